Source: an optimization exercise on an open RTL-to-GDS flow (aim: small area and a short achievable clock period). Production flows keep margins and buffers that such runs may drop. Where RTL was checked, it was by simulation tests only, not by an equivalence proof against the original. The runs stand in the order in which they began. Some may have run side by side, so a run need not build on the results above it, and the first need not be the original design. Not every run is shown, and edits may drop behaviour that the tests do not exercise. No functional check of the RTL was part of runs 2 to 9 and 11 to 15. Power figures rest on the tool's default switching activity, not on a simulated workload.

==> flow/design.v <==
module ALU(clk,operand_a,operand_b,result,opcode,zero_flag);
    parameter OPERAND_SIZE=32;
    parameter OPCODE_SIZE=8;
    input clk;
    input[OPERAND_SIZE-1:0] operand_a;
    input[OPERAND_SIZE-1:0] operand_b;
    input[OPCODE_SIZE-1:0] opcode;
    output reg[OPERAND_SIZE-1:0] result;
    output reg zero_flag;
    always@(posedge clk)
    begin
        casex(opcode)
        { {(OPCODE_SIZE-3){1'b0}},1'b0,1'b0 }:begin  
            result<=operand_a+operand_b;
        end
        { {(OPCODE_SIZE-3){1'b0}},1'b0,1'b1 }:begin  
            result<=operand_a+(~operand_b+32'b1);
        end
        { {(OPCODE_SIZE-3){1'b0}},1'b1,1'b0}:begin  
            result<=operand_a & operand_b;
        end
        { {(OPCODE_SIZE-3){1'b0}},1'b1,1'b1 }:begin  
            result<=operand_a | operand_b; 
        end
        { {(OPCODE_SIZE-4){1'b0}},1'b1,1'b0,1'b0 }:begin 
            result<=~(operand_a | operand_b);
        end
        { {(OPCODE_SIZE-4){1'b0}},1'b1,1'b0,1'b1 }:begin  
            result<=operand_a ^ operand_b;
        end
        { {(OPCODE_SIZE-4){1'b0}},1'b1,1'b1,1'b0 }:begin  
            result<=( operand_a < operand_b ? {OPERAND_SIZE-1{1'b1}}:{OPERAND_SIZE-1{1'b0}} );
        end
        default: begin  
            result<={OPERAND_SIZE{1'b0}};
        end
        endcase
        if(result==0)
                zero_flag<=1'b1;
        else
            zero_flag<=1'b0;
    end
endmodule
==> flow/run.sh <==
#!/bin/bash
# synth_recipe.tcl (not shown) runs the flow's synth.tcl, then flattens the netlist and writes it again
# the make line also repeats each setting of config.mk as NAME=value (left out here)
make -C /OpenROAD-flow-scripts/flow DESIGN_CONFIG=/design/flow/config.mk WORK_HOME=/design/flow/orfs CLKGATE_MAP_FILE= SYNTH_SCRIPT=/design/flow/synth_recipe.tcl finish
==> flow/config.mk <==
export PLATFORM = sky130hd
export DESIGN_NAME = ALU
export DESIGN_NICKNAME = ALU
export VERILOG_FILES = /design/flow/design.v
export SDC_FILE = /design/flow/constraint.sdc
export NUM_CORES = 4
export LEC_CHECK = 0
export CAP_MARGIN = 20
export CORE_MARGIN = 2
export CORE_UTILIZATION = 40
export SLEW_MARGIN = 20
==> flow/constraint.sdc <==
create_clock -name core_clock -period 5.0 [get_ports {clk}]
set_input_delay 1.0000 -clock core_clock [delete_from_list [all_inputs] [get_ports {clk}]]
set_output_delay 1.0000 -clock core_clock [all_outputs]
set_load 0.01 [all_outputs]
==> summary.md, run 1 <==
| Metric | Value |
|---|---|
| Synthesized area | `0.00613 sq mm` |
| Final core occ | `50.2%` |
| Synth warn | `1` |
| Initial DRT Pass Iterations | `7` |
| Tmin final | `4.39 ns` |
| Area post-placement | `0.00740 sq mm` |
| CTS buffer count | `5` |
| PwrDens | `174 mW/mm^2` |
| Multi-input logic area | `0.00492 sq mm` |
| Fillers | `1538` |
| Endpoints failing hold | `0` |
| Maximum buffer depth of the clock tree | `2` |
| Die H | `128 um` |
| Syn_nets | `1063` |
| Largest stage delay, worst path | `0.55 ns` |
| Antenna cell count | `0` |
| Vias | `7010` |
| First-pass GRT wire length | `34.4 mm` |
| Hold buffers post-CTS | `0` |
| Htree depth | `2` |
| Post-route ant nets | `0` |
| HPWL Detailed | `16.6 mm` |
| Clock tree root driver cell | `clkbuf_16` |
| Crit path max fanout | `12` |
| CP Data Arrival Time | `4.56 ns` |
| Syn avg cell area | `6.94 sq um` |
| Initial Util | `40.6%` |
| Rel. slew slack | `31.1%` |
| Initial antenna violation count | `0` |
| Status | `no timing/DRC/antenna violations` |
| Worst EP required | `5.17 ns` |
| Placer Congestion | `0.939` |
| Setup TNS | `0 ns` |
| RSZ-0062 raised after global routing | `no` |
| Final setup margin | `0.610 ns` |
| Worst-path clk slew | `0.06 ns` |
| Sequential Area | `661 sq um` |
| Via-per-instance ratio | `6.07` |
| Lkg Pwr | `3.37 nW` |
| Setup Fix Bufs, Post-CTS | `0` |
| Final Routed Wirelength | `21.6 mm` |
| P&R area growth vs syn | `23.6%` |
| Cells resized by post-CTS repair | `0` |
| Least-Margin Pin Slew | `1.03 ns` |
| Max cap viols | `0` |
| Die area | `0.0163 sq mm` |
| Final max-slew violation count | `0` |
| Gate count of the mapped netlist | `883` |
| Fin crit share | `87.8%` |
| Asr flop ratio synth | `0%` |
| CTS tree | `done` |
| Chip width | `128 um` |
| Fmax | `228 MHz` |
| Num rows | `45` |
| CP max-delay cell | `or4b_4` |
| Vias in the first global route | `6358` |
| Synth Flop Type | `dfxtp_1` |
| Post-synthesis register bit count | `33` |
| Most frequent cells in the layout | `ha_1 (105), clkdlybuf4s50_1 (105), inv_1 (93)` |
| Startpoint Class | `input port` |
| CP Class | `input port to flop` |
| Final setup violation count | `0` |
| Pin count of the biggest net entering global routing | `33` |
| Register area share after synthesis | `10.8%` |
| Final Skew | `0.00546 ns` |
| # IOs | `106` |
| Crit. End Element | `flop` |
| DR WL/cell | `18.7 um` |
| Clock Latency Late Sink | `0.28 ns` |
| Design area | `0.00757 sq mm` |
| Grt ovf | `0` |
| Drt initial violations | `705` |
| Layout cells sized above 1 | `5.38%` |
| # DRC | `0` |
| Nets | `1145` |
| Core Area | `0.0151 sq mm` |
| Clk sinks | `33` |
| Crit-path cells | `clkdlybuf4s50_1, inv_1, ha_1, nand4_1, o21bai_1, a21oi_2, or4b_4, a211oi_4, o21ai_2, a2111o_1, a21o_1, a311o_1` |
| Post-synth EDFFs | `0` |
| IO buf count | `105` |
| Number of library cell types mapped by synthesis | `65` |
| Worst vdd ir | `0.120 mV` |
| HP Class | `flop to flop` |
| Worst slack, placed | `0.388 ns` |
| Total GRT Usage | `26.0%` |
-- worst paths after layout --
kind,slack [ns],startpoint,endpoint,cells after the start
setup / recovery,0.61,operand_a[9],result[30]$_DFF_P_,12
hold / removal,0.55,result[27]$_DFF_P_,zero_flag$_DFF_P_,3
setup reg to reg,3.70,result[17]$_DFF_P_,zero_flag$_DFF_P_,3
hold reg to reg,0.55,result[27]$_DFF_P_,zero_flag$_DFF_P_,3
-- worst max-delay path: cells and delay by family --
kind	cells	cell delay (ns)
AO/OA/AOI/OAI	7	1.78
adder cells (fa/ha/maj)	1	0.45
buffers and inverters	2	0.58
AND/OR/NAND/NOR	2	0.75
-- state kept, by name (all words and copies together), names as in the netlist --
register / cells
zero_flag: 1
result: 32
-- synth_stat cells (8+ instances only) --
library cell	number	area [sq um]
a211oi_1	10	75.1
a21o_1	10	75.1
a21oi_1	76	380
a221oi_1	30	263
a22oi_1	12	90.1
clkbuf_1	45	169
dfxtp_1	33	661
ha_1	105	1310
inv_1	93	349
nand2_1	63	236
nand3_1	34	170
nand4_1	13	81.3
nor2_1	85	319
nor3_1	20	100
nor4_1	16	100
o2111ai_1	13	114
o211ai_1	10	75.1
o21a_1	8	60.1
o21ai_0	53	265
o21bai_1	13	97.6
o22ai_1	10	62.6
o31ai_1	14	105
-- kinds of logic after synthesis --
family          synth area share [%]
xor+xnor                        1.00
flops                           10.8
buf+inv                         9.10
fa+ha+maj                       22.1
mux                            0.163
compound gates                  35.6
simple gates                    21.2
-- stage by stage --
stage / total power, W / std cells / hold WS, ns
after detailed placement: 0.000926 / 1146 / 0.539
after global routing: 0.00139 / 1154 / 0.596
final: 0.00132 / 1154 / 0.550
after global placement: 0.000927 / 1146 / 0.539
after floorplan: 0.000687 / 883 / 0.549
after CTS: 0.00131 / 1154 / 0.549
-- area by class of cell --
type | count | area share, %
clock buffer | 6 | 1.83
clock inverter | 2 | 0.496
inverter | 93 | 4.61
multi-input combinational | 704 | 64.9
sequential | 33 | 8.72
tap | 188 | 3.11
timing repair buffer | 128 | 16.3
-- layer usage --
metal / vias up / global-route usage (%) / part of all wire [%]
met3: 26 / 3.01 / 6.7
met4: 0 / 5.04 / 1.5
met5: - / 0 / 0
li1: 3400 / - / -
met2: 292 / 42.2 / 45
met1: 3292 / 37.5 / 47
-- where the power goes --
group / switching (W) / leakage (nW) / total (W) / internal, W
Clock: 0.000133 / 0.0831 / 0.000382 / 0.000249
Combinational: 0.000367 / 3.02 / 0.000636 / 0.000269
Sequential: 0.0000166 / 0.272 / 0.000300 / 0.000283
==> inputs of run 2 (changes only) <==
==> flow/design.v (replaced) <==
module ALU(clk,operand_a,operand_b,result,opcode,zero_flag);
    input clk;
    input [31:0] operand_a;
    input [31:0] operand_b;
    input [7:0] opcode;
    output reg [31:0] result;
    output reg zero_flag;
    wire valid = ~|opcode[7:3];
    wire [2:0] op = opcode[2:0];
    wire sub = (op == 3'd1) | (op == 3'd6);
    wire [31:0] bx = operand_b ^ {32{sub}};
    wire [31:0] p = operand_a ^ bx;
    wire [31:0] g = operand_a & bx;
    wire g0c = g[0] | (p[0] & sub);
    wire G0_1 = g[1] | (p[1] & g0c);
    wire P0_1 = p[1] & p[0];
    wire G0_3 = g[3] | (p[3] & g[2]);
    wire P0_3 = p[3] & p[2];
    wire G0_5 = g[5] | (p[5] & g[4]);
    wire P0_5 = p[5] & p[4];
    wire G0_7 = g[7] | (p[7] & g[6]);
    wire P0_7 = p[7] & p[6];
    wire G0_9 = g[9] | (p[9] & g[8]);
    wire P0_9 = p[9] & p[8];
    wire G0_11 = g[11] | (p[11] & g[10]);
    wire P0_11 = p[11] & p[10];
    wire G0_13 = g[13] | (p[13] & g[12]);
    wire P0_13 = p[13] & p[12];
    wire G0_15 = g[15] | (p[15] & g[14]);
    wire P0_15 = p[15] & p[14];
    wire G0_17 = g[17] | (p[17] & g[16]);
    wire P0_17 = p[17] & p[16];
    wire G0_19 = g[19] | (p[19] & g[18]);
    wire P0_19 = p[19] & p[18];
    wire G0_21 = g[21] | (p[21] & g[20]);
    wire P0_21 = p[21] & p[20];
    wire G0_23 = g[23] | (p[23] & g[22]);
    wire P0_23 = p[23] & p[22];
    wire G0_25 = g[25] | (p[25] & g[24]);
    wire P0_25 = p[25] & p[24];
    wire G0_27 = g[27] | (p[27] & g[26]);
    wire P0_27 = p[27] & p[26];
    wire G0_29 = g[29] | (p[29] & g[28]);
    wire P0_29 = p[29] & p[28];
    wire G0_31 = g[31] | (p[31] & g[30]);
    wire P0_31 = p[31] & p[30];
    wire G1_3 = G0_3 | (P0_3 & G0_1);
    wire P1_3 = P0_3 & P0_1;
    wire G1_5 = G0_5 | (P0_5 & G1_3);
    wire P1_5 = P0_5 & P1_3;
    wire G1_7 = G0_7 | (P0_7 & G1_5);
    wire P1_7 = P0_7 & P1_5;
    wire G1_9 = G0_9 | (P0_9 & G1_7);
    wire P1_9 = P0_9 & P1_7;
    wire G1_11 = G0_11 | (P0_11 & G1_9);
    wire P1_11 = P0_11 & P1_9;
    wire G1_13 = G0_13 | (P0_13 & G1_11);
    wire P1_13 = P0_13 & P1_11;
    wire G1_15 = G0_15 | (P0_15 & G1_13);
    wire P1_15 = P0_15 & P1_13;
    wire G1_17 = G0_17 | (P0_17 & G1_15);
    wire P1_17 = P0_17 & P1_15;
    wire G1_19 = G0_19 | (P0_19 & G1_17);
    wire P1_19 = P0_19 & P1_17;
    wire G1_21 = G0_21 | (P0_21 & G1_19);
    wire P1_21 = P0_21 & P1_19;
    wire G1_23 = G0_23 | (P0_23 & G1_21);
    wire P1_23 = P0_23 & P1_21;
    wire G1_25 = G0_25 | (P0_25 & G1_23);
    wire P1_25 = P0_25 & P1_23;
    wire G1_27 = G0_27 | (P0_27 & G1_25);
    wire P1_27 = P0_27 & P1_25;
    wire G1_29 = G0_29 | (P0_29 & G1_27);
    wire P1_29 = P0_29 & P1_27;
    wire G1_31 = G0_31 | (P0_31 & G1_29);
    wire P1_31 = P0_31 & P1_29;
    wire G2_5 = G1_5 | (P1_5 & G0_1);
    wire P2_5 = P1_5 & P0_1;
    wire G2_7 = G1_7 | (P1_7 & G1_3);
    wire P2_7 = P1_7 & P1_3;
    wire G2_9 = G1_9 | (P1_9 & G2_5);
    wire P2_9 = P1_9 & P2_5;
    wire G2_11 = G1_11 | (P1_11 & G2_7);
    wire P2_11 = P1_11 & P2_7;
    wire G2_13 = G1_13 | (P1_13 & G2_9);
    wire P2_13 = P1_13 & P2_9;
    wire G2_15 = G1_15 | (P1_15 & G2_11);
    wire P2_15 = P1_15 & P2_11;
    wire G2_17 = G1_17 | (P1_17 & G2_13);
    wire P2_17 = P1_17 & P2_13;
    wire G2_19 = G1_19 | (P1_19 & G2_15);
    wire P2_19 = P1_19 & P2_15;
    wire G2_21 = G1_21 | (P1_21 & G2_17);
    wire P2_21 = P1_21 & P2_17;
    wire G2_23 = G1_23 | (P1_23 & G2_19);
    wire P2_23 = P1_23 & P2_19;
    wire G2_25 = G1_25 | (P1_25 & G2_21);
    wire P2_25 = P1_25 & P2_21;
    wire G2_27 = G1_27 | (P1_27 & G2_23);
    wire P2_27 = P1_27 & P2_23;
    wire G2_29 = G1_29 | (P1_29 & G2_25);
    wire P2_29 = P1_29 & P2_25;
    wire G2_31 = G1_31 | (P1_31 & G2_27);
    wire P2_31 = P1_31 & P2_27;
    wire G3_9 = G2_9 | (P2_9 & G0_1);
    wire P3_9 = P2_9 & P0_1;
    wire G3_11 = G2_11 | (P2_11 & G1_3);
    wire P3_11 = P2_11 & P1_3;
    wire G3_13 = G2_13 | (P2_13 & G2_5);
    wire P3_13 = P2_13 & P2_5;
    wire G3_15 = G2_15 | (P2_15 & G2_7);
    wire P3_15 = P2_15 & P2_7;
    wire G3_17 = G2_17 | (P2_17 & G3_9);
    wire P3_17 = P2_17 & P3_9;
    wire G3_19 = G2_19 | (P2_19 & G3_11);
    wire P3_19 = P2_19 & P3_11;
    wire G3_21 = G2_21 | (P2_21 & G3_13);
    wire P3_21 = P2_21 & P3_13;
    wire G3_23 = G2_23 | (P2_23 & G3_15);
    wire P3_23 = P2_23 & P3_15;
    wire G3_25 = G2_25 | (P2_25 & G3_17);
    wire P3_25 = P2_25 & P3_17;
    wire G3_27 = G2_27 | (P2_27 & G3_19);
    wire P3_27 = P2_27 & P3_19;
    wire G3_29 = G2_29 | (P2_29 & G3_21);
    wire P3_29 = P2_29 & P3_21;
    wire G3_31 = G2_31 | (P2_31 & G3_23);
    wire P3_31 = P2_31 & P3_23;
    wire G4_17 = G3_17 | (P3_17 & G0_1);
    wire P4_17 = P3_17 & P0_1;
    wire G4_19 = G3_19 | (P3_19 & G1_3);
    wire P4_19 = P3_19 & P1_3;
    wire G4_21 = G3_21 | (P3_21 & G2_5);
    wire P4_21 = P3_21 & P2_5;
    wire G4_23 = G3_23 | (P3_23 & G2_7);
    wire P4_23 = P3_23 & P2_7;
    wire G4_25 = G3_25 | (P3_25 & G3_9);
    wire P4_25 = P3_25 & P3_9;
    wire G4_27 = G3_27 | (P3_27 & G3_11);
    wire P4_27 = P3_27 & P3_11;
    wire G4_29 = G3_29 | (P3_29 & G3_13);
    wire P4_29 = P3_29 & P3_13;
    wire G4_31 = G3_31 | (P3_31 & G3_15);
    wire P4_31 = P3_31 & P3_15;
    wire G5_2 = g[2] | (p[2] & G0_1);
    wire P5_2 = p[2] & P0_1;
    wire G5_4 = g[4] | (p[4] & G1_3);
    wire P5_4 = p[4] & P1_3;
    wire G5_6 = g[6] | (p[6] & G2_5);
    wire P5_6 = p[6] & P2_5;
    wire G5_8 = g[8] | (p[8] & G2_7);
    wire P5_8 = p[8] & P2_7;
    wire G5_10 = g[10] | (p[10] & G3_9);
    wire P5_10 = p[10] & P3_9;
    wire G5_12 = g[12] | (p[12] & G3_11);
    wire P5_12 = p[12] & P3_11;
    wire G5_14 = g[14] | (p[14] & G3_13);
    wire P5_14 = p[14] & P3_13;
    wire G5_16 = g[16] | (p[16] & G3_15);
    wire P5_16 = p[16] & P3_15;
    wire G5_18 = g[18] | (p[18] & G4_17);
    wire P5_18 = p[18] & P4_17;
    wire G5_20 = g[20] | (p[20] & G4_19);
    wire P5_20 = p[20] & P4_19;
    wire G5_22 = g[22] | (p[22] & G4_21);
    wire P5_22 = p[22] & P4_21;
    wire G5_24 = g[24] | (p[24] & G4_23);
    wire P5_24 = p[24] & P4_23;
    wire G5_26 = g[26] | (p[26] & G4_25);
    wire P5_26 = p[26] & P4_25;
    wire G5_28 = g[28] | (p[28] & G4_27);
    wire P5_28 = p[28] & P4_27;
    wire G5_30 = g[30] | (p[30] & G4_29);
    wire P5_30 = p[30] & P4_29;
    wire [32:0] c;
    assign c[0] = sub;
    assign c[1] = g0c;
    assign c[2] = G0_1;
    assign c[3] = G5_2;
    assign c[4] = G1_3;
    assign c[5] = G5_4;
    assign c[6] = G2_5;
    assign c[7] = G5_6;
    assign c[8] = G2_7;
    assign c[9] = G5_8;
    assign c[10] = G3_9;
    assign c[11] = G5_10;
    assign c[12] = G3_11;
    assign c[13] = G5_12;
    assign c[14] = G3_13;
    assign c[15] = G5_14;
    assign c[16] = G3_15;
    assign c[17] = G5_16;
    assign c[18] = G4_17;
    assign c[19] = G5_18;
    assign c[20] = G4_19;
    assign c[21] = G5_20;
    assign c[22] = G4_21;
    assign c[23] = G5_22;
    assign c[24] = G4_23;
    assign c[25] = G5_24;
    assign c[26] = G4_25;
    assign c[27] = G5_26;
    assign c[28] = G4_27;
    assign c[29] = G5_28;
    assign c[30] = G4_29;
    assign c[31] = G5_30;
    assign c[32] = G4_31;
    wire [31:0] sum = p ^ c[31:0];
    wire lt = ~c[32];
    reg [31:0] r;
    always @* begin
        case (op)
            3'd0, 3'd1: r = sum;
            3'd2: r = g;
            3'd3: r = g | p;
            3'd4: r = ~(g | p);
            3'd5: r = p;
            3'd6: r = {1'b0, {31{lt}}};
            default: r = 32'b0;
        endcase
    end
    always @(posedge clk) begin
        result <= valid ? r : 32'b0;
        zero_flag <= ~|result;
    end
endmodule
==> flow/flow/run.sh (new file) <==
#!/bin/bash
# Standard ORFS layout, with two changes: Yosys's full/half-adder extraction is
# off (ADDER_MAP_FILE empty) so ABC maps the whole datapath, and the I/O port
# buffers use buf_1 instead of the cell buffer_ports picks by default.
set -euo pipefail
bash standard.sh ADDER_MAP_FILE= "BUFFER_PORTS_ARGS=-buffer_cell sky130_fd_sc_hd__buf_1" finish > standard_flow.log 2>&1
==> flow/standard.sh (new file) <==
#!/bin/bash
# synth_recipe.tcl (not shown) runs the flow's synth.tcl, then flattens the netlist and writes it again
# the make line also repeats each setting of config.mk as NAME=value (left out here)
make -C /OpenROAD-flow-scripts/flow DESIGN_CONFIG=/design/flow/config.mk WORK_HOME=/design/flow/orfs CLKGATE_MAP_FILE= SYNTH_SCRIPT=/design/flow/synth_recipe.tcl "${@:-finish}"
--- a/flow/config.mk
+++ b/flow/config.mk
@@ -7,2 +7,3 @@
 export LEC_CHECK = 0
+export ABC_AREA = 1
 export CAP_MARGIN = 20
removed: flow/run.sh
==> run 2 against run 1 <==
Against the previous run:
- worst setup slack worse by 0.13 ns
- clock skew up 0.0013 ns
- first-iteration DRC count down 67%
- sequential power down 9.7%
- die area down 40%
- critical path depth up 28
- clock power down 48%
- largest cell class unchanged
- highest routed layer unchanged
==> summary.md, run 2 <==
| Metric | Value |
|---|---|
| Crit path max fanout | `24 (+12)` |
| Rel. slew slack | `53.5% (+22 points)` |
| Int Pwr | `0.000504 W (-37%)` |
| Biggest register | `result` |
| Tmin final | `4.52 ns (+0.134 ns)` |
| Worst vdd ir | `0.0857 mV (-29%)` |
| Startpoint Class | `input port` |
| Syn avg cell area | `5.91 sq um (-15%)` |
| CP max-delay cell | `nand2_4` |
| Die H | `99.1 um (-22%)` |
| Register area share after synthesis | `18.3% (+7.5 points)` |
| Crit-path leading delay family | `simple AND/OR/NAND/NOR gates` |
| Logic pwr share | `46.1% (-2.1 points)` |
| R2R setup slack | `3.84 ns (+0.14 ns)` |
| Asr flop ratio synth | `0% (unchanged)` |
| Initial DRT Pass Iterations | `5 (-2)` |
| Lkg Pwr | `2.01 nW (-40%)` |
| Largest register FFs | `32 (unchanged)` |
| Pin count of the biggest net entering global routing | `33 (unchanged)` |
| Num rows | `34 (-24%)` |
| Most frequent cells in the layout | `nand2_1 (129), buf_1 (102), inv_1 (94)` |
| Antenna cell count | `0 (unchanged)` |
| CTS buffer count | `5 (unchanged)` |
| Die area | `0.00982 sq mm (-40%)` |
| Final Skew | `0.00680 ns (+0.00134 ns)` |
| Drt initial violations | `236 (-67%)` |
| Most numerous cell in the Yosys netlist | `nand2_1` |
| Nets | `784 (-32%)` |
| Hold WS | `0.525 ns (-0.0248 ns)` |
| IO buf count | `105 (unchanged)` |
| Synth area leaders | `dfxtp_1 (18%), nand2_1 (13%), inv_1 (9.8%)` |
| Commonest non-fill, non-tap cell in the layout | `nand2_1` |
| Clock Latency Late Sink | `0.29 ns (about the same)` |
| Grt ovf | `0 (unchanged)` |
| Worst-path clk slew | `0.07 ns (about the same)` |
| First-pass GRT wire length | `17.5 mm (-49%)` |
| Clock tree root driver cell | `clkbuf_8` |
| Fin crit share | `90.5% (+2.7 points)` |
| CP Class | `input port to flop` |
| Status | `no timing/DRC/antenna violations` |
| RSZ-0062 raised after global routing | `no` |
| Final core occ | `47.7% (-2.5 points)` |
| Maximum buffer depth of the clock tree | `2 (unchanged)` |
| Area post-placement | `0.00410 sq mm (-45%)` |
| P&R area growth vs syn | `15.7%` |
| Design area | `0.00418 sq mm (-45%)` |
| Layout cells sized above 1 | `7.87% (+2.5 points)` |
| Synth warn | `1 (unchanged)` |
| Fmax | `221 MHz (-3.0%)` |
| Post-synthesis register bit count | `33 (unchanged)` |
| Core Area | `0.00876 sq mm (-42%)` |
| Post-route ant nets | `0 (unchanged)` |
| Synth top area share | `18.3% (-3.2 points)` |
| Gate count of the mapped netlist | `612 (-31%)` |
| Worst EP required | `5.14 ns (-0.03 ns)` |
| HPWL Detailed | `7.90 mm (-53%)` |
| Number of library cell types mapped by synthesis | `41 (-37%)` |
| Placer Congestion | `0.929 (-1.1%)` |
| HP Class | `flop to flop` |
| Htree depth | `2 (unchanged)` |
| DR WL/cell | `13.1 um (-30%)` |
| Clk sinks | `33 (unchanged)` |
| Switching fraction of total power | `42.0% (+2.8 points)` |
| Final Routed Wirelength | `10.7 mm (-50%)` |
| Endpoints failing hold | `0 (unchanged)` |
| Synthesized area | `0.00362 sq mm (-41%)` |
| Worst Path Buf+Inv | `3 (+1)` |
| Post-synth top cells | `nand2_1 (130), inv_1 (94), nor2_1 (63), nand3_1 (45), a21oi_1 (41)` |
| Total GRT Usage | `21.3% (-4.7 points)` |
| Biggest regs | `result x32, zero_flag x1` |
| Post-synth EDFFs | `0 (unchanged)` |
| Vias | `4296 (-39%)` |
| Setup Fix Bufs, Post-CTS | `0 (unchanged)` |
| # DRC | `0 (unchanged)` |
| # IOs | `106 (unchanged)` |
| Clock power frac | `22.8% (-6.2 points)` |
| Synth area leader | `dfxtp_1` |
| CTS tree | `done` |
| Least-Margin Pin Slew | `0.693 ns (-0.338 ns)` |
| Max cap viols | `0 (unchanged)` |
| Initial antenna violation count | `0 (unchanged)` |
| Crit. End Element | `flop` |
| CP dominant cell by count | `nand2_2` |
| Initial Util | `41.3% (+0.65 points)` |
| PwrDens | `208 mW/mm^2 (+19%)` |
| Fillers | `949 (-38%)` |
| Largest stage delay, worst path | `0.26 ns (-0.29 ns)` |
| Sw Pwr | `0.000365 W (-29%)` |
| Setup TNS | `0 ns (unchanged)` |
| CP Data Arrival Time | `4.66 ns (+0.10 ns)` |
| Synth Flop Type | `dfxtp_1` |
| Syn_nets | `685 (-36%)` |
| Vias in the first global route | `3876 (-39%)` |
| Chip width | `99.1 um (-22%)` |
| Sequential share of power | `31.1% (+8.3 points)` |
| Via-per-instance ratio | `5.24 (-14%)` |
| Final setup violation count | `0 (unchanged)` |
| Final max-slew violation count | `0 (unchanged)` |
-- run 2: changes by cell type after synthesis, moves of 22 or more --
cell      previous run  this run
xor2_1               0        32
nor2_1              85        63
clkbuf_1            45        13
a21oi_1             76        41
nand2_2              0        22
nand2_1             63       130
ha_1               105         0
-- run 2: area by class of cell --
type                    instances  area, sq um  area share [%]
multi-input cells             463         2490            59.6
flip-flops and latches         33          661            15.8
repair buffers                112          450            10.8
inverters                      96          360            8.61
well taps                     108          135            3.23
clock buffers                   6         72.6            1.73
clock inverters                 2         10.0           0.239
-- run 2: metrics by stage --
| stage | std cells | worst slack (ns) | total power, W |
|---|---|---|---|
| finish | 820 | 0.476 | 0.000869 |
| global route | 820 | 0.0337 | 0.000939 |
| CTS | 820 | 0.347 | 0.000871 |
| detailed placement | 812 | 0.0467 | 0.000672 |
| global placement | 812 | 0.191 | 0.000666 |
| floorplan | 612 | 0.893 | 0.000584 |
-- run 2: what timing repair did --
action	4_1_cts	5_1_grt
hold buffers	0	0
gates resized for setup	0	3
setup endpoints to repair	0	10
-- run 2: power by group through the flow --
stage	clock network [W]	logic [W]	registers, W
finish	0.000198	0.000401	0.000271
global route	0.000212	0.000456	0.000271
CTS	0.000203	0.000398	0.000271
detailed placement	0	0.000395	0.000277
global placement	0	0.000390	0.000277
floorplan	0	0.000306	0.000279
-- run 2: per-layer routing --
layer	up-vias	global-route usage, %	wire, um
met5	-	0	0
met4	0	4.74	65
met3	7	3.09	685
met2	154	36.9	5130
met1	1905	28.1	4870
li1	2230	-	-
-- run 2: final timing paths --
kind                                end  cells past startpoint                   from
setup / recovery  result[20]$_SDFF_PP0_                     40              opcode[0]
hold reg to reg       zero_flag$_DFF_P_                      3  result[21]$_SDFF_PP0_
hold / removal        zero_flag$_DFF_P_                      3  result[21]$_SDFF_PP0_
setup reg to reg      zero_flag$_DFF_P_                      3  result[12]$_SDFF_PP0_
-- run 2: cells by family (layout without fill, tap and decap cells) --
| logic type | Yosys count | in the layout | share of synthesized area, % |
|---|---|---|---|
| simple gates | 295 | 295 | 37.2 |
| flops | 33 | 33 | 18.3 |
| xor+xnor | 33 | 33 | 7.99 |
| buf+inv | 116 | 216 | 13.4 |
| compound gates | 135 | 135 | 23.1 |
-- run 2: worst register-to-register path, delay by kind of cell (launching register included) --
kind          cells  cell delay, ns
flops             1            0.33
simple gates      3            0.77
==> inputs of run 3 (changes only) <==
--- a/flow/config.mk
+++ b/flow/config.mk
@@ -8,2 +8,3 @@
 export ABC_AREA = 1
+export ABC_CLOCK_PERIOD_IN_PS = 2500
 export CAP_MARGIN = 20
==> run 3 against run 2 <==
Against the previous run:
- non-clock buffer count stayed put
- largest power group unchanged
- final cell count stayed put
- largest cell class unchanged
- sequential share of layout area stayed put
- still clean
- area after synthesis stayed put
- combinational power hardly changed
- maximum frequency stayed put
- critical path depth stayed put
- cell area stayed put
- critical endpoint unchanged
==> summary.md, run 3 <==
| Metric | Value |
|---|---|
| Gate count of the mapped netlist | `612 (unchanged)` |
| Post-route ant nets | `0 (unchanged)` |
| Clock Latency Late Sink | `0.29 ns (about the same)` |
| Fmax | `221 MHz (unchanged)` |
| Layout cells sized above 1 | `7.87% (unchanged)` |
| Largest stage delay, worst path | `0.26 ns (about the same)` |
| PwrDens | `208 mW/mm^2 (unchanged)` |
| Rel. slew slack | `53.5% (unchanged)` |
| Antenna cell count | `0 (unchanged)` |
| Via-per-instance ratio | `5.24 (unchanged)` |
| Number of library cell types mapped by synthesis | `41 (unchanged)` |
| Final cell count without fillers | `820 (unchanged)` |
| Largest register FFs | `32 (unchanged)` |
| Synth Flop Type | `dfxtp_1` |
| Num rows | `34 (unchanged)` |
| Post-synth EDFFs | `0 (unchanged)` |
| Initial Util | `41.3% (unchanged)` |
| P&R area growth vs syn | `15.7% (unchanged)` |
| RSZ-0062 raised after global routing | `no` |
| Final max-slew violation count | `0 (unchanged)` |
| First-pass GRT wire length | `17.5 mm (unchanged)` |
| IO buf count | `105 (unchanged)` |
| # DRC | `0 (unchanged)` |
| Clk sinks | `33 (unchanged)` |
| Drt initial violations | `236 (unchanged)` |
| Worst-path clk slew | `0.07 ns (about the same)` |
| Final setup violation count | `0 (unchanged)` |
| Crit path max fanout | `24 (unchanged)` |
| Lkg Pwr | `2.01 nW (unchanged)` |
| Post-synth top cells | `nand2_1 (130), inv_1 (94), nor2_1 (63), nand3_1 (45), a21oi_1 (41)` |
| Total GRT Usage | `21.3% (unchanged)` |
| CTS buffer count | `5 (unchanged)` |
| Endpoints failing hold | `0 (unchanged)` |
| CP Data Arrival Time | `4.66 ns (about the same)` |
| Chip width | `99.1 um (unchanged)` |
| # IOs | `106 (unchanged)` |
| Max cap viols | `0 (unchanged)` |
| Worst vdd ir | `0.0857 mV (unchanged)` |
| Final Routed Wirelength | `10.7 mm (unchanged)` |
| Clock tree root driver cell | `clkbuf_8` |
| Worst EP required | `5.14 ns (about the same)` |
| Most frequent cells in the layout | `nand2_1 (129), buf_1 (102), inv_1 (94)` |
| Core Area | `0.00876 sq mm (unchanged)` |
| Asr flop ratio synth | `0% (unchanged)` |
| DR WL/cell | `13.1 um (unchanged)` |
| Placed Cells | `812 (unchanged)` |
| CP dominant cell by count | `nand2_2` |
| Syn_nets | `685 (unchanged)` |
| Least-Margin Pin Slew | `0.693 ns (unchanged)` |
| Setup TNS | `0 ns (unchanged)` |
| Die area | `0.00982 sq mm (unchanged)` |
| Crit. End Element | `flop` |
| HPWL Detailed | `7.90 mm (unchanged)` |
| Maximum buffer depth of the clock tree | `2 (unchanged)` |
| Status | `no timing/DRC/antenna violations` |
| Initial DRT Pass Iterations | `5 (unchanged)` |
| Placer Congestion | `0.929 (unchanged)` |
| Synth area leaders | `dfxtp_1 (18%), nand2_1 (13%), inv_1 (9.8%)` |
| Setup Fix Bufs, Post-CTS | `0 (unchanged)` |
| CP Class | `input port to flop` |
| Register area share after synthesis | `18.3% (unchanged)` |
| Post-synthesis register bit count | `33 (unchanged)` |
| Hold buffers post-CTS | `0 (unchanged)` |
| HP Class | `flop to flop` |
| Synthesized area | `0.00362 sq mm (unchanged)` |
| Vias | `4296 (unchanged)` |
| Commonest non-fill, non-tap cell in the layout | `nand2_1` |
| Tmin final | `4.52 ns (unchanged)` |
| Fin crit share | `90.5% (unchanged)` |
| Vias in the first global route | `3876 (unchanged)` |
| Grt ovf | `0 (unchanged)` |
| Synth warn | `1 (unchanged)` |
| Biggest regs | `result x32, zero_flag x1` |
| Synth area leader | `dfxtp_1` |
| Die H | `99.1 um (unchanged)` |
| Pin count of the biggest net entering global routing | `33 (unchanged)` |
| Htree depth | `2 (unchanged)` |
| Syn avg cell area | `5.91 sq um (unchanged)` |
| Biggest register | `result` |
| Initial antenna violation count | `0 (unchanged)` |
| CTS tree | `done` |
| Most numerous cell in the Yosys netlist | `nand2_1` |
| Nets | `784 (unchanged)` |
| Startpoint Class | `input port` |
| Final Skew | `0.00680 ns (unchanged)` |
| CP max-delay cell | `nand2_4` |
| Synth top area share | `18.3% (unchanged)` |
## run 3: cell counts after synthesis
Identical to the previous run, type by type.
## run 3: timing repair
item                       4_1_cts  5_1_grt
resized for setup                0        3
setup endpoints to repair        0       10
hold endpoints to repair         0        0
## run 3: area by class of cell
cell class | count | area [sq um]
clock buffers | 6 | 72.6
inverters | 96 | 360
flip-flops and latches | 33 | 661
repair buffers | 112 | 450
fillers | 949 | 4580
multi-input cells | 463 | 2490
clock inverters | 2 | 10.0
well taps | 108 | 135
## run 3: power by group
part / internal [W] / total [W] / switching (W)
sequential: 0.000268 / 0.000271 / 0.00000255
combinational: 0.000139 / 0.000401 / 0.000262
clock: 0.0000965 / 0.000198 / 0.000101
total: 0.000504 / 0.000869 / 0.000365
## run 3: critical path, delay by kind of cell
kind	cells	cell delay (ns)
and+or+nand+nor	36	3.09
AOI/OAI and AO/OA	1	0.08
buffers and inverters	3	0.48
## run 3: kinds of logic after synthesis
kind of cell | count (synthesis) | share of synthesized area [%]
AOI/OAI and AO/OA | 135 | 23.1
buffers and inverters | 116 | 13.4
DFF | 33 | 18.3
xor gates and xnor gates | 33 | 7.99
and+or+nand+nor | 295 | 37.2
## run 3: path summary, 6_finish.rpt
path              cells after the start                    end  slack, ns             startpoint
setup reg to reg                      3      zero_flag$_DFF_P_       3.84  result[12]$_SDFF_PP0_
setup / recovery                     40  result[20]$_SDFF_PP0_       0.48              opcode[0]
hold / removal                        3      zero_flag$_DFF_P_       0.52  result[21]$_SDFF_PP0_
hold reg to reg                       3      zero_flag$_DFF_P_       0.52  result[21]$_SDFF_PP0_
## run 3: per-stage QoR
stage          utilization (%)  setup slack (ns)  total power (W)  cell area [sq um]  hold WS [ns]
4_1_cts                   47.7             0.347         0.000871               4180         0.531
5_1_grt                   47.7            0.0337         0.000939               4180         0.571
6_report                  47.7             0.476         0.000869               4180         0.525
3_5_place_dp              46.7            0.0467         0.000672               4100         0.528
3_3_place_gp              46.7             0.191         0.000666               4100         0.524
2_1_floorplan                -             0.893         0.000584               3620         0.549
## run 3: layer usage
metal / share of wire (%) / vias up / global-route usage [%]
li1: - / 2230 / -
met1: 45 / 1905 / 28.1
met2: 48 / 154 / 36.9
met3: 6.4 / 7 / 3.09
met4: 0.61 / 0 / 4.74
met5: 0 / - / 0
==> inputs of run 4 (changes only) <==
--- a/flow/config.mk
+++ b/flow/config.mk
@@ -8,3 +8,3 @@
 export ABC_AREA = 1
-export ABC_CLOCK_PERIOD_IN_PS = 2500
+export ABC_CLOCK_PERIOD_IN_PS = 1500
 export CAP_MARGIN = 20
==> run 4 against run 3 <==
Against the previous run:
- synthesized cell count stayed put
- worst hold slack is the same
- area after synthesis unchanged
- clock power barely moved
- critical path type unchanged
- largest cell class unchanged
- highest routed layer unchanged
- critical path depth is the same
- sequential cell count did not move
- combinational power barely moved
- clock-buffer cell count stayed put
- register-to-register slack is essentially flat
==> summary.md, run 4 <==
| Metric | Value |
|---|---|
| Status | `no timing/DRC/antenna violations` |
| Most frequent cells in the layout | `nand2_1 (129), buf_1 (102), inv_1 (94)` |
| Fmax | `221 MHz (unchanged)` |
| Drt initial violations | `236 (unchanged)` |
| Worst R2R End | `zero_flag$_DFF_P_` |
| Grt ovf | `0 (unchanged)` |
| Worst slack, placed | `0.0467 ns (unchanged)` |
| HP Class | `flop to flop` |
| DR WL/cell | `13.1 um (unchanged)` |
| Final setup violation count | `0 (unchanged)` |
| CTS buffer count | `5 (unchanged)` |
| Register area share after synthesis | `18.3% (unchanged)` |
| Syn_nets | `685 (unchanged)` |
| Commonest non-fill, non-tap cell in the layout | `nand2_1` |
| Num rows | `34 (unchanged)` |
| Synth area leader | `dfxtp_1` |
| Crit path max fanout | `24 (unchanged)` |
| Biggest regs | `result x32, zero_flag x1` |
| Synth top area share | `18.3% (unchanged)` |
| Post-route ant nets | `0 (unchanged)` |
| Die area | `0.00982 sq mm (unchanged)` |
| Most numerous cell in the Yosys netlist | `nand2_1` |
| Total GRT Usage | `21.3% (unchanged)` |
| Lkg Pwr | `2.01 nW (unchanged)` |
| CTS tree | `done` |
| Final max-slew violation count | `0 (unchanged)` |
| Setup Fix Bufs, Post-CTS | `0 (unchanged)` |
| CP Class | `input port to flop` |
| Worst-path clk slew | `0.07 ns (about the same)` |
| Least-Margin Pin Slew | `0.693 ns (unchanged)` |
| Gate count of the mapped netlist | `612 (unchanged)` |
| Asr flop ratio synth | `0% (unchanged)` |
| IO buf count | `105 (unchanged)` |
| # IOs | `106 (unchanged)` |
| Final setup margin | `0.476 ns (unchanged)` |
| RSZ-0062 raised after global routing | `no` |
| P&R area growth vs syn | `15.7% (unchanged)` |
| Largest register FFs | `32 (unchanged)` |
| Initial Util | `41.3% (unchanged)` |
| Clock tree root driver cell | `clkbuf_8` |
| Worst EP required | `5.14 ns (about the same)` |
| Number of library cell types mapped by synthesis | `41 (unchanged)` |
| Placer Congestion | `0.929 (unchanged)` |
| R2R setup slack | `3.84 ns (about the same)` |
| Largest stage delay, worst path | `0.26 ns (about the same)` |
| Reg2Reg Depth | `3 (unchanged)` |
| Die H | `99.1 um (unchanged)` |
| HPWL Detailed | `7.90 mm (unchanged)` |
| Maximum buffer depth of the clock tree | `2 (unchanged)` |
| Layout cells sized above 1 | `7.87% (unchanged)` |
| Rel. slew slack | `53.5% (unchanged)` |
| CP dominant cell by count | `nand2_2` |
| Tot Pwr | `0.000869 W (unchanged)` |
| First-pass GRT wire length | `17.5 mm (unchanged)` |
| Initial antenna violation count | `0 (unchanged)` |
| Final Routed Wirelength | `10.7 mm (unchanged)` |
| Nets | `784 (unchanged)` |
| Worst vdd ir | `0.0857 mV (unchanged)` |
| Hold Path Stages | `3 (unchanged)` |
| Biggest register | `result` |
| Tmin final | `4.52 ns (unchanged)` |
| Crit. End Element | `flop` |
| Hold path endpoint | `zero_flag$_DFF_P_` |
| Via-per-instance ratio | `5.24 (unchanged)` |
| Clk sinks | `33 (unchanged)` |
| Core Area | `0.00876 sq mm (unchanged)` |
| Antenna cell count | `0 (unchanged)` |
| Clock Latency Late Sink | `0.29 ns (about the same)` |
| Setup TNS | `0 ns (unchanged)` |
| # DRC | `0 (unchanged)` |
| Final Skew | `0.00680 ns (unchanged)` |
| Htree depth | `2 (unchanged)` |
| HP Start | `result[21]$_SDFF_PP0_` |
| Vias in the first global route | `3876 (unchanged)` |
| Post-synth top cells | `nand2_1 (130), inv_1 (94), nor2_1 (63), nand3_1 (45), a21oi_1 (41)` |
| FF-to-FF Start | `result[12]$_SDFF_PP0_` |
| Synth warn | `1 (unchanged)` |
| Vias | `4296 (unchanged)` |
| Pin count of the biggest net entering global routing | `33 (unchanged)` |
| Chip width | `99.1 um (unchanged)` |
| Syn avg cell area | `5.91 sq um (unchanged)` |
| Post-synth EDFFs | `0 (unchanged)` |
| Fin crit share | `90.5% (unchanged)` |
| Startpoint Class | `input port` |
| PwrDens | `208 mW/mm^2 (unchanged)` |
| Endpoints failing hold | `0 (unchanged)` |
| Synth Flop Type | `dfxtp_1` |
| Synth area leaders | `dfxtp_1 (18%), nand2_1 (13%), inv_1 (9.8%)` |
| CP max-delay cell | `nand2_4` |
| CP Data Arrival Time | `4.66 ns (about the same)` |
| Synthesized area | `0.00362 sq mm (unchanged)` |
| Post-synthesis register bit count | `33 (unchanged)` |
| Initial DRT Pass Iterations | `5 (unchanged)` |
| Max cap viols | `0 (unchanged)` |
[run 4: cell counts in the layout (fill, tap and decap cells not counted)]
No cell type changed its count.
[run 4: critical path: cells and delay by family]
kind | cells | cell delay [ns]
buffers and inverters | 3 | 0.48
and+or+nand+nor | 36 | 3.09
AOI/OAI and AO/OA | 1 | 0.08
[run 4: timing repair]
item	in CTS	in global routing
hold buffers	0	0
resized for setup	0	3
setup endpoints to repair	0	10
[run 4: power by group]
group          switching, W  internal (W)
sequential       0.00000255      0.000268
clock              0.000101     0.0000965
combinational      0.000262      0.000139
total              0.000365      0.000504
[run 4: worst max-delay path by stage]
stage | slack, ns | startpoint | end
after floorplan | 0.89 | opcode[2] | result[29]$_SDFF_PP0_
after global placement | 0.19 | opcode[2] | result[16]$_SDFF_PP0_
after detailed placement | 0.05 | opcode[2] | result[16]$_SDFF_PP0_
after CTS | 0.35 | opcode[2] | result[22]$_SDFF_PP0_
after global routing | 0.03 | opcode[0] | result[30]$_SDFF_PP0_
final | 0.48 | opcode[0] | result[20]$_SDFF_PP0_
[run 4: metrics by stage]
stage	hold slack [ns]	cell area (sq um)	utilization (%)	std cells
2_1_floorplan	0.549	3620	-	612
3_3_place_gp	0.524	4100	46.7	812
3_5_place_dp	0.528	4100	46.7	812
4_1_cts	0.531	4180	47.7	820
5_1_grt	0.571	4180	47.7	820
6_report	0.525	4180	47.7	820
[run 4: layout make-up]
cell class | count | area, sq um
clock buffers | 6 | 72.6
well taps | 108 | 135
clock inverters | 2 | 10.0
flip-flops and latches | 33 | 661
inverters | 96 | 360
repair buffers | 112 | 450
fillers | 949 | 4580
multi-input cells | 463 | 2490
[run 4: cell families after synthesis]
family,count (synthesis),synth area share [%]
xor gates and xnor gates,33,7.99
DFF,33,18.3
buffers and inverters,116,13.4
AOI/OAI and AO/OA,135,23.1
and+or+nand+nor,295,37.2
[run 4: layer usage]
metal	global-route usage, %	part of all wire [%]	up-vias	routed length [um]
met5	0	0	-	0
met4	4.74	0.61	0	65
met3	3.09	6.4	7	685
met2	36.9	48	154	5130
met1	28.1	45	1905	4870
li1	-	-	2230	-
==> inputs of run 5 (changes only) <==
--- a/flow/config.mk
+++ b/flow/config.mk
@@ -7,4 +7,3 @@
 export LEC_CHECK = 0
-export ABC_AREA = 1
-export ABC_CLOCK_PERIOD_IN_PS = 1500
+export ABC_AREA = 0
 export CAP_MARGIN = 20
==> run 5 against run 4 <==
Against the previous run:
- still clean on timing, DRC and antenna
- non-clock buffer count grew 37
- routed wire length up 110%
- sequential cell count is the same
- synthesized cell count is 57% higher
- clock power rose by 86%
- largest cell class unchanged
- largest power group unchanged
==> summary.md, run 5 <==
| Metric | Value |
|---|---|
| Status | `no timing/DRC/antenna violations` |
| Post-synth top cells | `o21ai_0 (107), a21oi_1 (89), clkbuf_1 (76), nand2_1 (75), nor2_1 (65)` |
| Biggest register | `result` |
| Syn avg cell area | `6.64 sq um (+12%)` |
| Biggest regs | `result x32, zero_flag x1` |
| CP dominant cell by count | `o21ai_1` |
| Gate count of the mapped netlist | `959 (+57%)` |
| Rel. slew slack | `40.4% (-13 points)` |
| CP Class | `input port to flop` |
| Via-per-instance ratio | `6.28 (+20%)` |
| Synth area leader | `dfxtp_1` |
| Vias in the first global route | `6571 (+70%)` |
| HPWL Detailed | `16.8 mm (+110%)` |
| Setup TNS | `0 ns (unchanged)` |
| DR WL/cell | `18.4 um (+41%)` |
| Pin count of the biggest net entering global routing | `46 (+39%)` |
| Tot Pwr | `0.00135 W (+55%)` |
| Least-Margin Pin Slew | `0.891 ns (+0.197 ns)` |
| Clock tree root driver cell | `clkbuf_16` |
| Core Area | `0.0157 sq mm (+79%)` |
| Synth warn | `1 (unchanged)` |
| Synth top area share | `10.4% (-7.9 points)` |
| Final Skew | `0.00544 ns (-0.00136 ns)` |
| Fmax | `225 MHz (+1.7%)` |
| Largest register FFs | `32 (unchanged)` |
| Startpoint Class | `input port` |
| Vias | `7663 (+78%)` |
| RSZ-0062 raised after global routing | `no` |
| Crit-path cells | `clkbuf_2, or3b_1, buf_4, a21oi_1, nand4_1, o21ai_1, nand4_1, a31oi_4, o21ai_1, o22ai_1, o21ai_1, a221oi_1, nand4bb_1, a22o_1` |
| Total GRT Usage | `25.9% (+4.6 points)` |
| Hold Path Stages | `3 (unchanged)` |
| Drt initial violations | `823 (+250%)` |
| Post-synth EDFFs | `0 (unchanged)` |
| Endpoints failing hold | `0 (unchanged)` |
| Largest stage delay, worst path | `0.53 ns (+0.27 ns)` |
| Placer Congestion | `0.931 (+0.24%)` |
| Cells resized by post-CTS repair | `0 (unchanged)` |
| Final max-slew violation count | `0 (unchanged)` |
| First-pass GRT wire length | `35.3 mm (+100%)` |
| Most frequent cells in the layout | `o21ai_0 (107), buf_1 (102), a21oi_1 (89)` |
| CTS tree | `done` |
| Clock Latency Late Sink | `0.28 ns (about the same)` |
| Worst-path clk slew | `0.05 ns (-0.02 ns)` |
| Tmin final | `4.45 ns (-0.0739 ns)` |
| Chip width | `130 um (+31%)` |
| Final setup violation count | `0 (unchanged)` |
| # IOs | `106 (unchanged)` |
| Num rows | `46 (+35%)` |
| Setup Fix Bufs, Post-CTS | `0 (unchanged)` |
| Worst EP required | `5.22 ns (+0.08 ns)` |
| Max cap viols | `0 (unchanged)` |
| Final Routed Wirelength | `22.5 mm (+110%)` |
| # DRC | `0 (unchanged)` |
| Fillers | `1667 (+76%)` |
| Crit path max fanout | `13 (-46%)` |
| Worst vdd ir | `0.160 mV (+87%)` |
| P&R area growth vs syn | `10.8%` |
| HP Class | `flop to flop` |
| Register area share after synthesis | `10.4% (-7.9 points)` |
| CP Data Arrival Time | `4.67 ns (about the same)` |
| Reg2Reg Depth | `3 (unchanged)` |
| Clk sinks | `33 (unchanged)` |
| Fin crit share | `89.0% (-1.5 points)` |
| Die area | `0.0169 sq mm (+72%)` |
| Syn_nets | `1032 (+51%)` |
| Initial antenna violation count | `0 (unchanged)` |
| Synth Flop Type | `dfxtp_1` |
| CTS buffer count | `5 (unchanged)` |
| Antenna cell count | `0 (unchanged)` |
| Asr flop ratio synth | `0% (unchanged)` |
| Htree depth | `2 (unchanged)` |
| CP max-delay cell | `or3b_1` |
| Post-route ant nets | `0 (unchanged)` |
| Synth area leaders | `dfxtp_1 (10%), o21ai_0 (8.4%), a21oi_1 (7.0%)` |
| Initial Util | `40.5% (-0.78 points)` |
| Grt ovf | `0 (unchanged)` |
| Commonest non-fill, non-tap cell in the layout | `o21ai_0` |
| Number of library cell types mapped by synthesis | `97 (+140%)` |
| Crit. End Element | `flop` |
| Most numerous cell in the Yosys netlist | `o21ai_0` |
| Synthesized area | `0.00636 sq mm (+76%)` |
| Die H | `130 um (+31%)` |
| Lkg Pwr | `2.39 nW (+19%)` |
| Initial DRT Pass Iterations | `6 (+1)` |
| Nets | `1077 (+37%)` |
| Layout cells sized above 1 | `10.3% (+2.5 points)` |
| Maximum buffer depth of the clock tree | `2 (unchanged)` |
| PwrDens | `192 mW/mm^2 (-7.8%)` |
| IO buf count | `105 (unchanged)` |
| Post-synthesis register bit count | `33 (unchanged)` |
| Hold buffers post-CTS | `0 (unchanged)` |
## run 5: cell count changes after synthesis, moves of 34 or more
cell	previous run	this run
nor3_1	8	42
inv_1	94	16
o21ai_0	35	107
a21oi_1	41	89
clkbuf_1	13	76
nand2_1	130	75
## run 5: per-stage QoR
step / hold WS (ns) / cells / utilization (%) / worst slack (ns) / instance area [sq um]
floorplan: 0.549 / 959 / - / 0.888 / 6360
global placement: 0.535 / 1213 / 43.7 / 0.398 / 6870
detailed placement: 0.554 / 1213 / 43.7 / 0.336 / 6870
CTS: 0.562 / 1221 / 44.9 / 0.629 / 7050
global route: 0.569 / 1221 / 44.9 / 0.211 / 7050
finish: 0.546 / 1221 / 44.9 / 0.549 / 7050
## run 5: area by class of cell
class	count	area, sq um	share of cell area [%]
timing repair buffer	149	728	10.3
multi-input combinational	798	5150	73.1
tap	216	270	3.83
sequential	33	661	9.37
clock buffer	6	139	1.97
clock inverter	2	37.5	0.532
inverter	17	63.8	0.905
## run 5: final timing paths
check	start	end	slack, ns
max	opcode[1]	result[23]$_SDFF_PP0_	0.55
min	result[2]$_SDFF_PP0_	zero_flag$_DFF_P_	0.55
max reg2reg	result[20]$_SDFF_PP0_	zero_flag$_DFF_P_	4.02
min reg2reg	result[2]$_SDFF_PP0_	zero_flag$_DFF_P_	0.55
## run 5: report_power, final
part	internal (W)	switching, W	total (W)	leakage [nW]
Clock	0.000249	0.000119	0.000368	0.0831
Sequential	0.000268	0.00000231	0.000270	0.266
Combinational	0.000272	0.000441	0.000712	2.04
Total	0.000789	0.000562	0.00135	2.39
## run 5: metal layers
metal	GRT usage (%)	share of wire (%)	wire length, um
met5	0	0	0
met4	6.64	1.5	345
met3	5.29	10	2310
met2	37.7	42	9510
met1	38.7	46	10300
## run 5: worst max-delay path, delay by kind of cell
family / cells / cell delay (ns)
simple gates: 4 / 1.11
buf+inv: 2 / 0.40
compound gates: 8 / 2.14
## run 5: logic make-up after synthesis
kind of cell | after synthesis | synth area share, %
mux | 27 | 4.42
simple gates | 304 | 24.1
buf+inv | 128 | 8.87
compound gates | 399 | 42.4
xor+xnor | 48 | 6.61
fa+ha+maj | 20 | 3.20
flops | 33 | 10.4
==> inputs of run 6 (changes only) <==
==> flow/design.v (replaced) <==
module ALU(clk,operand_a,operand_b,result,opcode,zero_flag);
    input clk;
    input [31:0] operand_a;
    input [31:0] operand_b;
    input [7:0] opcode;
    output reg [31:0] result;
    output reg zero_flag;
    wire valid = ~|opcode[7:3];
    wire [2:0] op = opcode[2:0];
    wire sub = (op == 3'd1) | (op == 3'd6);
    wire [31:0] bx = operand_b ^ {32{sub}};
    wire [31:0] p = operand_a ^ bx;
    wire [31:0] g = operand_a & bx;
    wire g0c = g[0] | (p[0] & sub);
    wire G0_1 = g[1] | (p[1] & g0c);
    wire P0_1 = p[1] & p[0];
    wire G0_3 = g[3] | (p[3] & g[2]);
    wire P0_3 = p[3] & p[2];
    wire G0_5 = g[5] | (p[5] & g[4]);
    wire P0_5 = p[5] & p[4];
    wire G0_7 = g[7] | (p[7] & g[6]);
    wire P0_7 = p[7] & p[6];
    wire G0_9 = g[9] | (p[9] & g[8]);
    wire P0_9 = p[9] & p[8];
    wire G0_11 = g[11] | (p[11] & g[10]);
    wire P0_11 = p[11] & p[10];
    wire G0_13 = g[13] | (p[13] & g[12]);
    wire P0_13 = p[13] & p[12];
    wire G0_15 = g[15] | (p[15] & g[14]);
    wire P0_15 = p[15] & p[14];
    wire G0_17 = g[17] | (p[17] & g[16]);
    wire P0_17 = p[17] & p[16];
    wire G0_19 = g[19] | (p[19] & g[18]);
    wire P0_19 = p[19] & p[18];
    wire G0_21 = g[21] | (p[21] & g[20]);
    wire P0_21 = p[21] & p[20];
    wire G0_23 = g[23] | (p[23] & g[22]);
    wire P0_23 = p[23] & p[22];
    wire G0_25 = g[25] | (p[25] & g[24]);
    wire P0_25 = p[25] & p[24];
    wire G0_27 = g[27] | (p[27] & g[26]);
    wire P0_27 = p[27] & p[26];
    wire G0_29 = g[29] | (p[29] & g[28]);
    wire P0_29 = p[29] & p[28];
    wire G0_31 = g[31] | (p[31] & g[30]);
    wire P0_31 = p[31] & p[30];
    wire G1_3 = G0_3 | (P0_3 & G0_1);
    wire P1_3 = P0_3 & P0_1;
    wire G1_7 = G0_7 | (P0_7 & G0_5);
    wire P1_7 = P0_7 & P0_5;
    wire G1_11 = G0_11 | (P0_11 & G0_9);
    wire P1_11 = P0_11 & P0_9;
    wire G1_15 = G0_15 | (P0_15 & G0_13);
    wire P1_15 = P0_15 & P0_13;
    wire G1_19 = G0_19 | (P0_19 & G0_17);
    wire P1_19 = P0_19 & P0_17;
    wire G1_23 = G0_23 | (P0_23 & G0_21);
    wire P1_23 = P0_23 & P0_21;
    wire G1_27 = G0_27 | (P0_27 & G0_25);
    wire P1_27 = P0_27 & P0_25;
    wire G1_31 = G0_31 | (P0_31 & G0_29);
    wire P1_31 = P0_31 & P0_29;
    wire G2_7 = G1_7 | (P1_7 & G1_3);
    wire P2_7 = P1_7 & P1_3;
    wire G2_15 = G1_15 | (P1_15 & G1_11);
    wire P2_15 = P1_15 & P1_11;
    wire G2_23 = G1_23 | (P1_23 & G1_19);
    wire P2_23 = P1_23 & P1_19;
    wire G2_31 = G1_31 | (P1_31 & G1_27);
    wire P2_31 = P1_31 & P1_27;
    wire G3_15 = G2_15 | (P2_15 & G2_7);
    wire P3_15 = P2_15 & P2_7;
    wire G3_31 = G2_31 | (P2_31 & G2_23);
    wire P3_31 = P2_31 & P2_23;
    wire G4_31 = G3_31 | (P3_31 & G3_15);
    wire P4_31 = P3_31 & P3_15;
    wire G5_23 = G2_23 | (P2_23 & G3_15);
    wire P5_23 = P2_23 & P3_15;
    wire G6_11 = G1_11 | (P1_11 & G2_7);
    wire P6_11 = P1_11 & P2_7;
    wire G6_19 = G1_19 | (P1_19 & G3_15);
    wire P6_19 = P1_19 & P3_15;
    wire G6_27 = G1_27 | (P1_27 & G5_23);
    wire P6_27 = P1_27 & P5_23;
    wire G7_5 = G0_5 | (P0_5 & G1_3);
    wire P7_5 = P0_5 & P1_3;
    wire G7_9 = G0_9 | (P0_9 & G2_7);
    wire P7_9 = P0_9 & P2_7;
    wire G7_13 = G0_13 | (P0_13 & G6_11);
    wire P7_13 = P0_13 & P6_11;
    wire G7_17 = G0_17 | (P0_17 & G3_15);
    wire P7_17 = P0_17 & P3_15;
    wire G7_21 = G0_21 | (P0_21 & G6_19);
    wire P7_21 = P0_21 & P6_19;
    wire G7_25 = G0_25 | (P0_25 & G5_23);
    wire P7_25 = P0_25 & P5_23;
    wire G7_29 = G0_29 | (P0_29 & G6_27);
    wire P7_29 = P0_29 & P6_27;
    wire G8_2 = g[2] | (p[2] & G0_1);
    wire P8_2 = p[2] & P0_1;
    wire G8_4 = g[4] | (p[4] & G1_3);
    wire P8_4 = p[4] & P1_3;
    wire G8_6 = g[6] | (p[6] & G7_5);
    wire P8_6 = p[6] & P7_5;
    wire G8_8 = g[8] | (p[8] & G2_7);
    wire P8_8 = p[8] & P2_7;
    wire G8_10 = g[10] | (p[10] & G7_9);
    wire P8_10 = p[10] & P7_9;
    wire G8_12 = g[12] | (p[12] & G6_11);
    wire P8_12 = p[12] & P6_11;
    wire G8_14 = g[14] | (p[14] & G7_13);
    wire P8_14 = p[14] & P7_13;
    wire G8_16 = g[16] | (p[16] & G3_15);
    wire P8_16 = p[16] & P3_15;
    wire G8_18 = g[18] | (p[18] & G7_17);
    wire P8_18 = p[18] & P7_17;
    wire G8_20 = g[20] | (p[20] & G6_19);
    wire P8_20 = p[20] & P6_19;
    wire G8_22 = g[22] | (p[22] & G7_21);
    wire P8_22 = p[22] & P7_21;
    wire G8_24 = g[24] | (p[24] & G5_23);
    wire P8_24 = p[24] & P5_23;
    wire G8_26 = g[26] | (p[26] & G7_25);
    wire P8_26 = p[26] & P7_25;
    wire G8_28 = g[28] | (p[28] & G6_27);
    wire P8_28 = p[28] & P6_27;
    wire G8_30 = g[30] | (p[30] & G7_29);
    wire P8_30 = p[30] & P7_29;
    wire [32:0] c;
    assign c[0] = sub;
    assign c[1] = g0c;
    assign c[2] = G0_1;
    assign c[3] = G8_2;
    assign c[4] = G1_3;
    assign c[5] = G8_4;
    assign c[6] = G7_5;
    assign c[7] = G8_6;
    assign c[8] = G2_7;
    assign c[9] = G8_8;
    assign c[10] = G7_9;
    assign c[11] = G8_10;
    assign c[12] = G6_11;
    assign c[13] = G8_12;
    assign c[14] = G7_13;
    assign c[15] = G8_14;
    assign c[16] = G3_15;
    assign c[17] = G8_16;
    assign c[18] = G7_17;
    assign c[19] = G8_18;
    assign c[20] = G6_19;
    assign c[21] = G8_20;
    assign c[22] = G7_21;
    assign c[23] = G8_22;
    assign c[24] = G5_23;
    assign c[25] = G8_24;
    assign c[26] = G7_25;
    assign c[27] = G8_26;
    assign c[28] = G6_27;
    assign c[29] = G8_28;
    assign c[30] = G7_29;
    assign c[31] = G8_30;
    assign c[32] = G4_31;
    wire [31:0] sum = p ^ c[31:0];
    wire lt = ~c[32];
    reg [31:0] r;
    always @* begin
        case (op)
            3'd0, 3'd1: r = sum;
            3'd2: r = g;
            3'd3: r = g | p;
            3'd4: r = ~(g | p);
            3'd5: r = p;
            3'd6: r = {1'b0, {31{lt}}};
            default: r = 32'b0;
        endcase
    end
    always @(posedge clk) begin
        result <= valid ? r : 32'b0;
        zero_flag <= ~|result;
    end
endmodule
--- a/flow/config.mk
+++ b/flow/config.mk
@@ -7,3 +7,3 @@
 export LEC_CHECK = 0
-export ABC_AREA = 0
+export ABC_AREA = 1
 export CAP_MARGIN = 20
==> run 6 against run 5 <==
Against the previous run:
- synthesized cell count fell by 28%
- clock power shrank 44%
- sequential power hardly changed
- combinational power decreased by 37%
- cell area is 34% lower
- critical endpoint is now result[20]$_SDFF_PP0_
- largest cell class unchanged
- sequential share of layout area increased by 4.8 points
- die area decreased by 35%
- clock skew grew 0.0011 ns
- non-clock buffer count is 33 lower
- final cell count decreased by 25%
==> summary.md, run 6 <==
| Metric | Value |
|---|---|
| Tmin final | `3.68 ns (-0.775 ns)` |
| Worst Path Buf+Inv | `5 (+3)` |
| Tot Pwr | `0.000922 W (-32%)` |
| Final core occ | `47.2% (+2.3 points)` |
| Register area share after synthesis | `16.2% (+5.8 points)` |
| First-pass GRT wire length | `21.8 mm (-38%)` |
| Biggest regs | `result x32, zero_flag x1` |
| Fmax | `272 MHz (+21%)` |
| Core Area | `0.00986 sq mm (-37%)` |
| Hold Path Stages | `3 (unchanged)` |
| Worst vdd ir | `0.100 mV (-37%)` |
| Crit path max fanout | `24 (+11)` |
| CP Data Arrival Time | `3.85 ns (-0.82 ns)` |
| CTS buffer count | `5 (unchanged)` |
| Synth warn | `1 (unchanged)` |
| Max cap viols | `0 (unchanged)` |
| Worst-path clk slew | `0.07 ns (+0.02 ns)` |
| Gate count of the mapped netlist | `688 (-28%)` |
| Largest register FFs | `32 (unchanged)` |
| Least-Margin Pin Slew | `0.900 ns (+0.00932 ns)` |
| Commonest non-fill, non-tap cell in the layout | `nand2_1` |
| HPWL Detailed | `9.85 mm (-41%)` |
| P&R area growth vs syn | `13.9%` |
| Final Skew | `0.00656 ns (+0.00112 ns)` |
| Htree depth | `2 (unchanged)` |
| Switching fraction of total power | `43.7% (+2.1 points)` |
| Number of library cell types mapped by synthesis | `58 (-40%)` |
| Total GRT Usage | `24.1% (-1.9 points)` |
| Crit-path leading delay family | `simple AND/OR/NAND/NOR gates` |
| Logic pwr share | `48.5% (-4.2 points)` |
| Sequential share of power | `29.2% (+9.2 points)` |
| Syn_nets | `761 (-26%)` |
| Synth top area share | `16.4% (+6.0 points)` |
| Placer Congestion | `0.933 (+0.24%)` |
| Vias in the first global route | `4604 (-30%)` |
| Placed Cells | `911 (-25%)` |
| Fin crit share | `73.5% (-15 points)` |
| Setup TNS | `0 ns (unchanged)` |
| Drt initial violations | `315 (-62%)` |
| Final setup violation count | `0 (unchanged)` |
| Synth area leaders | `nand2_1 (16%), dfxtp_1 (16%), inv_1 (8.4%)` |
| Clock Latency Late Sink | `0.29 ns (about the same)` |
| Rel. slew slack | `39.9% (-0.55 points)` |
| # IOs | `106 (unchanged)` |
| Clk sinks | `33 (unchanged)` |
| Antenna cell count | `0 (unchanged)` |
| Post-route ant nets | `0 (unchanged)` |
| PwrDens | `198 mW/mm^2 (+3.5%)` |
| Cells resized by post-CTS repair | `0 (unchanged)` |
| Initial antenna violation count | `0 (unchanged)` |
| Grt ovf | `0 (unchanged)` |
| Synth Flop Type | `dfxtp_1` |
| Asr flop ratio synth | `0% (unchanged)` |
| IO buf count | `105 (unchanged)` |
| Most frequent cells in the layout | `nand2_1 (178), buf_1 (105), inv_1 (91)` |
| Die area | `0.0110 sq mm (-35%)` |
| Final setup margin | `1.32 ns (+0.775 ns)` |
| Lkg Pwr | `2.29 nW (-4.2%)` |
| RSZ-0062 raised after global routing | `no` |
| Biggest register | `result` |
| DR WL/cell | `14.3 um (-23%)` |
| Crit-path cells | `buf_1, nand3_2, nand2_4, buf_12, xor2_1, nor2_1, inv_1, nand2_1, nor3_4, and2_4, nand3_1, nand3_2, buf_4, o21ai_0, o31ai_1, inv_1` |
| Int Pwr | `0.000519 W (-34%)` |
| Status | `no timing/DRC/antenna violations` |
| Layout cells sized above 1 | `11.2% (+0.85 points)` |
| # DRC | `0 (unchanged)` |
| Clock power frac | `22.3% (-4.9 points)` |
| Synthesized area | `0.00408 sq mm (-36%)` |
| HP Class | `flop to flop` |
| Setup Fix Bufs, Post-CTS | `0 (unchanged)` |
| Post-synth top cells | `nand2_1 (178), inv_1 (91), nand3_1 (59), nor2_1 (46), dfxtp_1 (33)` |
| Post-synth EDFFs | `0 (unchanged)` |
| Vias | `4849 (-37%)` |
| Final max-slew violation count | `0 (unchanged)` |
| Nets | `858 (-20%)` |
| CP Class | `input port to flop` |
| Num rows | `36 (-22%)` |
| Hold buffers post-CTS | `0 (unchanged)` |
| Reg2Reg Depth | `3 (unchanged)` |
| Synth area leader | `nand2_1` |
| Sw Pwr | `0.000403 W (-28%)` |
| Post-synthesis register bit count | `33 (unchanged)` |
| Final cell count without fillers | `919 (-25%)` |
| Chip width | `105 um (-19%)` |
| Largest stage delay, worst path | `0.34 ns (-0.19 ns)` |
| Maximum buffer depth of the clock tree | `2 (unchanged)` |
| CTS tree | `done` |
| Syn avg cell area | `5.94 sq um (-11%)` |
| Startpoint Class | `input port` |
| Final Routed Wirelength | `13.1 mm (-42%)` |
| Crit. End Element | `flop` |
| Clock tree root driver cell | `clkbuf_8` |
| Pin count of the biggest net entering global routing | `30 (-35%)` |
| Initial DRT Pass Iterations | `4 (-2)` |
| WP depth | `16 (+2)` |
| Via-per-instance ratio | `5.28 (-16%)` |
| Worst slack, placed | `1.06 ns (+0.721 ns)` |
| Initial Util | `41.4% (+0.90 points)` |
| CP max-delay cell | `nand2_4` |
| Endpoints failing hold | `0 (unchanged)` |
| Most numerous cell in the Yosys netlist | `nand2_1` |
| Worst EP required | `5.17 ns (-0.05 ns)` |
| Die H | `105 um (-19%)` |
run 6: worst min-delay path, stage by stage, from the launching register on:
cell and delay (ns):
dfxtp_1 0.33, nor4_1 0.05, nand4_1 0.06, nor2_1 0.04
run 6: per-layer routing:
layer / track usage, % / part of all wire, %
met5: 0 / 0
met4: 7.71 / 2.1
met3: 2.81 / 7.9
met2: 41.2 / 46
met1: 31.4 / 44
run 6: cells by family after synthesis:
family	synth area share, %
DFF	16.2
xor gates and xnor gates	5.67
and+or+nand+nor	41.9
AOI/OAI and AO/OA	22.5
buffers and inverters	13.8
run 6: final timing paths:
path                    startpoint               endpoint  slack (ns)
min reg2reg   result[6]$_SDFF_PP0_      zero_flag$_DFF_P_        0.52
max reg2reg  result[13]$_SDFF_PP0_      zero_flag$_DFF_P_        3.58
min           result[6]$_SDFF_PP0_      zero_flag$_DFF_P_        0.52
max                      opcode[2]  result[20]$_SDFF_PP0_        1.32
run 6: layout make-up:
cell class,count,area [sq um]
inverters,103,388
well taps,133,166
repair buffers,116,489
flip-flops and latches,33,661
clock inverters,2,10.0
multi-input cells,526,2870
fillers,1081,5210
clock buffers,6,72.6
run 6: per-stage QoR:
step	cell area [sq um]	hold slack (ns)
floorplan	4080	0.549
global placement	4570	0.512
detailed placement	4570	0.518
CTS	4650	0.528
global route	4650	0.570
finish	4650	0.520
run 6: power by group through the flow:
stage	Sequential [W]	Combinational, W	Clock, W
finish	0.000270	0.000447	0.000205
global route	0.000270	0.000505	0.000223
CTS	0.000270	0.000442	0.000212
detailed placement	0.000276	0.000440	0
global placement	0.000276	0.000432	0
floorplan	0.000278	0.000337	0
==> inputs of run 7 (changes only) <==
==> flow/design.v (replaced) <==
module ALU(clk,operand_a,operand_b,result,opcode,zero_flag);
    input clk;
    input [31:0] operand_a;
    input [31:0] operand_b;
    input [7:0] opcode;
    output reg [31:0] result;
    output reg zero_flag;
    wire valid = ~|opcode[7:3];
    wire [2:0] op = opcode[2:0];
    wire sub = (op == 3'd1) | (op == 3'd6);
    wire [31:0] bx = operand_b ^ {32{sub}};
    wire [31:0] p = operand_a ^ bx;
    wire [31:0] g = operand_a & bx;
    wire g0c = g[0] | (p[0] & sub);
    wire G0_1 = g[1] | (p[1] & g0c);
    wire P0_1 = p[1] & p[0];
    wire G0_3 = g[3] | (p[3] & g[2]);
    wire P0_3 = p[3] & p[2];
    wire G0_5 = g[5] | (p[5] & g[4]);
    wire P0_5 = p[5] & p[4];
    wire G0_7 = g[7] | (p[7] & g[6]);
    wire P0_7 = p[7] & p[6];
    wire G0_9 = g[9] | (p[9] & g[8]);
    wire P0_9 = p[9] & p[8];
    wire G0_11 = g[11] | (p[11] & g[10]);
    wire P0_11 = p[11] & p[10];
    wire G0_13 = g[13] | (p[13] & g[12]);
    wire P0_13 = p[13] & p[12];
    wire G0_15 = g[15] | (p[15] & g[14]);
    wire P0_15 = p[15] & p[14];
    wire G0_17 = g[17] | (p[17] & g[16]);
    wire P0_17 = p[17] & p[16];
    wire G0_19 = g[19] | (p[19] & g[18]);
    wire P0_19 = p[19] & p[18];
    wire G0_21 = g[21] | (p[21] & g[20]);
    wire P0_21 = p[21] & p[20];
    wire G0_23 = g[23] | (p[23] & g[22]);
    wire P0_23 = p[23] & p[22];
    wire G0_25 = g[25] | (p[25] & g[24]);
    wire P0_25 = p[25] & p[24];
    wire G0_27 = g[27] | (p[27] & g[26]);
    wire P0_27 = p[27] & p[26];
    wire G0_29 = g[29] | (p[29] & g[28]);
    wire P0_29 = p[29] & p[28];
    wire G0_31 = g[31] | (p[31] & g[30]);
    wire P0_31 = p[31] & p[30];
    wire G1_2 = g[2] | (p[2] & G0_1);
    wire P1_2 = p[2] & P0_1;
    wire G1_3 = G0_3 | (P0_3 & G0_1);
    wire P1_3 = P0_3 & P0_1;
    wire G1_6 = g[6] | (p[6] & G0_5);
    wire P1_6 = p[6] & P0_5;
    wire G1_7 = G0_7 | (P0_7 & G0_5);
    wire P1_7 = P0_7 & P0_5;
    wire G1_10 = g[10] | (p[10] & G0_9);
    wire P1_10 = p[10] & P0_9;
    wire G1_11 = G0_11 | (P0_11 & G0_9);
    wire P1_11 = P0_11 & P0_9;
    wire G1_14 = g[14] | (p[14] & G0_13);
    wire P1_14 = p[14] & P0_13;
    wire G1_15 = G0_15 | (P0_15 & G0_13);
    wire P1_15 = P0_15 & P0_13;
    wire G1_18 = g[18] | (p[18] & G0_17);
    wire P1_18 = p[18] & P0_17;
    wire G1_19 = G0_19 | (P0_19 & G0_17);
    wire P1_19 = P0_19 & P0_17;
    wire G1_22 = g[22] | (p[22] & G0_21);
    wire P1_22 = p[22] & P0_21;
    wire G1_23 = G0_23 | (P0_23 & G0_21);
    wire P1_23 = P0_23 & P0_21;
    wire G1_26 = g[26] | (p[26] & G0_25);
    wire P1_26 = p[26] & P0_25;
    wire G1_27 = G0_27 | (P0_27 & G0_25);
    wire P1_27 = P0_27 & P0_25;
    wire G1_30 = g[30] | (p[30] & G0_29);
    wire P1_30 = p[30] & P0_29;
    wire G1_31 = G0_31 | (P0_31 & G0_29);
    wire P1_31 = P0_31 & P0_29;
    wire G2_4 = g[4] | (p[4] & G1_3);
    wire P2_4 = p[4] & P1_3;
    wire G2_5 = G0_5 | (P0_5 & G1_3);
    wire P2_5 = P0_5 & P1_3;
    wire G2_6 = G1_6 | (P1_6 & G1_3);
    wire P2_6 = P1_6 & P1_3;
    wire G2_7 = G1_7 | (P1_7 & G1_3);
    wire P2_7 = P1_7 & P1_3;
    wire G2_12 = g[12] | (p[12] & G1_11);
    wire P2_12 = p[12] & P1_11;
    wire G2_13 = G0_13 | (P0_13 & G1_11);
    wire P2_13 = P0_13 & P1_11;
    wire G2_14 = G1_14 | (P1_14 & G1_11);
    wire P2_14 = P1_14 & P1_11;
    wire G2_15 = G1_15 | (P1_15 & G1_11);
    wire P2_15 = P1_15 & P1_11;
    wire G2_20 = g[20] | (p[20] & G1_19);
    wire P2_20 = p[20] & P1_19;
    wire G2_21 = G0_21 | (P0_21 & G1_19);
    wire P2_21 = P0_21 & P1_19;
    wire G2_22 = G1_22 | (P1_22 & G1_19);
    wire P2_22 = P1_22 & P1_19;
    wire G2_23 = G1_23 | (P1_23 & G1_19);
    wire P2_23 = P1_23 & P1_19;
    wire G2_28 = g[28] | (p[28] & G1_27);
    wire P2_28 = p[28] & P1_27;
    wire G2_29 = G0_29 | (P0_29 & G1_27);
    wire P2_29 = P0_29 & P1_27;
    wire G2_30 = G1_30 | (P1_30 & G1_27);
    wire P2_30 = P1_30 & P1_27;
    wire G2_31 = G1_31 | (P1_31 & G1_27);
    wire P2_31 = P1_31 & P1_27;
    wire G3_8 = g[8] | (p[8] & G2_7);
    wire P3_8 = p[8] & P2_7;
    wire G3_9 = G0_9 | (P0_9 & G2_7);
    wire P3_9 = P0_9 & P2_7;
    wire G3_10 = G1_10 | (P1_10 & G2_7);
    wire P3_10 = P1_10 & P2_7;
    wire G3_11 = G1_11 | (P1_11 & G2_7);
    wire P3_11 = P1_11 & P2_7;
    wire G3_12 = G2_12 | (P2_12 & G2_7);
    wire P3_12 = P2_12 & P2_7;
    wire G3_13 = G2_13 | (P2_13 & G2_7);
    wire P3_13 = P2_13 & P2_7;
    wire G3_14 = G2_14 | (P2_14 & G2_7);
    wire P3_14 = P2_14 & P2_7;
    wire G3_15 = G2_15 | (P2_15 & G2_7);
    wire P3_15 = P2_15 & P2_7;
    wire G3_24 = g[24] | (p[24] & G2_23);
    wire P3_24 = p[24] & P2_23;
    wire G3_25 = G0_25 | (P0_25 & G2_23);
    wire P3_25 = P0_25 & P2_23;
    wire G3_26 = G1_26 | (P1_26 & G2_23);
    wire P3_26 = P1_26 & P2_23;
    wire G3_27 = G1_27 | (P1_27 & G2_23);
    wire P3_27 = P1_27 & P2_23;
    wire G3_28 = G2_28 | (P2_28 & G2_23);
    wire P3_28 = P2_28 & P2_23;
    wire G3_29 = G2_29 | (P2_29 & G2_23);
    wire P3_29 = P2_29 & P2_23;
    wire G3_30 = G2_30 | (P2_30 & G2_23);
    wire P3_30 = P2_30 & P2_23;
    wire G3_31 = G2_31 | (P2_31 & G2_23);
    wire P3_31 = P2_31 & P2_23;
    wire G4_16 = g[16] | (p[16] & G3_15);
    wire P4_16 = p[16] & P3_15;
    wire G4_17 = G0_17 | (P0_17 & G3_15);
    wire P4_17 = P0_17 & P3_15;
    wire G4_18 = G1_18 | (P1_18 & G3_15);
    wire P4_18 = P1_18 & P3_15;
    wire G4_19 = G1_19 | (P1_19 & G3_15);
    wire P4_19 = P1_19 & P3_15;
    wire G4_20 = G2_20 | (P2_20 & G3_15);
    wire P4_20 = P2_20 & P3_15;
    wire G4_21 = G2_21 | (P2_21 & G3_15);
    wire P4_21 = P2_21 & P3_15;
    wire G4_22 = G2_22 | (P2_22 & G3_15);
    wire P4_22 = P2_22 & P3_15;
    wire G4_23 = G2_23 | (P2_23 & G3_15);
    wire P4_23 = P2_23 & P3_15;
    wire G4_24 = G3_24 | (P3_24 & G3_15);
    wire P4_24 = P3_24 & P3_15;
    wire G4_25 = G3_25 | (P3_25 & G3_15);
    wire P4_25 = P3_25 & P3_15;
    wire G4_26 = G3_26 | (P3_26 & G3_15);
    wire P4_26 = P3_26 & P3_15;
    wire G4_27 = G3_27 | (P3_27 & G3_15);
    wire P4_27 = P3_27 & P3_15;
    wire G4_28 = G3_28 | (P3_28 & G3_15);
    wire P4_28 = P3_28 & P3_15;
    wire G4_29 = G3_29 | (P3_29 & G3_15);
    wire P4_29 = P3_29 & P3_15;
    wire G4_30 = G3_30 | (P3_30 & G3_15);
    wire P4_30 = P3_30 & P3_15;
    wire G4_31 = G3_31 | (P3_31 & G3_15);
    wire P4_31 = P3_31 & P3_15;
    wire [32:0] c;
    assign c[0] = sub;
    assign c[1] = g0c;
    assign c[2] = G0_1;
    assign c[3] = G1_2;
    assign c[4] = G1_3;
    assign c[5] = G2_4;
    assign c[6] = G2_5;
    assign c[7] = G2_6;
    assign c[8] = G2_7;
    assign c[9] = G3_8;
    assign c[10] = G3_9;
    assign c[11] = G3_10;
    assign c[12] = G3_11;
    assign c[13] = G3_12;
    assign c[14] = G3_13;
    assign c[15] = G3_14;
    assign c[16] = G3_15;
    assign c[17] = G4_16;
    assign c[18] = G4_17;
    assign c[19] = G4_18;
    assign c[20] = G4_19;
    assign c[21] = G4_20;
    assign c[22] = G4_21;
    assign c[23] = G4_22;
    assign c[24] = G4_23;
    assign c[25] = G4_24;
    assign c[26] = G4_25;
    assign c[27] = G4_26;
    assign c[28] = G4_27;
    assign c[29] = G4_28;
    assign c[30] = G4_29;
    assign c[31] = G4_30;
    assign c[32] = G4_31;
    wire [31:0] sum = p ^ c[31:0];
    wire lt = ~c[32];
    reg [31:0] r;
    always @* begin
        case (op)
            3'd0, 3'd1: r = sum;
            3'd2: r = g;
            3'd3: r = g | p;
            3'd4: r = ~(g | p);
            3'd5: r = p;
            3'd6: r = {1'b0, {31{lt}}};
            default: r = 32'b0;
        endcase
    end
    always @(posedge clk) begin
        result <= valid ? r : 32'b0;
        zero_flag <= ~|result;
    end
endmodule
==> run 7 against run 6 <==
Against the previous run:
- utilization decreased by 1.0 points
- clock-buffer cell count stayed put
- worst hold slack improved by 0.00084 ns
- clock power up 3%
- routed wire length up 9.2%
- maximum frequency down 8.6%
- cell area rose by 7.0%
==> summary.md, run 7 <==
| Metric | Value |
|---|---|
| Status | `no timing/DRC/antenna violations` |
| Vias | `5453 (+12%)` |
| Synth area leaders | `nand2_1 (24%), dfxtp_1 (15%), nand3_1 (12%)` |
| Synth warn | `1 (unchanged)` |
| Largest register FFs | `32 (unchanged)` |
| Final Skew | `0.0145 ns (+0.00791 ns)` |
| HP Start | `result[10]$_SDFF_PP0_` |
| Post-synth top cells | `nand2_1 (279), inv_1 (133), nand3_1 (102), nor2_1 (58), a21oi_1 (45)` |
| Nets | `998 (+16%)` |
| Layout cells sized above 1 | `4.86% (-6.3 points)` |
| DR WL/cell | `13.4 um (-5.9%)` |
| CP max-delay cell | `nand2_4` |
| CP dominant cell by count | `nand2_1` |
| IO buf count | `105 (unchanged)` |
| Number of library cell types mapped by synthesis | `37 (-36%)` |
| Rel. slew slack | `28.1% (-12 points)` |
| Most frequent cells in the layout | `nand2_1 (279), inv_1 (133), buf_1 (105)` |
| Syn avg cell area | `5.32 sq um (-10%)` |
| HPWL Detailed | `10.3 mm (+4.2%)` |
| Startpoint Class | `input port` |
| Worst R2R End | `zero_flag$_DFF_P_` |
| Num rows | `38 (+5.6%)` |
| Hold path endpoint | `zero_flag$_DFF_P_` |
| Core Area | `0.0108 sq mm (+9.4%)` |
| CP Class | `input port to flop` |
| Sequential Area | `661 sq um (unchanged)` |
| Fmax | `249 MHz (-8.6%)` |
| R2R setup slack | `3.62 ns (+0.04 ns)` |
| Syn_nets | `904 (+19%)` |
| FF-to-FF Start | `result[31]$_SDFF_PP0_` |
| # DRC | `0 (unchanged)` |
| Register area share after synthesis | `14.9% (-1.2 points)` |
| Final setup violation count | `0 (unchanged)` |
| Chip width | `109 um (+3.9%)` |
| Initial DRT Pass Iterations | `5 (+1)` |
| PwrDens | `191 mW/mm^2 (-3.9%)` |
| Least-Margin Pin Slew | `1.08 ns (+0.176 ns)` |
| Clock Latency Late Sink | `0.31 ns (+0.02 ns)` |
| Post-route ant nets | `0 (unchanged)` |
| Synth Flop Type | `dfxtp_1` |
| Vias in the first global route | `4691 (+1.9%)` |
| CP Data Arrival Time | `4.26 ns (+0.41 ns)` |
| Crit. End Element | `flop` |
| Most numerous cell in the Yosys netlist | `nand2_1` |
| Fin crit share | `80.4% (+6.9 points)` |
| Post-synth EDFFs | `0 (unchanged)` |
| Worst vdd ir | `0.0822 mV (-18%)` |
| Commonest non-fill, non-tap cell in the layout | `nand2_1` |
| Largest stage delay, worst path | `0.49 ns (+0.15 ns)` |
| Biggest register | `result` |
| Worst-path clk slew | `0.06 ns (about the same)` |
| Die H | `109 um (+3.9%)` |
| # IOs | `106 (unchanged)` |
| Initial Util | `40.9% (-0.45 points)` |
| CTS buffer count | `5 (unchanged)` |
| Drt initial violations | `395 (+25%)` |
| Worst EP required | `5.24 ns (+0.07 ns)` |
| Maximum buffer depth of the clock tree | `2 (unchanged)` |
| Synthesized area | `0.00442 sq mm (+8.2%)` |
| Antenna cell count | `0 (unchanged)` |
| Grt ovf | `0 (unchanged)` |
| Fillers | `1210 (+12%)` |
| Crit path max fanout | `39 (+63%)` |
| RSZ-0062 raised after global routing | `no` |
| Max cap viols | `0 (unchanged)` |
| Clock tree root driver cell | `clkbuf_8` |
| Initial antenna violation count | `0 (unchanged)` |
| Crit-path cells | `buf_1, nor2_2, nand2_4, nand2_4, nand2_1, nand3_1, inv_1, nand2_1, nand2_1, nand2_1, nand2_1, a21oi_2, nand2_2, nand2_1, nand3_2, buf_4, nand3_1, nand2_1, inv_1` |
| Final max-slew violation count | `0 (unchanged)` |
| Reg2Reg Depth | `3 (unchanged)` |
| Hold buffers post-CTS | `0 (unchanged)` |
| Asr flop ratio synth | `0% (unchanged)` |
| First-pass GRT wire length | `22.7 mm (+4.5%)` |
| Gate count of the mapped netlist | `831 (+21%)` |
| Setup TNS | `0 ns (unchanged)` |
| Post-synthesis register bit count | `33 (unchanged)` |
| Placer Congestion | `0.853 (-8.6%)` |
| Hold Path Stages | `3 (unchanged)` |
| Setup Fix Bufs, Post-CTS | `0 (unchanged)` |
| Clk sinks | `33 (unchanged)` |
| HP Class | `flop to flop` |
| Synth top area share | `23.7% (+7.3 points)` |
| Tmin final | `4.02 ns (+0.346 ns)` |
| CTS tree | `done` |
| Die area | `0.0119 sq mm (+7.9%)` |
| Tot Pwr | `0.000949 W (+2.9%)` |
| Synth area leader | `nand2_1` |
| Cells resized by post-CTS repair | `0 (unchanged)` |
| Multi-input logic area | `0.00308 sq mm (+7.4%)` |
| Htree depth | `2 (unchanged)` |
| Lkg Pwr | `2.65 nW (+15%)` |
| Via-per-instance ratio | `5.12 (-3.1%)` |
| Pin count of the biggest net entering global routing | `40 (+33%)` |
| Total GRT Usage | `24.3% (+0.21 points)` |
| Biggest regs | `result x32, zero_flag x1` |
| Final core occ | `46.2% (-1.0 points)` |
| Endpoints failing hold | `0 (unchanged)` |
| P&R area growth vs syn | `12.7%` |
| Final Routed Wirelength | `14.3 mm (+9.2%)` |
==> run 7: changes by cell type after synthesis, sizes merged, moves of 12 or more <==
cell,delta
inv,+36
nand2,+80
nand3,+38
nand3b,+12
nor2,+13
o21ai,-18
==> run 7: per-stage QoR <==
step	hold slack, ns	cell area (sq um)	instances	setup slack, ns
global route	0.544	4980	1066	0.531
floorplan	0.549	4420	831	1.86
finish	0.521	4980	1066	0.978
detailed placement	0.518	4900	1058	0.627
global placement	0.519	4900	1058	0.697
CTS	0.524	4980	1066	0.944
==> run 7: routing by layer <==
| metal | vias up | wire [um] | track usage (%) |
|---|---|---|---|
| met4 | 0 | 286 | 6.78 |
| met5 | - | 0 | 0 |
| met1 | 2325 | 6540 | 33.7 |
| met3 | 23 | 1110 | 2.69 |
| met2 | 204 | 6390 | 39.5 |
| li1 | 2901 | - | - |
==> run 7: how the worst max path moves through the flow <==
stage,from,to,slack (ns)
2_1_floorplan,opcode[1],result[30]$_SDFF_PP0_,1.86
3_3_place_gp,opcode[1],result[1]$_SDFF_PP0_,0.70
3_5_place_dp,opcode[1],result[10]$_SDFF_PP0_,0.63
4_1_cts,opcode[1],result[10]$_SDFF_PP0_,0.94
5_1_grt,opcode[1],result[14]$_SDFF_PP0_,0.53
6_report,opcode[2],result[9]$_SDFF_PP0_,0.98
==> run 7: area by class of cell <==
type | instances | area share (%)
multi-input cells | 634 | 61.8
flip-flops and latches | 33 | 13.3
inverters | 135 | 10.2
repair buffers | 116 | 9.57
well taps | 140 | 3.52
clock buffers | 6 | 1.46
clock inverters | 2 | 0.201
==> run 7: worst max-delay path, delay by kind of cell <==
family,cells,cell delay [ns]
buffers and inverters,4,0.65
AND/OR/NAND/NOR,14,2.38
AO/OA/AOI/OAI,1,0.22
==> run 7: cell families (layout without fill, tap and decap cells) <==
group	after synthesis	after routing	share of synthesized area, %
buffers and inverters	164	259	15.6
and+or+nand+nor	501	501	50.2
AOI/OAI and AO/OA	125	125	17.7
xor gates and xnor gates	8	8	1.59
DFF	33	33	14.9
==> run 7: where the power goes <==
part | internal (W) | switching, W
combinational | 0.000157 | 0.000311
clock | 0.0000967 | 0.000115
sequential | 0.000268 | 0.00000209
total | 0.000522 | 0.000427
==> inputs of run 8 (changes only) <==
==> flow/design.v (replaced) <==
module ALU(clk,operand_a,operand_b,result,opcode,zero_flag);
    input clk;
    input [31:0] operand_a;
    input [31:0] operand_b;
    input [7:0] opcode;
    output reg [31:0] result;
    output reg zero_flag;
    wire valid = ~|opcode[7:3];
    wire [2:0] op = opcode[2:0];
    wire sub = op[0] | op[1];
    wire arith = valid & (op[2:1] == 2'b00);
    wire slt = valid & (op == 3'd6);
    wire kp = valid & ((op == 3'd0) | (op == 3'd3) | (op == 3'd5));
    wire kg = valid & ((op == 3'd1) | (op == 3'd2) | (op == 3'd3));
    wire k0 = valid & ((op == 3'd1) | (op == 3'd4));
    wire [31:0] t = operand_a ^ operand_b;
    wire [31:0] ab = operand_a & operand_b;
    wire [31:0] l = (t & {32{kp}}) | (ab & {32{kg}}) | (~t & ~ab & {32{k0}});
    wire [31:0] p = t ^ {32{sub}};
    wire [31:0] g = operand_a & ~p;
    wire g0c = g[0] | (p[0] & sub);
    wire G0_1 = g[1] | (p[1] & g0c);
    wire P0_1 = p[1] & p[0];
    wire G0_3 = g[3] | (p[3] & g[2]);
    wire P0_3 = p[3] & p[2];
    wire G0_5 = g[5] | (p[5] & g[4]);
    wire P0_5 = p[5] & p[4];
    wire G0_7 = g[7] | (p[7] & g[6]);
    wire P0_7 = p[7] & p[6];
    wire G0_9 = g[9] | (p[9] & g[8]);
    wire P0_9 = p[9] & p[8];
    wire G0_11 = g[11] | (p[11] & g[10]);
    wire P0_11 = p[11] & p[10];
    wire G0_13 = g[13] | (p[13] & g[12]);
    wire P0_13 = p[13] & p[12];
    wire G0_15 = g[15] | (p[15] & g[14]);
    wire P0_15 = p[15] & p[14];
    wire G0_17 = g[17] | (p[17] & g[16]);
    wire P0_17 = p[17] & p[16];
    wire G0_19 = g[19] | (p[19] & g[18]);
    wire P0_19 = p[19] & p[18];
    wire G0_21 = g[21] | (p[21] & g[20]);
    wire P0_21 = p[21] & p[20];
    wire G0_23 = g[23] | (p[23] & g[22]);
    wire P0_23 = p[23] & p[22];
    wire G0_25 = g[25] | (p[25] & g[24]);
    wire P0_25 = p[25] & p[24];
    wire G0_27 = g[27] | (p[27] & g[26]);
    wire P0_27 = p[27] & p[26];
    wire G0_29 = g[29] | (p[29] & g[28]);
    wire P0_29 = p[29] & p[28];
    wire G0_31 = g[31] | (p[31] & g[30]);
    wire P0_31 = p[31] & p[30];
    wire G1_3 = G0_3 | (P0_3 & G0_1);
    wire P1_3 = P0_3 & P0_1;
    wire G1_7 = G0_7 | (P0_7 & G0_5);
    wire P1_7 = P0_7 & P0_5;
    wire G1_11 = G0_11 | (P0_11 & G0_9);
    wire P1_11 = P0_11 & P0_9;
    wire G1_15 = G0_15 | (P0_15 & G0_13);
    wire P1_15 = P0_15 & P0_13;
    wire G1_19 = G0_19 | (P0_19 & G0_17);
    wire P1_19 = P0_19 & P0_17;
    wire G1_23 = G0_23 | (P0_23 & G0_21);
    wire P1_23 = P0_23 & P0_21;
    wire G1_27 = G0_27 | (P0_27 & G0_25);
    wire P1_27 = P0_27 & P0_25;
    wire G1_31 = G0_31 | (P0_31 & G0_29);
    wire P1_31 = P0_31 & P0_29;
    wire G2_7 = G1_7 | (P1_7 & G1_3);
    wire P2_7 = P1_7 & P1_3;
    wire G2_15 = G1_15 | (P1_15 & G1_11);
    wire P2_15 = P1_15 & P1_11;
    wire G2_23 = G1_23 | (P1_23 & G1_19);
    wire P2_23 = P1_23 & P1_19;
    wire G2_31 = G1_31 | (P1_31 & G1_27);
    wire P2_31 = P1_31 & P1_27;
    wire G3_15 = G2_15 | (P2_15 & G2_7);
    wire P3_15 = P2_15 & P2_7;
    wire G3_31 = G2_31 | (P2_31 & G2_23);
    wire P3_31 = P2_31 & P2_23;
    wire G4_31 = G3_31 | (P3_31 & G3_15);
    wire P4_31 = P3_31 & P3_15;
    wire G5_23 = G2_23 | (P2_23 & G3_15);
    wire P5_23 = P2_23 & P3_15;
    wire G6_11 = G1_11 | (P1_11 & G2_7);
    wire P6_11 = P1_11 & P2_7;
    wire G6_19 = G1_19 | (P1_19 & G3_15);
    wire P6_19 = P1_19 & P3_15;
    wire G6_27 = G1_27 | (P1_27 & G5_23);
    wire P6_27 = P1_27 & P5_23;
    wire G7_5 = G0_5 | (P0_5 & G1_3);
    wire P7_5 = P0_5 & P1_3;
    wire G7_9 = G0_9 | (P0_9 & G2_7);
    wire P7_9 = P0_9 & P2_7;
    wire G7_13 = G0_13 | (P0_13 & G6_11);
    wire P7_13 = P0_13 & P6_11;
    wire G7_17 = G0_17 | (P0_17 & G3_15);
    wire P7_17 = P0_17 & P3_15;
    wire G7_21 = G0_21 | (P0_21 & G6_19);
    wire P7_21 = P0_21 & P6_19;
    wire G7_25 = G0_25 | (P0_25 & G5_23);
    wire P7_25 = P0_25 & P5_23;
    wire G7_29 = G0_29 | (P0_29 & G6_27);
    wire P7_29 = P0_29 & P6_27;
    wire G8_2 = g[2] | (p[2] & G0_1);
    wire P8_2 = p[2] & P0_1;
    wire G8_4 = g[4] | (p[4] & G1_3);
    wire P8_4 = p[4] & P1_3;
    wire G8_6 = g[6] | (p[6] & G7_5);
    wire P8_6 = p[6] & P7_5;
    wire G8_8 = g[8] | (p[8] & G2_7);
    wire P8_8 = p[8] & P2_7;
    wire G8_10 = g[10] | (p[10] & G7_9);
    wire P8_10 = p[10] & P7_9;
    wire G8_12 = g[12] | (p[12] & G6_11);
    wire P8_12 = p[12] & P6_11;
    wire G8_14 = g[14] | (p[14] & G7_13);
    wire P8_14 = p[14] & P7_13;
    wire G8_16 = g[16] | (p[16] & G3_15);
    wire P8_16 = p[16] & P3_15;
    wire G8_18 = g[18] | (p[18] & G7_17);
    wire P8_18 = p[18] & P7_17;
    wire G8_20 = g[20] | (p[20] & G6_19);
    wire P8_20 = p[20] & P6_19;
    wire G8_22 = g[22] | (p[22] & G7_21);
    wire P8_22 = p[22] & P7_21;
    wire G8_24 = g[24] | (p[24] & G5_23);
    wire P8_24 = p[24] & P5_23;
    wire G8_26 = g[26] | (p[26] & G7_25);
    wire P8_26 = p[26] & P7_25;
    wire G8_28 = g[28] | (p[28] & G6_27);
    wire P8_28 = p[28] & P6_27;
    wire G8_30 = g[30] | (p[30] & G7_29);
    wire P8_30 = p[30] & P7_29;
    wire [32:0] c;
    assign c[0] = sub;
    assign c[1] = g0c;
    assign c[2] = G0_1;
    assign c[3] = G8_2;
    assign c[4] = G1_3;
    assign c[5] = G8_4;
    assign c[6] = G7_5;
    assign c[7] = G8_6;
    assign c[8] = G2_7;
    assign c[9] = G8_8;
    assign c[10] = G7_9;
    assign c[11] = G8_10;
    assign c[12] = G6_11;
    assign c[13] = G8_12;
    assign c[14] = G7_13;
    assign c[15] = G8_14;
    assign c[16] = G3_15;
    assign c[17] = G8_16;
    assign c[18] = G7_17;
    assign c[19] = G8_18;
    assign c[20] = G6_19;
    assign c[21] = G8_20;
    assign c[22] = G7_21;
    assign c[23] = G8_22;
    assign c[24] = G5_23;
    assign c[25] = G8_24;
    assign c[26] = G7_25;
    assign c[27] = G8_26;
    assign c[28] = G6_27;
    assign c[29] = G8_28;
    assign c[30] = G7_29;
    assign c[31] = G8_30;
    assign c[32] = G4_31;
    wire lt = ~c[32];
    wire [31:0] x = arith ? c[31:0] : {1'b0, {31{slt & lt}}};
    always @(posedge clk) begin
        result <= l ^ x;
        zero_flag <= ~|result;
    end
endmodule
==> run 8 against run 7 <==
Against the previous run:
- register-to-register slack better by 0.09 ns
- via count is 16% lower
- final cell count is 17% lower
- global-route usage is 2.1 points lower
- critical path depth is 7 lower
- clock skew is 0.0090 ns lower
- worst setup slack better by 0.46 ns
- largest cell class unchanged
- utilization is 1.3 points higher
- worst hold slack worse by 0.0033 ns
==> summary.md, run 8 <==
| Metric | Value |
|---|---|
| HP Class | `flop to flop` |
| CP max-delay cell | `nor2_2` |
| Synth area leader | `nand2_1` |
| Final max-slew violation count | `0 (unchanged)` |
| Placer Congestion | `0.876 (+2.7%)` |
| Chip width | `101 um (-7.2%)` |
| Status | `no timing/DRC/antenna violations` |
| R2R setup slack | `3.71 ns (+0.09 ns)` |
| Final cell count without fillers | `888 (-17%)` |
| Number of library cell types mapped by synthesis | `39 (+5.4%)` |
| HP Start | `result[22]$_DFF_P_` |
| Met1 Wirelength | `5.35 mm (-18%)` |
| CP Data Arrival Time | `3.76 ns (-0.50 ns)` |
| WL met2 | `5.20 mm (-19%)` |
| Fin crit share | `71.3% (-9.1 points)` |
| Biggest register | `result` |
| Hold Path Stages | `3 (unchanged)` |
| Vias | `4588 (-16%)` |
| Startpoint Class | `input port` |
| Largest stage delay, worst path | `0.59 ns (+0.10 ns)` |
| Clock tree root driver cell | `clkbuf_8` |
| Layout cells sized above 1 | `5.92% (+1.1 points)` |
| Crit. End Element | `flop` |
| Worst slack, placed | `1.26 ns (+0.628 ns)` |
| P&R area growth vs syn | `15.4%` |
| Largest register FFs | `32 (unchanged)` |
| Cells resized by post-CTS repair | `0 (unchanged)` |
| Vias in the first global route | `4013 (-14%)` |
| Switching fraction of total power | `37.5% (-7.5 points)` |
| Initial DRT Pass Iterations | `8 (+3)` |
| Commonest non-fill, non-tap cell in the layout | `nand2_1` |
| Worst vdd ir | `0.0843 mV (+2.5%)` |
| Setup Fix Bufs, Post-CTS | `0 (unchanged)` |
| RSZ-0062 raised after global routing | `no` |
| Drt initial violations | `147 (-63%)` |
| Clock power frac | `29.3% (+7.0 points)` |
| Least-Margin Pin Slew | `0.791 ns (-0.285 ns)` |
| Hold path endpoint | `zero_flag$_DFF_P_` |
| CTS buffer count | `5 (unchanged)` |
| Synth Flop Type | `dfxtp_1` |
| Initial Util | `41.1% (+0.16 points)` |
| Grt ovf | `0 (unchanged)` |
| Most numerous cell in the Yosys netlist | `nand2_1` |
| Final setup violation count | `0 (unchanged)` |
| Most frequent cells in the layout | `nand2_1 (242), buf_1 (105), inv_1 (78)` |
| Placed Cells | `879 (-17%)` |
| Crit-path cells | `buf_1, nor2_2, buf_12, o21ai_0, nor2_1, clkinv_1, buf_16, o22ai_1, a31oi_1, nand3b_1, nand2_1, inv_1` |
| Hold WS | `0.518 ns (-0.00327 ns)` |
| IO buf count | `105 (unchanged)` |
| Worst-path clk slew | `0.07 ns (about the same)` |
| Num rows | `35 (-7.9%)` |
| Clk sinks | `33 (unchanged)` |
| # IOs | `106 (unchanged)` |
| Asr flop ratio synth | `0% (unchanged)` |
| Biggest regs | `result x32, zero_flag x1` |
| Post-synthesis register bit count | `33 (unchanged)` |
| Setup TNS | `0 ns (unchanged)` |
| Antenna cell count | `0 (unchanged)` |
| Tot Pwr | `0.000784 W (-17%)` |
| # DRC | `0 (unchanged)` |
| Total GRT Usage | `22.1% (-2.1 points)` |
| Initial antenna violation count | `0 (unchanged)` |
| Htree depth | `2 (unchanged)` |
| Clock Latency Late Sink | `0.29 ns (-0.02 ns)` |
| Maximum buffer depth of the clock tree | `2 (unchanged)` |
| Synth area leaders | `nand2_1 (24%), dfxtp_1 (17%), inv_1 (7.8%)` |
| Syn_nets | `750 (-17%)` |
| Int Pwr | `0.000490 W (-6.1%)` |
| Endpoints failing hold | `0 (unchanged)` |
| Rel. slew slack | `47.1% (+19 points)` |
| Tmin final | `3.57 ns (-0.456 ns)` |
| Hold buffers post-CTS | `0 (unchanged)` |
| Register area share after synthesis | `17.5% (+2.5 points)` |
| HPWL Detailed | `8.63 mm (-16%)` |
| DR WL/cell | `12.9 um (-4.0%)` |
| Reg2Reg Depth | `3 (unchanged)` |
| First-pass GRT wire length | `18.3 mm (-20%)` |
| Via-per-instance ratio | `5.17 (+1.0%)` |
| Final Skew | `0.00549 ns (-0.00898 ns)` |
| Post-synth top cells | `nand2_1 (242), inv_1 (79), nor2_1 (68), nand3_1 (59), dfxtp_1 (33)` |
| CP Class | `input port to flop` |
| Lkg Pwr | `2.16 nW (-18%)` |
| Worst R2R End | `zero_flag$_DFF_P_` |
| Syn avg cell area | `5.58 sq um (+5.0%)` |
| Logic pwr share | `35.7% (-14 points)` |
| Final setup margin | `1.43 ns (+0.456 ns)` |
| Highest Signal Layer | `met4` |
| Final Routed Wirelength | `11.4 mm (-20%)` |
| Core Area | `0.00920 sq mm (-15%)` |
| Die area | `0.0102 sq mm (-14%)` |
| Die H | `101 um (-7.2%)` |
| Max cap viols | `0 (unchanged)` |
| Sequential share of power | `35.0% (+6.6 points)` |
| PwrDens | `180 mW/mm^2 (-5.7%)` |
| Crit path max fanout | `17 (-56%)` |
| Synth warn | `1 (unchanged)` |
| Worst EP required | `5.19 ns (-0.05 ns)` |
| FF-to-FF Start | `result[1]$_DFF_P_` |
| Post-route ant nets | `0 (unchanged)` |
| Sw Pwr | `0.000294 W (-31%)` |
| Gate count of the mapped netlist | `677 (-19%)` |
| Synthesized area | `0.00378 sq mm (-14%)` |
| Fmax | `280 MHz (+13%)` |
| Synth top area share | `24.0% (+0.33 points)` |
| CTS tree | `done` |
| Post-synth EDFFs | `0 (unchanged)` |
| Nets | `849 (-15%)` |
| Pin count of the biggest net entering global routing | `31 (-23%)` |
| Met3 wire length | `770 um (-30%)` |
==> run 8: changes by cell type in the layout (fill, tap and decap cells not counted), moves of 10 or more <==
cell,change
a211oi_1,-12
xor2_1,+20
o211ai_1,+12
nand2_1,-37
nand3b_1,-17
or2_2,+12
o21ai_0,-16
a221oi_1,-13
nor3_1,+13
o21ai_1,+13
nor2_1,+10
inv_1,-55
a21oi_1,-40
nand3_1,-43
==> run 8: stage by stage <==
| stage | instance area (sq um) | utilization [%] |
|---|---|---|
| 2_1_floorplan | 3780 | - |
| 3_3_place_gp | 4230 | 46.0 |
| 3_5_place_dp | 4230 | 46.0 |
| 4_1_cts | 4330 | 47.1 |
| 5_1_grt | 4360 | 47.4 |
| 6_report | 4360 | 47.4 |
==> run 8: worst max path at each step <==
| stage | slack (ns) | end | start | depth (start not counted) |
|---|---|---|---|---|
| after floorplan | 2.25 | result[16]$_DFF_P_ | opcode[1] | 18 |
| after global placement | 1.39 | result[9]$_DFF_P_ | opcode[1] | 16 |
| after detailed placement | 1.26 | result[12]$_DFF_P_ | opcode[1] | 11 |
| after CTS | 1.57 | result[12]$_DFF_P_ | opcode[1] | 11 |
| after global routing | 1.16 | result[12]$_DFF_P_ | opcode[1] | 12 |
| final | 1.43 | result[12]$_DFF_P_ | opcode[1] | 12 |
==> run 8: routing by layer <==
| metal | global-route usage [%] | up-vias |
|---|---|---|
| met1 | 29.4 | 2033 |
| met4 | 4.89 | 0 |
| met5 | 0 | - |
| met2 | 38.0 | 165 |
| li1 | - | 2374 |
| met3 | 3.45 | 16 |
==> run 8: power groups by stage <==
stage                     Sequential [W]  Combinational [W]  Clock (W)
after global placement          0.000280           0.000271          0
final                           0.000274           0.000280   0.000230
after global routing            0.000275           0.000319   0.000246
after detailed placement        0.000280           0.000277          0
after CTS                       0.000274           0.000278   0.000238
after floorplan                 0.000283           0.000196          0
==> run 8: cells by family (layout without fill, tap and decap cells) <==
kind of cell,count (synthesis),count (layout),share of synthesized area (%)
simple gates,428,428,48.1
buf+inv,107,207,12.4
compound gates,74,74,12.5
xor+xnor,35,35,9.50
flops,33,33,17.5
==> run 8: worst max-delay path: cells and delay by family <==
kind	cells	cell delay, ns
buf+inv	5	1.29
simple gates	4	1.11
compound gates	3	0.35
==> run 8: area by class of cell <==
cell class                      instances  area, sq um
Clock inverter                          1         5.00
Sequential cell                        33          661
Fill cell                             999         4840
Tap cell                              111          139
Clock buffer                            7         96.3
Timing Repair Buffer                  112          479
Multi-Input combinational cell        537         2650
Inverter                               87          327
==> inputs of run 9 (changes only) <==
==> flow/design.v (replaced) <==
module ALU(clk,operand_a,operand_b,result,opcode,zero_flag);
    input clk;
    input [31:0] operand_a;
    input [31:0] operand_b;
    input [7:0] opcode;
    output reg [31:0] result;
    output reg zero_flag;
    wire valid = ~|opcode[7:3];
    wire [2:0] op = opcode[2:0];
    wire sub = op[0] | op[1];
    wire arith = valid & (op[2:1] == 2'b00);
    wire slt = valid & (op == 3'd6);
    wire kp = valid & ((op == 3'd0) | (op == 3'd3) | (op == 3'd5));
    wire kg = valid & ((op == 3'd1) | (op == 3'd2) | (op == 3'd3));
    wire k0 = valid & ((op == 3'd1) | (op == 3'd4));
    wire [31:0] t = operand_a ^ operand_b;
    wire [31:0] ab = operand_a & operand_b;
    wire [31:0] l = (t & {32{kp}}) | (ab & {32{kg}}) | (~t & ~ab & {32{k0}});
    wire [31:0] p = t ^ {32{sub}};
    wire [31:0] g = operand_a & ~p;
    wire g0c = g[0] | (p[0] & sub);
    wire G0_1 = g[1] | (p[1] & g0c);
    wire P0_1 = p[1] & p[0];
    wire G0_3 = g[3] | (p[3] & g[2]);
    wire P0_3 = p[3] & p[2];
    wire G0_5 = g[5] | (p[5] & g[4]);
    wire P0_5 = p[5] & p[4];
    wire G0_7 = g[7] | (p[7] & g[6]);
    wire P0_7 = p[7] & p[6];
    wire G0_9 = g[9] | (p[9] & g[8]);
    wire P0_9 = p[9] & p[8];
    wire G0_11 = g[11] | (p[11] & g[10]);
    wire P0_11 = p[11] & p[10];
    wire G0_13 = g[13] | (p[13] & g[12]);
    wire P0_13 = p[13] & p[12];
    wire G0_15 = g[15] | (p[15] & g[14]);
    wire P0_15 = p[15] & p[14];
    wire G0_17 = g[17] | (p[17] & g[16]);
    wire P0_17 = p[17] & p[16];
    wire G0_19 = g[19] | (p[19] & g[18]);
    wire P0_19 = p[19] & p[18];
    wire G0_21 = g[21] | (p[21] & g[20]);
    wire P0_21 = p[21] & p[20];
    wire G0_23 = g[23] | (p[23] & g[22]);
    wire P0_23 = p[23] & p[22];
    wire G0_25 = g[25] | (p[25] & g[24]);
    wire P0_25 = p[25] & p[24];
    wire G0_27 = g[27] | (p[27] & g[26]);
    wire P0_27 = p[27] & p[26];
    wire G0_29 = g[29] | (p[29] & g[28]);
    wire P0_29 = p[29] & p[28];
    wire G0_31 = g[31] | (p[31] & g[30]);
    wire P0_31 = p[31] & p[30];
    wire G1_2 = g[2] | (p[2] & G0_1);
    wire P1_2 = p[2] & P0_1;
    wire G1_3 = G0_3 | (P0_3 & G0_1);
    wire P1_3 = P0_3 & P0_1;
    wire G1_6 = g[6] | (p[6] & G0_5);
    wire P1_6 = p[6] & P0_5;
    wire G1_7 = G0_7 | (P0_7 & G0_5);
    wire P1_7 = P0_7 & P0_5;
    wire G1_10 = g[10] | (p[10] & G0_9);
    wire P1_10 = p[10] & P0_9;
    wire G1_11 = G0_11 | (P0_11 & G0_9);
    wire P1_11 = P0_11 & P0_9;
    wire G1_14 = g[14] | (p[14] & G0_13);
    wire P1_14 = p[14] & P0_13;
    wire G1_15 = G0_15 | (P0_15 & G0_13);
    wire P1_15 = P0_15 & P0_13;
    wire G1_18 = g[18] | (p[18] & G0_17);
    wire P1_18 = p[18] & P0_17;
    wire G1_19 = G0_19 | (P0_19 & G0_17);
    wire P1_19 = P0_19 & P0_17;
    wire G1_22 = g[22] | (p[22] & G0_21);
    wire P1_22 = p[22] & P0_21;
    wire G1_23 = G0_23 | (P0_23 & G0_21);
    wire P1_23 = P0_23 & P0_21;
    wire G1_26 = g[26] | (p[26] & G0_25);
    wire P1_26 = p[26] & P0_25;
    wire G1_27 = G0_27 | (P0_27 & G0_25);
    wire P1_27 = P0_27 & P0_25;
    wire G1_30 = g[30] | (p[30] & G0_29);
    wire P1_30 = p[30] & P0_29;
    wire G1_31 = G0_31 | (P0_31 & G0_29);
    wire P1_31 = P0_31 & P0_29;
    wire G2_4 = g[4] | (p[4] & G1_3);
    wire P2_4 = p[4] & P1_3;
    wire G2_5 = G0_5 | (P0_5 & G1_3);
    wire P2_5 = P0_5 & P1_3;
    wire G2_6 = G1_6 | (P1_6 & G1_3);
    wire P2_6 = P1_6 & P1_3;
    wire G2_7 = G1_7 | (P1_7 & G1_3);
    wire P2_7 = P1_7 & P1_3;
    wire G2_12 = g[12] | (p[12] & G1_11);
    wire P2_12 = p[12] & P1_11;
    wire G2_13 = G0_13 | (P0_13 & G1_11);
    wire P2_13 = P0_13 & P1_11;
    wire G2_14 = G1_14 | (P1_14 & G1_11);
    wire P2_14 = P1_14 & P1_11;
    wire G2_15 = G1_15 | (P1_15 & G1_11);
    wire P2_15 = P1_15 & P1_11;
    wire G2_20 = g[20] | (p[20] & G1_19);
    wire P2_20 = p[20] & P1_19;
    wire G2_21 = G0_21 | (P0_21 & G1_19);
    wire P2_21 = P0_21 & P1_19;
    wire G2_22 = G1_22 | (P1_22 & G1_19);
    wire P2_22 = P1_22 & P1_19;
    wire G2_23 = G1_23 | (P1_23 & G1_19);
    wire P2_23 = P1_23 & P1_19;
    wire G2_28 = g[28] | (p[28] & G1_27);
    wire P2_28 = p[28] & P1_27;
    wire G2_29 = G0_29 | (P0_29 & G1_27);
    wire P2_29 = P0_29 & P1_27;
    wire G2_30 = G1_30 | (P1_30 & G1_27);
    wire P2_30 = P1_30 & P1_27;
    wire G2_31 = G1_31 | (P1_31 & G1_27);
    wire P2_31 = P1_31 & P1_27;
    wire G3_8 = g[8] | (p[8] & G2_7);
    wire P3_8 = p[8] & P2_7;
    wire G3_9 = G0_9 | (P0_9 & G2_7);
    wire P3_9 = P0_9 & P2_7;
    wire G3_10 = G1_10 | (P1_10 & G2_7);
    wire P3_10 = P1_10 & P2_7;
    wire G3_11 = G1_11 | (P1_11 & G2_7);
    wire P3_11 = P1_11 & P2_7;
    wire G3_12 = G2_12 | (P2_12 & G2_7);
    wire P3_12 = P2_12 & P2_7;
    wire G3_13 = G2_13 | (P2_13 & G2_7);
    wire P3_13 = P2_13 & P2_7;
    wire G3_14 = G2_14 | (P2_14 & G2_7);
    wire P3_14 = P2_14 & P2_7;
    wire G3_15 = G2_15 | (P2_15 & G2_7);
    wire P3_15 = P2_15 & P2_7;
    wire G3_24 = g[24] | (p[24] & G2_23);
    wire P3_24 = p[24] & P2_23;
    wire G3_25 = G0_25 | (P0_25 & G2_23);
    wire P3_25 = P0_25 & P2_23;
    wire G3_26 = G1_26 | (P1_26 & G2_23);
    wire P3_26 = P1_26 & P2_23;
    wire G3_27 = G1_27 | (P1_27 & G2_23);
    wire P3_27 = P1_27 & P2_23;
    wire G3_28 = G2_28 | (P2_28 & G2_23);
    wire P3_28 = P2_28 & P2_23;
    wire G3_29 = G2_29 | (P2_29 & G2_23);
    wire P3_29 = P2_29 & P2_23;
    wire G3_30 = G2_30 | (P2_30 & G2_23);
    wire P3_30 = P2_30 & P2_23;
    wire G3_31 = G2_31 | (P2_31 & G2_23);
    wire P3_31 = P2_31 & P2_23;
    wire G4_16 = g[16] | (p[16] & G3_15);
    wire P4_16 = p[16] & P3_15;
    wire G4_17 = G0_17 | (P0_17 & G3_15);
    wire P4_17 = P0_17 & P3_15;
    wire G4_18 = G1_18 | (P1_18 & G3_15);
    wire P4_18 = P1_18 & P3_15;
    wire G4_19 = G1_19 | (P1_19 & G3_15);
    wire P4_19 = P1_19 & P3_15;
    wire G4_20 = G2_20 | (P2_20 & G3_15);
    wire P4_20 = P2_20 & P3_15;
    wire G4_21 = G2_21 | (P2_21 & G3_15);
    wire P4_21 = P2_21 & P3_15;
    wire G4_22 = G2_22 | (P2_22 & G3_15);
    wire P4_22 = P2_22 & P3_15;
    wire G4_23 = G2_23 | (P2_23 & G3_15);
    wire P4_23 = P2_23 & P3_15;
    wire G4_24 = G3_24 | (P3_24 & G3_15);
    wire P4_24 = P3_24 & P3_15;
    wire G4_25 = G3_25 | (P3_25 & G3_15);
    wire P4_25 = P3_25 & P3_15;
    wire G4_26 = G3_26 | (P3_26 & G3_15);
    wire P4_26 = P3_26 & P3_15;
    wire G4_27 = G3_27 | (P3_27 & G3_15);
    wire P4_27 = P3_27 & P3_15;
    wire G4_28 = G3_28 | (P3_28 & G3_15);
    wire P4_28 = P3_28 & P3_15;
    wire G4_29 = G3_29 | (P3_29 & G3_15);
    wire P4_29 = P3_29 & P3_15;
    wire G4_30 = G3_30 | (P3_30 & G3_15);
    wire P4_30 = P3_30 & P3_15;
    wire G4_31 = G3_31 | (P3_31 & G3_15);
    wire P4_31 = P3_31 & P3_15;
    wire [32:0] c;
    assign c[0] = sub;
    assign c[1] = g0c;
    assign c[2] = G0_1;
    assign c[3] = G1_2;
    assign c[4] = G1_3;
    assign c[5] = G2_4;
    assign c[6] = G2_5;
    assign c[7] = G2_6;
    assign c[8] = G2_7;
    assign c[9] = G3_8;
    assign c[10] = G3_9;
    assign c[11] = G3_10;
    assign c[12] = G3_11;
    assign c[13] = G3_12;
    assign c[14] = G3_13;
    assign c[15] = G3_14;
    assign c[16] = G3_15;
    assign c[17] = G4_16;
    assign c[18] = G4_17;
    assign c[19] = G4_18;
    assign c[20] = G4_19;
    assign c[21] = G4_20;
    assign c[22] = G4_21;
    assign c[23] = G4_22;
    assign c[24] = G4_23;
    assign c[25] = G4_24;
    assign c[26] = G4_25;
    assign c[27] = G4_26;
    assign c[28] = G4_27;
    assign c[29] = G4_28;
    assign c[30] = G4_29;
    assign c[31] = G4_30;
    assign c[32] = G4_31;
    wire lt = ~c[32];
    wire [31:0] x = arith ? c[31:0] : {1'b0, {31{slt & lt}}};
    always @(posedge clk) begin
        result <= l ^ x;
        zero_flag <= ~|result;
    end
endmodule
==> run 9 against run 8 <==
Against the previous run:
- first-iteration DRC count up 56%
- maximum frequency rose by 1.6%
- total power is 2.7% lower
- largest cell class unchanged
- critical path type unchanged
- still clean
- largest power group unchanged
==> summary.md, run 9 <==
| Metric | Value |
|---|---|
| Worst vdd ir | `0.0844 mV (+0.16%)` |
| Clock power frac | `28.0% (-1.3 points)` |
| Largest register FFs | `32 (unchanged)` |
| Maximum buffer depth of the clock tree | `2 (unchanged)` |
| Initial Util | `41.2% (+0.059 points)` |
| CP Data Arrival Time | `3.71 ns (-0.05 ns)` |
| CP dominant cell by count | `nand2_1` |
| Clk sinks | `33 (unchanged)` |
| Max cap viols | `0 (unchanged)` |
| Worst Path Buf+Inv | `4 (-1)` |
| # DRC | `0 (unchanged)` |
| Layout cells sized above 1 | `4.90% (-1.0 points)` |
| Crit-path cells | `buf_1, nor2_4, buf_4, nand3_1, and2_1, nor2_2, nand2_1, nor2_1, nand2_1, nand2_1, nand2_1, nand2_1, inv_2, nand2_2, nand2_4, nand2_1, nand2_1, nand2_1, inv_1` |
| Status | `no timing/DRC/antenna violations` |
| Largest stage delay, worst path | `0.47 ns (-0.12 ns)` |
| Worst-path clk slew | `0.08 ns (about the same)` |
| Setup TNS | `0 ns (unchanged)` |
| Sequential share of power | `35.9% (+0.9 points)` |
| PwrDens | `160 mW/mm^2 (-11%)` |
| Total GRT Usage | `21.3% (-0.79 points)` |
| Fin crit share | `70.2% (-1.1 points)` |
| Synth area leaders | `nand2_1 (29%), dfxtp_1 (16%), nand3_1 (13%)` |
| Sw Pwr | `0.000306 W (+4.2%)` |
| Asr flop ratio synth | `0% (unchanged)` |
| Worst EP required | `5.20 ns (about the same)` |
| Post-synth top cells | `nand2_1 (327), inv_1 (120), nor2_1 (111), nand3_1 (107)` |
| Clock Latency Late Sink | `0.30 ns (about the same)` |
| CP Class | `input port to flop` |
| Fillers | `1213 (+21%)` |
| Startpoint Class | `input port` |
| Most frequent cells in the layout | `nand2_1 (327), inv_1 (120), nor2_1 (111)` |
| Synthesized area | `0.00423 sq mm (+12%)` |
| HP Start | `result[7]$_DFF_P_` |
| Grt ovf | `0 (unchanged)` |
| Rel. slew slack | `52.0% (+4.9 points)` |
| Register area share after synthesis | `15.6% (-1.9 points)` |
| Switching fraction of total power | `40.2% (+2.7 points)` |
| Final max-slew violation count | `0 (unchanged)` |
| Biggest register | `result` |
| Vias | `5066 (+10%)` |
| Crit path max fanout | `62 (+45)` |
| Number of library cell types mapped by synthesis | `40 (+2.6%)` |
| Lkg Pwr | `2.75 nW (+27%)` |
| Die area | `0.0114 sq mm (+11%)` |
| Post-synthesis register bit count | `33 (unchanged)` |
| Hold Path Stages | `3 (unchanged)` |
| Chip width | `107 um (+5.6%)` |
| Syn avg cell area | `5.01 sq um (-10%)` |
| Final setup violation count | `0 (unchanged)` |
| Synth warn | `1 (unchanged)` |
| Post-route ant nets | `0 (unchanged)` |
| Multi-input logic area | `0.00292 sq mm (+10%)` |
| CTS buffer count | `5 (unchanged)` |
| Num rows | `37 (+5.7%)` |
| RSZ-0062 raised after global routing | `no` |
| Int Pwr | `0.000456 W (-6.9%)` |
| Synth area leader | `nand2_1` |
| CP max-delay cell | `nor2_4` |
| P&R area growth vs syn | `12.5%` |
| Synth Flop Type | `dfxtp_1` |
| Placer Congestion | `0.859 (-2.0%)` |
| Logic pwr share | `36.1% (+0.4 points)` |
| CTS tree | `done` |
| Hold buffers post-CTS | `0 (unchanged)` |
| Antenna cell count | `0 (unchanged)` |
| DR WL/cell | `11.1 um (-14%)` |
| HPWL Detailed | `9.11 mm (+5.6%)` |
| Most numerous cell in the Yosys netlist | `nand2_1` |
| Setup Fix Bufs, Post-CTS | `0 (unchanged)` |
| Post-synth EDFFs | `0 (unchanged)` |
| Tmin final | `3.51 ns (-0.0559 ns)` |
| First-pass GRT wire length | `19.8 mm (+8.5%)` |
| Hold path endpoint | `zero_flag$_DFF_P_` |
| Drt initial violations | `229 (+56%)` |
| Reg2Reg Depth | `3 (unchanged)` |
| Die H | `107 um (+5.6%)` |
| Worst R2R End | `zero_flag$_DFF_P_` |
| # IOs | `106 (unchanged)` |
| Cells resized by post-CTS repair | `0 (unchanged)` |
| IO buf count | `105 (unchanged)` |
| Final core occ | `46.3% (-1.1 points)` |
| Crit. End Element | `flop` |
| Nets | `1010 (+19%)` |
| Fmax | `285 MHz (+1.6%)` |
| Clock tree root driver cell | `clkbuf_8` |
| HP Class | `flop to flop` |
| Gate count of the mapped netlist | `844 (+25%)` |
| Synth top area share | `29.0% (+5.0 points)` |
| Final Routed Wirelength | `11.9 mm (+4.1%)` |
| Commonest non-fill, non-tap cell in the layout | `nand2_1` |
| FF-to-FF Start | `result[16]$_DFF_P_` |
| Initial antenna violation count | `0 (unchanged)` |
| Biggest regs | `result x32, zero_flag x1` |
| Syn_nets | `917 (+22%)` |
| Htree depth | `2 (unchanged)` |
| Sequential Area | `661 sq um (unchanged)` |
| Endpoints failing hold | `0 (unchanged)` |
| Final Skew | `0.00314 ns (-0.00235 ns)` |
| Pin count of the biggest net entering global routing | `63 (+100%)` |
| Via-per-instance ratio | `4.72 (-8.7%)` |
| Core Area | `0.0103 sq mm (+12%)` |
| Vias in the first global route | `4442 (+11%)` |
| Crit-path leading delay family | `simple AND/OR/NAND/NOR gates` |
| Least-Margin Pin Slew | `0.719 ns (-0.0717 ns)` |
| R2R setup slack | `3.70 ns (about the same)` |
| Initial DRT Pass Iterations | `4 (-4)` |
[run 9: changes by cell type after synthesis, moves of 7 or more]
cell / previous run / this run
nor2_1: 68 / 111
inv_1: 79 / 120
nand3_1: 59 / 107
nor3_1: 21 / 33
xor2_1: 24 / 4
o21ai_1: 13 / 0
xor2_2: 7 / 0
or2_2: 12 / 5
nand2_1: 242 / 327
a31oi_1: 14 / 3
o22ai_1: 13 / 0
[run 9: worst register-to-register path, stage by stage (launching register included)]
cell,delay [ns]
dfxtp_1,0.32
nor4_1,0.50
nand4_1,0.27
nor2_1,0.15
[run 9: metrics by stage]
stage               std cells  area [sq um]  hold slack, ns  total power, W  setup WS [ns]
global route             1074          4760           0.582        0.000823           1.10
detailed placement       1066          4670           0.538        0.000554           1.19
floorplan                 844          4230           0.549        0.000481           2.34
global placement         1066          4670           0.532        0.000556           1.24
CTS                      1074          4760           0.548        0.000770           1.50
finish                   1074          4760           0.550        0.000762           1.49
[run 9: how the worst max path moves through the flow]
stage | to | from | cells after the start
6_report | result[12]$_DFF_P_ | opcode[1] | 19
5_1_grt | result[16]$_DFF_P_ | opcode[1] | 19
4_1_cts | result[16]$_DFF_P_ | opcode[1] | 19
3_5_place_dp | result[16]$_DFF_P_ | opcode[1] | 19
3_3_place_gp | result[0]$_DFF_P_ | opcode[1] | 19
2_1_floorplan | result[16]$_DFF_P_ | opcode[1] | 18
[run 9: final cells by class]
cell class	count	area share (%)
sequential	33	13.9
tap	136	3.58
clock inverter	3	0.368
multi-input combinational	658	61.5
clock buffer	5	1.45
inverter	129	10.2
timing repair buffer	110	9.07
[run 9: power groups by stage]
| stage | combinational [W] | sequential [W] | clock, W |
|---|---|---|---|
| 6_report | 0.000275 | 0.000274 | 0.000213 |
| 5_1_grt | 0.000319 | 0.000275 | 0.000230 |
| 4_1_cts | 0.000276 | 0.000274 | 0.000221 |
| 3_5_place_dp | 0.000274 | 0.000280 | 0 |
| 3_3_place_gp | 0.000275 | 0.000280 | 0 |
| 2_1_floorplan | 0.000197 | 0.000284 | 0 |
[run 9: metal layers]
metal / vias to the layer above / global-route usage, % / share of wire (%)
li1: 2814 / - / -
met1: 2130 / 27.4 / 47
met2: 110 / 37.8 / 47
met3: 12 / 2.49 / 4.7
met4: 0 / 5.66 / 1.4
met5: - / 0 / 0
[run 9: cells by family after synthesis]
family | Yosys count | share of synthesized area (%)
AO/OA/AOI/OAI | 36 | 5.71
XOR/XNOR | 4 | 0.828
buffers and inverters | 153 | 15.4
flip-flops | 33 | 15.6
multiplexers | 1 | 0.237
AND/OR/NAND/NOR | 617 | 62.2
==> inputs of run 10 (changes only) <==
==> flow/design.v (replaced) <==
module ALU(clk,operand_a,operand_b,result,opcode,zero_flag);
    input clk;
    input [31:0] operand_a;
    input [31:0] operand_b;
    input [7:0] opcode;
    output reg [31:0] result;
    output reg zero_flag;
    wire valid = ~|opcode[7:3];
    wire [2:0] op = opcode[2:0];
    wire sub = op[0] | op[1];
    wire arith = valid & (op[2:1] == 2'b00);
    wire slt = valid & (op == 3'd6);
    wire [31:0] t = operand_a ^ operand_b;
    wire [31:0] ab = operand_a & operand_b;
    wire [31:0] p = t ^ {32{sub}};
    wire [31:0] g = operand_a & ~p;
    wire kp = valid & ((op == 3'd0) | (op == 3'd3) | (op == 3'd5));
    wire kg = valid & ((op == 3'd1) | (op == 3'd2) | (op == 3'd3));
    wire k0 = valid & ((op == 3'd1) | (op == 3'd4));
    wire [31:0] l = (t & {32{kp}}) | (ab & {32{kg}}) | (~t & ~ab & {32{k0}});
    wire g0c = g[0] | (p[0] & sub);
    wire G0_1 = g[1] | (p[1] & g0c);
    wire P0_1 = p[1] & p[0];
    wire G0_3 = g[3] | (p[3] & g[2]);
    wire P0_3 = p[3] & p[2];
    wire G0_5 = g[5] | (p[5] & g[4]);
    wire P0_5 = p[5] & p[4];
    wire G0_7 = g[7] | (p[7] & g[6]);
    wire P0_7 = p[7] & p[6];
    wire G0_9 = g[9] | (p[9] & g[8]);
    wire P0_9 = p[9] & p[8];
    wire G0_11 = g[11] | (p[11] & g[10]);
    wire P0_11 = p[11] & p[10];
    wire G0_13 = g[13] | (p[13] & g[12]);
    wire P0_13 = p[13] & p[12];
    wire G0_15 = g[15] | (p[15] & g[14]);
    wire P0_15 = p[15] & p[14];
    wire G0_17 = g[17] | (p[17] & g[16]);
    wire P0_17 = p[17] & p[16];
    wire G0_19 = g[19] | (p[19] & g[18]);
    wire P0_19 = p[19] & p[18];
    wire G0_21 = g[21] | (p[21] & g[20]);
    wire P0_21 = p[21] & p[20];
    wire G0_23 = g[23] | (p[23] & g[22]);
    wire P0_23 = p[23] & p[22];
    wire G0_25 = g[25] | (p[25] & g[24]);
    wire P0_25 = p[25] & p[24];
    wire G0_27 = g[27] | (p[27] & g[26]);
    wire P0_27 = p[27] & p[26];
    wire G0_29 = g[29] | (p[29] & g[28]);
    wire P0_29 = p[29] & p[28];
    wire G0_31 = g[31] | (p[31] & g[30]);
    wire P0_31 = p[31] & p[30];
    wire G1_3 = G0_3 | (P0_3 & G0_1);
    wire P1_3 = P0_3 & P0_1;
    wire G1_7 = G0_7 | (P0_7 & G0_5);
    wire P1_7 = P0_7 & P0_5;
    wire G1_11 = G0_11 | (P0_11 & G0_9);
    wire P1_11 = P0_11 & P0_9;
    wire G1_15 = G0_15 | (P0_15 & G0_13);
    wire P1_15 = P0_15 & P0_13;
    wire G1_19 = G0_19 | (P0_19 & G0_17);
    wire P1_19 = P0_19 & P0_17;
    wire G1_23 = G0_23 | (P0_23 & G0_21);
    wire P1_23 = P0_23 & P0_21;
    wire G1_27 = G0_27 | (P0_27 & G0_25);
    wire P1_27 = P0_27 & P0_25;
    wire G1_31 = G0_31 | (P0_31 & G0_29);
    wire P1_31 = P0_31 & P0_29;
    wire G2_7 = G1_7 | (P1_7 & G1_3);
    wire P2_7 = P1_7 & P1_3;
    wire G2_15 = G1_15 | (P1_15 & G1_11);
    wire P2_15 = P1_15 & P1_11;
    wire G2_23 = G1_23 | (P1_23 & G1_19);
    wire P2_23 = P1_23 & P1_19;
    wire G2_31 = G1_31 | (P1_31 & G1_27);
    wire P2_31 = P1_31 & P1_27;
    wire G3_15 = G2_15 | (P2_15 & G2_7);
    wire P3_15 = P2_15 & P2_7;
    wire G3_31 = G2_31 | (P2_31 & G2_23);
    wire P3_31 = P2_31 & P2_23;
    wire G4_31 = G3_31 | (P3_31 & G3_15);
    wire P4_31 = P3_31 & P3_15;
    wire G5_23 = G2_23 | (P2_23 & G3_15);
    wire P5_23 = P2_23 & P3_15;
    wire G6_11 = G1_11 | (P1_11 & G2_7);
    wire P6_11 = P1_11 & P2_7;
    wire G6_19 = G1_19 | (P1_19 & G3_15);
    wire P6_19 = P1_19 & P3_15;
    wire G6_27 = G1_27 | (P1_27 & G5_23);
    wire P6_27 = P1_27 & P5_23;
    wire G7_5 = G0_5 | (P0_5 & G1_3);
    wire P7_5 = P0_5 & P1_3;
    wire G7_9 = G0_9 | (P0_9 & G2_7);
    wire P7_9 = P0_9 & P2_7;
    wire G7_13 = G0_13 | (P0_13 & G6_11);
    wire P7_13 = P0_13 & P6_11;
    wire G7_17 = G0_17 | (P0_17 & G3_15);
    wire P7_17 = P0_17 & P3_15;
    wire G7_21 = G0_21 | (P0_21 & G6_19);
    wire P7_21 = P0_21 & P6_19;
    wire G7_25 = G0_25 | (P0_25 & G5_23);
    wire P7_25 = P0_25 & P5_23;
    wire G7_29 = G0_29 | (P0_29 & G6_27);
    wire P7_29 = P0_29 & P6_27;
    wire G8_2 = g[2] | (p[2] & G0_1);
    wire P8_2 = p[2] & P0_1;
    wire G8_4 = g[4] | (p[4] & G1_3);
    wire P8_4 = p[4] & P1_3;
    wire G8_6 = g[6] | (p[6] & G7_5);
    wire P8_6 = p[6] & P7_5;
    wire G8_8 = g[8] | (p[8] & G2_7);
    wire P8_8 = p[8] & P2_7;
    wire G8_10 = g[10] | (p[10] & G7_9);
    wire P8_10 = p[10] & P7_9;
    wire G8_12 = g[12] | (p[12] & G6_11);
    wire P8_12 = p[12] & P6_11;
    wire G8_14 = g[14] | (p[14] & G7_13);
    wire P8_14 = p[14] & P7_13;
    wire G8_16 = g[16] | (p[16] & G3_15);
    wire P8_16 = p[16] & P3_15;
    wire G8_18 = g[18] | (p[18] & G7_17);
    wire P8_18 = p[18] & P7_17;
    wire G8_20 = g[20] | (p[20] & G6_19);
    wire P8_20 = p[20] & P6_19;
    wire G8_22 = g[22] | (p[22] & G7_21);
    wire P8_22 = p[22] & P7_21;
    wire G8_24 = g[24] | (p[24] & G5_23);
    wire P8_24 = p[24] & P5_23;
    wire G8_26 = g[26] | (p[26] & G7_25);
    wire P8_26 = p[26] & P7_25;
    wire G8_28 = g[28] | (p[28] & G6_27);
    wire P8_28 = p[28] & P6_27;
    wire G8_30 = g[30] | (p[30] & G7_29);
    wire P8_30 = p[30] & P7_29;
    wire [32:0] c;
    assign c[0] = sub;
    assign c[1] = g0c;
    assign c[2] = G0_1;
    assign c[3] = G8_2;
    assign c[4] = G1_3;
    assign c[5] = G8_4;
    assign c[6] = G7_5;
    assign c[7] = G8_6;
    assign c[8] = G2_7;
    assign c[9] = G8_8;
    assign c[10] = G7_9;
    assign c[11] = G8_10;
    assign c[12] = G6_11;
    assign c[13] = G8_12;
    assign c[14] = G7_13;
    assign c[15] = G8_14;
    assign c[16] = G3_15;
    assign c[17] = G8_16;
    assign c[18] = G7_17;
    assign c[19] = G8_18;
    assign c[20] = G6_19;
    assign c[21] = G8_20;
    assign c[22] = G7_21;
    assign c[23] = G8_22;
    assign c[24] = G5_23;
    assign c[25] = G8_24;
    assign c[26] = G7_25;
    assign c[27] = G8_26;
    assign c[28] = G6_27;
    assign c[29] = G8_28;
    assign c[30] = G7_29;
    assign c[31] = G8_30;
    assign c[32] = G4_31;
    wire lt = ~c[32];
    wire [31:0] x = arith ? c[31:0] : {1'b0, {31{slt & lt}}};
    always @(posedge clk) begin
        result <= l ^ x;
        zero_flag <= ~|result;
    end
endmodule
==> run 10 against run 9 <==
Against the previous run:
- utilization is 1.1 points higher
- combinational power up 2%
- clock power increased by 8%
- largest cell class unchanged
- worst hold slack got worse by 0.032 ns
- die area down 10%
- critical endpoint unchanged
- first-iteration DRC count fell by 36%
- highest routed layer unchanged
- maximum frequency shrank 1.6%
- worst setup slack worse by 0.056 ns
- final cell count down 17%
- non-clock buffer count grew 2
==> summary.md, run 10 <==
| Metric | Value |
|---|---|
| Endpoints failing hold | `0 (unchanged)` |
| Commonest non-fill, non-tap cell in the layout | `nand2_1` |
| Vias | `4588 (-9.4%)` |
| Syn avg cell area | `5.58 sq um (+11%)` |
| Clock tree root driver cell | `clkbuf_8` |
| Synth warn | `1 (unchanged)` |
| Asr flop ratio synth | `0% (unchanged)` |
| Vias in the first global route | `4013 (-9.7%)` |
| Via-per-instance ratio | `5.17 (+9.5%)` |
| Max cap viols | `0 (unchanged)` |
| Final Skew | `0.00549 ns (+0.00235 ns)` |
| Synth area leader | `nand2_1` |
| Fmax | `280 MHz (-1.6%)` |
| Post-route ant nets | `0 (unchanged)` |
| Antenna cell count | `0 (unchanged)` |
| CP Class | `input port to flop` |
| Switching fraction of total power | `37.5% (-2.7 points)` |
| Cells resized by post-CTS repair | `0 (unchanged)` |
| Rel. slew slack | `47.1% (-4.9 points)` |
| Fillers | `999 (-18%)` |
| P&R area growth vs syn | `15.4%` |
| Worst slack, placed | `1.26 ns (+0.0662 ns)` |
| Clock power frac | `29.3% (+1.3 points)` |
| Crit. End Element | `flop` |
| HPWL Detailed | `8.63 mm (-5.3%)` |
| Worst-path clk slew | `0.07 ns (about the same)` |
| Worst vdd ir | `0.0843 mV (-0.16%)` |
| Synth top area share | `24.0% (-5.0 points)` |
| RSZ-0062 raised after global routing | `no` |
| Logic pwr share | `35.7% (-0.4 points)` |
| HP Class | `flop to flop` |
| Num rows | `35 (-5.4%)` |
| Tmin final | `3.57 ns (+0.0559 ns)` |
| Drt initial violations | `147 (-36%)` |
| Area post-placement | `0.00423 sq mm (-9.4%)` |
| Post-synthesis register bit count | `33 (unchanged)` |
| Startpoint Class | `input port` |
| Clk sinks | `33 (unchanged)` |
| Setup Fix Bufs, Post-CTS | `0 (unchanged)` |
| Post-synth top cells | `nand2_1 (242), inv_1 (79), nor2_1 (68), nand3_1 (59), dfxtp_1 (33)` |
| Synth area leaders | `nand2_1 (24%), dfxtp_1 (17%), inv_1 (7.8%)` |
| Post-synth EDFFs | `0 (unchanged)` |
| Tot Pwr | `0.000784 W (+2.8%)` |
| Most numerous cell in the Yosys netlist | `nand2_1` |
| # DRC | `0 (unchanged)` |
| Int Pwr | `0.000490 W (+7.4%)` |
| Final setup margin | `1.43 ns (-0.0559 ns)` |
| Biggest regs | `result x32, zero_flag x1` |
| CP Data Arrival Time | `3.76 ns (+0.05 ns)` |
| Crit path max fanout | `17 (-73%)` |
| Final setup violation count | `0 (unchanged)` |
| Maximum buffer depth of the clock tree | `2 (unchanged)` |
| Status | `no timing/DRC/antenna violations` |
| IO buf count | `105 (unchanged)` |
| Syn_nets | `750 (-18%)` |
| Pin count of the biggest net entering global routing | `31 (-51%)` |
| Synthesized area | `0.00378 sq mm (-11%)` |
| Initial DRT Pass Iterations | `8 (+4)` |
| Lkg Pwr | `2.16 nW (-21%)` |
| Initial Util | `41.1% (-0.059 points)` |
| Synth Flop Type | `dfxtp_1` |
| Clock Latency Late Sink | `0.29 ns (about the same)` |
| Final Routed Wirelength | `11.4 mm (-3.9%)` |
| Gate count of the mapped netlist | `677 (-20%)` |
| # IOs | `106 (unchanged)` |
| CTS buffer count | `5 (unchanged)` |
| DR WL/cell | `12.9 um (+16%)` |
| Register area share after synthesis | `17.5% (+1.9 points)` |
| Initial antenna violation count | `0 (unchanged)` |
| CTS tree | `done` |
| Placer Congestion | `0.876 (+2.0%)` |
| Hold buffers post-CTS | `0 (unchanged)` |
| Chip width | `101 um (-5.3%)` |
| Die H | `101 um (-5.3%)` |
| Most frequent cells in the layout | `nand2_1 (242), buf_1 (105), inv_1 (78)` |
| Nets | `849 (-16%)` |
| Number of library cell types mapped by synthesis | `39 (-2.5%)` |
| Fin crit share | `71.3% (+1.1 points)` |
| Grt ovf | `0 (unchanged)` |
| Core Area | `0.00920 sq mm (-11%)` |
| Sequential share of power | `35.0% (-0.9 points)` |
| Biggest register | `result` |
| First-pass GRT wire length | `18.3 mm (-7.8%)` |
| Worst EP required | `5.19 ns (about the same)` |
| Hold WS | `0.518 ns (-0.0322 ns)` |
| Setup TNS | `0 ns (unchanged)` |
| Largest register FFs | `32 (unchanged)` |
| Die area | `0.0102 sq mm (-10%)` |
| Least-Margin Pin Slew | `0.791 ns (+0.0717 ns)` |
| Final max-slew violation count | `0 (unchanged)` |
| Layout cells sized above 1 | `5.92% (+1.0 points)` |
| Sw Pwr | `0.000294 W (-4.1%)` |
| Htree depth | `2 (unchanged)` |
| Total GRT Usage | `22.1% (+0.79 points)` |
| PwrDens | `180 mW/mm^2 (+12%)` |
| Design area | `0.00436 sq mm (-8.3%)` |
==> run 10: cell types whose count changed after synthesis, sizes merged, moves of 7 or more <==
cell / before / now
a31oi: 3 / 14
inv: 127 / 83
nand2: 335 / 244
nand3: 108 / 59
nor2: 115 / 70
nor3: 34 / 22
o21ai: 11 / 18
o22ai: 0 / 13
or2: 5 / 13
xor2: 4 / 31
==> run 10: kinds of logic after synthesis <==
kind of cell / Yosys count / synth area share (%)
and+or+nand+nor: 428 / 48.1
xor gates and xnor gates: 35 / 9.50
AOI/OAI and AO/OA: 74 / 12.5
DFF: 33 / 17.5
buffers and inverters: 107 / 12.4
==> run 10: through the flow <==
| step | cells | util [%] |
|---|---|---|
| after floorplan | 677 | - |
| after global placement | 879 | 46.0 |
| after detailed placement | 879 | 46.0 |
| after CTS | 887 | 47.1 |
| after global routing | 888 | 47.4 |
| final | 888 | 47.4 |
==> run 10: power by group through the flow <==
stage          registers [W]  clock network (W)  logic [W]
2_1_floorplan       0.000283                  0   0.000196
3_3_place_gp        0.000280                  0   0.000271
3_5_place_dp        0.000280                  0   0.000277
4_1_cts             0.000274           0.000238   0.000278
5_1_grt             0.000275           0.000246   0.000319
6_report            0.000274           0.000230   0.000280
==> run 10: routing by layer <==
layer,up-vias,GRT usage (%),share of wire [%]
met4,0,4.89,1.1
met3,16,3.45,6.7
met1,2033,29.4,47
met5,-,0,0
li1,2374,-,-
met2,165,38.0,45
==> run 10: area by class of cell <==
type,count,area (sq um),share of cell area [%]
multi-input combinational,537,2650,60.9
sequential,33,661,15.2
timing repair buffer,112,479,11.0
inverter,87,327,7.49
tap,111,139,3.19
clock buffer,7,96.3,2.21
clock inverter,1,5.00,0.115
==> run 10: critical path: stages <==
cell and delay, ns:
buf_1 0.13, nor2_2 0.59, buf_12 0.27, o21ai_0 0.10, nor2_1 0.25, clkinv_1 0.50, buf_16 0.35, o22ai_1 0.16
a31oi_1 0.09, nand3b_1 0.18, nand2_1 0.09, inv_1 0.04
==> run 10: final timing paths <==
path	startpoint	end	slack [ns]	cells past startpoint
max reg2reg	result[1]$_DFF_P_	zero_flag$_DFF_P_	3.71	3
min	result[22]$_DFF_P_	zero_flag$_DFF_P_	0.52	3
max	opcode[1]	result[12]$_DFF_P_	1.43	12
min reg2reg	result[22]$_DFF_P_	zero_flag$_DFF_P_	0.52	3
==> inputs of run 11 (changes only) <==
--- a/flow/design.v
+++ b/flow/design.v
@@ -12,6 +12,2 @@
     wire slt = valid & (op == 3'd6);
-    wire [31:0] t = operand_a ^ operand_b;
-    wire [31:0] ab = operand_a & operand_b;
-    wire [31:0] p = t ^ {32{sub}};
-    wire [31:0] g = operand_a & ~p;
     wire kp = valid & ((op == 3'd0) | (op == 3'd3) | (op == 3'd5));
@@ -19,3 +15,7 @@
     wire k0 = valid & ((op == 3'd1) | (op == 3'd4));
+    wire [31:0] t = operand_a ^ operand_b;
+    wire [31:0] ab = operand_a & operand_b;
     wire [31:0] l = (t & {32{kp}}) | (ab & {32{kg}}) | (~t & ~ab & {32{k0}});
+    wire [31:0] p = t ^ {32{sub}};
+    wire [31:0] g = operand_a & ~p;
     wire g0c = g[0] | (p[0] & sub);
--- a/flow/config.mk
+++ b/flow/config.mk
@@ -11,2 +11,3 @@
 export CORE_UTILIZATION = 40
+export SETUP_SLACK_MARGIN = 1.8
 export SLEW_MARGIN = 20
==> run 11 against run 10 <==
Against the previous run:
- area after synthesis unchanged
- highest routed layer unchanged
- die area did not move
- final cell count up 0.79%
- largest cell class unchanged
- critical path type unchanged
==> summary.md, run 11 <==
| Metric | Value |
|---|---|
| # DRC | `0 (unchanged)` |
| # IOs | `106 (unchanged)` |
| PwrDens | `178 mW/mm^2 (-1.1%)` |
| Initial antenna violation count | `0 (unchanged)` |
| Final setup violation count | `0 (unchanged)` |
| RSZ-0062 raised after global routing | `yes` |
| CP Class | `input port to flop` |
| Final Skew | `0.00719 ns (+0.00170 ns)` |
| Synth top area share | `24.0% (unchanged)` |
| IO buf count | `105 (unchanged)` |
| Biggest register | `result` |
| Maximum buffer depth of the clock tree | `2 (unchanged)` |
| Grt ovf | `0 (unchanged)` |
| Num rows | `35 (unchanged)` |
| Lkg Pwr | `2.20 nW (+1.8%)` |
| Post-synth EDFFs | `0 (unchanged)` |
| Chip width | `101 um (unchanged)` |
| Hold path endpoint | `zero_flag$_DFF_P_` |
| Rel. slew slack | `45.9% (-1.3 points)` |
| Worst R2R End | `zero_flag$_DFF_P_` |
| Post-synth top cells | `nand2_1 (242), inv_1 (79), nor2_1 (68), nand3_1 (59), dfxtp_1 (33)` |
| First-pass GRT wire length | `18.3 mm (+0.19%)` |
| Register area share after synthesis | `17.5% (unchanged)` |
| P&R area growth vs syn | `17.6%` |
| Most frequent cells in the layout | `nand2_1 (241), buf_1 (103), inv_1 (78)` |
| Vias in the first global route | `4022 (+0.22%)` |
| Drt initial violations | `199 (+35%)` |
| Design area | `0.00445 sq mm (+2.0%)` |
| Post-synthesis register bit count | `33 (unchanged)` |
| Number of library cell types mapped by synthesis | `39 (unchanged)` |
| Syn avg cell area | `5.58 sq um (unchanged)` |
| Core Area | `0.00920 sq mm (unchanged)` |
| Worst-path clk slew | `0.08 ns (about the same)` |
| Multi-input logic area | `0.00269 sq mm (+1.2%)` |
| Nets | `856 (+0.82%)` |
| Asr flop ratio synth | `0% (unchanged)` |
| CTS buffer count | `5 (unchanged)` |
| Worst setup startpoint | `opcode[0]` |
| Worst vdd ir | `0.0837 mV (-0.74%)` |
| Synthesized area | `0.00378 sq mm (unchanged)` |
| Pin count of the biggest net entering global routing | `31 (unchanged)` |
| Initial DRT Pass Iterations | `5 (-3)` |
| Antenna cell count | `0 (unchanged)` |
| Area post-placement | `0.00423 sq mm (unchanged)` |
| Tmin final | `2.99 ns (-0.580 ns)` |
| Commonest non-fill, non-tap cell in the layout | `nand2_1` |
| CTS tree | `done` |
| Endpoints failing hold | `0 (unchanged)` |
| CP Data Arrival Time | `3.17 ns (-0.59 ns)` |
| Largest register FFs | `32 (unchanged)` |
| Die H | `101 um (unchanged)` |
| Fin crit share | `59.7% (-12 points)` |
| Reg2Reg Depth | `3 (unchanged)` |
| Sequential Area | `661 sq um (unchanged)` |
| Max cap viols | `0 (unchanged)` |
| Syn_nets | `750 (unchanged)` |
| Post-route ant nets | `0 (unchanged)` |
| Clock tree root driver cell | `clkbuf_8` |
| Crit. End Element | `flop` |
| Startpoint Class | `input port` |
| Synth area leaders | `nand2_1 (24%), dfxtp_1 (17%), inv_1 (7.8%)` |
| Gate count of the mapped netlist | `677 (unchanged)` |
| Hold Path Stages | `3 (unchanged)` |
| HP Class | `flop to flop` |
| Htree depth | `2 (unchanged)` |
| Biggest regs | `result x32, zero_flag x1` |
| Final Routed Wirelength | `11.7 mm (+1.8%)` |
| Fmax | `335 MHz (+19%)` |
| Die area | `0.0102 sq mm (unchanged)` |
| Via-per-instance ratio | `5.13 (-0.78%)` |
| Most numerous cell in the Yosys netlist | `nand2_1` |
| Least-Margin Pin Slew | `0.810 ns (+0.0190 ns)` |
| FF-to-FF Start | `result[25]$_DFF_P_` |
| Clock Latency Late Sink | `0.29 ns (about the same)` |
| Hold buffers post-CTS | `0 (unchanged)` |
| Layout cells sized above 1 | `7.53% (+1.6 points)` |
| HP Start | `result[22]$_DFF_P_` |
| Total GRT Usage | `22.2% (+0.043 points)` |
| R2R setup slack | `3.73 ns (+0.02 ns)` |
| Status | `no timing/DRC/antenna violations` |
| Worst EP required | `5.18 ns (about the same)` |
| Vias | `4588 (unchanged)` |
| HPWL Detailed | `8.63 mm (unchanged)` |
| Final max-slew violation count | `0 (unchanged)` |
| Clk sinks | `33 (unchanged)` |
| DR WL/cell | `13.0 um (+0.99%)` |
| Initial Util | `41.1% (unchanged)` |
| Synth Flop Type | `dfxtp_1` |
| Synth area leader | `nand2_1` |
| Fillers | `987 (-1.2%)` |
| Placer Congestion | `0.876 (unchanged)` |
| Setup TNS | `0 ns (unchanged)` |
| Synth warn | `1 (unchanged)` |
| Crit path max fanout | `24 (+7)` |
-- run 11: cell count changes in the layout (fill, tap and decap cells not counted), sizes merged --
| cell | change |
|---|---|
| buf | +4 |
| clkinvlp | +2 |
| nand2 | +1 |
| clkbuf | +2 |
| clkinv | -2 |
-- run 11: worst max path at each step --
stage                                    end  slack (ns)
after global placement     result[9]$_DFF_P_        1.39
after floorplan           result[16]$_DFF_P_        2.25
after global routing      result[22]$_DFF_P_        1.76
final                      result[9]$_DFF_P_        2.01
after detailed placement  result[12]$_DFF_P_        1.26
after CTS                 result[12]$_DFF_P_        1.78
-- run 11: cell type report --
class | count | share of cell area (%)
Tap cell | 111 | 3.12
Sequential cell | 33 | 14.9
Multi-Input combinational cell | 538 | 60.4
Clock inverter | 1 | 0.113
Clock buffer | 7 | 2.17
Timing Repair Buffer | 118 | 11.8
Inverter | 87 | 7.51
-- run 11: routing by layer --
metal  vias to the layer above  GRT usage (%)  share of wire [%]
met5                         -              0                  0
met4                         0           4.89               0.67
met1                      2039           29.4                 47
met2                       148           38.1                 46
li1                       2392              -                  -
met3                         9           3.45                6.8
-- run 11: cells by family (layout without fill, tap and decap cells) --
| group | count (synthesis) | after routing | share of synthesized area, % |
|---|---|---|---|
| AOI/OAI and AO/OA | 74 | 74 | 12.5 |
| xor gates and xnor gates | 35 | 35 | 9.50 |
| buffers and inverters | 107 | 213 | 12.4 |
| DFF | 33 | 33 | 17.5 |
| and+or+nand+nor | 428 | 429 | 48.1 |
-- run 11: power breakdown --
| part | switching, W | total [W] | internal, W |
|---|---|---|---|
| combinational | 0.000189 | 0.000287 | 0.0000984 |
| clock | 0.000105 | 0.000229 | 0.000125 |
| sequential | 0.00000375 | 0.000274 | 0.000270 |
| total | 0.000297 | 0.000790 | 0.000493 |
-- run 11: worst max-delay path, cell delays in order --
cell      delay [ns]
clkbuf_2        0.14
nor2_4          0.20
buf_4           0.21
nand3_1         0.09
nand3_1         0.09
nand2_1         0.08
nand2_1         0.06
nand2_1         0.09
nand2_1         0.07
nand2_1         0.10
nand2_1         0.11
nand2_2         0.08
nand3_1         0.08
nand4_1         0.09
nand2_1         0.11
buf_4           0.29
nand2_1         0.11
xor2_1          0.16
-- run 11: stage by stage --
step	setup WS (ns)	total power (W)	utilization, %	hold WS [ns]	instances
2_1_floorplan	2.25	0.000480	-	0.549	677
3_5_place_dp	1.26	0.000557	46.0	0.524	879
6_report	2.01	0.000790	48.4	0.518	895
3_3_place_gp	1.39	0.000552	46.0	0.524	879
4_1_cts	1.78	0.000792	47.3	0.534	887
5_1_grt	1.76	0.000848	48.4	0.559	895
-- run 11: timing repair --
| action | CTS | global route |
|---|---|---|
| setup endpoints to repair | 32 | 32 |
| resized for setup | 2 | 6 |
| pin swaps | 0 | 2 |
| cloned | 0 | 1 |
| buffers inserted | 0 | 6 |
==> inputs of run 12 (changes only) <==
--- a/flow/config.mk
+++ b/flow/config.mk
@@ -11,3 +11,3 @@
 export CORE_UTILIZATION = 40
-export SETUP_SLACK_MARGIN = 1.8
+export SETUP_SLACK_MARGIN = 2.3
 export SLEW_MARGIN = 20
==> run 12 against run 11 <==
Against the previous run:
- critical path depth grew 1
- sequential share of layout area shrank 3.1 points
- largest cell class unchanged
- clock-buffer cell count unchanged
- maximum frequency increased by 0.66%
- via count up 12%
- final cell count grew 7.7%
- area after synthesis unchanged
- register-to-register slack worse by 0.15 ns
==> summary.md, run 12 <==
| Metric | Value |
|---|---|
| Status | `no timing/DRC/antenna violations` |
| First-pass GRT wire length | `21.7 mm (+19%)` |
| Synth area leaders | `nand2_1 (24%), dfxtp_1 (17%), inv_1 (7.8%)` |
| Endpoints failing hold | `0 (unchanged)` |
| Clock Latency Late Sink | `0.30 ns (about the same)` |
| Synthesized area | `0.00378 sq mm (unchanged)` |
| CTS tree | `done` |
| Post-synthesis register bit count | `33 (unchanged)` |
| Pin count of the biggest net entering global routing | `31 (unchanged)` |
| Core Area | `0.00920 sq mm (unchanged)` |
| Hold path endpoint | `zero_flag$_DFF_P_` |
| Worst vdd ir | `0.0986 mV (+18%)` |
| Vias | `5119 (+12%)` |
| Initial antenna violation count | `0 (unchanged)` |
| Num rows | `35 (unchanged)` |
| Sequential Area | `661 sq um (unchanged)` |
| IO buf count | `105 (unchanged)` |
| Worst EP required | `5.19 ns (about the same)` |
| Final max-slew violation count | `0 (unchanged)` |
| Synth top area share | `24.0% (unchanged)` |
| Crit-path leading delay family | `simple AND/OR/NAND/NOR gates` |
| P&R area growth vs syn | `48.6%` |
| Startpoint Class | `input port` |
| Least-Margin Pin Slew | `0.814 ns (+0.00415 ns)` |
| Initial DRT Pass Iterations | `4 (-1)` |
| Met1 Wirelength | `6.01 mm (+10%)` |
| Largest register FFs | `32 (unchanged)` |
| PwrDens | `173 mW/mm^2 (-2.8%)` |
| Asr flop ratio synth | `0% (unchanged)` |
| Number of library cell types mapped by synthesis | `39 (unchanged)` |
| Hold buffers post-CTS | `0 (unchanged)` |
| Synth warn | `1 (unchanged)` |
| DR WL/cell | `14.8 um (+14%)` |
| Nets | `925 (+8.1%)` |
| Design area | `0.00562 sq mm (+26%)` |
| HPWL Detailed | `8.67 mm (+0.52%)` |
| Antenna cell count | `0 (unchanged)` |
| # DRC | `0 (unchanged)` |
| Gate count of the mapped netlist | `677 (unchanged)` |
| Drt initial violations | `330 (+66%)` |
| Setup TNS | `0 ns (unchanged)` |
| Rel. slew slack | `45.2% (-0.65 points)` |
| Biggest register | `result` |
| Worst Path Buf+Inv | `6 (+3)` |
| WL met2 | `6.86 mm (+29%)` |
| Final Routed Wirelength | `14.3 mm (+23%)` |
| Met3 wire length | `1.09 mm (+37%)` |
| Crit. End Element | `flop` |
| Hold Path Stages | `3 (unchanged)` |
| Final setup violation count | `0 (unchanged)` |
| RSZ-0062 raised after global routing | `yes` |
| Tmin final | `2.97 ns (-0.0196 ns)` |
| Maximum buffer depth of the clock tree | `2 (unchanged)` |
| Via-per-instance ratio | `5.31 (+3.6%)` |
| Placer Congestion | `0.869 (-0.87%)` |
| Htree depth | `2 (unchanged)` |
| CTS buffer count | `5 (unchanged)` |
| Synth area leader | `nand2_1` |
| Most numerous cell in the Yosys netlist | `nand2_1` |
| Die H | `101 um (unchanged)` |
| Post-route ant nets | `0 (unchanged)` |
| Die area | `0.0102 sq mm (unchanged)` |
| Final core occ | `61.1% (+13 points)` |
| FF-to-FF Start | `result[1]$_DFF_P_` |
| Final Skew | `0.00443 ns (-0.00276 ns)` |
| Worst-path clk slew | `0.07 ns (about the same)` |
| Lkg Pwr | `2.67 nW (+22%)` |
| Max cap viols | `0 (unchanged)` |
| Clk sinks | `33 (unchanged)` |
| Biggest regs | `result x32, zero_flag x1` |
| # IOs | `106 (unchanged)` |
| Chip width | `101 um (unchanged)` |
| Post-synth top cells | `nand2_1 (242), inv_1 (79), nor2_1 (68), nand3_1 (59), dfxtp_1 (33)` |
| Crit path max fanout | `8 (-67%)` |
| Grt ovf | `0 (unchanged)` |
| Worst R2R End | `zero_flag$_DFF_P_` |
| Largest stage delay, worst path | `0.16 ns (-0.13 ns)` |
| Layout cells sized above 1 | `24.6% (+17 points)` |
| Crit-path cells | `buf_8, nor2_4, buf_6, buf_12, nand3_2, nand2_2, inv_1, nor2_2, nand3_2, nor2_2, nand2_2, nand2_2, nand3_2, nand4_1, nand2_4, buf_12, buf_16, o211ai_1, nand2_1` |
| Vias in the first global route | `4756 (+18%)` |
| Syn avg cell area | `5.58 sq um (unchanged)` |
| Synth Flop Type | `dfxtp_1` |
| Reg2Reg Depth | `3 (unchanged)` |
| Total GRT Usage | `26.6% (+4.4 points)` |
| Area post-placement | `0.00426 sq mm (+0.56%)` |
| Clock tree root driver cell | `clkbuf_8` |
| WP depth | `19 (+1)` |
| Placed Cells | `881 (+0.23%)` |
| CP Class | `input port to flop` |
| Most frequent cells in the layout | `nand2_1 (211), buf_1 (102), inv_1 (77)` |
| Highest Signal Layer | `met4` |
| HP Class | `flop to flop` |
| Multi-input logic area | `0.00314 sq mm (+17%)` |
| Fin crit share | `59.3% (-0.39 points)` |
| CP max-delay cell | `nor2_4` |
| Initial Util | `41.1% (unchanged)` |
| Fmax | `337 MHz (+0.66%)` |
| CP Data Arrival Time | `3.15 ns (-0.02 ns)` |
| Syn_nets | `750 (unchanged)` |
| Register area share after synthesis | `17.5% (unchanged)` |
| Commonest non-fill, non-tap cell in the layout | `nand2_1` |
| Fillers | `829 (-16%)` |
| R2R setup slack | `3.58 ns (-0.15 ns)` |
| Final cell count without fillers | `964 (+7.7%)` |
| HP Start | `result[22]$_DFF_P_` |
| Post-synth EDFFs | `0 (unchanged)` |
==> run 12: kinds of logic (layout without fill, tap and decap cells) <==
group                  count (synthesis)  count (layout)  share of synthesized area [%]
AND/OR/NAND/NOR                      428             429                           48.1
AO/OA/AOI/OAI                         74              74                           12.5
buffers and inverters                107             282                           12.4
flip-flops                            33              33                           17.5
XOR/XNOR                              35              35                           9.50
==> run 12: cell type report <==
cell class / instances / share of cell area [%]
flip-flops and latches: 33 / 11.8
clock buffers: 7 / 1.72
repair buffers: 187 / 22.0
inverters: 87 / 5.93
well taps: 111 / 2.47
multi-input cells: 538 / 56.0
clock inverters: 1 / 0.0891
==> run 12: worst reg2reg max path, stage by stage (launching register included) <==
cell     delay (ns)
dfxtp_1        0.33
nor4_1         0.72
nand4_1        0.19
nor2_1         0.12
==> run 12: worst max-delay path by stage <==
stage,from,endpoint,slack (ns)
floorplan,opcode[1],result[12]$_DFF_P_,2.31
global placement,opcode[1],result[25]$_DFF_P_,1.32
detailed placement,opcode[0],result[25]$_DFF_P_,1.24
CTS,opcode[0],result[20]$_DFF_P_,2.18
global route,opcode[1],result[12]$_DFF_P_,1.94
finish,opcode[1],result[18]$_DFF_P_,2.03
==> run 12: metal layers <==
layer / up-vias / GRT usage [%]
met5: - / 0
met4: 0 / 9.04
met3: 35 / 4.21
met2: 231 / 45.4
met1: 2327 / 34.1
li1: 2526 / -
==> run 12: metrics by stage <==
| step | hold slack (ns) | total power (W) | worst slack [ns] |
|---|---|---|---|
| 2_1_floorplan | 0.549 | 0.000483 | 2.31 |
| 3_3_place_gp | 0.538 | 0.000554 | 1.32 |
| 3_5_place_dp | 0.538 | 0.000561 | 1.24 |
| 4_1_cts | 0.547 | 0.000895 | 2.18 |
| 5_1_grt | 0.561 | 0.00102 | 1.94 |
| 6_report | 0.539 | 0.000970 | 2.03 |
==> run 12: where the power goes <==
part / switching (W) / internal [W] / leakage, nW
Combinational: 0.000265 / 0.000197 / 2.35
Clock: 0.000109 / 0.000125 / 0.0542
Sequential: 0.00000346 / 0.000270 / 0.267
==> run 12: timing repair <==
action	in CTS	in global routing
pin swaps	18	40
gates resized for setup	91	51
buffers inserted	58	11
endpoints found under the setup margin	32	32
gates cloned	6	0
==> inputs of run 13 (changes only) <==
--- a/flow/config.mk
+++ b/flow/config.mk
@@ -11,3 +11,3 @@
 export CORE_UTILIZATION = 40
-export SETUP_SLACK_MARGIN = 2.3
+export SETUP_SLACK_MARGIN = 1.5
 export SLEW_MARGIN = 20
==> run 13 against run 12 <==
Against the previous run:
- global-route usage decreased by 4.4 points
- cell area decreased by 22%
- critical path depth decreased by 8
- largest cell class unchanged
==> summary.md, run 13 <==
| Metric | Value |
|---|---|
| Synth top area share | `24.0% (unchanged)` |
| Worst-path clk slew | `0.07 ns (about the same)` |
| Clock tree root driver cell | `clkbuf_8` |
| CP Data Arrival Time | `3.34 ns (+0.19 ns)` |
| Logic pwr share | `36.0% (-12 points)` |
| Endpoints failing hold | `0 (unchanged)` |
| Design area | `0.00440 sq mm (-22%)` |
| Biggest regs | `result x32, zero_flag x1` |
| Synth warn | `1 (unchanged)` |
| Vias in the first global route | `4013 (-16%)` |
| Number of library cell types mapped by synthesis | `39 (unchanged)` |
| Synth area leader | `nand2_1` |
| Hold WS | `0.518 ns (-0.0218 ns)` |
| Synth Flop Type | `dfxtp_1` |
| Clk sinks | `33 (unchanged)` |
| Fin crit share | `63.1% (+3.8 points)` |
| Sw Pwr | `0.000297 W (-21%)` |
| Initial Util | `41.1% (unchanged)` |
| Grt ovf | `0 (unchanged)` |
| Tmin final | `3.15 ns (+0.189 ns)` |
| Worst vdd ir | `0.0859 mV (-13%)` |
| Layout cells sized above 1 | `6.41% (-18 points)` |
| DR WL/cell | `13.0 um (-12%)` |
| First-pass GRT wire length | `18.3 mm (-16%)` |
| # IOs | `106 (unchanged)` |
| Hold buffers post-CTS | `0 (unchanged)` |
| Initial antenna violation count | `0 (unchanged)` |
| # DRC | `0 (unchanged)` |
| Fillers | `994 (+20%)` |
| Most frequent cells in the layout | `nand2_1 (242), buf_1 (105), inv_1 (78)` |
| Worst slack, placed | `1.26 ns (+0.0173 ns)` |
| Multi-input logic area | `0.00267 sq mm (-15%)` |
| Drt initial violations | `150 (-55%)` |
| Post-synthesis register bit count | `33 (unchanged)` |
| Commonest non-fill, non-tap cell in the layout | `nand2_1` |
| Clock power frac | `29.2% (+5.1 points)` |
| Int Pwr | `0.000492 W (-17%)` |
| Least-Margin Pin Slew | `0.831 ns (+0.0165 ns)` |
| Synth area leaders | `nand2_1 (24%), dfxtp_1 (17%), inv_1 (7.8%)` |
| Lkg Pwr | `2.17 nW (-19%)` |
| Most numerous cell in the Yosys netlist | `nand2_1` |
| Gate count of the mapped netlist | `677 (unchanged)` |
| Chip width | `101 um (unchanged)` |
| Post-synth EDFFs | `0 (unchanged)` |
| Startpoint Class | `input port` |
| Total GRT Usage | `22.1% (-4.4 points)` |
| Die area | `0.0102 sq mm (unchanged)` |
| Via-per-instance ratio | `5.13 (-3.4%)` |
| Crit path max fanout | `24 (+16)` |
| Switching fraction of total power | `37.7% (-1.3 points)` |
| Die H | `101 um (unchanged)` |
| Syn avg cell area | `5.58 sq um (unchanged)` |
| CTS tree | `done` |
| P&R area growth vs syn | `16.4%` |
| Initial DRT Pass Iterations | `4 (unchanged)` |
| HP Class | `flop to flop` |
| Num rows | `35 (unchanged)` |
| Placer Congestion | `0.876 (+0.87%)` |
| HPWL Detailed | `8.63 mm (-0.51%)` |
| Synthesized area | `0.00378 sq mm (unchanged)` |
| Setup TNS | `0 ns (unchanged)` |
| Area post-placement | `0.00423 sq mm (-0.56%)` |
| Core Area | `0.00920 sq mm (unchanged)` |
| Clock Latency Late Sink | `0.29 ns (about the same)` |
| Syn_nets | `750 (unchanged)` |
| CTS buffer count | `5 (unchanged)` |
| Pin count of the biggest net entering global routing | `31 (unchanged)` |
| Final max-slew violation count | `0 (unchanged)` |
| Post-route ant nets | `0 (unchanged)` |
| Sequential Area | `661 sq um (unchanged)` |
| Antenna cell count | `0 (unchanged)` |
| Rel. slew slack | `44.5% (-0.74 points)` |
| IO buf count | `105 (unchanged)` |
| Final setup margin | `1.85 ns (-0.189 ns)` |
| Fmax | `317 MHz (-6.0%)` |
| Final Skew | `0.00600 ns (+0.00157 ns)` |
| Nets | `852 (-7.9%)` |
| Worst EP required | `5.18 ns (about the same)` |
| Final Routed Wirelength | `11.6 mm (-19%)` |
| Htree depth | `2 (unchanged)` |
| Largest register FFs | `32 (unchanged)` |
| Biggest register | `result` |
| RSZ-0062 raised after global routing | `no` |
| Crit. End Element | `flop` |
| Register area share after synthesis | `17.5% (unchanged)` |
| Vias | `4571 (-11%)` |
| PwrDens | `179 mW/mm^2 (+3.8%)` |
| Maximum buffer depth of the clock tree | `2 (unchanged)` |
| Asr flop ratio synth | `0% (unchanged)` |
| CP Class | `input port to flop` |
| Sequential share of power | `34.7% (+6.5 points)` |
| Post-synth top cells | `nand2_1 (242), inv_1 (79), nor2_1 (68), nand3_1 (59), dfxtp_1 (33)` |
| Final setup violation count | `0 (unchanged)` |
| Max cap viols | `0 (unchanged)` |
| Status | `no timing/DRC/antenna violations` |
[run 13: cell count changes in the layout (fill, tap and decap cells not counted), sizes merged]
cell      before  now
buf          186  115
clkinvlp       0    1
nand2        245  244
inv           83   82
clkbuf         8    7
[run 13: cell families (layout without fill, tap and decap cells)]
| family | count (synthesis) | count (layout) | synth area share, % |
|---|---|---|---|
| compound gates | 74 | 74 | 12.5 |
| xor+xnor | 35 | 35 | 9.50 |
| buf+inv | 107 | 210 | 12.4 |
| flops | 33 | 33 | 17.5 |
| simple gates | 428 | 428 | 48.1 |
[run 13: final cells by class]
class | count | area share [%]
Clock buffer | 7 | 2.19
Inverter | 87 | 7.51
Timing Repair Buffer | 115 | 11.4
Clock inverter | 1 | 0.114
Multi-Input combinational cell | 537 | 60.6
Tap cell | 111 | 3.16
Sequential cell | 33 | 15.0
[run 13: layer usage]
layer	global-route usage [%]	vias up	wire (um)	share of wire [%]
met5	0	-	0	0
met1	29.4	2041	5500	47
met4	4.89	0	77	0.66
met3	3.45	9	726	6.3
li1	-	2373	-	-
met2	38.0	148	5280	46
[run 13: repair_timing]
action	CTS	global route
resized for setup	0	3
setup endpoints to repair	0	32
setup buffers	0	3
[run 13: final timing paths]
check / start / to / slack, ns / cells past startpoint
setup / recovery: opcode[7] / result[9]$_DFF_P_ / 1.85 / 11
hold / removal: result[22]$_DFF_P_ / zero_flag$_DFF_P_ / 0.52 / 3
setup reg to reg: result[25]$_DFF_P_ / zero_flag$_DFF_P_ / 3.72 / 3
hold reg to reg: result[22]$_DFF_P_ / zero_flag$_DFF_P_ / 0.52 / 3
[run 13: metrics by stage]
step                cells  power (W)  util [%]
floorplan             677   0.000480         -
global placement      879   0.000552      46.0
detailed placement    879   0.000557      46.0
CTS                   887   0.000790      47.1
global route          891   0.000844      47.9
finish                891   0.000789      47.9
[run 13: power groups by stage]
stage / clock [W] / combinational (W) / sequential (W)
2_1_floorplan: 0 / 0.000196 / 0.000283
5_1_grt: 0.000246 / 0.000323 / 0.000275
4_1_cts: 0.000238 / 0.000278 / 0.000274
3_3_place_gp: 0 / 0.000271 / 0.000280
6_report: 0.000231 / 0.000284 / 0.000274
3_5_place_dp: 0 / 0.000277 / 0.000280
[run 13: worst max-delay path: stages]
cell and delay [ns]:
buf_1 0.07, nor3_1 0.15, and2_1 0.17, inv_2 0.07, nor3_2 0.12, buf_4 0.34
clkinv_1 0.58, nand2_1 0.27, buf_4 0.30, nand2_1 0.11, xor2_1 0.16
==> inputs of run 14 (changes only) <==
--- a/flow/config.mk
+++ b/flow/config.mk
@@ -11,3 +11,3 @@
 export CORE_UTILIZATION = 40
-export SETUP_SLACK_MARGIN = 1.5
+export SETUP_SLACK_MARGIN = 2.0
 export SLEW_MARGIN = 20
==> run 14 against run 13 <==
Against the previous run:
- total power grew 5.3%
- clock skew grew 0.0016 ns
- combinational power grew 14%
- clock-buffer cell count is the same
- sequential share of layout area shrank 1.4 points
- via count grew 4.1%
- largest power group unchanged
- highest routed layer unchanged
==> summary.md, run 14 <==
| Metric | Value |
|---|---|
| Status | `no timing/DRC/antenna violations` |
| Post-synthesis register bit count | `33 (unchanged)` |
| Synth warn | `1 (unchanged)` |
| Core Area | `0.00920 sq mm (unchanged)` |
| Clock tree root driver cell | `clkbuf_8` |
| FF-to-FF Start | `result[25]$_DFF_P_` |
| Drt initial violations | `206 (+37%)` |
| CP Data Arrival Time | `3.12 ns (-0.22 ns)` |
| Layout cells sized above 1 | `13.0% (+6.6 points)` |
| Syn_nets | `750 (unchanged)` |
| Final Routed Wirelength | `12.7 mm (+9.3%)` |
| Clk sinks | `33 (unchanged)` |
| First-pass GRT wire length | `18.8 mm (+3.1%)` |
| Post-route ant nets | `0 (unchanged)` |
| Tmin final | `2.94 ns (-0.215 ns)` |
| Post-synth top cells | `nand2_1 (242), inv_1 (79), nor2_1 (68), nand3_1 (59), dfxtp_1 (33)` |
| Antenna cell count | `0 (unchanged)` |
| Worst vdd ir | `0.0870 mV (+1.4%)` |
| Largest register FFs | `32 (unchanged)` |
| Asr flop ratio synth | `0% (unchanged)` |
| Hold Path Stages | `3 (unchanged)` |
| Worst EP required | `5.18 ns (about the same)` |
| Crit. End Element | `flop` |
| # DRC | `0 (unchanged)` |
| Total GRT Usage | `23.0% (+0.88 points)` |
| Clock Latency Late Sink | `0.29 ns (about the same)` |
| IO buf count | `105 (unchanged)` |
| Register area share after synthesis | `17.5% (unchanged)` |
| Nets | `872 (+2.3%)` |
| PwrDens | `171 mW/mm^2 (-4.7%)` |
| Pin count of the biggest net entering global routing | `25 (-19%)` |
| Most frequent cells in the layout | `nand2_1 (227), buf_1 (103), inv_1 (78)` |
| Max cap viols | `0 (unchanged)` |
| HP Start | `result[22]$_DFF_P_` |
| Vias | `4759 (+4.1%)` |
| RSZ-0062 raised after global routing | `no` |
| Synth Flop Type | `dfxtp_1` |
| CTS buffer count | `5 (unchanged)` |
| Chip width | `101 um (unchanged)` |
| Final cell count without fillers | `911 (+2.2%)` |
| Fin crit share | `58.8% (-4.3 points)` |
| Maximum buffer depth of the clock tree | `2 (unchanged)` |
| CP Class | `input port to flop` |
| Num rows | `35 (unchanged)` |
| Crit path max fanout | `6 (-75%)` |
| Worst R2R End | `zero_flag$_DFF_P_` |
| Worst-path clk slew | `0.07 ns (about the same)` |
| Fmax | `340 MHz (+7.3%)` |
| Placed Cells | `879 (unchanged)` |
| DR WL/cell | `13.9 um (+6.9%)` |
| Die area | `0.0102 sq mm (unchanged)` |
| Rel. slew slack | `55.5% (+11 points)` |
| Synth area leader | `nand2_1` |
| Final max-slew violation count | `0 (unchanged)` |
| Final setup violation count | `0 (unchanged)` |
| Synthesized area | `0.00378 sq mm (unchanged)` |
| Htree depth | `2 (unchanged)` |
| P&R area growth vs syn | `28.6%` |
| Initial Util | `41.1% (unchanged)` |
| Vias in the first global route | `4094 (+2.0%)` |
| CP endpoint | `result[3]$_DFF_P_` |
| CTS tree | `done` |
| # IOs | `106 (unchanged)` |
| Worst setup startpoint | `opcode[1]` |
| Via-per-instance ratio | `5.22 (+1.8%)` |
| Initial antenna violation count | `0 (unchanged)` |
| Startpoint Class | `input port` |
| Most numerous cell in the Yosys netlist | `nand2_1` |
| Die H | `101 um (unchanged)` |
| HP Class | `flop to flop` |
| Commonest non-fill, non-tap cell in the layout | `nand2_1` |
| Reg2Reg Depth | `3 (unchanged)` |
| Endpoints failing hold | `0 (unchanged)` |
| Initial DRT Pass Iterations | `5 (+1)` |
| Placer Congestion | `0.876 (unchanged)` |
| Biggest regs | `result x32, zero_flag x1` |
| Synth top area share | `24.0% (unchanged)` |
| Synth area leaders | `nand2_1 (24%), dfxtp_1 (17%), inv_1 (7.8%)` |
| Least-Margin Pin Slew | `0.661 ns (-0.170 ns)` |
| HPWL Detailed | `8.63 mm (unchanged)` |
| Setup TNS | `0 ns (unchanged)` |
| Grt ovf | `0 (unchanged)` |
| Post-synth EDFFs | `0 (unchanged)` |
| Biggest register | `result` |
| Lkg Pwr | `2.35 nW (+8.1%)` |
| R2R setup slack | `3.71 ns (about the same)` |
| Number of library cell types mapped by synthesis | `39 (unchanged)` |
| Gate count of the mapped netlist | `677 (unchanged)` |
| Syn avg cell area | `5.58 sq um (unchanged)` |
| Final Skew | `0.00761 ns (+0.00161 ns)` |
[run 14: cell counts after synthesis]
No cell type changed its count.
[run 14: layout make-up]
cell class / count / area [sq um]
fill: 944 / 4330
clock buffer: 7 / 96.3
inverter: 87 / 340
tap: 111 / 139
clock inverter: 1 / 5.00
multi-input combinational: 538 / 2790
timing repair buffer: 133 / 825
sequential: 33 / 661
timing repair inverter: 1 / 7.51
[run 14: stage by stage]
step / setup WS [ns] / cell area (sq um) / util (%) / power, W / hold WS, ns
after floorplan: 2.25 / 3780 / - / 0.000480 / 0.549
after global placement: 1.39 / 4230 / 46.0 / 0.000552 / 0.524
after detailed placement: 1.26 / 4230 / 46.0 / 0.000557 / 0.524
after CTS: 2.06 / 4460 / 48.5 / 0.000798 / 0.534
after global routing: 1.91 / 4860 / 52.9 / 0.000883 / 0.559
final: 2.06 / 4860 / 52.9 / 0.000831 / 0.517
[run 14: logic make-up after synthesis]
logic type / count (synthesis) / synth area share, %
AOI/OAI and AO/OA: 74 / 12.5
xor gates and xnor gates: 35 / 9.50
buffers and inverters: 107 / 12.4
DFF: 33 / 17.5
and+or+nand+nor: 428 / 48.1
[run 14: what timing repair did]
item | 4_1_cts | 5_1_grt
gates cloned | 2 | 6
hold buffers | 0 | 0
setup endpoints to repair | 32 | 32
resized for setup | 8 | 45
pin swaps | 2 | 10
setup buffers | 8 | 8
[run 14: worst min-delay path by stage]
stage | to | slack (ns)
3_3_place_gp | zero_flag$_DFF_P_ | 0.52
2_1_floorplan | zero_flag$_DFF_P_ | 0.55
5_1_grt | zero_flag$_DFF_P_ | 0.56
6_report | zero_flag$_DFF_P_ | 0.52
3_5_place_dp | zero_flag$_DFF_P_ | 0.52
4_1_cts | zero_flag$_DFF_P_ | 0.53
[run 14: power breakdown]
group | internal [W] | total (W) | switching [W]
logic | 0.000121 | 0.000324 | 0.000204
registers | 0.000270 | 0.000274 | 0.00000375
clock network | 0.000125 | 0.000233 | 0.000108
[run 14: critical path, stage by stage]
cell,delay [ns]
buf_6,0.11
nor2_4,0.12
buf_12,0.14
clkbuf_16,0.14
buf_4,0.11
nand2_1,0.06
nand2_2,0.09
nor2_1,0.06
nand3_1,0.08
nand2_2,0.07
a21oi_2,0.17
nand2_2,0.10
nand3_2,0.07
nand4_1,0.16
nand2_4,0.25
clkbuf_16,0.19
nand2_1,0.06
xor2_1,0.13
[run 14: layer usage]
layer  GRT usage [%]  routed length [um]  up-vias
li1                -                   -     2423
met2            39.3                5780      192
met3            4.14                1040       23
met5               0                   0        -
met1            30.3                5620     2121
met4            5.30                 226        0
==> inputs of run 15 (changes only) <==
==> flow/design.v: back to that of run 9 <==
--- a/flow/config.mk
+++ b/flow/config.mk
@@ -11,3 +11,3 @@
 export CORE_UTILIZATION = 40
-export SETUP_SLACK_MARGIN = 2.0
+export SETUP_SLACK_MARGIN = 1.8
 export SLEW_MARGIN = 20
==> run 15 against run 14 <==
Against the previous run:
- total power fell by 7.4%
- die area increased by 11%
- final cell count rose by 18%
- area after synthesis grew 12%
- combinational power shrank 13%
- sequential share of layout area about the same
- register-to-register slack worse by 0.02 ns
- synthesized cell count grew 25%
- first-iteration DRC count up 22%
- maximum frequency rose by 0.55%
- critical path type unchanged
- critical endpoint is now result[4]$_DFF_P_
- largest power group unchanged
==> summary.md, run 15 <==
| Metric | Value |
|---|---|
| Chip width | `107 um (+5.6%)` |
| Clock tree root driver cell | `clkbuf_8` |
| Clk sinks | `33 (unchanged)` |
| Most frequent cells in the layout | `nand2_1 (327), inv_1 (120), nor2_1 (111)` |
| IO buf count | `105 (unchanged)` |
| DR WL/cell | `11.8 um (-15%)` |
| Final max-slew violation count | `0 (unchanged)` |
| Placer Congestion | `0.859 (-2.0%)` |
| Endpoints failing hold | `0 (unchanged)` |
| Sequential Area | `661 sq um (unchanged)` |
| Post-synthesis register bit count | `33 (unchanged)` |
| Most numerous cell in the Yosys netlist | `nand2_1` |
| Final Routed Wirelength | `12.7 mm (+0.72%)` |
| Antenna cell count | `0 (unchanged)` |
| Status | `no timing/DRC/antenna violations` |
| Multi-input logic area | `0.00300 sq mm (+7.6%)` |
| Initial antenna violation count | `0 (unchanged)` |
| Clock Latency Late Sink | `0.30 ns (about the same)` |
| Final setup violation count | `0 (unchanged)` |
| Biggest regs | `result x32, zero_flag x1` |
| Rel. slew slack | `41.0% (-15 points)` |
| Worst EP required | `5.19 ns (about the same)` |
| Synth area leaders | `nand2_1 (29%), dfxtp_1 (16%), nand3_1 (13%)` |
| Vias in the first global route | `4452 (+8.7%)` |
| Crit path max fanout | `17 (+11)` |
| Maximum buffer depth of the clock tree | `2 (unchanged)` |
| Final Skew | `0.00547 ns (-0.00214 ns)` |
| Setup TNS | `0 ns (unchanged)` |
| # IOs | `106 (unchanged)` |
| Least-Margin Pin Slew | `0.885 ns (+0.223 ns)` |
| Fin crit share | `58.5% (-0.32 points)` |
| CTS tree | `done` |
| Register area share after synthesis | `15.6% (-1.9 points)` |
| Hold buffers post-CTS | `0 (unchanged)` |
| Total GRT Usage | `21.5% (-1.5 points)` |
| Max cap viols | `0 (unchanged)` |
| Lkg Pwr | `2.79 nW (+19%)` |
| Synth warn | `1 (unchanged)` |
| Startpoint Class | `input port` |
| Die area | `0.0114 sq mm (+11%)` |
| Initial Util | `41.2% (+0.059 points)` |
| Crit. End Element | `flop` |
| Pin count of the biggest net entering global routing | `63 (+150%)` |
| Largest family of logic cells by synthesized area | `simple AND/OR/NAND/NOR gates` |
| Largest stage delay, worst path | `0.21 ns (-0.04 ns)` |
| Number of library cell types mapped by synthesis | `40 (+2.6%)` |
| Grt ovf | `0 (unchanged)` |
| Layout cells sized above 1 | `5.62% (-7.4 points)` |
| P&R area growth vs syn | `14.6%` |
| Mux cell area share after synthesis | `0.237% (+0.24 points)` |
| Final cell count without fillers | `1079 (+18%)` |
| Nets | `1015 (+16%)` |
| Syn avg cell area | `5.01 sq um (-10%)` |
| Drt initial violations | `251 (+22%)` |
| Synth Area in Simple Gates | `62.2% (+14 points)` |
| Post-synthesis adder-cell area fraction | `0% (unchanged)` |
| HPWL Detailed | `9.11 mm (+5.6%)` |
| Largest register FFs | `32 (unchanged)` |
| Crit-path leading delay family | `simple AND/OR/NAND/NOR gates` |
| # DRC | `0 (unchanged)` |
| RSZ-0062 raised after global routing | `no` |
| Crit-path cells | `clkbuf_2, inv_2, nand2_4, nand2_1, nand3_1, nand2_1, nand2_1, nand2_2, nand2_1, nand2_4, nand2_2, nand2_4, nand3_2, nand2_4, nand2_4, o211ai_1, nand2_1` |
| Synth Flop Type | `dfxtp_1` |
| Synth top area share | `29.0% (+5.0 points)` |
| CP Class | `input port to flop` |
| Worst Path Buf+Inv | `2 (-3)` |
| First-pass GRT wire length | `20.0 mm (+6.0%)` |
| Htree depth | `2 (unchanged)` |
| Via-per-instance ratio | `4.80 (-8.1%)` |
| Worst vdd ir | `0.110 mV (+26%)` |
| Asr flop ratio synth | `0% (unchanged)` |
| Core Area | `0.0103 sq mm (+12%)` |
| Biggest register | `result` |
| Commonest non-fill, non-tap cell in the layout | `nand2_1` |
| Num rows | `37 (+5.7%)` |
| Vias | `5180 (+8.8%)` |
| CP max-delay cell | `nand2_4` |
| Tmin final | `2.92 ns (-0.0160 ns)` |
| Worst-path clk slew | `0.08 ns (about the same)` |
| HP Class | `flop to flop` |
| Synthesized area | `0.00423 sq mm (+12%)` |
| CP Data Arrival Time | `3.12 ns (about the same)` |
| Syn_nets | `917 (+22%)` |
| Die H | `107 um (+5.6%)` |
| PwrDens | `159 mW/mm^2 (-7.1%)` |
| Post-synth EDFFs | `0 (unchanged)` |
| Post-synth top cells | `nand2_1 (327), inv_1 (120), nor2_1 (111), nand3_1 (107)` |
| Synth Area in XOR/XNOR | `0.828% (-8.7 points)` |
| Fillers | `1202 (+27%)` |
| Area fraction in compound gates after synthesis | `5.71% (-6.8 points)` |
| Fmax | `342 MHz (+0.55%)` |
| Placed Cells | `1066 (+21%)` |
| Tot Pwr | `0.000770 W (-7.4%)` |
| CTS buffer count | `5 (unchanged)` |
| Synth area leader | `nand2_1` |
| Initial DRT Pass Iterations | `5 (unchanged)` |
| Gate count of the mapped netlist | `844 (+25%)` |
| Post-route ant nets | `0 (unchanged)` |
run 15: changes by cell type after synthesis, moves of 7 or more:
cell / delta
a31oi_1: -11
inv_1: +41
nand2_1: +85
nand3_1: +48
nor2_1: +43
nor3_1: +12
o21ai_1: -13
o22ai_1: -13
or2_2: -7
xor2_1: -20
xor2_2: -7
run 15: through the flow:
step,worst slack (ns),hold slack [ns],utilization (%),cell area [sq um]
detailed placement,1.19,0.538,45.4,4670
global placement,1.24,0.532,45.4,4670
finish,2.08,0.553,47.2,4850
CTS,1.82,0.548,46.6,4790
floorplan,2.34,0.549,-,4230
global route,1.82,0.581,47.2,4850
run 15: path summary, 6_finish.rpt:
path                      start                end  slack, ns  depth (start not counted)
max                   opcode[1]  result[4]$_DFF_P_       2.08                         17
min          result[10]$_DFF_P_  zero_flag$_DFF_P_       0.55                          3
max reg2reg  result[16]$_DFF_P_  zero_flag$_DFF_P_       3.69                          3
min reg2reg  result[10]$_DFF_P_  zero_flag$_DFF_P_       0.55                          3
run 15: tightest hold or removal path, stage by stage (launching register included):
cell,delay [ns]
dfxtp_1,0.33
nor4_1,0.04
nand4_1,0.09
nor2_1,0.04
run 15: repair_timing:
action / CTS / global route
gates resized for setup: 2 / 6
setup endpoints to repair: 32 / 32
pin swaps: 1 / 1
hold endpoints to repair: 0 / 0
cloned: 1 / 3
setup buffers: 1 / 0
run 15: area by class of cell:
| type | instances | area share [%] |
|---|---|---|
| Timing Repair Buffer | 111 | 9.19 |
| Multi-Input combinational cell | 662 | 61.9 |
| Inverter | 129 | 9.99 |
| Clock buffer | 5 | 1.42 |
| Clock inverter | 3 | 0.361 |
| Sequential cell | 33 | 13.6 |
| Tap cell | 136 | 3.51 |
run 15: cells by family (layout without fill, tap and decap cells):
logic type             count (synthesis)  after routing
AND/OR/NAND/NOR                      617            621
buffers and inverters                153            248
AO/OA/AOI/OAI                         36             36
flip-flops                            33             33
XOR/XNOR                               4              4
multiplexers                           1              1
run 15: power breakdown:
part           total [W]  switching [W]  internal, W  leakage (nW)
sequential      0.000274     0.00000347     0.000271         0.267
combinational   0.000283       0.000191    0.0000915          2.47
clock           0.000213       0.000117    0.0000963        0.0439
total           0.000770       0.000312     0.000458          2.79
run 15: routing by layer:
layer  vias up  part of all wire [%]  global-route usage, %
met2       136                    46                   38.0
met4         0                   1.5                   5.75
met1      2196                    47                   27.7
li1       2834                     -                      -
met3        14                   5.4                   2.49
met5         -                     0                      0
==> inputs of run 16 (changes only) <==
==> flow/design.v: back to that of run 10 <==
==> run 16 against run 15 <==
Against the previous run:
- still clean on timing, DRC and antenna
- synthesized cell count down 20%
- sequential cell count unchanged
- sequential power about the same
- final cell count down 17%
- via count down 11%
- clock-buffer cell count up 2
- non-clock buffer count up 7
- global-route usage up 0.64 points
- utilization up 1.2 points
- sequential share of layout area up 1.2 points
- area after synthesis down 11%
==> summary.md, run 16 <==
| Metric | Value |
|---|---|
| # DRC | `0 (unchanged)` |
| DR WL/cell | `13.0 um (+10%)` |
| Lkg Pwr | `2.20 nW (-21%)` |
| Synth Flop Type | `dfxtp_1` |
| Worst-path clk slew | `0.08 ns (about the same)` |
| Worst setup startpoint | `opcode[0]` |
| First-pass GRT wire length | `18.3 mm (-8.4%)` |
| Crit-path cells | `clkbuf_2, nor2_4, buf_4, nand3_1, nand3_1, nand2_1, nand2_1, nand2_1, nand2_1, nand2_1, nand2_1, nand2_2, nand3_1, nand4_1, nand2_1, buf_4, nand2_1, xor2_1` |
| Post-synth EDFFs | `0 (unchanged)` |
| Most numerous cell in the Yosys netlist | `nand2_1` |
| CP Data Arrival Time | `3.17 ns (+0.05 ns)` |
| Final Routed Wirelength | `11.7 mm (-8.6%)` |
| Worst EP required | `5.18 ns (about the same)` |
| Number of library cell types mapped by synthesis | `39 (-2.5%)` |
| Worst vdd ir | `0.0837 mV (-24%)` |
| R2R setup slack | `3.73 ns (+0.04 ns)` |
| Antenna cell count | `0 (unchanged)` |
| Max cap viols | `0 (unchanged)` |
| Initial DRT Pass Iterations | `5 (unchanged)` |
| Synth area leaders | `nand2_1 (24%), dfxtp_1 (17%), inv_1 (7.8%)` |
| Largest register FFs | `32 (unchanged)` |
| Synth area leader | `nand2_1` |
| Via-per-instance ratio | `5.13 (+6.8%)` |
| HP Start | `result[22]$_DFF_P_` |
| Clock power frac | `29.0% (+1.3 points)` |
| Endpoints failing hold | `0 (unchanged)` |
| Initial antenna violation count | `0 (unchanged)` |
| Rel. slew slack | `45.9% (+4.9 points)` |
| Crit. End Element | `flop` |
| Hold path endpoint | `zero_flag$_DFF_P_` |
| HP Class | `flop to flop` |
| Syn avg cell area | `5.58 sq um (+11%)` |
| Sequential share of power | `34.7% (-0.9 points)` |
| Initial Util | `41.1% (-0.059 points)` |
| Status | `no timing/DRC/antenna violations` |
| Post-route ant nets | `0 (unchanged)` |
| Fin crit share | `59.7% (+1.2 points)` |
| Area post-placement | `0.00423 sq mm (-9.4%)` |
| FF-to-FF Start | `result[25]$_DFF_P_` |
| Asr flop ratio synth | `0% (unchanged)` |
| Clock tree root driver cell | `clkbuf_8` |
| PwrDens | `178 mW/mm^2 (+12%)` |
| CP Class | `input port to flop` |
| Final setup violation count | `0 (unchanged)` |
| Clk sinks | `33 (unchanged)` |
| Placer Congestion | `0.876 (+2.0%)` |
| Htree depth | `2 (unchanged)` |
| Synth warn | `1 (unchanged)` |
| Final max-slew violation count | `0 (unchanged)` |
| CP dominant cell by count | `nand2_1` |
| Setup TNS | `0 ns (unchanged)` |
| IO buf count | `105 (unchanged)` |
| Sw Pwr | `0.000297 W (-4.7%)` |
| Pin count of the biggest net entering global routing | `31 (-51%)` |
| HPWL Detailed | `8.63 mm (-5.3%)` |
| Design area | `0.00445 sq mm (-8.3%)` |
| Die area | `0.0102 sq mm (-10%)` |
| P&R area growth vs syn | `17.6%` |
| Synth top area share | `24.0% (-5.0 points)` |
| Gate count of the mapped netlist | `677 (-20%)` |
| Total GRT Usage | `22.2% (+0.64 points)` |
| Die H | `101 um (-5.3%)` |
| Vias in the first global route | `4022 (-9.7%)` |
| Post-synth top cells | `nand2_1 (242), inv_1 (79), nor2_1 (68), nand3_1 (59), dfxtp_1 (33)` |
| Vias | `4588 (-11%)` |
| Drt initial violations | `199 (-21%)` |
| Logic pwr share | `36.3% (-0.5 points)` |
| Post-synthesis register bit count | `33 (unchanged)` |
| Clock Latency Late Sink | `0.29 ns (about the same)` |
| Fillers | `987 (-18%)` |
| Hold buffers post-CTS | `0 (unchanged)` |
| Grt ovf | `0 (unchanged)` |
| Layout cells sized above 1 | `7.53% (+1.9 points)` |
| CTS buffer count | `5 (unchanged)` |
| Worst R2R End | `zero_flag$_DFF_P_` |
| Least-Margin Pin Slew | `0.810 ns (-0.0746 ns)` |
| Register area share after synthesis | `17.5% (+1.9 points)` |
| # IOs | `106 (unchanged)` |
| RSZ-0062 raised after global routing | `yes` |
| Synthesized area | `0.00378 sq mm (-11%)` |
| Crit path max fanout | `24 (+7)` |
| Biggest register | `result` |
| Num rows | `35 (-5.4%)` |
| Commonest non-fill, non-tap cell in the layout | `nand2_1` |
| Core Area | `0.00920 sq mm (-11%)` |
| Hold Path Stages | `3 (unchanged)` |
| Int Pwr | `0.000493 W (+7.6%)` |
| Final Skew | `0.00719 ns (+0.00172 ns)` |
| Tmin final | `2.99 ns (+0.0623 ns)` |
| Chip width | `101 um (-5.3%)` |
| Biggest regs | `result x32, zero_flag x1` |
| CP max-delay cell | `buf_4` |
| Startpoint Class | `input port` |
| Most frequent cells in the layout | `nand2_1 (241), buf_1 (103), inv_1 (78)` |
| Maximum buffer depth of the clock tree | `2 (unchanged)` |
| Fmax | `335 MHz (-2.1%)` |
| CTS tree | `done` |
| Largest stage delay, worst path | `0.29 ns (+0.08 ns)` |
| Reg2Reg Depth | `3 (unchanged)` |
| Nets | `856 (-16%)` |
| Syn_nets | `750 (-18%)` |
| Switching fraction of total power | `37.6% (-2.9 points)` |
-- run 16: changes by cell type in the layout (fill, tap and decap cells not counted), moves of 6 or more --
cell / delta
xor2_1: +20
xor2_2: +7
nor2_1: -43
o21ai_1: +13
buf_4: +6
a31oi_1: +11
o22ai_1: +13
nand2_1: -86
nor3_1: -13
inv_1: -42
or2_2: +7
nand3_1: -48
-- run 16: layout make-up --
class                      count  area, sq um  area share, %
sequential                    33          661           14.9
clock buffer                   7         96.3           2.17
tap                          111          139           3.12
multi-input combinational    538         2690           60.4
timing repair buffer         118          527           11.8
inverter                      87          334           7.51
clock inverter                 1         5.00          0.113
-- run 16: worst max path at each step --
stage	end	depth (start not counted)	slack [ns]
6_report	result[9]$_DFF_P_	18	2.01
5_1_grt	result[22]$_DFF_P_	17	1.76
4_1_cts	result[12]$_DFF_P_	11	1.78
3_5_place_dp	result[12]$_DFF_P_	11	1.26
3_3_place_gp	result[9]$_DFF_P_	16	1.39
2_1_floorplan	result[16]$_DFF_P_	18	2.25
-- run 16: cell families after synthesis --
group	count (synthesis)	share of synthesized area, %
AOI/OAI and AO/OA	74	12.5
xor gates and xnor gates	35	9.50
buffers and inverters	107	12.4
DFF	33	17.5
and+or+nand+nor	428	48.1
-- run 16: metrics by stage --
step | instances | worst slack [ns] | hold slack (ns) | total power [W] | utilization [%]
after global routing | 895 | 1.76 | 0.559 | 0.000848 | 48.4
final | 895 | 2.01 | 0.518 | 0.000790 | 48.4
after CTS | 887 | 1.78 | 0.534 | 0.000792 | 47.3
after floorplan | 677 | 2.25 | 0.549 | 0.000480 | -
after global placement | 879 | 1.39 | 0.524 | 0.000552 | 46.0
after detailed placement | 879 | 1.26 | 0.524 | 0.000557 | 46.0
-- run 16: worst max-delay path, delay by kind of cell --
family / cells / cell delay [ns]
xor+xnor: 1 / 0.16
buf+inv: 3 / 0.64
simple gates: 14 / 1.36
-- run 16: repair_timing --
item                                    4_1_cts  5_1_grt
pin swaps                                     0        2
gates cloned                                  0        1
gates resized for setup                       2        6
endpoints found under the setup margin       32       32
setup buffers                                 0        6
-- run 16: power by group through the flow --
stage	Sequential [W]	Combinational, W	Clock (W)
floorplan	0.000283	0.000196	0
global placement	0.000280	0.000271	0
detailed placement	0.000280	0.000277	0
CTS	0.000274	0.000279	0.000238
global route	0.000275	0.000327	0.000246
finish	0.000274	0.000287	0.000229
-- run 16: per-layer routing --
metal	up-vias	track usage [%]	share of wire, %
li1	2392	-	-
met1	2039	29.4	47
met2	148	38.1	46
met3	9	3.45	6.8
met4	0	4.89	0.67
met5	-	0	0

separate check: timing with driven ports:
How much do the figures lean on ideal ports? The routed layouts below were timed once more, with nothing changed but the port constraints. Step 1 sets driving cells, clkbuf_16 on the clock port and buf_2 on the other inputs (assumed; they add their load-dependent delay and slew). Step 2 adds t to the input delays and takes it off the output delays; t is the mean of the earliest and latest rising clock arrival at the registers after step 1. Input paths then give back, and output paths get back, about the clock's delay inside the block. Slacks: ideal / step 1 / step 2; pairs: ideal / step 1.
| run | t (ns) | setup WS [ns] | worst setup path after step 2 | cell pins on the clock port's net |
|---|---|---|---|---|
| run 1 | 0.321 | 0.610 / 0.625 / 0.304 | input to register | 1 |
| run 2 | 0.307 | 0.476 / 0.477 / 0.170 | input to register | 1 |
| run 3 | 0.307 | 0.476 / 0.477 / 0.170 | input to register | 1 |
| run 4 | 0.307 | 0.476 / 0.477 / 0.170 | input to register | 1 |
| run 5 | 0.310 | 0.549 / 0.564 / 0.254 | input to register | 1 |
| run 6 | 0.318 | 1.324 / 1.335 / 1.018 | input to register | 1 |
| run 7 | 0.333 | 0.978 / 0.985 / 0.652 | input to register | 1 |
| run 8 | 0.315 | 1.434 / 1.441 / 1.127 | input to register | 1 |
| run 9 | 0.325 | 1.490 / 1.483 / 1.158 | input to register | 1 |
| run 10 | 0.315 | 1.434 / 1.441 / 1.127 | input to register | 1 |
| run 11 | 0.317 | 2.014 / 2.021 / 1.704 | input to register | 1 |
| run 12 | 0.326 | 2.034 / 2.025 / 1.700 | input to register | 1 |
| run 13 | 0.316 | 1.845 / 1.852 / 1.537 | input to register | 1 |
| run 14 | 0.319 | 2.061 / 2.057 / 1.738 | input to register | 1 |
| run 15 | 0.325 | 2.077 / 2.075 / 1.750 | input to register | 1 |
| run 16 | 0.317 | 2.014 / 2.021 / 1.704 | input to register | 1 |
After both steps every run listed still meets setup and hold. For run 12, which loses most, drivers alone change the setup slack by -0.009 ns; drivers and shift together by -0.334 ns.
